Context: an optimization exercise on an open-source flow, tuned for small area and a short achievable clock period. The choices shown serve that exercise and are no tape-out recipe.
The RTL was checked by simulation tests, not by an equivalence proof against the original design.
Order is by start time. A run may have started before the one above it ended, and the first run may already hold edits.
The series may have gaps, and a smaller design here may also do less where the tests do not look.

File: flow/design.v
module DIv (clock, rst, numerator, denom, div );
	input clock , rst ;
	input [63:0] numerator, denom;
	output reg [63:0] div;
	reg [63:0] one_by_x ;  
	reg [127:0] a_div;
	wire [127:0] t;
	wire [63:0] h , t2;
	wire [7:0] t1; 
	reg [7:0] n ; 
	reg [63:0]  numerator1, sum1,sum2;
	reg [7:0] n1 ; 
	reg [8:0] lut_index ;
	always @(*)
	begin
		case (lut_index)
		9'd0 : one_by_x = 64'h0000000000000000 ;
		9'd1 : one_by_x = 64'hffffffffffffffff ;
		9'd2 : one_by_x = 64'h7fffffffffffffff ;
		9'd3 : one_by_x = 64'h55554f7fffffffff ;
		9'd4 : one_by_x = 64'h3fffffffffffffff ;
		9'd5 : one_by_x = 64'h3333333fffffffff ;
		9'd6 : one_by_x = 64'h2aaab03fffffffff ;
		9'd7 : one_by_x = 64'h249246bfffffffff ;
		9'd8 : one_by_x = 64'h1fffffffffffffff ;
		9'd9 : one_by_x = 64'h1c71c53fffffffff ;
		9'd10 : one_by_x = 64'h1999999fffffffff ;
		9'd11 : one_by_x = 64'h1745cfdfffffffff ;
		9'd12 : one_by_x = 64'h15554fbfffffffff ;
		9'd13 : one_by_x = 64'h13b139bfffffffff ;
		9'd14 : one_by_x = 64'h12492bbfffffffff ;
		9'd15 : one_by_x = 64'h1111169fffffffff ;
		9'd16 : one_by_x = 64'h0fffffffffffffff ;
		9'd17 : one_by_x = 64'h0f0f16efffffffff ;
		9'd18 : one_by_x = 64'h0e38eaffffffffff ;
		9'd19 : one_by_x = 64'h0d794a6fffffffff ;
		9'd20 : one_by_x = 64'h0ccccccfffffffff ;
		9'd21 : one_by_x = 64'h0c30c23fffffffff ;
		9'd22 : one_by_x = 64'h0ba2f05fffffffff ;
		9'd23 : one_by_x = 64'h0b215fcfffffffff ;
		9'd24 : one_by_x = 64'h0aaab03fffffffff ;
		9'd25 : one_by_x = 64'h0a3d709fffffffff ;
		9'd26 : one_by_x = 64'h09d8a54fffffffff ;
		9'd27 : one_by_x = 64'h097b41bfffffffff ;
		9'd28 : one_by_x = 64'h09248d7fffffffff ;
		9'd29 : one_by_x = 64'h08d3e0bfffffffff ;
		9'd30 : one_by_x = 64'h088882efffffffff ;
		9'd31 : one_by_x = 64'h08420f6fffffffff ;
		9'd32 : one_by_x = 64'h07ffffffffffffff ;
		9'd33 : one_by_x = 64'h07c1eff7ffffffff ;
		9'd34 : one_by_x = 64'h07878b77ffffffff ;
		9'd35 : one_by_x = 64'h07506dd7ffffffff ;
		9'd36 : one_by_x = 64'h071c757fffffffff ;
		9'd37 : one_by_x = 64'h06eb3dcfffffffff ;
		9'd38 : one_by_x = 64'h06bca537ffffffff ;
		9'd39 : one_by_x = 64'h06906897ffffffff ;
		9'd40 : one_by_x = 64'h06666667ffffffff ;
		9'd41 : one_by_x = 64'h063e6c4fffffffff ;
		9'd42 : one_by_x = 64'h0618697fffffffff ;
		9'd43 : one_by_x = 64'h05f41aefffffffff ;
		9'd44 : one_by_x = 64'h05d16fc7ffffffff ;
		9'd45 : one_by_x = 64'h05b05747ffffffff ;
		9'd46 : one_by_x = 64'h0590afe7ffffffff ;
		9'd47 : one_by_x = 64'h057268cfffffffff ;
		9'd48 : one_by_x = 64'h05554fbfffffffff ;
		9'd49 : one_by_x = 64'h0539756fffffffff ;
		9'd50 : one_by_x = 64'h051eb84fffffffff ;
		9'd51 : one_by_x = 64'h050507a7ffffffff ;
		9'd52 : one_by_x = 64'h04ec52a7ffffffff ;
		9'd53 : one_by_x = 64'h04d4887fffffffff ;
		9'd54 : one_by_x = 64'h04bda93fffffffff ;
		9'd55 : one_by_x = 64'h04a79357ffffffff ;
		9'd56 : one_by_x = 64'h049246bfffffffff ;
		9'd57 : one_by_x = 64'h047dc377ffffffff ;
		9'd58 : one_by_x = 64'h0469e7f7ffffffff ;
		9'd59 : one_by_x = 64'h0456c507ffffffff ;
		9'd60 : one_by_x = 64'h044449d7ffffffff ;
		9'd61 : one_by_x = 64'h043254e7ffffffff ;
		9'd62 : one_by_x = 64'h042107b7ffffffff ;
		9'd63 : one_by_x = 64'h041040bfffffffff ;
		9'd64 : one_by_x = 64'h03ffffffffffffff ;
		9'd65 : one_by_x = 64'h03f04577ffffffff ;
		9'd66 : one_by_x = 64'h03e1005fffffffff ;
		9'd67 : one_by_x = 64'h03d21ff3ffffffff ;
		9'd68 : one_by_x = 64'h03c3c5bbffffffff ;
		9'd69 : one_by_x = 64'h03b5d02fffffffff ;
		9'd70 : one_by_x = 64'h03a83f4fffffffff ;
		9'd71 : one_by_x = 64'h039b1317ffffffff ;
		9'd72 : one_by_x = 64'h038e3abfffffffff ;
		9'd73 : one_by_x = 64'h0381c713ffffffff ;
		9'd74 : one_by_x = 64'h0375a74bffffffff ;
		9'd75 : one_by_x = 64'h0369ca9fffffffff ;
		9'd76 : one_by_x = 64'h035e529bffffffff ;
		9'd77 : one_by_x = 64'h03531db3ffffffff ;
		9'd78 : one_by_x = 64'h03483cafffffffff ;
		9'd79 : one_by_x = 64'h033d8dffffffffff ;
		9'd80 : one_by_x = 64'h03333333ffffffff ;
		9'd81 : one_by_x = 64'h03291b83ffffffff ;
		9'd82 : one_by_x = 64'h031f3627ffffffff ;
		9'd83 : one_by_x = 64'h031593e3ffffffff ;
		9'd84 : one_by_x = 64'h030c34bfffffffff ;
		9'd85 : one_by_x = 64'h030307f3ffffffff ;
		9'd86 : one_by_x = 64'h02fa0d77ffffffff ;
		9'd87 : one_by_x = 64'h02f14553ffffffff ;
		9'd88 : one_by_x = 64'h02e8c047ffffffff ;
		9'd89 : one_by_x = 64'h02e05ccbffffffff ;
		9'd90 : one_by_x = 64'h02d82ba3ffffffff ;
		9'd91 : one_by_x = 64'h02d02cd3ffffffff ;
		9'd92 : one_by_x = 64'h02c86057ffffffff ;
		9'd93 : one_by_x = 64'h02c0b567ffffffff ;
		9'd94 : one_by_x = 64'h02b92c07ffffffff ;
		9'd95 : one_by_x = 64'h02b1d4f7ffffffff ;
		9'd96 : one_by_x = 64'h02aab043ffffffff ;
		9'd97 : one_by_x = 64'h02a39c4fffffffff ;
		9'd98 : one_by_x = 64'h029cbab7ffffffff ;
		9'd99 : one_by_x = 64'h0295faa7ffffffff ;
		9'd100 : one_by_x = 64'h028f5c27ffffffff ;
		9'd101 : one_by_x = 64'h0288df37ffffffff ;
		9'd102 : one_by_x = 64'h028283d3ffffffff ;
		9'd103 : one_by_x = 64'h027c49fbffffffff ;
		9'd104 : one_by_x = 64'h027620efffffffff ;
		9'd105 : one_by_x = 64'h02702a33ffffffff ;
		9'd106 : one_by_x = 64'h026a443fffffffff ;
		9'd107 : one_by_x = 64'h02647fdbffffffff ;
		9'd108 : one_by_x = 64'h025ecc3fffffffff ;
		9'd109 : one_by_x = 64'h02593a2bffffffff ;
		9'd110 : one_by_x = 64'h0253c9abffffffff ;
		9'd111 : one_by_x = 64'h024e69efffffffff ;
		9'd112 : one_by_x = 64'h02492bc3ffffffff ;
		9'd113 : one_by_x = 64'h0243fe5bffffffff ;
		9'd114 : one_by_x = 64'h023ee1bbffffffff ;
		9'd115 : one_by_x = 64'h0239e6abffffffff ;
		9'd116 : one_by_x = 64'h0234fc5fffffffff ;
		9'd117 : one_by_x = 64'h023022dbffffffff ;
		9'd118 : one_by_x = 64'h022b6ae7ffffffff ;
		9'd119 : one_by_x = 64'h0226b2f3ffffffff ;
		9'd120 : one_by_x = 64'h02221c8bffffffff ;
		9'd121 : one_by_x = 64'h021d96e7ffffffff ;
		9'd122 : one_by_x = 64'h021932d7ffffffff ;
		9'd123 : one_by_x = 64'h0214cec3ffffffff ;
		9'd124 : one_by_x = 64'h02108c3fffffffff ;
		9'd125 : one_by_x = 64'h020c49bbffffffff ;
		9'd126 : one_by_x = 64'h020828c3ffffffff ;
		9'd127 : one_by_x = 64'h020407cbffffffff ;
		9'd128 : one_by_x = 64'h01fff79bffffffff ;
		9'd129 : one_by_x = 64'h01fc08f9ffffffff ;
		9'd130 : one_by_x = 64'h01f81a57ffffffff ;
		9'd131 : one_by_x = 64'h01f44d43ffffffff ;
		9'd132 : one_by_x = 64'h01f0802fffffffff ;
		9'd133 : one_by_x = 64'h01ecc3e3ffffffff ;
		9'd134 : one_by_x = 64'h01e9185bffffffff ;
		9'd135 : one_by_x = 64'h01e56cd5ffffffff ;
		9'd136 : one_by_x = 64'h01e1e2ddffffffff ;
		9'd137 : one_by_x = 64'h01de58e5ffffffff ;
		9'd138 : one_by_x = 64'h01dadfb5ffffffff ;
		9'd139 : one_by_x = 64'h01d77749ffffffff ;
		9'd140 : one_by_x = 64'h01d41fa7ffffffff ;
		9'd141 : one_by_x = 64'h01d0c803ffffffff ;
		9'd142 : one_by_x = 64'h01cd8127ffffffff ;
		9'd143 : one_by_x = 64'h01ca4b11ffffffff ;
		9'd144 : one_by_x = 64'h01c714fbffffffff ;
		9'd145 : one_by_x = 64'h01c40075ffffffff ;
		9'd146 : one_by_x = 64'h01c0db27ffffffff ;
		9'd147 : one_by_x = 64'h01bdd765ffffffff ;
		9'd148 : one_by_x = 64'h01bad3a5ffffffff ;
		9'd149 : one_by_x = 64'h01b7cfe5ffffffff ;
		9'd150 : one_by_x = 64'h01b4edb1ffffffff ;
		9'd151 : one_by_x = 64'h01b20b7fffffffff ;
		9'd152 : one_by_x = 64'h01af294dffffffff ;
		9'd153 : one_by_x = 64'h01ac57e1ffffffff ;
		9'd154 : one_by_x = 64'h01a9973dffffffff ;
		9'd155 : one_by_x = 64'h01a6d697ffffffff ;
		9'd156 : one_by_x = 64'h01a415f3ffffffff ;
		9'd157 : one_by_x = 64'h01a16615ffffffff ;
		9'd158 : one_by_x = 64'h019ec6ffffffffff ;
		9'd159 : one_by_x = 64'h019c27e9ffffffff ;
		9'd160 : one_by_x = 64'h01999999ffffffff ;
		9'd161 : one_by_x = 64'h01970b49ffffffff ;
		9'd162 : one_by_x = 64'h01948dc1ffffffff ;
		9'd163 : one_by_x = 64'h01921037ffffffff ;
		9'd164 : one_by_x = 64'h018fa375ffffffff ;
		9'd165 : one_by_x = 64'h018d36b3ffffffff ;
		9'd166 : one_by_x = 64'h018ac9f1ffffffff ;
		9'd167 : one_by_x = 64'h01886df7ffffffff ;
		9'd168 : one_by_x = 64'h018611fdffffffff ;
		9'd169 : one_by_x = 64'h0183c6c9ffffffff ;
		9'd170 : one_by_x = 64'h01817b95ffffffff ;
		9'd171 : one_by_x = 64'h017f4127ffffffff ;
		9'd172 : one_by_x = 64'h017d06bbffffffff ;
		9'd173 : one_by_x = 64'h017acc4dffffffff ;
		9'd174 : one_by_x = 64'h0178a2a9ffffffff ;
		9'd175 : one_by_x = 64'h01767903ffffffff ;
		9'd176 : one_by_x = 64'h01746023ffffffff ;
		9'd177 : one_by_x = 64'h01724745ffffffff ;
		9'd178 : one_by_x = 64'h01702e65ffffffff ;
		9'd179 : one_by_x = 64'h016e264dffffffff ;
		9'd180 : one_by_x = 64'h016c1e35ffffffff ;
		9'd181 : one_by_x = 64'h016a161dffffffff ;
		9'd182 : one_by_x = 64'h01681ecdffffffff ;
		9'd183 : one_by_x = 64'h016616b5ffffffff ;
		9'd184 : one_by_x = 64'h0164302bffffffff ;
		9'd185 : one_by_x = 64'h016238d9ffffffff ;
		9'd186 : one_by_x = 64'h0160524fffffffff ;
		9'd187 : one_by_x = 64'h015e7c8dffffffff ;
		9'd188 : one_by_x = 64'h015c9603ffffffff ;
		9'd189 : one_by_x = 64'h015ac03fffffffff ;
		9'd190 : one_by_x = 64'h0158ea7bffffffff ;
		9'd191 : one_by_x = 64'h0157257fffffffff ;
		9'd192 : one_by_x = 64'h01554fbdffffffff ;
		9'd193 : one_by_x = 64'h01538ac1ffffffff ;
		9'd194 : one_by_x = 64'h0151d68bffffffff ;
		9'd195 : one_by_x = 64'h0150118fffffffff ;
		9'd196 : one_by_x = 64'h014e5d5bffffffff ;
		9'd197 : one_by_x = 64'h014ca925ffffffff ;
		9'd198 : one_by_x = 64'h014b05b7ffffffff ;
		9'd199 : one_by_x = 64'h01495181ffffffff ;
		9'd200 : one_by_x = 64'h0147ae13ffffffff ;
		9'd201 : one_by_x = 64'h01460aa5ffffffff ;
		9'd202 : one_by_x = 64'h01446737ffffffff ;
		9'd203 : one_by_x = 64'h0142d48fffffffff ;
		9'd204 : one_by_x = 64'h014141e9ffffffff ;
		9'd205 : one_by_x = 64'h013faf41ffffffff ;
		9'd206 : one_by_x = 64'h013e1c9bffffffff ;
		9'd207 : one_by_x = 64'h013c9abbffffffff ;
		9'd208 : one_by_x = 64'h013b18d9ffffffff ;
		9'd209 : one_by_x = 64'h013996f9ffffffff ;
		9'd210 : one_by_x = 64'h01381519ffffffff ;
		9'd211 : one_by_x = 64'h01369339ffffffff ;
		9'd212 : one_by_x = 64'h0135221fffffffff ;
		9'd213 : one_by_x = 64'h0133b107ffffffff ;
		9'd214 : one_by_x = 64'h01323fedffffffff ;
		9'd215 : one_by_x = 64'h0130ced3ffffffff ;
		9'd216 : one_by_x = 64'h012f6e81ffffffff ;
		9'd217 : one_by_x = 64'h012dfd69ffffffff ;
		9'd218 : one_by_x = 64'h012c9d15ffffffff ;
		9'd219 : one_by_x = 64'h012b3cc3ffffffff ;
		9'd220 : one_by_x = 64'h0129dc71ffffffff ;
		9'd221 : one_by_x = 64'h01288ce7ffffffff ;
		9'd222 : one_by_x = 64'h01273d5bffffffff ;
		9'd223 : one_by_x = 64'h0125dd09ffffffff ;
		9'd224 : one_by_x = 64'h01248d7dffffffff ;
		9'd225 : one_by_x = 64'h01233df1ffffffff ;
		9'd226 : one_by_x = 64'h0121ff2dffffffff ;
		9'd227 : one_by_x = 64'h0120afa1ffffffff ;
		9'd228 : one_by_x = 64'h011f70ddffffffff ;
		9'd229 : one_by_x = 64'h011e3219ffffffff ;
		9'd230 : one_by_x = 64'h011cf355ffffffff ;
		9'd231 : one_by_x = 64'h011bb491ffffffff ;
		9'd232 : one_by_x = 64'h011a75cdffffffff ;
		9'd233 : one_by_x = 64'h011947cfffffffff ;
		9'd234 : one_by_x = 64'h011819d1ffffffff ;
		9'd235 : one_by_x = 64'h0116db0dffffffff ;
		9'd236 : one_by_x = 64'h0115ad0fffffffff ;
		9'd237 : one_by_x = 64'h01147f13ffffffff ;
		9'd238 : one_by_x = 64'h011361dbffffffff ;
		9'd239 : one_by_x = 64'h011233dfffffffff ;
		9'd240 : one_by_x = 64'h011116a7ffffffff ;
		9'd241 : one_by_x = 64'h010fe8abffffffff ;
		9'd242 : one_by_x = 64'h010ecb73ffffffff ;
		9'd243 : one_by_x = 64'h010dae3dffffffff ;
		9'd244 : one_by_x = 64'h010c9107ffffffff ;
		9'd245 : one_by_x = 64'h010b8497ffffffff ;
		9'd246 : one_by_x = 64'h010a6761ffffffff ;
		9'd247 : one_by_x = 64'h01095af1ffffffff ;
		9'd248 : one_by_x = 64'h01083dbbffffffff ;
		9'd249 : one_by_x = 64'h0107314bffffffff ;
		9'd250 : one_by_x = 64'h010624ddffffffff ;
		9'd251 : one_by_x = 64'h0105186dffffffff ;
		9'd252 : one_by_x = 64'h01040bfdffffffff ;
		9'd253 : one_by_x = 64'h01031055ffffffff ;
		9'd254 : one_by_x = 64'h010203e5ffffffff ;
		9'd255 : one_by_x = 64'h0101083dffffffff ;
		9'd256 : one_by_x = 64'h00ff00feffffffff ;
		default : one_by_x = 64'h0000000000000000 ;
		endcase
	end
	always @(posedge clock)
	begin
		if (rst==1'b0)
		begin
			a_div <= 128'b0;
			numerator1 <= 64'b0;			
			lut_index <= 8'b0;
			div <= 64'b0;
		    n <= 8'd0 ; 
			n1 <= 8'b0 ; 
	end
		else 
		begin
			numerator1 <= numerator ; 
			if (denom[63] ^ 1'b1   == 1'b0)
			begin
			lut_index <= denom[63:56] ;  
			n <= 8'd0 ;
			end                                  
			else if (denom[62] ^ 1'b1   == 1'b0) 
			begin                                
			lut_index <= denom[62:55] + 8'd1 ;       
			n <= 8'd1 ;
			end                                 
			else if (denom[61] ^ 1'b1   == 1'b0) 
			begin                                
			lut_index <= denom[61:54] + 8'd1 ;       
			n <= 8'd2 ;
			end                                
			else if (denom[60] ^ 1'b1   == 1'b0) 
			begin                                
			lut_index <= denom[60:53] + 8'd1 ;       
			n <= 8'd3 ;
			end                                
			else if (denom[59] ^ 1'b1   == 1'b0) 
			begin                                
			lut_index <= denom[59:52] + 8'd1 ;       
			n <= 8'd4 ;
			end                               
			else if (denom[58] ^ 1'b1   == 1'b0) 
			begin                                
			lut_index <= denom[58:51] + 8'd1 ;       
			n <= 8'd5 ;
			end                               
			else if (denom[57] ^ 1'b1   == 1'b0) 
			begin                                
			lut_index <= denom[57:50] + 8'd1 ;       
			n <= 8'd6 ;
			end                               
			else if (denom[56] ^ 1'b1   == 1'b0) 
			begin                                
			lut_index <= denom[56:49] + 8'd1 ;       
			n <= 8'd7 ;
			end                               
			else if (denom[55] ^ 1'b1   == 1'b0) 
			begin                                
			lut_index <= denom[55:48] + 8'd1 ;       
			n <= 8'd8 ;
			end                              
			else if (denom[54] ^ 1'b1   == 1'b0) 
			begin                                
			lut_index <= denom[54:47] + 8'd1 ;       
			n <= 8'd9 ;
			end 
			else if (denom[53] ^ 1'b1   == 1'b0) 
			begin                                
			lut_index <= denom[53:46] + 8'd1 ;       
			n <= 8'd10 ;
			end                             
			else if (denom[52] ^ 1'b1   == 1'b0) 
			begin                                
			lut_index <= denom[52:45] + 8'd1 ;       
			n <= 8'd11 ;
			end                            
			else if (denom[51] ^ 1'b1   == 1'b0) 
			begin                                
			lut_index <= denom[51:44] + 8'd1 ;       
			n <= 8'd12 ;
			end                           
			else if (denom[50] ^ 1'b1   == 1'b0) 
			begin                                
			lut_index <= denom[50:43] + 8'd1 ;       
			n <= 8'd13 ;
			end                          
			else if (denom[49] ^ 1'b1   == 1'b0) 
			begin                                
			lut_index <= denom[49:42] + 8'd1 ;       
			n <= 8'd14 ;
			end                         
			else if (denom[48] ^ 1'b1   == 1'b0) 
			begin                                
			lut_index <= denom[48:41] + 8'd1 ;       
			n <= 8'd15 ;
			end                        
			else if (denom[47] ^ 1'b1   == 1'b0) 
			begin                                
			lut_index <= denom[47:40] + 8'd1 ;       
			n <= 8'd16 ;
			end                        
			else if (denom[46] ^ 1'b1   == 1'b0) 
			begin                                
			lut_index <= denom[46:39] + 8'd1 ;       
			n <= 8'd17 ;
			end                       
			else if (denom[45] ^ 1'b1   == 1'b0) 
			begin                                
			lut_index <= denom[45:38] + 8'd1 ;       
			n <= 8'd18 ;
			end                       
			else if (denom[44] ^ 1'b1   == 1'b0) 
			begin                                
			lut_index <= denom[44:37] + 8'd1 ;       
			n <= 8'd19 ;
			end                      
			else if (denom[43] ^ 1'b1   == 1'b0) 
			begin                                
			lut_index <= denom[43:36] + 8'd1 ;       
			n <= 8'd20 ;
			end         
			else if (denom[42] ^ 1'b1   == 1'b0) 
			begin                                
			lut_index <= denom[42:35] + 8'd1 ;       
			n <= 8'd21 ;
			end 
			else if (denom[41] ^ 1'b1   == 1'b0) 
			begin                                
			lut_index <= denom[41:34] + 8'd1 ;       
			n <= 8'd22 ;
			end 
			else if (denom[40] ^ 1'b1   == 1'b0) 
			begin                                
			lut_index <= denom[40:33] + 8'd1 ;       
			n <= 8'd23 ;
			end 
			else if (denom[39] ^ 1'b1   == 1'b0) 
			begin                                
			lut_index <= denom[39:32] + 8'd1 ;       
			n <= 8'd24 ;
			end 
			else if (denom[38] ^ 1'b1   == 1'b0) 
			begin                                
			lut_index <= denom[38:31] + 8'd1 ;       
			n <= 8'd25 ;
			end 
			else if (denom[37] ^ 1'b1   == 1'b0) 
			begin                                
			lut_index <= denom[37:30] + 8'd1 ;       
			n <= 8'd26 ;
			end 
			else if (denom[36] ^ 1'b1   == 1'b0) 
			begin                                
			lut_index <= denom[36:29] + 8'd1 ;       
			n <= 8'd27 ;
			end 
			else if (denom[35] ^ 1'b1   == 1'b0) 
			begin                                
			lut_index <= denom[35:28] + 8'd1 ;       
			n <= 8'd28 ;
			end 
			else if (denom[34] ^ 1'b1   == 1'b0) 
			begin                                
			lut_index <= denom[34:27] + 8'd1 ;       
			n <= 8'd29 ;
			end 
			else if (denom[33] ^ 1'b1   == 1'b0) 
			begin                                
			lut_index <= denom[33:26] + 8'd1 ;       
			n <= 8'd30 ;
			end 
			else if (denom[32] ^ 1'b1   == 1'b0) 
			begin                                
			lut_index <= denom[32:25] + 8'd1 ;       
			n <= 8'd31 ;
			end 
			else if (denom[31] ^ 1'b1   == 1'b0)
			begin
			lut_index <= denom[31:24] + 8'd1 ;
			n <= 8'd32 ;			
			end                                  
			else if (denom[30] ^ 1'b1   == 1'b0) 
			begin                                
			lut_index <= denom[30:23] + 8'd1 ;       
			n <= 8'd33 ;
			end                                  
			else if (denom[29] ^ 1'b1   == 1'b0) 
			begin                                
			lut_index <= denom[29:22] + 8'd1 ;       
			n <= 8'd34 ;
			end			                         
			else if (denom[28] ^ 1'b1  == 1'b0)  
			begin                                
			lut_index <= denom[28:21] + 8'd1 ;       
			n <= 8'd35 ;
			end			                        
			else if (denom[27] ^ 1'b1  == 1'b0) 
			begin                               
			lut_index <= denom[27:20] + 8'd1 ;      
			n <= 8'd36 ;
			end			                         
			else if (denom[26] ^ 1'b1  == 1'b0)  
			begin                                
			lut_index <= denom[26:19] + 8'd1 ;       
			n <= 8'd37 ;
			end			                         
			else if (denom[25] ^ 1'b1  == 1'b0)  
			begin                                
			lut_index <= denom[25:18] + 8'd1 ;       
			n <= 8'd38 ;
			end				                     
			else if (denom[24] ^ 1'b1  == 1'b0)  
			begin                                
			lut_index <= denom[24:17] + 8'd1 ;       
			n <= 8'd39 ;
			end				                    
			else if (denom[23] ^ 1'b1  == 1'b0) 
			begin                               
			lut_index <= denom[23:16] + 8'd1 ;      
			n <= 8'd40 ;
			end				                     
			else if (denom[22] ^ 1'b1  == 1'b0)  
			begin                                
			lut_index <= denom[22:15] + 8'd1 ;       
			n <= 8'd41 ;
			end				                     
			else if (denom[21] ^ 1'b1 == 1'b0)   
			begin                                
			lut_index <= denom[21:14] + 8'd1 ;       
			n <= 8'd42 ;
			end				                     
			else if (denom[20] ^ 1'b1 == 1'b0)   
			begin                                
			lut_index <= denom[20:13] + 8'd1 ;       
			n <= 8'd43 ;
			end				                    
			else if (denom[19] ^ 1'b1 == 1'b0)  
			begin                               
			lut_index <= denom[19:12] + 8'd1 ;      
			n <= 8'd44 ;
			end				                     
			else if (denom[18] ^ 1'b1 == 1'b0)   
			begin                                
			lut_index <= denom[18:11] + 8'd1 ;       							
			n <= 8'd45 ;
			end				                     
			else if (denom[17] ^ 1'b1 == 1'b0)   
			begin                                
			lut_index <= denom[17:10] + 8'd1 ;       
			n <= 8'd46 ;
			end				                     
			else if (denom[16] ^ 1'b1 == 1'b0)   
			begin                                
			lut_index <= denom[16:9] + 8'd1  ;      
			n <= 8'd47 ;
			end				                    
			else if (denom[15] ^ 1'b1 == 1'b0)  
			begin                               
			lut_index <= denom[15:8] + 8'd1 ;       
			n <= 8'd48 ;
			end			                        
			else if (denom[14] ^ 1'b1 == 1'b0)  
			begin                               
			lut_index <= denom[14:7] + 8'd1 ;       
			n <= 8'd49 ;
			end			                        
			else if (denom[13] ^ 1'b1 == 1'b0)  
			begin                               
			lut_index <= denom[13:6] + 8'd1 ;       
			n <= 8'd50 ;
			end			                        
			else if (denom[12] ^ 1'b1 == 1'b0)  
			begin                               
			lut_index <= denom[12:5] + 8'd1 ;       
			n <= 8'd51 ;
			end			                        
			else if (denom[11] ^ 1'b1 == 1'b0)  
			begin                               
			lut_index <= denom[11:4] + 8'd1 ;       
			n <= 8'd52 ;
			end			                        
			else if (denom[10] ^ 1'b1 == 1'b0)  
			begin                               
			lut_index <= denom[10:3] + 8'd1 ;       
			n <= 8'd53 ;
			end			                        
			else if (denom[9 ] ^ 1'b1 == 1'b0)  
			begin                              
			lut_index <= denom[9:2] + 8'd1 ;        
			n <= 8'd54 ;
			end			                        
			else if (denom[8 ] ^ 1'b1 == 1'b0)  
			begin                               
			lut_index <= denom[8:1] + 8'd1 ;        
			n <= 8'd55 ;
			end			                        
			else if (denom[7 ] ^ 1'b1 == 1'b0)  
			begin                               
			lut_index <= denom[7:0] + 8'd1 ;        
			n <= 8'd56 ;
			end	
			else if (denom[6 ] ^ 1'b1 == 1'b0)
			begin
			lut_index <= {1'b0,denom[6:0]} + 8'd1 ;
			n <= 8'd57 ;
			end			  
			else if (denom[5 ] ^ 1'b1 == 1'b0)
			begin
			lut_index <= {2'b0,denom[5:0]} + 8'd1 ;
			n <= 8'd58 ;
			end			  
			else if (denom[4 ] ^ 1'b1 == 1'b0)
			begin
			lut_index <= {3'b0,denom[4:0]} + 8'd1 ;
			n <= 8'd59 ;
			end			  
			else if (denom[3 ] ^ 1'b1 == 1'b0)
			begin
			lut_index <= {4'b0,denom[3:0]} + 8'd1;
			n <= 8'd60 ;
			end			  
			else if (denom[2 ] ^ 1'b1 == 1'b0)
			begin
			lut_index <= {5'b0,denom[2:0]} + 8'd1;
			n <= 8'd61 ;
			end			                                 
			else if (denom[1 ] ^ 1'b1 == 1'b0)           
			begin                                        
			lut_index <= {6'b0,denom[1:0]} + 8'd1;           
			n <= 8'd62 ;
			end			                                 
			else if (denom[0 ] ^ 1'b1 == 1'b0)           
			begin                                        
			lut_index <= {7'b0,denom[0]} + 8'd1 ;            
			n <= 8'd63 ;
			end	
		    n1 <= n ; 
			a_div <= one_by_x * numerator1 ; 
			div <= a_div[127:64] <<< (n1+4'd8)	    ;
			end
	end
assign h = one_by_x ;
assign t = a_div;
assign t1 = lut_index; 
assign t2 = numerator1;
endmodule
File: flow/run.sh
#!/bin/bash
# synth_recipe.tcl (not shown) runs the flow's synth.tcl, then flattens the netlist and writes it again
# the make line also repeats each setting of config.mk as NAME=value (left out here)
make -C /OpenROAD-flow-scripts/flow DESIGN_CONFIG=/design/flow/config.mk WORK_HOME=/design/flow/orfs CLKGATE_MAP_FILE= SYNTH_SCRIPT=/design/flow/synth_recipe.tcl finish
File: flow/config.mk
export PLATFORM = sky130hd
export DESIGN_NAME = DIv
export DESIGN_NICKNAME = DIv
export VERILOG_FILES = /design/flow/design.v
export SDC_FILE = /design/flow/constraint.sdc
export NUM_CORES = 4
export LEC_CHECK = 0
export CAP_MARGIN = 20
export CORE_MARGIN = 2
export CORE_UTILIZATION = 40
export SETUP_SLACK_MARGIN = 0.5
export SLEW_MARGIN = 20
export SYNTH_MEMORY_MAX_BITS = 32768
File: flow/constraint.sdc
create_clock -name core_clock -period 12.5 [get_ports {clock}]
set_input_delay 2.5000 -clock core_clock [delete_from_list [all_inputs] [get_ports {clock}]]
set_output_delay 2.5000 -clock core_clock [all_outputs]
set_load 0.01 [all_outputs]
==> summary.txt, run 1 <==
Flow run
  – Max_cap viols: 0

Timing
  – Slew Limit Fails: 0
  – Period minus WS final: 11.81 ns
  – Relative slew margins: 0.237
  – Crit share post-route: 0.945
  – Tightest Pin Transition: 1.14 ns
  – Worst Skew: 0.0499 ns
  – Setup violations, final: 0
  – Setup TNS: 0 ns
  – RSZ-0062 raised after global routing: true
  – Max Clk Rate: 84.7 MHz
  – Hold Fails Final Rpt: 0

Setup path
  – CP Data Arrival Time: 12.39 ns
  – Setup crit start kind: register
  – R2R Path Start: lut_index[1]
  – Cell family with most CP delay: adder cells
  – R2R Setup Slk: 0.69 ns
  – Reg2reg end: a_div[112]
  – Critical path startpoint: lut_index[1]
  – Nature of the critical path endpoint: register
  – CP Buf/Inv Count: 14
  – Critical path class: reg2reg
  – Top cell by count, worst path: fa_1
  – R2r worst-path depth: 46
  – Crit path max fanout: 16
  – WP data required: 13.08 ns
  – Slowest CP cell: fa_1
  – Worst path max stage delay: 0.56 ns

Hold path
  – HP Class: reg2reg
  – Worst hold stages: 1
  – HP Start: n[4]
  – Hold Path End: n1[4]

Layout
  – Final instance area: 125000 sq um
  – Leading cell type in the layout, fill and taps excluded: fa_1
  – Multi-input logic area: 96100 sq um
  – FF+latch area: 4320 sq um
  – Share of layout cells above drive strength 1: 0.0930
  – Layout filler cell count: 27.6k
  – Most frequent cells in the layout: 2591 x fa_1, 2548 x inv_1, 2175 x nand2_1
  – Layout area overhead: 11.7%
  – Nets: 16.7k

Synthesis
  – Distinct cells, synth: 96
  – Avg Synthesized Cell Area: 8.63 sq um
  – Number of synthesized register bits: 213
  – Synth Instances: 13.0k
  – Synth top area share: 0.466
  – Async SR Flop Fraction: 0
  – Top_reg_cell synth: dfxtp_1
  – Number of flops mapped to enable cells by yosys: 0
  – Area contributors post-synth: fa_1 47%, inv_1 8.6%, ha_1 8.5%
  – Synthesis Warnings: 1
  – Cell Area, Synth: 112000 sq um
  – Sequential fraction of the synthesis area: 0.0380
  – Largest area contributor in the netlist: fa_1

Clock tree
  – Clk latency of the worst-skew pair: 0.69 ns
  – Clock Sink Count: 213
  – CTS root buffer: clkbuf_16
  – TritonCTS clock tree: yes
  – Longest Clk Path Bufs: 3
  – Worst-path clk slew: 0.10 ns
  – Number of H-tree levels: 2
  – Num CTS Buffers: 34

Global route
  – GRT Util Overall: 0.299
  – First-pass GRT wire length: 640000 um
  – Initial antenna violation count: 35
  – Largest net degree at the start of global routing: 100
  – GRT overflow: 0
  – Number of global-route vias before repair: 97.9k

Drt
  – Initial DRC count: 9400
  – Vias/cell: 5.59
  – Vias: 94.8k
  – Wirelength per Cell: 25.2 um
  – Drc violations: 0
  – Antenna-violating nets left: 0
  – Pre-antenna DRT Iters: 8
  – Final WL: 427000 um

Outcome
  – Outcome: timing/DRC/antenna clean

Die
  – Die area: 285000 sq um
  – Core Region: 279000 sq um
  – Die height: 534 um
  – Top Ports: 194
  – Die Width: 534 um
  – Row count: 194
  – Initial Util: 0.402

Placement
  – PortBufs: 193
  – Placed instance area: 122000 sq um
  – Hpwl dp: 348000 um
  – GP Congestion: 1.03
==> cell families after synthesis <==
kind of cell	share of synthesized area
XOR/XNOR	0.0253
AO/OA/AOI/OAI	0.0982
flip-flops	0.0380
AND/OR/NAND/NOR	0.152
buffers and inverters	0.116
adder cells (fa/ha/maj)	0.551
multiplexers	0.0190
==> registers in the layout, summed over array words and instances, names as in the netlist <==
signal and count:
a_div 64, div 64, numerator1 64, lut_index 9
n1 6, n 6
==> cells in the mapped netlist (all sizes together) (31+ instances only) <==
| cell type | count |
|---|---|
| fa | 2612 |
| xor2 | 60 |
| nor3 | 99 |
| a311oi | 44 |
| a211oi | 109 |
| o21ai | 379 |
| inv | 2572 |
| o31ai | 39 |
| mux4 | 48 |
| xnor2 | 264 |
| nor2 | 445 |
| mux2 | 44 |
| dfxtp | 213 |
| o211ai | 71 |
| nand3 | 182 |
| buf | 187 |
| a21o | 64 |
| o221ai | 31 |
| o22ai | 58 |
| ha | 765 |
| a221oi | 55 |
| nand2 | 2191 |
| clkbuf | 658 |
| mux2i | 56 |
| and3 | 52 |
| and2 | 636 |
| a21oi | 447 |
| a31oi | 89 |
| nand4 | 65 |
| o311ai | 32 |
==> worst max-delay path by stage <==
stage                       endpoint  slack (ns)  cells past startpoint
final                     a_div[112]        0.69                     46
after floorplan           a_div[127]        0.99                     39
after global placement    a_div[109]       -0.14                     39
after detailed placement  a_div[109]       -0.14                     39
after global routing      a_div[109]        0.45                     47
after CTS                 a_div[109]        0.47                     42
==> what timing repair did <==
action | in CTS | in global routing
endpoints found under the setup margin | 50 | 54
pin swaps | 5 | 64
hold buffers | 0 | 0
cloned | 1 | 11
buffers inserted | 5 | 50
gates resized for setup | 55 | 204
==> cell type report <==
cell class	count	area share
Timing Repair Buffer	1005	0.0744
Clock buffer	37	0.00712
Tap cell	3724	0.0372
Antenna cell	18	0.000359
Inverter	2594	0.0780
Sequential cell	213	0.0344
Multi-Input combinational cell	9360	0.766
Clock inverter	21	0.00219
==> metrics by stage <==
step / hold slack, ns / instances / setup WS (ns) / util
after floorplan: 0.424 / 13012 / 0.991 / -
after global placement: 0.439 / 16829 / -0.141 / 0.438
after detailed placement: 0.448 / 16829 / -0.138 / 0.438
after CTS: 0.468 / 16893 / 0.474 / 0.443
after global routing: 0.487 / 16958 / 0.453 / 0.449
final: 0.466 / 16972 / 0.688 / 0.449
==> metal layers <==
metal / GRT usage / vias to the layer above / routed length, um
met4: 0.137 / 26 / 23800
met2: 0.472 / 4785 / 195000
met5: 0 / - / 171
met3: 0.0681 / 987 / 44100
li1: - / 40508 / -
met1: 0.389 / 48484 / 165000
Power of run 1 is not shown: default switching activity piles up to over one toggle a cycle in this logic, so the estimate is an artifact.
## Run 2: large edit since run 1, in outline
flow/design.v: 620 -> 2015 lines; modules unchanged: 0
  DIv: edited, 620 -> 2015 lines, shown in part
==> module DIv as of run 2, first 41 of 2015 lines <==
module DIv (clock, rst, numerator, denom, div);
  input clock, rst;
  input [63:0] numerator, denom;
  output [63:0] div;
  reg  [63:0] x;       
  reg  [5:0]  n;       
  reg         f;       
  reg  [6:0]  m;       
  reg  [5:0]  lz;
  integer k;
  always @(*) begin
    lz = 6'd63;
    for (k = 0; k < 64; k = k + 1) if (denom[k]) lz = 6'd63 - k[5:0];
  end
  wire [63:0] dn = denom << lz;
  always @(posedge clock) begin
    x <= numerator;
    if (!rst) n <= 6'd63;
    else if (|denom) n <= lz;
    if (|denom) begin f <= denom[63]; m <= dn[62:56]; end
  end
  reg [12:0] one, two, neg;
  always @(*) begin
    case ({f, m})
      8'd0: begin one = 13'h252; two = 13'h1021; neg = 13'h223; end
      8'd1: begin one = 13'h28; two = 13'h1256; neg = 13'h232; end
      8'd2: begin one = 13'h6fa; two = 13'h1000; neg = 13'h420; end
      8'd3: begin one = 13'h50c; two = 13'h1080; neg = 13'h484; end
      8'd4: begin one = 13'h7a2; two = 13'h1004; neg = 13'h684; end
      8'd5: begin one = 13'h50a; two = 13'h1264; neg = 13'h622; end
      8'd6: begin one = 13'h37c; two = 13'h1483; neg = 13'h469; end
      8'd7: begin one = 13'h38; two = 13'h1545; neg = 13'h459; end
      8'd8: begin one = 13'h890; two = 13'h1567; neg = 13'h925; end
      8'd9: begin one = 13'hb8c; two = 13'h1443; neg = 13'hb8d; end
      8'd10: begin one = 13'hd5e; two = 13'h12a1; neg = 13'h953; end
      8'd11: begin one = 13'he0c; two = 13'h1042; neg = 13'h80e; end
      8'd12: begin one = 13'hdc2; two = 13'h1020; neg = 13'h8a0; end
      8'd13: begin one = 13'he1c; two = 13'h1182; neg = 13'ha86; end
      8'd14: begin one = 13'hef6; two = 13'h1101; neg = 13'hb31; end
      8'd15: begin one = 13'h972; two = 13'h1200; neg = 13'h902; end
      8'd16: begin one = 13'ha04; two = 13'h100b; neg = 13'h805; end
==> run 2 against run 1 <==
Effect of this change: still clean on timing, DRC and antenna; utilization decreased by 0.89 points; die area fell by 48%; clock-buffer cell count is 5 higher; global-route usage rose by 13 points; worst hold slack worse by 0.023 ns; first-iteration DRC count up 2.1%; critical path type unchanged.
==> summary.txt, run 2 <==
Timing
  – Max Clk Rate: 96.4 MHz (+14%)
  – Hold Fails Final Rpt: 0 (unchanged)
  – Period minus WS final: 10.37 ns (-1.44 ns)
  – Relative slew margins: 0.126 (-0.111)
  – Slew Limit Fails: 0 (unchanged)
  – Setup violations, final: 0 (unchanged)
  – Crit share post-route: 0.830 (-0.115)
  – Worst Skew: 0.0692 ns (+0.0192 ns)
  – Tightest Pin Transition: 1.28 ns (+0.135 ns)
  – RSZ-0062 raised after global routing: false
  – Setup TNS: 0 ns (unchanged)

Layout
  – Most frequent cells in the layout: 830 x a22oi_1, 749 x inv_1, 720 x fa_1
  – Layout area overhead: 8.98%
  – Multi-input logic area: 47500 sq um (-51%)
  – Max reg flops: 64
  – Largest reg by FF count: x
  – Top flop regs: x x64, dv x56, w x56
  – Layout filler cell count: 14.4k (-48%)
  – Share of layout cells above drive strength 1: 0.0938 (+0.000736)
  – Leading cell type in the layout, fill and taps excluded: a22oi_1
  – FF+latch area: 4880 sq um (+13%)
  – Nets: 7883 (-53%)

Synthesis
  – Async SR Flop Fraction: 0 (unchanged)
  – Number of flops mapped to enable cells by yosys: 8 (+8)
  – Top_reg_cell synth: dfxtp_1
  – Synth top area share: 0.248 (-0.217)
  – Synthesis Warnings: 1 (unchanged)
  – Synth top cells by count: 830 x a22oi_1, 750 x inv_1, 720 x fa_1, 460 x xor2_1, 409 x nand2_1
  – Synth Instances: 7019 (-46%)
  – Most frequent cell after synthesis: a22oi_1
  – Avg Synthesized Cell Area: 8.27 sq um (-4.2%)
  – Sequential fraction of the synthesis area: 0.0821 (+0.0441)
  – Area contributors post-synth: fa_1 25%, a22oi_1 11%, dfxtp_1 7.8%
  – Number of synthesized register bits: 234 (+9.9%)
  – Largest area contributor in the netlist: fa_1
  – Distinct cells, synth: 110 (+15%)
  – Cell Area, Synth: 58000 sq um (-48%)

Placement
  – Hpwl dp: 222000 um (-36%)
  – PortBufs: 185 (-4.1%)
  – GP Congestion: 1.10 (+6.5%)

Drt
  – Wirelength per Cell: 36.7 um (+46%)
  – Vias/cell: 6.95 (+24%)
  – Antenna-violating nets left: 0 (unchanged)
  – Vias: 60.8k (-36%)
  – Final WL: 321000 um (-25%)
  – Initial DRC count: 9602 (+2.1%)
  – Drc violations: 0 (unchanged)
  – Pre-antenna DRT Iters: 7 (-1)

Global route
  – GRT overflow: 0 (unchanged)
  – GRT Util Overall: 0.424 (+0.126)
  – Number of global-route vias before repair: 59.9k (-39%)
  – First-pass GRT wire length: 454000 um (-29%)
  – Largest net degree at the start of global routing: 81 (-19%)
  – Initial antenna violation count: 23 (-34%)

Setup path
  – Critical path class: reg2reg
  – Worst path max stage delay: 0.80 ns (+0.24 ns)
  – WP data required: 13.05 ns (-0.03 ns)
  – Crit path max fanout: 35 (+19)
  – Top cell by count, worst path: fa_1
  – Setup crit start kind: register
  – Nature of the critical path endpoint: register
  – Slowest CP cell: nor3_1
  – CP Data Arrival Time: 10.92 ns (-1.47 ns)

Die
  – Row count: 139 (-28%)
  – Core Region: 144000 sq um (-49%)
  – Initial Util: 0.404 (+0.00167)
  – Die area: 148000 sq um (-48%)
  – Die Width: 385 um (-28%)
  – Top Ports: 194 (unchanged)
  – Die height: 385 um (-28%)

Clock tree
  – Clock Sink Count: 234 (+9.9%)
  – TritonCTS clock tree: yes
  – Hold buffers post-CTS: 0 (unchanged)
  – Number of H-tree levels: 2 (unchanged)
  – Longest Clk Path Bufs: 3 (unchanged)
  – Cells resized by post-CTS repair: 0 (-100%)
  – Worst-path clk slew: 0.06 ns (-0.04 ns)
  – Post-CTS Setup Bufs: 0 (-5)
  – Clk latency of the worst-skew pair: 0.66 ns (-0.03 ns)
  – CTS root buffer: clkbuf_16
  – Num CTS Buffers: 34 (unchanged)

Hold path
  – HP Class: reg2reg

Outcome
  – Outcome: timing/DRC/antenna clean

Flow run
  – Max_cap viols: 0 (unchanged)
-- run 2: cell count changes after synthesis, moves of 50 or more --
cell	previous run	this run
nand2_1	2189	409
ha_1	765	223
a21oi_1	444	292
xor2_1	60	460
and2_1	634	25
fa_1	2612	720
a22oi_1	24	830
xnor2_1	264	370
a211oi_1	107	57
clkbuf_1	658	400
buf_1	76	218
o21ai_0	365	268
inv_1	2559	750
nor2_1	444	275
-- run 2: final timing paths --
kind | startpoint | endpoint | slack, ns | cells past startpoint
min | n[5] | n1[5] | 0.44 | 1
max | two[2] | w[55] | 2.13 | 28
max reg2reg | two[2] | w[55] | 2.13 | 28
min reg2reg | n[5] | n1[5] | 0.44 | 1
-- run 2: cell type report --
| class | instances | share of cell area |
|---|---|---|
| multi-input cells | 5259 | 0.750 |
| flip-flops and latches | 234 | 0.0771 |
| repair buffers | 521 | 0.0701 |
| inverters | 760 | 0.0451 |
| well taps | 1903 | 0.0376 |
| clock buffers | 42 | 0.0153 |
| clock inverters | 19 | 0.00374 |
| diodes | 16 | 0.000633 |
-- run 2: worst max-delay path: cells and delay by family, from the launching register on --
family | cells | cell delay [ns]
buffers and inverters | 4 | 0.73
DFF | 1 | 0.60
xor gates and xnor gates | 2 | 0.40
AOI/OAI and AO/OA | 12 | 3.85
and+or+nand+nor | 3 | 1.09
adders and majority gates | 7 | 3.59
-- run 2: logic make-up (layout without fill, tap and decap cells) --
family	Yosys count	after routing	share of synthesized area
muxes	145	145	0.0342
adders and majority gates	943	943	0.296
and+or+nand+nor	1177	1177	0.0954
buffers and inverters	1533	1342	0.104
DFF	234	234	0.0821
other	1	24	0.0000646
AOI/OAI and AO/OA	2156	2156	0.262
xor gates and xnor gates	830	830	0.125
-- run 2: per-stage QoR --
step	hold WS [ns]	utilization	setup slack (ns)	cells	cell area, sq um
after floorplan	0.405	-	4.73	7026	58100
after global placement	0.423	0.431	1.97	8677	62000
after detailed placement	0.425	0.431	1.95	8677	62000
after CTS	0.449	0.439	2.57	8738	63200
after global routing	0.480	0.440	1.95	8739	63200
final	0.444	0.440	2.13	8754	63300
-- run 2: routing by layer --
metal	wire (um)	track usage
met1	120000	0.542
met2	132000	0.608
met3	41900	0.133
met4	27300	0.292
met5	58	0
Power of run 2 is left out for the same reason.
==> inputs of run 3 (changes only) <==
--- a/flow/design.v
+++ b/flow/design.v
@@ -2,311 +2,101 @@
   input clock, rst;
   input [63:0] numerator, denom;
   output [63:0] div;
-  reg  [63:0] x;       
-  reg  [5:0]  n;       
+  reg  [63:0] x;
+  reg  [5:0]  n;
   reg         f;       
   reg  [6:0]  m;       
-  reg  [5:0]  lz;
+  wire [7:0]  bnz;     
+  genvar gi;
+  generate for (gi = 0; gi < 8; gi = gi + 1) begin : g_bnz
+    assign bnz[gi] = |denom[8*gi+7:8*gi];
+  end endgenerate
+  reg [2:0] hb;        
   integer k;
   always @(*) begin
-    lz = 6'd63;
-    for (k = 0; k < 64; k = k + 1) if (denom[k]) lz = 6'd63 - k[5:0];
+    hb = 3'd7;
+    for (k = 0; k < 8; k = k + 1) if (bnz[k]) hb = 3'd7 - k[2:0];
   end
-  wire [63:0] dn = denom << lz;
+  wire [63:0] d1 = denom << {hb, 3'b000};    
+  reg [2:0] lb;
+  always @(*) begin
+    lb = 3'd7;
+    for (k = 0; k < 8; k = k + 1) if (d1[56+k]) lb = 3'd7 - k[2:0];
+  end
+  wire [14:0] d2 = d1[62:48] << lb;
   always @(posedge clock) begin
     x <= numerator;
     if (!rst) n <= 6'd63;
-    else if (|denom) n <= lz;
-    if (|denom) begin f <= denom[63]; m <= dn[62:56]; end
-  end
-  reg [12:0] one, two, neg;
-  always @(*) begin
-    case ({f, m})
-      8'd0: begin one = 13'h252; two = 13'h1021; neg = 13'h223; end
-      8'd1: begin one = 13'h28; two = 13'h1256; neg = 13'h232; end
-      8'd2: begin one = 13'h6fa; two = 13'h1000; neg = 13'h420; end
-      8'd3: begin one = 13'h50c; two = 13'h1080; neg = 13'h484; end
-      8'd4: begin one = 13'h7a2; two = 13'h1004; neg = 13'h684; end
-      8'd5: begin one = 13'h50a; two = 13'h1264; neg = 13'h622; end
-      8'd6: begin one = 13'h37c; two = 13'h1483; neg = 13'h469; end
-      8'd7: begin one = 13'h38; two = 13'h1545; neg = 13'h459; end
-      8'd8: begin one = 13'h890; two = 13'h1567; neg = 13'h925; end
-      8'd9: begin one = 13'hb8c; two = 13'h1443; neg = 13'hb8d; end
-      8'd10: begin one = 13'hd5e; two = 13'h12a1; neg = 13'h953; end
-      8'd11: begin one = 13'he0c; two = 13'h1042; neg = 13'h80e; end
-      8'd12: begin one = 13'hdc2; two = 13'h1020; neg = 13'h8a0; end
-      8'd13: begin one = 13'he1c; two = 13'h1182; neg = 13'ha86; end
-      8'd14: begin one = 13'hef6; two = 13'h1101; neg = 13'hb31; end
-      8'd15: begin one = 13'h972; two = 13'h1200; neg = 13'h902; end
-      8'd16: begin one = 13'ha04; two = 13'h100b; neg = 13'h805; end
-      8'd17: begin one = 13'h9bc; two = 13'h1042; neg = 13'h8b6; end
-      8'd18: begin one = 13'had0; two = 13'h112f; neg = 13'ha95; end
-      8'd19: begin one = 13'hbe8; two = 13'h1007; neg = 13'hb8d; end
-      8'd20: begin one = 13'hcc0; two = 13'h1207; neg = 13'hc85; end
-      8'd21: begin one = 13'hf6e; two = 13'h1011; neg = 13'hc6d; end
-      8'd22: begin one = 13'he60; two = 13'h1108; neg = 13'hd28; end
-      8'd23: begin one = 13'hddc; two = 13'h1021; neg = 13'hd61; end
-      8'd24: begin one = 13'hec2; two = 13'h1025; neg = 13'he05; end
-      8'd25: begin one = 13'hc58; two = 13'h13a1; neg = 13'he91; end
-      8'd26: begin one = 13'h9d0; two = 13'h162e; neg = 13'hd9a; end
-      8'd27: begin one = 13'ha66; two = 13'h1410; neg = 13'hc04; end
-      8'd28: begin one = 13'h904; two = 13'h14f3; neg = 13'hc51; end
-      8'd29: begin one = 13'h190; two = 13'h1c20; neg = 13'h990; end
-      8'd30: begin one = 13'h286; two = 13'h1c61; neg = 13'ha47; end
-      8'd31: begin one = 13'h2; two = 13'h1ffd; neg = 13'haab; end
-      8'd32: begin one = 13'h57e; two = 13'h1a01; neg = 13'h933; end
-      8'd33: begin one = 13'h76a; two = 13'h1891; neg = 13'h8a9; end
-      8'd34: begin one = 13'h648; two = 13'h1902; neg = 13'h902; end
-      8'd35: begin one = 13'h4b4; two = 13'h184b; neg = 13'h8d5; end
-      8'd36: begin one = 13'h7de; two = 13'h1820; neg = 13'ha5c; end
-      8'd37: begin one = 13'h7c6; two = 13'h1831; neg = 13'hba5; end
-      8'd38: begin one = 13'h460; two = 13'h1a92; neg = 13'ha62; end
-      8'd39: begin one = 13'h40; two = 13'h1b11; neg = 13'h901; end
-      8'd40: begin one = 13'h29e; two = 13'h1821; neg = 13'h89b; end
-      8'd41: begin one = 13'h124; two = 13'h188b; neg = 13'h829; end
-      8'd42: begin one = 13'h119c; two = 13'h802; neg = 13'h106; end
-      8'd43: begin one = 13'h131a; two = 13'h820; neg = 13'h21a; end
-      8'd44: begin one = 13'h13ec; two = 13'h801; neg = 13'h3a1; end
-      8'd45: begin one = 13'h11be; two = 13'ha41; neg = 13'h2df; end
-      8'd46: begin one = 13'h1412; two = 13'hba0; neg = 13'h520; end
-      8'd47: begin one = 13'h160a; two = 13'h8c4; neg = 13'h444; end
-      8'd48: begin one = 13'h1698; two = 13'h923; neg = 13'h511; end
-      8'd49: begin one = 13'h14c0; two = 13'h81f; neg = 13'h455; end
-      8'd50: begin one = 13'h148c; two = 13'h971; neg = 13'h551; end
-      8'd51: begin one = 13'h160c; two = 13'h853; neg = 13'h615; end
-      8'd52: begin one = 13'h1640; two = 13'h935; neg = 13'h711; end
-      8'd53: begin one = 13'h141c; two = 13'ha41; neg = 13'h619; end
-      8'd54: begin one = 13'h105c; two = 13'hf23; neg = 13'h51d; end
-      8'd55: begin one = 13'h12ce; two = 13'hc00; neg = 13'h446; end
-      8'd56: begin one = 13'h129a; two = 13'hd25; neg = 13'h52b; end
-      8'd57: begin one = 13'h10ec; two = 13'hc10; neg = 13'h410; end
-      8'd58: begin one = 13'h1834; two = 13'h589; neg = 13'h129; end
-      8'd59: begin one = 13'h1b42; two = 13'h4b0; neg = 13'h290; end
-      8'd60: begin one = 13'h1b88; two = 13'h400; neg = 13'h380; end
-      8'd61: begin one = 13'h1962; two = 13'h618; neg = 13'h272; end
-      8'd62: begin one = 13'h1da0; two = 13'h258; neg = 13'h148; end
-      8'd63: begin one = 13'h1fc8; two = 13'h1; neg = 13'h9; end
-      8'd64: begin one = 13'h1e7a; two = 13'h81; neg = 13'hb9; end
-      8'd65: begin one = 13'h1cd6; two = 13'h128; neg = 13'h9a; end
-      8'd66: begin one = 13'h1c44; two = 13'h18; neg = 13'h8; end
-      8'd67: begin one = 13'h1cba; two = 13'h144; neg = 13'h122; end
-      8'd68: begin one = 13'h1fd8; two = 13'h27; neg = 13'h2e5; end
-      8'd69: begin one = 13'h1f28; two = 13'h12; neg = 13'h30a; end
-      8'd70: begin one = 13'h1dc2; two = 13'h219; neg = 13'h209; end
-      8'd71: begin one = 13'h18c6; two = 13'h210; neg = 13'hd0; end
-      8'd72: begin one = 13'h1878; two = 13'h307; neg = 13'h13d; end
-      8'd73: begin one = 13'h1a18; two = 13'he2; neg = 13'h52; end
-      8'd74: begin one = 13'h1bf4; two = 13'h8; neg = 13'h188; end
-      8'd75: begin one = 13'h1986; two = 13'h11; neg = 13'h7; end
-      8'd76: begin one = 13'h18da; two = 13'h1; neg = 13'hd1; end
-      8'd77: begin one = 13'h1832; two = 13'h14c; neg = 13'h12a; end
-      8'd78: begin one = 13'h1b3a; two = 13'hc0; neg = 13'h2ba; end
-      8'd79: begin one = 13'h1b1a; two = 13'h65; neg = 13'h32b; end
-      8'd80: begin one = 13'h1852; two = 13'h3a1; neg = 13'h293; end
-      8'd81: begin one = 13'h1872; two = 13'h205; neg = 13'h203; end
-      8'd82: begin one = 13'h1d7a; two = 13'h281; neg = 13'h593; end
-      8'd83: begin one = 13'h1fa8; two = 13'h54; neg = 13'h454; end
-      8'd84: begin one = 13'h1ed4; two = 13'h2; neg = 13'h4c2; end
-      8'd85: begin one = 13'h1e84; two = 13'h101; neg = 13'h505; end
-      8'd86: begin one = 13'h1dde; two = 13'h0; neg = 13'h498; end
-      8'd87: begin one = 13'h1d52; two = 13'h89; neg = 13'h559; end
-      8'd88: begin one = 13'h1e36; two = 13'h109; neg = 13'h627; end
-      8'd89: begin one = 13'h1f34; two = 13'hc3; neg = 13'h6a1; end
-      8'd90: begin one = 13'h1fba; two = 13'h0; neg = 13'h728; end
-      8'd91: begin one = 13'h1ca6; two = 13'h349; neg = 13'h6a5; end
-      8'd92: begin one = 13'h1d74; two = 13'h282; neg = 13'h6a6; end
-      8'd93: begin one = 13'h19ba; two = 13'h604; neg = 13'h522; end
-      8'd94: begin one = 13'h1ab6; two = 13'h541; neg = 13'h4a3; end
-      8'd95: begin one = 13'h1b70; two = 13'h489; neg = 13'h4a1; end
-      8'd96: begin one = 13'h1ba6; two = 13'h411; neg = 13'h525; end
-      8'd97: begin one = 13'h181c; two = 13'h501; neg = 13'h415; end
-      8'd98: begin one = 13'h19ca; two = 13'h405; neg = 13'h4cd; end
-      8'd99: begin one = 13'h1158; two = 13'h485; neg = 13'h149; end
-      8'd100: begin one = 13'h10e2; two = 13'h515; neg = 13'h153; end
-      8'd101: begin one = 13'h137c; two = 13'h403; neg = 13'h251; end
-      8'd102: begin one = 13'h12f6; two = 13'h409; neg = 13'h2c9; end
-      8'd103: begin one = 13'h126c; two = 13'h591; neg = 13'h349; end
-      8'd104: begin one = 13'h118c; two = 13'h620; neg = 13'h208; end
-      8'd105: begin one = 13'h100e; two = 13'h671; neg = 13'h229; end
-      8'd106: begin one = 13'h15b4; two = 13'h241; neg = 13'h1b1; end
-      8'd107: begin one = 13'h16f4; two = 13'h100; neg = 13'he0; end
-      8'd108: begin one = 13'h1616; two = 13'h80; neg = 13'h10; end
-      8'd109: begin one = 13'h170a; two = 13'hd4; neg = 13'h14a; end
-      8'd110: begin one = 13'h16e0; two = 13'h104; neg = 13'h144; end
-      8'd111: begin one = 13'h155c; two = 13'h22; neg = 13'h1e; end
-      8'd112: begin one = 13'h145e; two = 13'h20; neg = 13'h6e; end
-      8'd113: begin one = 13'h15f6; two = 13'h8; neg = 13'h1b4; end
-      8'd114: begin one = 13'h16c8; two = 13'h111; neg = 13'h2d1; end
-      8'd115: begin one = 13'h1754; two = 13'h82; neg = 13'h282; end
-      8'd116: begin one = 13'h1630; two = 13'h8e; neg = 13'h28a; end
-      8'd117: begin one = 13'h1612; two = 13'h1ed; neg = 13'h355; end
-      8'd118: begin one = 13'h15b6; two = 13'h241; neg = 13'h235; end
-      8'd119: begin one = 13'h14aa; two = 13'h210; neg = 13'h22a; end
-      8'd120: begin one = 13'h11de; two = 13'h200; neg = 13'h142; end
-      8'd121: begin one = 13'h10b8; two = 13'h345; neg = 13'h149; end
-      8'd122: begin one = 13'h1304; two = 13'h69; neg = 13'h25; end
-      8'd123: begin one = 13'h1260; two = 13'h1; neg = 13'h21; end
-      8'd124: begin one = 13'h134c; two = 13'h3; neg = 13'h101; end
-      8'd125: begin one = 13'h1220; two = 13'h107; neg = 13'h105; end
-      8'd126: begin one = 13'h1148; two = 13'h21; neg = 13'h21; end
-      8'd127: begin one = 13'h1111; two = 13'h0; neg = 13'h101; end
-      8'd128: begin one = 13'h42; two = 13'h102c; neg = 13'h4a; end
-      8'd129: begin one = 13'h252; two = 13'h1021; neg = 13'h223; end
-      8'd130: begin one = 13'h28; two = 13'h1256; neg = 13'h232; end
-      8'd131: begin one = 13'h6fa; two = 13'h1000; neg = 13'h420; end
-      8'd132: begin one = 13'h50c; two = 13'h1080; neg = 13'h484; end
-      8'd133: begin one = 13'h7a2; two = 13'h1004; neg = 13'h684; end
-      8'd134: begin one = 13'h50a; two = 13'h1264; neg = 13'h622; end
-      8'd135: begin one = 13'h37c; two = 13'h1483; neg = 13'h469; end
-      8'd136: begin one = 13'h38; two = 13'h1545; neg = 13'h459; end
-      8'd137: begin one = 13'h890; two = 13'h1567; neg = 13'h925; end
-      8'd138: begin one = 13'hb8c; two = 13'h1443; neg = 13'hb8d; end
-      8'd139: begin one = 13'hd5e; two = 13'h12a1; neg = 13'h953; end
-      8'd140: begin one = 13'he0c; two = 13'h1042; neg = 13'h80e; end
-      8'd141: begin one = 13'hdc2; two = 13'h1020; neg = 13'h8a0; end
-      8'd142: begin one = 13'he1c; two = 13'h1182; neg = 13'ha86; end
-      8'd143: begin one = 13'hef6; two = 13'h1101; neg = 13'hb31; end
-      8'd144: begin one = 13'h972; two = 13'h1200; neg = 13'h902; end
-      8'd145: begin one = 13'ha04; two = 13'h100b; neg = 13'h805; end
-      8'd146: begin one = 13'h9bc; two = 13'h1042; neg = 13'h8b6; end
-      8'd147: begin one = 13'had0; two = 13'h112f; neg = 13'ha95; end
-      8'd148: begin one = 13'hbe8; two = 13'h1007; neg = 13'hb8d; end
-      8'd149: begin one = 13'hcc0; two = 13'h1207; neg = 13'hc85; end
-      8'd150: begin one = 13'hf6e; two = 13'h1011; neg = 13'hc6d; end
-      8'd151: begin one = 13'he60; two = 13'h1108; neg = 13'hd28; end
-      8'd152: begin one = 13'hddc; two = 13'h1021; neg = 13'hd61; end
-      8'd153: begin one = 13'hec2; two = 13'h1025; neg = 13'he05; end
-      8'd154: begin one = 13'hc58; two = 13'h13a1; neg = 13'he91; end
-      8'd155: begin one = 13'h9d0; two = 13'h162e; neg = 13'hd9a; end
-      8'd156: begin one = 13'ha66; two = 13'h1410; neg = 13'hc04; end
-      8'd157: begin one = 13'h904; two = 13'h14f3; neg = 13'hc51; end
-      8'd158: begin one = 13'h190; two = 13'h1c20; neg = 13'h990; end
-      8'd159: begin one = 13'h286; two = 13'h1c61; neg = 13'ha47; end
-      8'd160: begin one = 13'h2; two = 13'h1ffd; neg = 13'haab; end
-      8'd161: begin one = 13'h57e; two = 13'h1a01; neg = 13'h933; end
-      8'd162: begin one = 13'h76a; two = 13'h1891; neg = 13'h8a9; end
-      8'd163: begin one = 13'h648; two = 13'h1902; neg = 13'h902; end
-      8'd164: begin one = 13'h4b4; two = 13'h184b; neg = 13'h8d5; end
-      8'd165: begin one = 13'h7de; two = 13'h1820; neg = 13'ha5c; end
-      8'd166: begin one = 13'h7c6; two = 13'h1831; neg = 13'hba5; end
-      8'd167: begin one = 13'h460; two = 13'h1a92; neg = 13'ha62; end
-      8'd168: begin one = 13'h40; two = 13'h1b11; neg = 13'h901; end
-      8'd169: begin one = 13'h29e; two = 13'h1821; neg = 13'h89b; end
-      8'd170: begin one = 13'h124; two = 13'h188b; neg = 13'h829; end
-      8'd171: begin one = 13'h119c; two = 13'h802; neg = 13'h106; end
-      8'd172: begin one = 13'h131a; two = 13'h820; neg = 13'h21a; end
-      8'd173: begin one = 13'h13ec; two = 13'h801; neg = 13'h3a1; end
-      8'd174: begin one = 13'h11be; two = 13'ha41; neg = 13'h2df; end
-      8'd175: begin one = 13'h1412; two = 13'hba0; neg = 13'h520; end
-      8'd176: begin one = 13'h160a; two = 13'h8c4; neg = 13'h444; end
-      8'd177: begin one = 13'h1698; two = 13'h923; neg = 13'h511; end
-      8'd178: begin one = 13'h14c0; two = 13'h81f; neg = 13'h455; end
-      8'd179: begin one = 13'h148c; two = 13'h971; neg = 13'h551; end
-      8'd180: begin one = 13'h160c; two = 13'h853; neg = 13'h615; end
-      8'd181: begin one = 13'h1640; two = 13'h935; neg = 13'h711; end
-      8'd182: begin one = 13'h141c; two = 13'ha41; neg = 13'h619; end
-      8'd183: begin one = 13'h105c; two = 13'hf23; neg = 13'h51d; end
-      8'd184: begin one = 13'h12ce; two = 13'hc00; neg = 13'h446; end
-      8'd185: begin one = 13'h129a; two = 13'hd25; neg = 13'h52b; end
-      8'd186: begin one = 13'h10ec; two = 13'hc10; neg = 13'h410; end
-      8'd187: begin one = 13'h1834; two = 13'h589; neg = 13'h129; end
-      8'd188: begin one = 13'h1b42; two = 13'h4b0; neg = 13'h290; end
-      8'd189: begin one = 13'h1b88; two = 13'h400; neg = 13'h380; end
-      8'd190: begin one = 13'h1962; two = 13'h618; neg = 13'h272; end
-      8'd191: begin one = 13'h1da0; two = 13'h258; neg = 13'h148; end
-      8'd192: begin one = 13'h1fc8; two = 13'h1; neg = 13'h9; end
-      8'd193: begin one = 13'h1e7a; two = 13'h81; neg = 13'hb9; end
-      8'd194: begin one = 13'h1cd6; two = 13'h128; neg = 13'h9a; end
-      8'd195: begin one = 13'h1c44; two = 13'h18; neg = 13'h8; end
-      8'd196: begin one = 13'h1cba; two = 13'h144; neg = 13'h122; end
-      8'd197: begin one = 13'h1fd8; two = 13'h27; neg = 13'h2e5; end
-      8'd198: begin one = 13'h1f28; two = 13'h12; neg = 13'h30a; end
-      8'd199: begin one = 13'h1dc2; two = 13'h219; neg = 13'h209; end
-      8'd200: begin one = 13'h18c6; two = 13'h210; neg = 13'hd0; end
-      8'd201: begin one = 13'h1878; two = 13'h307; neg = 13'h13d; end
-      8'd202: begin one = 13'h1a18; two = 13'he2; neg = 13'h52; end
-      8'd203: begin one = 13'h1bf4; two = 13'h8; neg = 13'h188; end
-      8'd204: begin one = 13'h1986; two = 13'h11; neg = 13'h7; end
-      8'd205: begin one = 13'h18da; two = 13'h1; neg = 13'hd1; end
-      8'd206: begin one = 13'h1832; two = 13'h14c; neg = 13'h12a; end
-      8'd207: begin one = 13'h1b3a; two = 13'hc0; neg = 13'h2ba; end
-      8'd208: begin one = 13'h1b1a; two = 13'h65; neg = 13'h32b; end
-      8'd209: begin one = 13'h1852; two = 13'h3a1; neg = 13'h293; end
-      8'd210: begin one = 13'h1872; two = 13'h205; neg = 13'h203; end
-      8'd211: begin one = 13'h1d7a; two = 13'h281; neg = 13'h593; end
-      8'd212: begin one = 13'h1fa8; two = 13'h54; neg = 13'h454; end
-      8'd213: begin one = 13'h1ed4; two = 13'h2; neg = 13'h4c2; end
-      8'd214: begin one = 13'h1e84; two = 13'h101; neg = 13'h505; end
-      8'd215: begin one = 13'h1dde; two = 13'h0; neg = 13'h498; end
-      8'd216: begin one = 13'h1d52; two = 13'h89; neg = 13'h559; end
-      8'd217: begin one = 13'h1e36; two = 13'h109; neg = 13'h627; end
-      8'd218: begin one = 13'h1f34; two = 13'hc3; neg = 13'h6a1; end
-      8'd219: begin one = 13'h1fba; two = 13'h0; neg = 13'h728; end
-      8'd220: begin one = 13'h1ca6; two = 13'h349; neg = 13'h6a5; end
-      8'd221: begin one = 13'h1d74; two = 13'h282; neg = 13'h6a6; end
-      8'd222: begin one = 13'h19ba; two = 13'h604; neg = 13'h522; end
-      8'd223: begin one = 13'h1ab6; two = 13'h541; neg = 13'h4a3; end
-      8'd224: begin one = 13'h1b70; two = 13'h489; neg = 13'h4a1; end
-      8'd225: begin one = 13'h1ba6; two = 13'h411; neg = 13'h525; end
-      8'd226: begin one = 13'h181c; two = 13'h501; neg = 13'h415; end
-      8'd227: begin one = 13'h19ca; two = 13'h405; neg = 13'h4cd; end
-      8'd228: begin one = 13'h1158; two = 13'h485; neg = 13'h149; end
-      8'd229: begin one = 13'h10e2; two = 13'h515; neg = 13'h153; end
-      8'd230: begin one = 13'h137c; two = 13'h403; neg = 13'h251; end
-      8'd231: begin one = 13'h12f6; two = 13'h409; neg = 13'h2c9; end
-      8'd232: begin one = 13'h126c; two = 13'h591; neg = 13'h349; end
-      8'd233: begin one = 13'h118c; two = 13'h620; neg = 13'h208; end
-      8'd234: begin one = 13'h100e; two = 13'h671; neg = 13'h229; end
-      8'd235: begin one = 13'h15b4; two = 13'h241; neg = 13'h1b1; end
-      8'd236: begin one = 13'h16f4; two = 13'h100; neg = 13'he0; end
-      8'd237: begin one = 13'h1616; two = 13'h80; neg = 13'h10; end
-      8'd238: begin one = 13'h170a; two = 13'hd4; neg = 13'h14a; end
-      8'd239: begin one = 13'h16e0; two = 13'h104; neg = 13'h144; end
-      8'd240: begin one = 13'h155c; two = 13'h22; neg = 13'h1e; end
-      8'd241: begin one = 13'h145e; two = 13'h20; neg = 13'h6e; end
-      8'd242: begin one = 13'h15f6; two = 13'h8; neg = 13'h1b4; end
-      8'd243: begin one = 13'h16c8; two = 13'h111; neg = 13'h2d1; end
-      8'd244: begin one = 13'h1754; two = 13'h82; neg = 13'h282; end
-      8'd245: begin one = 13'h1630; two = 13'h8e; neg = 13'h28a; end
-      8'd246: begin one = 13'h1612; two = 13'h1ed; neg = 13'h355; end
-      8'd247: begin one = 13'h15b6; two = 13'h241; neg = 13'h235; end
-      8'd248: begin one = 13'h14aa; two = 13'h210; neg = 13'h22a; end
-      8'd249: begin one = 13'h11de; two = 13'h200; neg = 13'h142; end
-      8'd250: begin one = 13'h10b8; two = 13'h345; neg = 13'h149; end
-      8'd251: begin one = 13'h1304; two = 13'h69; neg = 13'h25; end
-      8'd252: begin one = 13'h1260; two = 13'h1; neg = 13'h21; end
-      8'd253: begin one = 13'h134c; two = 13'h3; neg = 13'h101; end
-      8'd254: begin one = 13'h1220; two = 13'h107; neg = 13'h105; end
-      8'd255: begin one = 13'h1148; two = 13'h21; neg = 13'h21; end
-      default: begin one = 13'h0; two = 13'h0; neg = 13'h0; end
-    endcase
+    else if (|denom) n <= {hb, lb};
+    if (|denom) begin f <= denom[63]; m <= d2[14:8]; end
   end
-  wire [64:0] pp0;
-  assign pp0 = ({x, 1'b0} & {65{two[0]}} | {1'b0, x} & {65{one[0]}}) ^ {65{neg[0]}};
-  wire [64:0] pp1;
-  assign pp1 = ({x, 1'b0} & {65{two[1]}} | {1'b0, x} & {65{one[1]}}) ^ {65{neg[1]}};
-  wire [64:0] pp2;
-  assign pp2 = ({x, 1'b0} & {65{two[2]}} | {1'b0, x} & {65{one[2]}}) ^ {65{neg[2]}};
-  wire [64:0] pp3;
-  assign pp3 = ({x, 1'b0} & {65{two[3]}} | {1'b0, x} & {65{one[3]}}) ^ {65{neg[3]}};
-  wire [64:0] pp4;
-  assign pp4 = ({x, 1'b0} & {65{two[4]}} | {1'b0, x} & {65{one[4]}}) ^ {65{neg[4]}};
-  wire [64:0] pp5;
-  assign pp5 = ({x, 1'b0} & {65{two[5]}} | {1'b0, x} & {65{one[5]}}) ^ {65{neg[5]}};
-  wire [64:0] pp6;
-  assign pp6 = ({x, 1'b0} & {65{two[6]}} | {1'b0, x} & {65{one[6]}}) ^ {65{neg[6]}};
-  wire [64:0] pp7;
-  assign pp7 = ({x, 1'b0} & {65{two[7]}} | {1'b0, x} & {65{one[7]}}) ^ {65{neg[7]}};
-  wire [64:0] pp8;
-  assign pp8 = ({x, 1'b0} & {65{two[8]}} | {1'b0, x} & {65{one[8]}}) ^ {65{neg[8]}};
-  wire [64:0] pp9;
-  assign pp9 = ({x, 1'b0} & {65{two[9]}} | {1'b0, x} & {65{one[9]}}) ^ {65{neg[9]}};
-  wire [64:0] pp10;
-  assign pp10 = ({x, 1'b0} & {65{two[10]}} | {1'b0, x} & {65{one[10]}}) ^ {65{neg[10]}};
-  wire [64:0] pp11;
-  assign pp11 = ({x, 1'b0} & {65{two[11]}} | {1'b0, x} & {65{one[11]}}) ^ {65{neg[11]}};
-  wire [64:0] pp12;
-  assign pp12 = ({x, 1'b0} & {65{two[12]}} | {1'b0, x} & {65{one[12]}}) ^ {65{neg[12]}};
+  wire [7:0] ta = {f, m};
+  wire [12:0] one, two, neg;
+  localparam [255:0] ONE0 = 256'h0000000000000000000000000000000080000000000000000000000000000000;
+  localparam [255:0] TWO0 = 256'hfcc80dff974f32a30afe6757a77a8f827e6406ffcba79951857f33abd3bd47c1;
+  localparam [255:0] NEG0 = 256'hfcc80dff974f32a30afe6757a77a8f82fe6406ffcba79951857f33abd3bd47c1;
+  assign one[0] = ONE0[ta]; assign two[0] = TWO0[ta]; assign neg[0] = NEG0[ta];
+  localparam [255:0] ONE1 = 256'h03c664aadb8ff1965301d2679241a86b01e332556dc7f8cb2980e933c920d435;
+  localparam [255:0] TWO1 = 256'h603100402420066000960c98283e56843018802012100330004b064c141f2b42;
+  localparam [255:0] NEG1 = 256'h03334020e22fd45443005a8b880558470199a0107117ea2a21802d45c402ac23;
+  assign one[1] = ONE1[ta]; assign two[1] = TWO1[ta]; assign neg[1] = NEG1[ta];
+  localparam [255:0] ONE2 = 256'h2a973fc6b6e0190c0dd86e72b146dc90154b9fe35b700c8606ec373958a36e48;
+  localparam [255:0] TWO2 = 256'h4460c03840154230022500010a3803652230601c200aa11801128000851c01b2;
+  localparam [255:0] NEG2 = 256'h48c7800e3250122001954870927e56302463c0071928091000caa438493f2b18;
+  assign one[2] = ONE2[ta]; assign two[2] = TWO2[ta]; assign neg[2] = NEG2[ta];
+  localparam [255:0] ONE3 = 256'ha70b475c4899a67327db7a2e05545ddc5385a3ae244cd33993edbd1702aa2eee;
+  localparam [255:0] TWO3 = 256'h086400811300488cc8040411088a000104320040898024466402020884450000;
+  localparam [255:0] NEG3 = 256'h052347980981cacf8ac0562508d015810291a3cc04c0e567c5602b1284680ac0;
+  assign one[3] = ONE3[ta]; assign two[3] = TWO3[ta]; assign neg[3] = NEG3[ta];
+  localparam [255:0] ONE4 = 256'h06f738d5efafee360ac2da324d0dcb8a837b9c6af7d7f71b05616d192686e5c5;
+  localparam [255:0] TWO4 = 256'h01084522001011c8d43c01c53040000400842291000808e46a1e00e298200002;
+  localparam [255:0] NEG4 = 256'h00cd2864019aa70654fe52326c0c89040066943200cd53832a7f291936064482;
+  assign one[4] = ONE4[ta]; assign two[4] = TWO4[ta]; assign neg[4] = NEG4[ta];
+  localparam [255:0] ONE5 = 256'h55a499e3fe1cca52cc00649610d581ac2ad24cf1ff0e65296600324b086ac0d6;
+  localparam [255:0] TWO5 = 256'h884306000003042412aa9261ef082a43442183000001821209554930f7841521;
+  localparam [255:0] NEG5 = 256'h99861c03fe01c2324a00a4c701c4a2ce4cc30e01ff00e1192500526380e25167;
+  assign one[5] = ONE5[ta]; assign two[5] = TWO5[ta]; assign neg[5] = NEG5[ta];
+  localparam [255:0] ONE6 = 256'hb21f91f921ae2baf55a421ee1ff9a88b590fc8fc90d715d7aad210f70ffcd445;
+  localparam [255:0] TWO6 = 256'h0cc04c009411c41080594011a0041744066026004a08e208402ca008d0020ba2;
+  localparam [255:0] NEG6 = 256'h064ad1f801302520c10d40b0a1400981032568fc009812906086a05850a004c0;
+  assign one[6] = ONE6[ta]; assign two[6] = TWO6[ta]; assign neg[6] = NEG6[ta];
+  localparam [255:0] ONE7 = 256'h078c9aaad8f039b5a70e6a70cb3ca62803c64d556c781cdad3873538659e5314;
+  localparam [255:0] TWO7 = 256'h00706111250a8402180184852400489000383088928542010c00c24292002448;
+  localparam [255:0] NEG7 = 256'h003c1889b4aaa926300062554c3c6430001e0c44da5554931800312aa61e3218;
+  assign one[7] = ONE7[ta]; assign two[7] = TWO7[ta]; assign neg[7] = NEG7[ta];
+  localparam [255:0] ONE8 = 256'haa954a5b6d9998e1f0007c6669552cf0d54aa52db6cccc70f8003e3334aa9678;
+  localparam [255:0] TWO8 = 256'h44489124924242140aaa81090488c300222448924921210a0555408482446180;
+  localparam [255:0] NEG8 = 256'h6644c93249494a50aaaaa94a49918e00b322649924a4a528555554a524c8c700;
+  assign one[8] = ONE8[ta]; assign two[8] = TWO8[ta]; assign neg[8] = NEG8[ta];
+  localparam [255:0] ONE9 = 256'h7878f1c38e718c633333326c92dad4aa3c3c78e1c738c63199999936496d6a55;
+  localparam [255:0] TWO9 = 256'h07800e00700e0380c0c0c1830c21084403c00700380701c0606060c186108422;
+  localparam [255:0] NEG9 = 256'h01f807c03e0780e0707070e18618c46600fc03e01f03c07038383870c30c6233;
+  assign one[9] = ONE9[ta]; assign two[9] = TWO9[ta]; assign neg[9] = NEG9[ta];
+  localparam [255:0] ONE10 = 256'h01fff8003ff800ff807f80fe07e0f87800fffc001ffc007fc03fc07f03f07c3c;
+  localparam [255:0] TWO10 = 256'h000007ffc00000007f800001f8000780000003ffe00000003fc00000fc0003c0;
+  localparam [255:0] NEG10 = 256'h0000000ffff8000007ff80003fe001f800000007fffc000003ffc0001ff000fc;
+  assign one[10] = ONE10[ta]; assign two[10] = TWO10[ta]; assign neg[10] = NEG10[ta];
+  localparam [255:0] ONE11 = 256'h0000000ffffffffff80000003ffffe0000000007fffffffffc0000001fffff00;
+  localparam [255:0] TWO11 = 256'h000000000000000007ffffffc0000000000000000000000003ffffffe0000000;
+  localparam [255:0] NEG11 = 256'h0000000000000000000007fffffffe000000000000000000000003ffffffff00;
+  assign one[11] = ONE11[ta]; assign two[11] = TWO11[ta]; assign neg[11] = NEG11[ta];
+  localparam [255:0] ONE12 = 256'hfffffffffffffffffffff80000000000fffffffffffffffffffffc0000000000;
+  localparam [255:0] TWO12 = 256'h0000000000000000000007ffffffffff0000000000000000000003ffffffffff;
+  localparam [255:0] NEG12 = 256'h0000000000000000000000000000000000000000000000000000000000000000;
+  assign one[12] = ONE12[ta]; assign two[12] = TWO12[ta]; assign neg[12] = NEG12[ta];
+  wire [64:0] pp0 = ({x, 1'b0} & {65{two[0]}} | {1'b0, x} & {65{one[0]}}) ^ {65{neg[0]}};
+  wire [64:0] pp1 = ({x, 1'b0} & {65{two[1]}} | {1'b0, x} & {65{one[1]}}) ^ {65{neg[1]}};
+  wire [64:0] pp2 = ({x, 1'b0} & {65{two[2]}} | {1'b0, x} & {65{one[2]}}) ^ {65{neg[2]}};
+  wire [64:0] pp3 = ({x, 1'b0} & {65{two[3]}} | {1'b0, x} & {65{one[3]}}) ^ {65{neg[3]}};
+  wire [64:0] pp4 = ({x, 1'b0} & {65{two[4]}} | {1'b0, x} & {65{one[4]}}) ^ {65{neg[4]}};
+  wire [64:0] pp5 = ({x, 1'b0} & {65{two[5]}} | {1'b0, x} & {65{one[5]}}) ^ {65{neg[5]}};
+  wire [64:0] pp6 = ({x, 1'b0} & {65{two[6]}} | {1'b0, x} & {65{one[6]}}) ^ {65{neg[6]}};
+  wire [64:0] pp7 = ({x, 1'b0} & {65{two[7]}} | {1'b0, x} & {65{one[7]}}) ^ {65{neg[7]}};
+  wire [64:0] pp8 = ({x, 1'b0} & {65{two[8]}} | {1'b0, x} & {65{one[8]}}) ^ {65{neg[8]}};
+  wire [64:0] pp9 = ({x, 1'b0} & {65{two[9]}} | {1'b0, x} & {65{one[9]}}) ^ {65{neg[9]}};
+  wire [64:0] pp10 = ({x, 1'b0} & {65{two[10]}} | {1'b0, x} & {65{one[10]}}) ^ {65{neg[10]}};
+  wire [64:0] pp11 = ({x, 1'b0} & {65{two[11]}} | {1'b0, x} & {65{one[11]}}) ^ {65{neg[11]}};
+  wire [64:0] pp12 = ({x, 1'b0} & {65{two[12]}} | {1'b0, x} & {65{one[12]}}) ^ {65{neg[12]}};
   wire z = ~|x[31:0];
   wire t1 = pp0[22] ^ pp1[20];
   wire t2 = pp0[22] & pp1[20];
@@ -1998,15 +1788,27 @@
   wire t1688 = t1513 & 1'b1 | t1513 & t1512 | 1'b1 & t1512;
   wire t1689 = ~neg[11] ^ pp12[63] ^ t1514;
   wire t1690 = ~neg[11] & pp12[63] | ~neg[11] & t1514 | pp12[63] & t1514;
-  wire [87:0] ra = {t1689 , t1687 , t1685 , t1683 , t1681 , t1679 , t1677 , t1675 , t1673 , t1671 , t1669 , t1667 , t1665 , t1663 , t1661 , t1659 , t1657 , t1655 , t1653 , t1651 , t1649 , t1647 , t1645 , t1643 , t1641 , t1639 , t1637 , t1635 , t1633 , t1631 , t1629 , t1627 , t1625 , t1623 , t1621 , t1619 , t1617 , t1615 , t1613 , t1611 , t1609 , t1607 , t1605 , t1603 , t1601 , t1599 , t1597 , t1595 , t1593 , t1591 , t1589 , t1587 , t1585 , t1583 , t1581 , t1579 , t1577 , t1575 , t1573 , t1571 , t1569 , t1567 , t1565 , t1563 , t1561 , t1559 , t1557 , t1555 , t1553 , t1551 , t1549 , t1547 , t1545 , t1543 , t1541 , t1539 , t1537 , t1535 , t1533 , t1531 , t1529 , t1527 , t1525 , t1523 , t1521 , t1519 , t1517 , t1515};
-  wire [87:0] rb = {t1688 , t1686 , t1684 , t1682 , t1680 , t1678 , t1676 , t1674 , t1672 , t1670 , t1668 , t1666 , t1664 , t1662 , t1660 , t1658 , t1656 , t1654 , t1652 , t1650 , t1648 , t1646 , t1644 , t1642 , t1640 , t1638 , t1636 , t1634 , t1632 , t1630 , t1628 , t1626 , t1624 , t1622 , t1620 , t1618 , t1616 , t1614 , t1612 , t1610 , t1608 , t1606 , t1604 , t1602 , t1600 , t1598 , t1596 , t1594 , t1592 , t1590 , t1588 , t1586 , t1584 , t1582 , t1580 , t1578 , t1576 , t1574 , t1572 , t1570 , t1568 , t1566 , t1564 , t1562 , t1560 , t1558 , t1556 , t1554 , t1552 , t1550 , t1548 , t1546 , t1544 , t1542 , t1540 , t1538 , t1536 , t1534 , t1532 , t1530 , t1528 , t1526 , t1524 , t1522 , t1520 , t1518 , t1516 , z};
-  wire [87:0] r = ra + rb;
-  reg [55:0] w;
+  wire [87:0] ra = {t1689, t1687, t1685, t1683, t1681, t1679, t1677, t1675, t1673, t1671, t1669, t1667, t1665, t1663, t1661, t1659, t1657, t1655, t1653, t1651, t1649, t1647, t1645, t1643, t1641, t1639, t1637, t1635, t1633, t1631, t1629, t1627, t1625, t1623, t1621, t1619, t1617, t1615, t1613, t1611, t1609, t1607, t1605, t1603, t1601, t1599, t1597, t1595, t1593, t1591, t1589, t1587, t1585, t1583, t1581, t1579, t1577, t1575, t1573, t1571, t1569, t1567, t1565, t1563, t1561, t1559, t1557, t1555, t1553, t1551, t1549, t1547, t1545, t1543, t1541, t1539, t1537, t1535, t1533, t1531, t1529, t1527, t1525, t1523, t1521, t1519, t1517, t1515};
+  wire [87:0] rb = {t1688, t1686, t1684, t1682, t1680, t1678, t1676, t1674, t1672, t1670, t1668, t1666, t1664, t1662, t1660, t1658, t1656, t1654, t1652, t1650, t1648, t1646, t1644, t1642, t1640, t1638, t1636, t1634, t1632, t1630, t1628, t1626, t1624, t1622, t1620, t1618, t1616, t1614, t1612, t1610, t1608, t1606, t1604, t1602, t1600, t1598, t1596, t1594, t1592, t1590, t1588, t1586, t1584, t1582, t1580, t1578, t1576, t1574, t1572, t1570, t1568, t1566, t1564, t1562, t1560, t1558, t1556, t1554, t1552, t1550, t1548, t1546, t1544, t1542, t1540, t1538, t1536, t1534, t1532, t1530, t1528, t1526, t1524, t1522, t1520, t1518, t1516, z};
+  wire [7:0] lg, lp;
+  generate for (gi = 0; gi < 8; gi = gi + 1) begin : g_low
+    wire [4:0] s = {1'b0, ra[4*gi+3:4*gi]} + {1'b0, rb[4*gi+3:4*gi]};
+    assign lg[gi] = s[4];
+    assign lp[gi] = &(ra[4*gi+3:4*gi] ^ rb[4*gi+3:4*gi]);
+  end endgenerate
+  reg [55:0] sa, sb;
+  reg [7:0] sg, sp;
   reg [5:0] n1;
   always @(posedge clock) begin
-    w <= r[87:32];
+    sa <= ra[87:32]; sb <= rb[87:32]; sg <= lg; sp <= lp;
     if (!rst) n1 <= 6'd63; else n1 <= n;
   end
+  reg c32;
+  always @(*) begin
+    c32 = 1'b0;
+    for (k = 0; k < 8; k = k + 1) c32 = sg[k] | sp[k] & c32;
+  end
+  wire [55:0] w = sa + sb + c32;
   reg [55:0] dv;
   always @(posedge clock) begin
     if (!rst) dv <= 56'd0; else dv <= w << n1;
==> flow/config.mk (replaced) <==
export PLATFORM = sky130hd
export DESIGN_NAME = DIv
export DESIGN_NICKNAME = DIv
export VERILOG_FILES = /design/flow/design.v
export SDC_FILE = /design/flow/constraint.sdc
export NUM_CORES = 4
export LEC_CHECK = 0
export ABC_CLOCK_PERIOD_IN_PS = 6000
export CAP_MARGIN = 20
export CORE_MARGIN = 2
export CORE_UTILIZATION = 60
export SETUP_SLACK_MARGIN = 5
export SLEW_MARGIN = 20
export SYNTH_MEMORY_MAX_BITS = 32768
==> run 3 against run 2 <==
Effect of this change: synthesized cell count increased by 0.17%; synthesized area decreased by 1.0%; the run now fails in global routing.
==> summary.txt, run 3 <==
Synthesis
  – Synth top cells by count: 843 x inv_1, 764 x a22oi_1, 722 x fa_1, 564 x clkbuf_1, 428 x xnor2_1
  – Avg Synthesized Cell Area: 8.17 sq um (-1.2%)
  – Sequential fraction of the synthesis area: 0.0945 (+0.0124)
  – Largest area contributor in the netlist: fa_1
  – Number of synthesized register bits: 267 (+14%)
  – Synth Instances: 7031 (+0.17%)
  – Cell Area, Synth: 57400 sq um (-1.0%)
  – Async SR Flop Fraction: 0 (unchanged)
  – Distinct cells, synth: 93 (-15%)
  – Synthesis Warnings: 1 (unchanged)
  – Most frequent cell after synthesis: inv_1
  – Area contributors post-synth: fa_1 25%, a22oi_1 10%, dfxtp_1 9.0%
  – Synth top area share: 0.252 (+0.00332)
  – Top_reg_cell synth: dfxtp_1
  – Number of flops mapped to enable cells by yosys: 8 (unchanged)

Clock tree
  – Number of H-tree levels: 2 (unchanged)
  – Clock Sink Count: 267 (+14%)
  – Longest Clk Path Bufs: 3 (unchanged)
  – Num CTS Buffers: 35 (+2.9%)
  – CTS root buffer: clkbuf_16
  – Hold buffers post-CTS: 0 (unchanged)

Placement
  – Hpwl dp: 204000 um (-8.4%)
  – PortBufs: 185 (unchanged)
  – GP Congestion: 1.13 (+3.2%)

Outcome
  – Err: [ERROR GRT-0232] Routing congestion too high. Check the congestion heatmap in the GUI.
  – Halt Stage: global routing
  – Outcome: stopped before the end

Die
  – Row count: 113 (-19%)
  – Die height: 313 um (-19%)
  – Die Width: 313 um (-19%)
  – Initial Util: 0.605 (+0.202)
  – Top Ports: 194 (unchanged)

Global route
  – GRT overflow: 6
  – GRT Util Overall: 0.692
  – Largest net degree at the start of global routing: 137
[run 3: cell types whose count changed after synthesis, moves of 71 or more]
cell	delta
buf_2	-79
nand3_1	-71
inv_1	+93
clkbuf_1	+164
xor2_1	-130
o21ai_0	+79
buf_1	-91
[run 3: cells by family after synthesis]
kind of cell | synth area share
xor gates and xnor gates | 0.116
adders and majority gates | 0.299
AOI/OAI and AO/OA | 0.263
DFF | 0.0945
other | 0.0000653
buffers and inverters | 0.106
and+or+nand+nor | 0.0919
muxes | 0.0299
[run 3: repair_timing]
action | 4_1_cts
cloned | 11
gates resized for setup | 201
pin swaps | 11
endpoints found under the setup margin | 115
buffers inserted | 31
[run 3: per-layer routing]
metal	GRT overflow	track usage
met1	1	0.725
met2	5	0.853
met3	0	0.512
met4	0	0.637
met5	0	0.321
[run 3: how the worst max path moves through the flow]
stage | startpoint | endpoint | slack [ns] | cells past startpoint
floorplan | m[2] | sg[7] | 5.04 | 30
global placement | m[0] | sp[7] | 3.16 | 27
detailed placement | m[0] | sg[7] | 2.91 | 25
CTS | m[1] | sg[7] | 4.99 | 28
[run 3: metrics by stage]
step	instances	hold slack (ns)	cell area, sq um	utilization	worst slack (ns)
after floorplan	7038	0.405	57500	-	5.04
after global placement	7950	0.420	60000	0.632	3.16
after detailed placement	7950	0.425	60000	0.632	2.91
after CTS	8056	0.437	62400	0.658	4.99
--- run 4: outline of the changes from run 3 ---
flow/design.v: 1817 -> 2954 lines; modules unchanged: 0
  DIv: edited, 1817 -> 2931 lines, shown in part
  fa: new, 6 lines
  shl56: new, 6 lines
  aoi222: new, 5 lines
  ha: new, 6 lines
==> module DIv, changes in run 4, first 55 of 4719 lines <==
@@ -4,1814 +4,2928 @@
   output [63:0] div;
   reg  [63:0] x;
   reg  [5:0]  n;
-  reg         f;       
-  reg  [6:0]  m;       
-  wire [7:0]  bnz;     
   genvar gi;
-  generate for (gi = 0; gi < 8; gi = gi + 1) begin : g_bnz
-    assign bnz[gi] = |denom[8*gi+7:8*gi];
-  end endgenerate
-  reg [2:0] hb;        
   integer k;
+  wire [15:0] nz, hi, ln;
+  generate for (gi = 0; gi < 16; gi = gi + 1) begin : g_nz
+    assign nz[gi] = |denom[4*gi+3:4*gi];
+    if (gi == 15) begin : g_top
+      assign hi[gi] = 1'b0;
+    end else begin : g_low
+      assign hi[gi] = |nz[15:gi+1];
+    end
+    assign ln[gi] = nz[gi] & ~hi[gi];
+  end endgenerate
+  wire [71:0] dp = {denom, 8'd0};
+  reg [11:0] win;
+  reg [3:0] hn;       
   always @(*) begin
-    hb = 3'd7;
-    for (k = 0; k < 8; k = k + 1) if (bnz[k]) hb = 3'd7 - k[2:0];
-  end
-  wire [63:0] d1 = denom << {hb, 3'b000};    
-  reg [2:0] lb;
-  always @(*) begin
-    lb = 3'd7;
-    for (k = 0; k < 8; k = k + 1) if (d1[56+k]) lb = 3'd7 - k[2:0];
+    win = 12'd0; hn = 4'd0;
+    for (k = 0; k < 16; k = k + 1) begin
+      win = win | (dp[4*k +: 12] & {12{ln[k]}});
+      hn = hn | ((4'd15 - k[3:0]) & {4{ln[k]}});
+    end
   end
-  wire [14:0] d2 = d1[62:48] << lb;
+  wire c = ~denom[63];
+  wire [1:0] lq = win[11] ? 2'd0 : win[10] ? 2'd1 : win[9] ? 2'd2 : 2'd3;
+  wire [6:0] w7 = win[11] ? win[10:4] : win[10] ? win[9:3] : win[9] ? win[8:2] : win[7:1];
+  wire [15:0] e16;
+  wire [7:0] e8;
+  generate for (gi = 0; gi < 16; gi = gi + 1) begin : g_e16
+    assign e16[gi] = w7[3:0] == gi;
+  end endgenerate
+  generate for (gi = 0; gi < 8; gi = gi + 1) begin : g_e8
+    assign e8[gi] = w7[6:4] == gi;
+  end endgenerate
+  wire cy = c & (&w7[3:0]);
+  wire [15:0] al = c ? {e16[14:0], e16[15]} : e16;
==> module fa as of run 4 <==
module fa (a, b, c, s, co);
  input a, b, c;
  output s, co;
  assign s = a ^ b ^ c;
  assign co = a & b | a & c | b & c;
endmodule
==> module shl56 as of run 4 <==
module shl56 (a, n, y);
  input [55:0] a;
  input [5:0] n;
  output [55:0] y;
  assign y = a << n;
endmodule
==> module aoi222 as of run 4 <==
module aoi222 (a1, a2, b1, b2, c1, c2, y);
  input a1, a2, b1, b2, c1, c2;
  output y;
  assign y = ~(a1 & a2 | b1 & b2 | c1 & c2);
endmodule
==> module ha as of run 4 <==
module ha (a, b, s, co);
  input a, b;
  output s, co;
  assign s = a ^ b;
  assign co = a & b;
endmodule
removed: flow/run.sh
==> flow/flow/run.sh (new file) <==
#!/bin/bash
set -euo pipefail
MARGIN=$(cat flow/margin.txt)
sed -E "s/SETUP_SLACK_MARGIN=[^ ]*/SETUP_SLACK_MARGIN=${MARGIN}/" standard.sh > standard_margin.sh
grep -q "SETUP_SLACK_MARGIN=${MARGIN}" standard_margin.sh
bash standard_margin.sh > standard_margin.log 2>&1
==> flow/flow/margin.txt (new file) <==
7
==> flow/standard.sh (new file) <==
#!/bin/bash
# synth_recipe.tcl (not shown) runs the flow's synth.tcl, then flattens the netlist and writes it again
# the make line also repeats each setting of config.mk as NAME=value (left out here)
make -C /OpenROAD-flow-scripts/flow DESIGN_CONFIG=/design/flow/config.mk WORK_HOME=/design/flow/orfs CLKGATE_MAP_FILE= SYNTH_SCRIPT=/design/flow/synth_recipe.tcl "${@:-finish}"
==> flow/config.mk (replaced) <==
export PLATFORM = sky130hd
export DESIGN_NAME = DIv
export DESIGN_NICKNAME = DIv
export VERILOG_FILES = /design/flow/design.v
export SDC_FILE = /design/flow/constraint.sdc
export NUM_CORES = 4
export LEC_CHECK = 0
export CAP_MARGIN = 20
export CELL_PAD_IN_SITES_DETAIL_PLACEMENT = 1
export CELL_PAD_IN_SITES_GLOBAL_PLACEMENT = 1
export CORE_MARGIN = 2
export CORE_UTILIZATION = 40
export PLACE_DENSITY = 0.45
export SETUP_SLACK_MARGIN = 5
export SLEW_MARGIN = 20
export SYNTH_HIERARCHICAL = 1
export SYNTH_MEMORY_MAX_BITS = 32768
==> run 4 against run 3 <==
Effect of this change: now clean on timing, DRC and antenna; synthesized cell count down 41%; synthesized area shrank 20%.
==> summary.txt, run 4 <==
Die
  – Core Region: 114000 sq um
  – Die height: 342 um (+9.3%)
  – Top Ports: 194 (unchanged)
  – Die area: 117000 sq um
  – Die Width: 342 um (+9.3%)
  – Initial Util: 0.402 (-0.204)
  – Row count: 124 (+9.7%)

Drt
  – Pre-antenna DRT Iters: 17
  – Final WL: 252000 um
  – Vias/cell: 7.71
  – Initial DRC count: 11.6k
  – Wirelength per Cell: 40.4 um
  – Drc violations: 0
  – Antenna-violating nets left: 0
  – Vias: 48.0k

Timing
  – Max Clk Rate: 170 MHz
  – Tightest Pin Transition: 1.35 ns
  – Relative slew margins: 0.0987
  – Hold Fails Final Rpt: 0
  – Worst Skew: 0.0575 ns
  – Setup TNS: 0 ns
  – RSZ-0062 raised after global routing: true
  – Slew Limit Fails: 0
  – Crit share post-route: 0.469
  – Period minus WS final: 5.87 ns
  – Setup violations, final: 0

Setup path
  – Top cell by count, worst path: fa_1
  – Critical path class: reg2reg
  – R2r worst-path depth: 18
  – R2R Setup Slk: 6.63 ns
  – Cell-by-cell listing of the critical path: buf_12 > or2_4 > or2_4 > buf_4 > o31ai_2 > nand3_4 > buf_12 > a222oi_1 > fa_1 > fa_2 > fa_1 > fa_1 > inv_2 > ha_4 > a21oi_2 > nor2b_1 > o21ai_1 > nand2b_1
  – Nature of the critical path endpoint: register
  – Reg2reg end: sg[4]
  – Slowest CP cell: o31ai_2
  – CP Data Arrival Time: 6.42 ns
  – WP data required: 13.05 ns
  – Crit path max fanout: 47
  – Critical path startpoint: dl[0]
  – Worst path max stage delay: 0.79 ns
  – R2R Path Start: dl[0]
  – Setup crit start kind: register

Clock tree
  – TritonCTS clock tree: yes
  – Clk latency of the worst-skew pair: 0.69 ns
  – Clock Sink Count: 368 (+38%)
  – Longest Clk Path Bufs: 3 (unchanged)
  – Num CTS Buffers: 50 (+43%)
  – CTS root buffer: clkbuf_16
  – Number of H-tree levels: 2 (unchanged)
  – Worst-path clk slew: 0.06 ns

Global route
  – Initial antenna violation count: 9
  – Largest net degree at the start of global routing: 68
  – GRT overflow: 0
  – First-pass GRT wire length: 357000 um
  – GRT Util Overall: 0.414
  – Number of global-route vias before repair: 49.8k

Layout
  – Largest reg by FF count: cs
  – Max reg flops: 137
  – Nets: 5726
  – Final instance area: 56400 sq um
  – Layout area overhead: 23.1%
  – Share of layout cells above drive strength 1: 0.221
  – Top flop regs: cs x137, x3h x65, x x64
  – Most frequent cells in the layout: 769 x a222oi_1, 460 x fa_1, 314 x dfxtp_1
  – Leading cell type in the layout, fill and taps excluded: a222oi_1

Synthesis
  – Synth top cells by count: 769 x a222oi_1, 745 x fa_1, 343 x dfxtp_1, 254 x inv_1, 224 x nand2_1
  – Cell Area, Synth: 45800 sq um (-20%)
  – Distinct cells, synth: 105 (+13%)
  – Sequential fraction of the synthesis area: 0.166 (+0.0718)
  – Synth Instances: 4183 (-41%)
  – Most frequent cell after synthesis: a222oi_1
  – Area contributors post-synth: fa_1 33%, a222oi_1 17%, dfxtp_1 15%
  – Synth top area share: 0.325 (+0.0738)
  – Async SR Flop Fraction: 0 (unchanged)
  – Largest area contributor in the netlist: fa_1
  – Synthesis Warnings: 7 (+6)
  – Number of synthesized register bits: 368 (+38%)
  – Number of flops mapped to enable cells by yosys: 25 (+17)
  – Top_reg_cell synth: dfxtp_1
  – Avg Synthesized Cell Area: 11.0 sq um (+34%)

Placement
  – Placed instance area: 50600 sq um (-16%)
  – PortBufs: 185 (unchanged)
  – Hpwl dp: 145000 um (-29%)
  – GP Congestion: 0.921 (-19%)

Outcome
  – Outcome: timing/DRC/antenna clean

Hold path
  – Worst hold stages: 1
  – HP Start: n[1]
  – HP Class: reg2reg
  – Hold Path End: n1[1]

Flow run
  – Max_cap viols: 0
run 4: cell types whose count changed after synthesis, sizes merged, moves of 174 or more:
cell and delta:
nand2 -174, xor2 -295, o21ai -187, inv -591, a222oi +766, clkbuf -450, xnor2 -366, a22oi -730
a21oi -239
run 4: per-module statistics from Yosys, one instance, submodules excluded:
| module | cell area (sq um) | flip-flops and latches | copies in the design | cells |
|---|---|---|---|---|
| ha | 12.5 | 0 | 28 | 1 |
| aoi222 | 10.0 | 0 | 756 | 1 |
| fa | 20.0 | 0 | 739 | 1 |
| shl56 | 3650 | 0 | 1 | 406 |
| DIv | 19500 | 368 | 1 | 2254 |
run 4: cell families (layout without fill, tap and decap cells):
logic type               count (synthesis)  after routing  synth area share
other                                    1             76         0.0000818
flip-flops                             368            368             0.166
XOR/XNOR                                97             97            0.0185
buffers and inverters                  420            873            0.0393
AO/OA/AOI/OAI                         1386           1387             0.257
AND/OR/NAND/NOR                        857            861            0.0986
multiplexers                           132            132            0.0466
adder cells (fa/ha/maj)                922            922             0.374
run 4: final cells by class:
type                            instances  area [sq um]
Fill cell                           12169         57600
Multi-Input combinational cell       3470         38400
Sequential cell                       368          7660
Timing Repair Buffer                  528          5820
Tap cell                             1512          1890
Clock buffer                           64          1420
Inverter                              256           961
Clock inverter                         25           211
Antenna cell                            5          12.5
run 4: metrics by stage:
step	utilization	instances	setup WS [ns]	hold slack, ns
3_3_place_gp	0.443	5925	5.40	0.433
3_5_place_dp	0.444	5926	5.30	0.454
6_report	0.495	6228	6.63	0.452
5_1_grt	0.495	6224	6.58	0.476
4_1_cts	0.483	6168	6.79	0.462
2_1_floorplan	-	4253	5.94	0.406
run 4: how the worst max path moves through the flow:
stage / to / slack, ns / cells after the start
after floorplan: sg[4] / 5.94 / 21
after global placement: dh[5] / 5.40 / 14
after detailed placement: dh[5] / 5.30 / 14
after CTS: sg[3] / 6.79 / 22
after global routing: cs[88] / 6.58 / 16
final: sg[4] / 6.63 / 18
run 4: what timing repair did:
item,in CTS,in global routing
endpoints found under the setup margin,192,164
buffers inserted,124,45
cloned,29,9
pin swaps,324,227
gates resized for setup,322,212
hold buffers,0,0
run 4: critical path, delay by kind of cell (launching register included):
family,cells,cell delay [ns]
AOI/OAI and AO/OA,4,1.51
buffers and inverters,4,0.68
and+or+nand+nor,5,0.93
DFF,1,0.43
adders and majority gates,5,2.18
run 4: metal layers:
layer,up-vias,wire (um),global-route usage
met1,24022,91200,0.531
met3,1158,39300,0.168
met5,-,106,0.000408
met4,7,18200,0.222
li1,18135,-,-
met2,4699,103000,0.596
Power of run 4 is left out for the same reason.
--- run 5: outline of the changes from run 4 ---
flow/design.v: 2954 -> 2954 lines; modules unchanged: 4
  DIv: edited, 2931 -> 2931 lines, shown in part
==> module DIv, changes in run 5, first 21 of 1274 lines <==
@@ -1666,573 +1666,568 @@
   wire t357, t358; fa u_t357 (.a(t349), .b(t330), .c(t351), .s(t357), .co(t358));
   wire t359, t360; fa u_t359 (.a(t353), .b(t332), .c(t334), .s(t359), .co(t360));
   wire t361, t362; fa u_t361 (.a(t355), .b(t357), .c(t336), .s(t361), .co(t362));
-  wire t363, t364; fa u_t363 (.a(t359), .b(t338), .c(t361), .s(t363), .co(t364));
-  wire t365, t366; fa u_t365 (.a(x[60]), .b(pn0[28]), .c(pn10[8]), .s(t365), .co(t366));
-  wire t367, t368; fa u_t367 (.a(pn11[6]), .b(pn12[4]), .c(pn1[26]), .s(t367), .co(t368));
-  wire t369, t370; fa u_t369 (.a(pn2[24]), .b(pn3[22]), .c(pn4[20]), .s(t369), .co(t370));
-  wire t371, t372; fa u_t371 (.a(pn5[18]), .b(pn6[16]), .c(pn7[14]), .s(t371), .co(t372));
-  wire t373, t374; fa u_t373 (.a(pn8[12]), .b(pn9[10]), .c(t342), .s(t373), .co(t374));
-  wire t375, t376; fa u_t375 (.a(t344), .b(t346), .c(t348), .s(t375), .co(t376));
-  wire t377, t378; fa u_t377 (.a(t365), .b(t367), .c(t369), .s(t377), .co(t378));
-  wire t379, t380; fa u_t379 (.a(t371), .b(t350), .c(t352), .s(t379), .co(t380));
-  wire t381, t382; fa u_t381 (.a(t373), .b(t354), .c(t375), .s(t381), .co(t382));
-  wire t383, t384; fa u_t383 (.a(t377), .b(t356), .c(t358), .s(t383), .co(t384));
-  wire t385, t386; fa u_t385 (.a(t379), .b(t381), .c(t360), .s(t385), .co(t386));
-  wire t387, t388; fa u_t387 (.a(t383), .b(t362), .c(t385), .s(t387), .co(t388));
-  wire t389, t390; fa u_t389 (.a(x[61]), .b(pn0[29]), .c(pn10[9]), .s(t389), .co(t390));
-  wire t391, t392; fa u_t391 (.a(pn11[7]), .b(pn12[5]), .c(pn1[27]), .s(t391), .co(t392));
-  wire t393, t394; fa u_t393 (.a(pn2[25]), .b(pn3[23]), .c(pn4[21]), .s(t393), .co(t394));
-  wire t395, t396; fa u_t395 (.a(pn5[19]), .b(pn6[17]), .c(pn7[15]), .s(t395), .co(t396));
--- a/flow/config.mk
+++ b/flow/config.mk
@@ -15,3 +15,4 @@
 export SLEW_MARGIN = 20
 export SYNTH_HIERARCHICAL = 1
 export SYNTH_MEMORY_MAX_BITS = 32768
+export TNS_END_PERCENT = 5
==> run 5 against run 4 <==
Effect of this change: utilization is 1.8 points lower; worst hold slack improved by 0.0020 ns; still clean on timing, DRC and antenna; highest routed layer unchanged; synthesized cell count grew 1.9%; clock skew fell by 0.0091 ns; critical path type unchanged; global-route usage shrank 1.6 points; largest cell class unchanged; sequential cell count grew 5.
==> summary.txt, run 5 <==
Outcome
  – Outcome: timing/DRC/antenna clean

Drt
  – Wirelength per Cell: 39.3 um (-2.7%)
  – Drc violations: 0 (unchanged)
  – Final WL: 243000 um (-3.3%)
  – Initial DRC count: 10.9k (-6.6%)
  – Vias/cell: 7.65 (-0.74%)
  – Pre-antenna DRT Iters: 13 (-4)
  – Antenna-violating nets left: 0 (unchanged)
  – Vias: 47.4k (-1.3%)

Layout
  – Nets: 5690 (-0.63%)
  – Largest reg by FF count: cs
  – Layout area overhead: 17.7%
  – Share of layout cells above drive strength 1: 0.134 (-0.0870)
  – Most frequent cells in the layout: 759 x a222oi_1, 729 x fa_1, 317 x dfxtp_1
  – Max reg flops: 142 (+3.6%)
  – Top flop regs: cs x142, x3h x65, x x64
  – Leading cell type in the layout, fill and taps excluded: a222oi_1
  – Post-Layout Cell Count: 6190 (-0.61%)
  – Layout filler cell count: 12.3k (+1.3%)

Clock tree
  – TritonCTS clock tree: yes
  – Clock Sink Count: 373 (+1.4%)
  – CTS root buffer: clkbuf_16
  – Num CTS Buffers: 49 (-2.0%)
  – Worst-path clk slew: 0.06 ns (about the same)
  – Hold buffers post-CTS: 0 (unchanged)
  – Clk latency of the worst-skew pair: 0.68 ns (about the same)
  – Longest Clk Path Bufs: 3 (unchanged)
  – Number of H-tree levels: 2 (unchanged)

Flow run
  – Max_cap viols: 0 (unchanged)

Placement
  – Setup WS pre-CTS: 4.87 ns (-0.429 ns)
  – GP Congestion: 0.914 (-0.80%)
  – Hpwl dp: 147000 um (+1.1%)
  – PortBufs: 185 (unchanged)
  – DP Cell Count: 5992 (+1.1%)

Setup path
  – Worst path max stage delay: 0.62 ns (-0.17 ns)
  – Slowest CP cell: fa_1
  – Crit path max fanout: 11 (-77%)
  – Cell family with most CP delay: adder cells
  – Cell-by-cell listing of the critical path: buf_12 > buf_12 > or2_4 > or3_4 > or4_1 > a222oi_1 > buf_4 > nand3_4 > buf_12 > buf_12 > buf_16 > a222oi_1 > fa_1 > fa_1 > fa_1 > fa_1 > fa_1
  – Top cell by count, worst path: fa_1
  – WP data required: 13.03 ns (-0.02 ns)
  – Setup crit start kind: register
  – CP Buf/Inv Count: 6 (+2)
  – CP Data Arrival Time: 6.43 ns (about the same)
  – Critical path class: reg2reg
  – Nature of the critical path endpoint: register

Synthesis
  – Cell Area, Synth: 46400 sq um (+1.2%)
  – Top_reg_cell synth: dfxtp_1
  – Distinct cells, synth: 99 (-5.7%)
  – Most frequent cell after synthesis: a222oi_1
  – Synthesis Warnings: 7 (unchanged)
  – Avg Synthesized Cell Area: 10.9 sq um (-0.61%)
  – Synth Instances: 4261 (+1.9%)
  – Synth top area share: 0.323 (-0.00269)
  – Number of synthesized register bits: 373 (+1.4%)
  – Largest area contributor in the netlist: fa_1
  – Area contributors post-synth: fa_1 32%, a222oi_1 16%, dfxtp_1 15%
  – Synth top cells by count: 759 x a222oi_1, 748 x fa_1, 348 x dfxtp_1, 264 x inv_1, 247 x nand2_1
  – Sequential fraction of the synthesis area: 0.166 (about the same)
  – Number of flops mapped to enable cells by yosys: 25 (unchanged)
  – Async SR Flop Fraction: 0 (unchanged)

Die
  – Die Width: 345 um (+0.61%)
  – Top Ports: 194 (unchanged)
  – Initial Util: 0.405 (+0.00278)
  – Row count: 124 (unchanged)
  – Die height: 345 um (+0.61%)
  – Die area: 119000 sq um (+1.2%)
  – Core Region: 115000 sq um (+0.54%)

Global route
  – GRT Util Overall: 0.399 (-0.0157)
  – First-pass GRT wire length: 348000 um (-2.4%)
  – Largest net degree at the start of global routing: 68 (unchanged)
  – Initial antenna violation count: 4 (-5)
  – GRT overflow: 0 (unchanged)
  – Number of global-route vias before repair: 49.6k (-0.38%)

Timing
  – Worst Skew: 0.0484 ns (-0.00913 ns)
  – Relative slew margins: 0.117 (+0.0180)
  – RSZ-0062 raised after global routing: true
  – Setup ws final: 6.60 ns (-0.0352 ns)
  – Hold Fails Final Rpt: 0 (unchanged)
  – Setup violations, final: 0 (unchanged)
  – Setup TNS: 0 ns (unchanged)
  – Tightest Pin Transition: 1.32 ns (-0.0270 ns)
  – Crit share post-route: 0.472 (+0.00282)
  – WHS: 0.454 ns (+0.00205 ns)
  – Max Clk Rate: 169 MHz (-0.60%)
  – Period minus WS final: 5.90 ns (+0.0352 ns)
  – Slew Limit Fails: 0 (unchanged)

Hold path
  – HP Class: reg2reg
[run 5: cell types whose count changed after synthesis, moves of 10 or more]
cell      previous run  this run
nand3_1             46        71
nand2_1            224       247
clkbuf_1           112       130
a22oi_1             33        22
a21oi_1            118       128
a222oi_1           769       759
a22o_1              11         1
inv_1              254       264
nor2_1             157       147
[run 5: per-module statistics from Yosys (local to each module, per instance)]
module  cells inside  flip-flops and latches  cell area [sq um]  copies in the design
DIv             2332                     373              20000                     1
shl56            406                       0               3650                     1
fa                 1                       0               20.0                   739
ha                 1                       0               12.5                    28
aoi222             1                       0               10.0                   756
[run 5: layer usage]
metal  wire length, um  GRT usage
met1             89800      0.512
met2            101000      0.587
met3             37600      0.154
met4             14500      0.193
met5               201    0.00441
[run 5: worst reg2reg max path: cells and delay by family (launching register included)]
kind                       cells  cell delay [ns]
adders and majority gates      5             2.53
and+or+nand+nor                4             1.12
buffers and inverters          6             1.03
AOI/OAI and AO/OA              2             0.67
DFF                            1             0.44
[run 5: cells by family (layout without fill, tap and decap cells)]
logic type | Yosys count | after routing | share of synthesized area
simple gates | 863 | 864 | 0.0984
flops | 373 | 373 | 0.166
compound gates | 1422 | 1422 | 0.260
buf+inv | 449 | 790 | 0.0405
fa+ha+maj | 923 | 923 | 0.370
xor+xnor | 95 | 95 | 0.0179
other cells | 1 | 76 | 0.0000808
mux | 135 | 135 | 0.0465
[run 5: layout make-up]
type / instances / area [sq um] / share of cell area
clock buffer: 59 / 1360 / 0.0248
inverter: 265 / 995 / 0.0182
multi-input combinational: 3510 / 37800 / 0.692
sequential: 373 / 7760 / 0.142
tap: 1512 / 1890 / 0.0346
antenna: 5 / 12.5 / 0.000229
timing repair buffer: 438 / 4350 / 0.0796
clock inverter: 28 / 433 / 0.00793
[run 5: metrics by stage]
stage | cell area (sq um) | util
2_1_floorplan | 46700 | -
3_3_place_gp | 50800 | 0.443
3_5_place_dp | 50800 | 0.443
4_1_cts | 54000 | 0.471
5_1_grt | 54600 | 0.476
6_report | 54600 | 0.476
[run 5: what timing repair did]
action | 4_1_cts | 5_1_grt
gates cloned | 9 | 3
setup endpoints to repair | 244 | 197
pin swaps | 64 | 62
buffers inserted | 73 | 19
resized for setup | 167 | 62
[run 5: final timing paths]
kind | start | to | slack [ns] | depth (start not counted)
setup / recovery | dl[4] | cs[89] | 6.60 | 17
hold / removal | n[2] | n1[2] | 0.45 | 1
setup reg to reg | dl[4] | cs[89] | 6.60 | 17
hold reg to reg | n[2] | n1[2] | 0.45 | 1
Power of run 5 is left out for the same reason.
==> inputs of run 6 (changes only) <==
==> flow/flow/margin.txt (replaced) <==
8
==> run 6 against run 5 <==
Effect of this change: still clean on timing, DRC and antenna; synthesized cell count stayed put; first-iteration DRC count is 6.4% higher; fmax grew 1.7%; sequential cell count unchanged.
==> summary.txt, run 6 <==
Outcome
  – Outcome: timing/DRC/antenna clean

Die
  – Die area: 119000 sq um (unchanged)
  – Top Ports: 194 (unchanged)
  – Initial Util: 0.405 (unchanged)
  – Row count: 124 (unchanged)
  – Core Region: 115000 sq um (unchanged)
  – Die height: 345 um (unchanged)
  – Die Width: 345 um (unchanged)

Flow run
  – Max_cap viols: 0 (unchanged)

Placement
  – GP Congestion: 0.914 (about the same)
  – Placed instance area: 50700 sq um (about the same)
  – Hpwl dp: 147000 um (-0.18%)
  – PortBufs: 185 (unchanged)

Clock tree
  – TritonCTS clock tree: yes
  – Longest Clk Path Bufs: 3 (unchanged)
  – Number of H-tree levels: 2 (unchanged)
  – Worst-path clk slew: 0.06 ns (about the same)
  – Hold buffers post-CTS: 0 (unchanged)
  – Clock Sink Count: 373 (unchanged)
  – CTS root buffer: clkbuf_16
  – Clk latency of the worst-skew pair: 0.67 ns (about the same)
  – Num CTS Buffers: 48 (-2.0%)

Synthesis
  – Most frequent cell after synthesis: a222oi_1
  – Synth top area share: 0.323 (unchanged)
  – Synthesis Warnings: 7 (unchanged)
  – Number of flops mapped to enable cells by yosys: 25 (unchanged)
  – Area contributors post-synth: fa_1 32%, a222oi_1 16%, dfxtp_1 15%
  – Top_reg_cell synth: dfxtp_1
  – Synth Instances: 4261 (unchanged)
  – Number of synthesized register bits: 373 (unchanged)
  – Async SR Flop Fraction: 0 (unchanged)
  – Sequential fraction of the synthesis area: 0.166 (unchanged)
  – Largest area contributor in the netlist: fa_1
  – Distinct cells, synth: 99 (unchanged)
  – Synth top cells by count: 759 x a222oi_1, 748 x fa_1, 348 x dfxtp_1, 264 x inv_1, 247 x nand2_1
  – Cell Area, Synth: 46400 sq um (unchanged)
  – Avg Synthesized Cell Area: 10.9 sq um (unchanged)

Global route
  – GR Util met2: 0.578 (-0.00873)
  – Initial antenna violation count: 5 (+1)
  – Met1 global-route usage: 0.511 (-0.00131)
  – GR Util met3: 0.139 (-0.0144)
  – Largest net degree at the start of global routing: 68 (unchanged)
  – Grt peak-use layer: met2
  – GRT overflow: 0 (unchanged)
  – Number of global-route vias before repair: 49.7k (+0.21%)
  – GRT Util Overall: 0.393 (-0.00580)
  – First-pass GRT wire length: 345000 um (-1.0%)

Setup path
  – CP Buf/Inv Count: 4 (-2)
  – Top cell by count, worst path: fa_1
  – WP data required: 13.00 ns (-0.03 ns)
  – Worst path max stage delay: 0.56 ns (-0.06 ns)
  – Setup crit start kind: register
  – Cell family with most CP delay: adder cells
  – Slowest CP cell: fa_1
  – Nature of the critical path endpoint: register
  – Cell-by-cell listing of the critical path: buf_12 > or2_4 > or3_4 > or4_4 > a222oi_1 > nand3_4 > buf_12 > buf_4 > clkbuf_16 > a222oi_1 > fa_1 > fa_1 > fa_1 > fa_1 > fa_1
  – Critical path class: reg2reg
  – Crit path max fanout: 9 (-2)
  – CP Data Arrival Time: 6.31 ns (-0.12 ns)

Drt
  – Drc violations: 0 (unchanged)
  – Wirelength per Cell: 39.3 um (about the same)
  – Antenna-violating nets left: 0 (unchanged)
  – Initial DRC count: 11.6k (+6.4%)
  – Pre-antenna DRT Iters: 12 (-1)
  – Final WL: 247000 um (+1.3%)
  – Vias/cell: 7.66 (about the same)
  – Vias: 48.0k (+1.3%)

Layout
  – Leading cell type in the layout, fill and taps excluded: a222oi_1
  – Layout filler cell count: 12.2k (-0.68%)
  – Final instance area: 55700 sq um (+1.9%)
  – Most frequent cells in the layout: 759 x a222oi_1, 730 x fa_1, 322 x dfxtp_1
  – Top flop regs: cs x142, x3h x65, x x64
  – Max reg flops: 142 (unchanged)
  – Nets: 5767 (+1.4%)
  – Share of layout cells above drive strength 1: 0.172 (+0.0378)
  – Largest reg by FF count: cs
  – Layout area overhead: 20.0%

Timing
  – Hold Fails Final Rpt: 0 (unchanged)
  – Slew Limit Fails: 0 (unchanged)
  – Setup violations, final: 0 (unchanged)
  – Period minus WS final: 5.80 ns (-0.101 ns)
  – Worst Skew: 0.0525 ns (+0.00413 ns)
  – Tightest Pin Transition: 1.31 ns (-0.0179 ns)
  – Crit share post-route: 0.464 (-0.00808)
  – RSZ-0062 raised after global routing: true
  – Setup TNS: 0 ns (unchanged)
  – Relative slew margins: 0.129 (+0.0120)
  – Max Clk Rate: 172 MHz (+1.7%)

Hold path
  – HP Class: reg2reg
run 6: what timing repair did:
item,CTS,global route
endpoints found under the setup margin,310,275
gates resized for setup,449,147
pin swaps,101,97
buffers inserted,100,63
cloned,5,16
run 6: logic make-up (layout without fill, tap and decap cells):
logic type / Yosys count / in the layout / synth area share
xor+xnor: 95 / 95 / 0.0179
fa+ha+maj: 923 / 923 / 0.370
flops: 373 / 373 / 0.166
simple gates: 863 / 864 / 0.0984
compound gates: 1422 / 1423 / 0.260
buf+inv: 449 / 867 / 0.0405
other cells: 1 / 73 / 0.0000808
mux: 135 / 135 / 0.0465
run 6: layout make-up:
cell class                      instances  area, sq um  share of cell area
Sequential cell                       373         7750               0.139
Timing Repair Buffer                  515         4990              0.0896
Antenna cell                            2         5.00           0.0000899
Clock inverter                         28          322             0.00578
Tap cell                             1512         1890              0.0340
Multi-Input combinational cell       3511        38400               0.689
Clock buffer                           59         1350              0.0242
Inverter                              265          995              0.0179
run 6: final timing paths:
| path | from | to | slack, ns | cells past startpoint |
|---|---|---|---|---|
| worst max-delay path | dl[10] | cs[33] | 6.70 | 15 |
| worst min-delay path | n[2] | n1[2] | 0.45 | 1 |
| worst max register to register | dl[10] | cs[33] | 6.70 | 15 |
| worst min register to register | n[2] | n1[2] | 0.45 | 1 |
run 6: metal layers:
| metal | share of wire | vias up |
|---|---|---|
| li1 | - | 18354 |
| met5 | 0.00091 | - |
| met4 | 0.062 | 12 |
| met2 | 0.41 | 4481 |
| met3 | 0.15 | 1038 |
| met1 | 0.37 | 24088 |
run 6: worst reg2reg max path, stage by stage, from the launching register on:
cell       delay (ns)
edfxtp_1         0.43
buf_12           0.17
or2_4            0.27
or3_4            0.40
or4_4            0.42
a222oi_1         0.43
nand3_4          0.15
buf_12           0.21
buf_4            0.17
clkbuf_16        0.17
a222oi_1         0.41
fa_1             0.53
fa_1             0.54
fa_1             0.41
fa_1             0.56
fa_1             0.42
run 6: Yosys stat by module (local to each module, per instance):
module / flip-flops and latches / cells inside
DIv: 373 / 2332
aoi222: 0 / 1
fa: 0 / 1
ha: 0 / 1
shl56: 0 / 406
run 6: stage by stage:
stage                     hold slack (ns)  setup WS, ns   util  instances
after CTS                           0.460          6.87  0.472       6183
after detailed placement            0.441          4.62  0.442       5991
final                               0.450          6.70  0.486       6265
after floorplan                     0.401          6.02      -       4331
after global routing                0.491          6.55  0.485       6263
after global placement              0.443          4.76  0.442       5991
Power of run 6 is left out for the same reason.
==> inputs of run 7 (changes only) <==
--- a/flow/design.v
+++ b/flow/design.v
@@ -667,70 +667,70 @@
   wire u24 = (dh[0]) | (dh[1]) | (dh[2]) | (dh[3]) | (dh[4]) | (dh[5]) | (dh[6]) | (dh[7]);
   wire [65:0] x3 = {x3h, x[0]};
   wire [65:0] pn0;
-  assign pn0[0] = ~(s1_0 & x[0] | s3_0 & x3[0]);
-  aoi222 u_pp0_1 (.a1(s1_0), .a2(x[1]), .b1(s2_0), .b2(x[0]), .c1(s3_0), .c2(x3[1]), .y(pn0[1]));
-  aoi222 u_pp0_2 (.a1(s1_0), .a2(x[2]), .b1(s2_0), .b2(x[1]), .c1(s3_0), .c2(x3[2]), .y(pn0[2]));
-  aoi222 u_pp0_3 (.a1(s1_0), .a2(x[3]), .b1(s2_0), .b2(x[2]), .c1(s3_0), .c2(x3[3]), .y(pn0[3]));
-  aoi222 u_pp0_4 (.a1(s1_0), .a2(x[4]), .b1(s2_0), .b2(x[3]), .c1(s3_0), .c2(x3[4]), .y(pn0[4]));
-  aoi222 u_pp0_5 (.a1(s1_0), .a2(x[5]), .b1(s2_0), .b2(x[4]), .c1(s3_0), .c2(x3[5]), .y(pn0[5]));
-  aoi222 u_pp0_6 (.a1(s1_0), .a2(x[6]), .b1(s2_0), .b2(x[5]), .c1(s3_0), .c2(x3[6]), .y(pn0[6]));
-  aoi222 u_pp0_7 (.a1(s1_0), .a2(x[7]), .b1(s2_0), .b2(x[6]), .c1(s3_0), .c2(x3[7]), .y(pn0[7]));
-  aoi222 u_pp0_8 (.a1(s1_0), .a2(x[8]), .b1(s2_0), .b2(x[7]), .c1(s3_0), .c2(x3[8]), .y(pn0[8]));
-  aoi222 u_pp0_9 (.a1(s1_0), .a2(x[9]), .b1(s2_0), .b2(x[8]), .c1(s3_0), .c2(x3[9]), .y(pn0[9]));
-  aoi222 u_pp0_10 (.a1(s1_0), .a2(x[10]), .b1(s2_0), .b2(x[9]), .c1(s3_0), .c2(x3[10]), .y(pn0[10]));
-  aoi222 u_pp0_11 (.a1(s1_0), .a2(x[11]), .b1(s2_0), .b2(x[10]), .c1(s3_0), .c2(x3[11]), .y(pn0[11]));
-  aoi222 u_pp0_12 (.a1(s1_0), .a2(x[12]), .b1(s2_0), .b2(x[11]), .c1(s3_0), .c2(x3[12]), .y(pn0[12]));
-  aoi222 u_pp0_13 (.a1(s1_0), .a2(x[13]), .b1(s2_0), .b2(x[12]), .c1(s3_0), .c2(x3[13]), .y(pn0[13]));
-  aoi222 u_pp0_14 (.a1(s1_0), .a2(x[14]), .b1(s2_0), .b2(x[13]), .c1(s3_0), .c2(x3[14]), .y(pn0[14]));
-  aoi222 u_pp0_15 (.a1(s1_0), .a2(x[15]), .b1(s2_0), .b2(x[14]), .c1(s3_0), .c2(x3[15]), .y(pn0[15]));
-  aoi222 u_pp0_16 (.a1(s1_0), .a2(x[16]), .b1(s2_0), .b2(x[15]), .c1(s3_0), .c2(x3[16]), .y(pn0[16]));
-  aoi222 u_pp0_17 (.a1(s1_0), .a2(x[17]), .b1(s2_0), .b2(x[16]), .c1(s3_0), .c2(x3[17]), .y(pn0[17]));
-  aoi222 u_pp0_18 (.a1(s1_0), .a2(x[18]), .b1(s2_0), .b2(x[17]), .c1(s3_0), .c2(x3[18]), .y(pn0[18]));
-  aoi222 u_pp0_19 (.a1(s1_0), .a2(x[19]), .b1(s2_0), .b2(x[18]), .c1(s3_0), .c2(x3[19]), .y(pn0[19]));
-  aoi222 u_pp0_20 (.a1(s1_0), .a2(x[20]), .b1(s2_0), .b2(x[19]), .c1(s3_0), .c2(x3[20]), .y(pn0[20]));
-  aoi222 u_pp0_21 (.a1(s1_0), .a2(x[21]), .b1(s2_0), .b2(x[20]), .c1(s3_0), .c2(x3[21]), .y(pn0[21]));
-  aoi222 u_pp0_22 (.a1(s1_0), .a2(x[22]), .b1(s2_0), .b2(x[21]), .c1(s3_0), .c2(x3[22]), .y(pn0[22]));
-  aoi222 u_pp0_23 (.a1(s1_0), .a2(x[23]), .b1(s2_0), .b2(x[22]), .c1(s3_0), .c2(x3[23]), .y(pn0[23]));
-  aoi222 u_pp0_24 (.a1(s1_0), .a2(x[24]), .b1(s2_0), .b2(x[23]), .c1(s3_0), .c2(x3[24]), .y(pn0[24]));
-  aoi222 u_pp0_25 (.a1(s1_0), .a2(x[25]), .b1(s2_0), .b2(x[24]), .c1(s3_0), .c2(x3[25]), .y(pn0[25]));
-  aoi222 u_pp0_26 (.a1(s1_0), .a2(x[26]), .b1(s2_0), .b2(x[25]), .c1(s3_0), .c2(x3[26]), .y(pn0[26]));
-  aoi222 u_pp0_27 (.a1(s1_0), .a2(x[27]), .b1(s2_0), .b2(x[26]), .c1(s3_0), .c2(x3[27]), .y(pn0[27]));
-  aoi222 u_pp0_28 (.a1(s1_0), .a2(x[28]), .b1(s2_0), .b2(x[27]), .c1(s3_0), .c2(x3[28]), .y(pn0[28]));
-  aoi222 u_pp0_29 (.a1(s1_0), .a2(x[29]), .b1(s2_0), .b2(x[28]), .c1(s3_0), .c2(x3[29]), .y(pn0[29]));
-  aoi222 u_pp0_30 (.a1(s1_0), .a2(x[30]), .b1(s2_0), .b2(x[29]), .c1(s3_0), .c2(x3[30]), .y(pn0[30]));
-  aoi222 u_pp0_31 (.a1(s1_0), .a2(x[31]), .b1(s2_0), .b2(x[30]), .c1(s3_0), .c2(x3[31]), .y(pn0[31]));
-  aoi222 u_pp0_32 (.a1(s1_0), .a2(x[32]), .b1(s2_0), .b2(x[31]), .c1(s3_0), .c2(x3[32]), .y(pn0[32]));
-  aoi222 u_pp0_33 (.a1(s1_0), .a2(x[33]), .b1(s2_0), .b2(x[32]), .c1(s3_0), .c2(x3[33]), .y(pn0[33]));
-  aoi222 u_pp0_34 (.a1(s1_0), .a2(x[34]), .b1(s2_0), .b2(x[33]), .c1(s3_0), .c2(x3[34]), .y(pn0[34]));
-  aoi222 u_pp0_35 (.a1(s1_0), .a2(x[35]), .b1(s2_0), .b2(x[34]), .c1(s3_0), .c2(x3[35]), .y(pn0[35]));
-  aoi222 u_pp0_36 (.a1(s1_0), .a2(x[36]), .b1(s2_0), .b2(x[35]), .c1(s3_0), .c2(x3[36]), .y(pn0[36]));
-  aoi222 u_pp0_37 (.a1(s1_0), .a2(x[37]), .b1(s2_0), .b2(x[36]), .c1(s3_0), .c2(x3[37]), .y(pn0[37]));
-  aoi222 u_pp0_38 (.a1(s1_0), .a2(x[38]), .b1(s2_0), .b2(x[37]), .c1(s3_0), .c2(x3[38]), .y(pn0[38]));
-  aoi222 u_pp0_39 (.a1(s1_0), .a2(x[39]), .b1(s2_0), .b2(x[38]), .c1(s3_0), .c2(x3[39]), .y(pn0[39]));
-  aoi222 u_pp0_40 (.a1(s1_0), .a2(x[40]), .b1(s2_0), .b2(x[39]), .c1(s3_0), .c2(x3[40]), .y(pn0[40]));
-  aoi222 u_pp0_41 (.a1(s1_0), .a2(x[41]), .b1(s2_0), .b2(x[40]), .c1(s3_0), .c2(x3[41]), .y(pn0[41]));
-  aoi222 u_pp0_42 (.a1(s1_0), .a2(x[42]), .b1(s2_0), .b2(x[41]), .c1(s3_0), .c2(x3[42]), .y(pn0[42]));
-  aoi222 u_pp0_43 (.a1(s1_0), .a2(x[43]), .b1(s2_0), .b2(x[42]), .c1(s3_0), .c2(x3[43]), .y(pn0[43]));
-  aoi222 u_pp0_44 (.a1(s1_0), .a2(x[44]), .b1(s2_0), .b2(x[43]), .c1(s3_0), .c2(x3[44]), .y(pn0[44]));
-  aoi222 u_pp0_45 (.a1(s1_0), .a2(x[45]), .b1(s2_0), .b2(x[44]), .c1(s3_0), .c2(x3[45]), .y(pn0[45]));
-  aoi222 u_pp0_46 (.a1(s1_0), .a2(x[46]), .b1(s2_0), .b2(x[45]), .c1(s3_0), .c2(x3[46]), .y(pn0[46]));
-  aoi222 u_pp0_47 (.a1(s1_0), .a2(x[47]), .b1(s2_0), .b2(x[46]), .c1(s3_0), .c2(x3[47]), .y(pn0[47]));
-  aoi222 u_pp0_48 (.a1(s1_0), .a2(x[48]), .b1(s2_0), .b2(x[47]), .c1(s3_0), .c2(x3[48]), .y(pn0[48]));
-  aoi222 u_pp0_49 (.a1(s1_0), .a2(x[49]), .b1(s2_0), .b2(x[48]), .c1(s3_0), .c2(x3[49]), .y(pn0[49]));
-  aoi222 u_pp0_50 (.a1(s1_0), .a2(x[50]), .b1(s2_0), .b2(x[49]), .c1(s3_0), .c2(x3[50]), .y(pn0[50]));
-  aoi222 u_pp0_51 (.a1(s1_0), .a2(x[51]), .b1(s2_0), .b2(x[50]), .c1(s3_0), .c2(x3[51]), .y(pn0[51]));
-  aoi222 u_pp0_52 (.a1(s1_0), .a2(x[52]), .b1(s2_0), .b2(x[51]), .c1(s3_0), .c2(x3[52]), .y(pn0[52]));
-  aoi222 u_pp0_53 (.a1(s1_0), .a2(x[53]), .b1(s2_0), .b2(x[52]), .c1(s3_0), .c2(x3[53]), .y(pn0[53]));
-  aoi222 u_pp0_54 (.a1(s1_0), .a2(x[54]), .b1(s2_0), .b2(x[53]), .c1(s3_0), .c2(x3[54]), .y(pn0[54]));
-  aoi222 u_pp0_55 (.a1(s1_0), .a2(x[55]), .b1(s2_0), .b2(x[54]), .c1(s3_0), .c2(x3[55]), .y(pn0[55]));
-  aoi222 u_pp0_56 (.a1(s1_0), .a2(x[56]), .b1(s2_0), .b2(x[55]), .c1(s3_0), .c2(x3[56]), .y(pn0[56]));
-  aoi222 u_pp0_57 (.a1(s1_0), .a2(x[57]), .b1(s2_0), .b2(x[56]), .c1(s3_0), .c2(x3[57]), .y(pn0[57]));
-  aoi222 u_pp0_58 (.a1(s1_0), .a2(x[58]), .b1(s2_0), .b2(x[57]), .c1(s3_0), .c2(x3[58]), .y(pn0[58]));
-  aoi222 u_pp0_59 (.a1(s1_0), .a2(x[59]), .b1(s2_0), .b2(x[58]), .c1(s3_0), .c2(x3[59]), .y(pn0[59]));
-  aoi222 u_pp0_60 (.a1(s1_0), .a2(x[60]), .b1(s2_0), .b2(x[59]), .c1(s3_0), .c2(x3[60]), .y(pn0[60]));
-  aoi222 u_pp0_61 (.a1(s1_0), .a2(x[61]), .b1(s2_0), .b2(x[60]), .c1(s3_0), .c2(x3[61]), .y(pn0[61]));
-  aoi222 u_pp0_62 (.a1(s1_0), .a2(x[62]), .b1(s2_0), .b2(x[61]), .c1(s3_0), .c2(x3[62]), .y(pn0[62]));
-  aoi222 u_pp0_63 (.a1(s1_0), .a2(x[63]), .b1(s2_0), .b2(x[62]), .c1(s3_0), .c2(x3[63]), .y(pn0[63]));
+  assign pn0[0] = ~(s3_0 & x3[0]);
+  assign pn0[1] = ~(s2_0 & x[0] | s3_0 & x3[1]);
+  assign pn0[2] = ~(s2_0 & x[1] | s3_0 & x3[2]);
+  assign pn0[3] = ~(s2_0 & x[2] | s3_0 & x3[3]);
+  assign pn0[4] = ~(s2_0 & x[3] | s3_0 & x3[4]);
+  assign pn0[5] = ~(s2_0 & x[4] | s3_0 & x3[5]);
+  assign pn0[6] = ~(s2_0 & x[5] | s3_0 & x3[6]);
+  assign pn0[7] = ~(s2_0 & x[6] | s3_0 & x3[7]);
+  assign pn0[8] = ~(s2_0 & x[7] | s3_0 & x3[8]);
+  assign pn0[9] = ~(s2_0 & x[8] | s3_0 & x3[9]);
+  assign pn0[10] = ~(s2_0 & x[9] | s3_0 & x3[10]);
+  assign pn0[11] = ~(s2_0 & x[10] | s3_0 & x3[11]);
+  assign pn0[12] = ~(s2_0 & x[11] | s3_0 & x3[12]);
+  assign pn0[13] = ~(s2_0 & x[12] | s3_0 & x3[13]);
+  assign pn0[14] = ~(s2_0 & x[13] | s3_0 & x3[14]);
+  assign pn0[15] = ~(s2_0 & x[14] | s3_0 & x3[15]);
+  assign pn0[16] = ~(s2_0 & x[15] | s3_0 & x3[16]);
+  assign pn0[17] = ~(s2_0 & x[16] | s3_0 & x3[17]);
+  assign pn0[18] = ~(s2_0 & x[17] | s3_0 & x3[18]);
+  assign pn0[19] = ~(s2_0 & x[18] | s3_0 & x3[19]);
+  assign pn0[20] = ~(s2_0 & x[19] | s3_0 & x3[20]);
+  assign pn0[21] = ~(s2_0 & x[20] | s3_0 & x3[21]);
+  assign pn0[22] = ~(s2_0 & x[21] | s3_0 & x3[22]);
+  assign pn0[23] = ~(s2_0 & x[22] | s3_0 & x3[23]);
+  assign pn0[24] = ~(s2_0 & x[23] | s3_0 & x3[24]);
+  assign pn0[25] = ~(s2_0 & x[24] | s3_0 & x3[25]);
+  assign pn0[26] = ~(s2_0 & x[25] | s3_0 & x3[26]);
+  assign pn0[27] = ~(s2_0 & x[26] | s3_0 & x3[27]);
+  assign pn0[28] = ~(s2_0 & x[27] | s3_0 & x3[28]);
+  assign pn0[29] = ~(s2_0 & x[28] | s3_0 & x3[29]);
+  assign pn0[30] = ~(s2_0 & x[29] | s3_0 & x3[30]);
+  assign pn0[31] = ~(s2_0 & x[30] | s3_0 & x3[31]);
+  assign pn0[32] = ~(s2_0 & x[31] | s3_0 & x3[32]);
+  assign pn0[33] = ~(s2_0 & x[32] | s3_0 & x3[33]);
+  assign pn0[34] = ~(s2_0 & x[33] | s3_0 & x3[34]);
+  assign pn0[35] = ~(s2_0 & x[34] | s3_0 & x3[35]);
+  assign pn0[36] = ~(s2_0 & x[35] | s3_0 & x3[36]);
+  assign pn0[37] = ~(s2_0 & x[36] | s3_0 & x3[37]);
+  assign pn0[38] = ~(s2_0 & x[37] | s3_0 & x3[38]);
+  assign pn0[39] = ~(s2_0 & x[38] | s3_0 & x3[39]);
+  assign pn0[40] = ~(s2_0 & x[39] | s3_0 & x3[40]);
+  assign pn0[41] = ~(s2_0 & x[40] | s3_0 & x3[41]);
+  assign pn0[42] = ~(s2_0 & x[41] | s3_0 & x3[42]);
+  assign pn0[43] = ~(s2_0 & x[42] | s3_0 & x3[43]);
+  assign pn0[44] = ~(s2_0 & x[43] | s3_0 & x3[44]);
+  assign pn0[45] = ~(s2_0 & x[44] | s3_0 & x3[45]);
+  assign pn0[46] = ~(s2_0 & x[45] | s3_0 & x3[46]);
+  assign pn0[47] = ~(s2_0 & x[46] | s3_0 & x3[47]);
+  assign pn0[48] = ~(s2_0 & x[47] | s3_0 & x3[48]);
+  assign pn0[49] = ~(s2_0 & x[48] | s3_0 & x3[49]);
+  assign pn0[50] = ~(s2_0 & x[49] | s3_0 & x3[50]);
+  assign pn0[51] = ~(s2_0 & x[50] | s3_0 & x3[51]);
+  assign pn0[52] = ~(s2_0 & x[51] | s3_0 & x3[52]);
+  assign pn0[53] = ~(s2_0 & x[52] | s3_0 & x3[53]);
+  assign pn0[54] = ~(s2_0 & x[53] | s3_0 & x3[54]);
+  assign pn0[55] = ~(s2_0 & x[54] | s3_0 & x3[55]);
+  assign pn0[56] = ~(s2_0 & x[55] | s3_0 & x3[56]);
+  assign pn0[57] = ~(s2_0 & x[56] | s3_0 & x3[57]);
+  assign pn0[58] = ~(s2_0 & x[57] | s3_0 & x3[58]);
+  assign pn0[59] = ~(s2_0 & x[58] | s3_0 & x3[59]);
+  assign pn0[60] = ~(s2_0 & x[59] | s3_0 & x3[60]);
+  assign pn0[61] = ~(s2_0 & x[60] | s3_0 & x3[61]);
+  assign pn0[62] = ~(s2_0 & x[61] | s3_0 & x3[62]);
+  assign pn0[63] = ~(s2_0 & x[62] | s3_0 & x3[63]);
   assign pn0[64] = ~(s2_0 & x[63] | s3_0 & x3[64]);
   assign pn0[65] = ~(s3_0 & x3[65]);
   wire [65:0] pn1;
@@ -2922,10 +2922,11 @@
   wire [87:0] r = {fc_s, 20'd0};
   wire [55:0] w = r[87:32];
   wire [55:0] ws;
-  shl56 u_shl (.a(w), .n(n1), .y(ws));
+  wire [5:0] sh = rst ? n1 : 6'd63;    
+  shl56 u_shl (.a(w), .n(sh), .y(ws));
   reg [55:0] dv;
   always @(posedge clock) begin
-    if (!rst) dv <= 56'd0; else dv <= ws;
+    dv <= ws;
   end
   assign div = {dv, 8'd0};
 endmodule
==> flow/flow/margin.txt (replaced) <==
7
==> run 7 against run 6 <==
Effect of this change: still clean on timing, DRC and antenna; via count is 1.7% lower; clock-buffer cell count is 1 higher; fmax is 0.97% higher; synthesized area is 1.6% lower; critical path depth is 1 higher; register-to-register slack better by 0.06 ns; largest cell class unchanged.
==> summary.txt, run 7 <==
Timing
  – Hold Fails Final Rpt: 0 (unchanged)
  – Crit share post-route: 0.460 (-0.00448)
  – Slew Limit Fails: 0 (unchanged)
  – Max Clk Rate: 174 MHz (+0.97%)
  – Relative slew margins: 0.116 (-0.0127)
  – Period minus WS final: 5.75 ns (-0.0560 ns)
  – Tightest Pin Transition: 1.32 ns (+0.0191 ns)
  – RSZ-0062 raised after global routing: true
  – Setup violations, final: 0 (unchanged)
  – Setup TNS: 0 ns (unchanged)
  – Worst Skew: 0.0522 ns (-0.000281 ns)
  – Setup ws final: 6.75 ns (+0.0560 ns)

Synthesis
  – Synthesis Warnings: 7 (unchanged)
  – Avg Synthesized Cell Area: 10.9 sq um (about the same)
  – Number of flops mapped to enable cells by yosys: 25 (unchanged)
  – Async SR Flop Fraction: 0 (unchanged)
  – Synth Area in Compound Gates: 0.257 (-0.00297)
  – Post-Synth Adder-Cell Area: 0.376 (+0.00594)
  – Largest family of logic cells by synthesized area: adder cells
  – Area contributors post-synth: fa_1 33%, a222oi_1 15%, dfxtp_1 15%
  – Distinct cells, synth: 95 (-4.0%)
  – Mux contribution to synthesized area: 0.0460 (-0.000568)
  – Top_reg_cell synth: dfxtp_1
  – Number of synthesized register bits: 373 (unchanged)
  – Synth Instances: 4197 (-1.5%)
  – Most frequent cell after synthesis: fa_1
  – Largest area contributor in the netlist: fa_1
  – Cell Area, Synth: 45700 sq um (-1.6%)
  – Sequential fraction of the synthesis area: 0.169 (+0.00267)
  – Synth top area share: 0.328 (+0.00518)
  – Post-synthesis simple-gate area fraction: 0.0922 (-0.00615)
  – XOR/XNOR Fraction of Synth Area: 0.0200 (+0.00201)
  – Synth top cells by count: 748 x fa_1, 701 x a222oi_1, 348 x dfxtp_1, 253 x inv_1, 237 x nand2_1

Drt
  – Final WL: 243000 um (-1.3%)
  – Antenna-violating nets left: 0 (unchanged)
  – Initial DRC count: 10.9k (-5.4%)
  – Vias/cell: 7.73 (+0.99%)
  – Pre-antenna DRT Iters: 17 (+5)
  – Drc violations: 0 (unchanged)
  – Vias: 47.1k (-1.7%)
  – Wirelength per Cell: 39.9 um (+1.4%)

Clock tree
  – Hold buffers post-CTS: 0 (unchanged)
  – Num CTS Buffers: 49 (+2.1%)
  – CTS root buffer: clkbuf_16
  – Longest Clk Path Bufs: 3 (unchanged)
  – Clock Sink Count: 373 (unchanged)
  – Number of H-tree levels: 2 (unchanged)
  – TritonCTS clock tree: yes
  – Worst-path clk slew: 0.06 ns (about the same)
  – Clk latency of the worst-skew pair: 0.67 ns (about the same)

Placement
  – PortBufs: 185 (unchanged)
  – GP Congestion: 0.895 (-2.0%)
  – Hpwl dp: 145000 um (-1.5%)
  – Setup WS pre-CTS: 4.92 ns (+0.302 ns)

Setup path
  – Reg2reg end: cs[73]
  – Nature of the critical path endpoint: register
  – Cell family with most CP delay: adder cells
  – Cell-by-cell listing of the critical path: buf_12 > or2_4 > buf_12 > buf_6 > or4_4 > a221oi_4 > nand3_4 > buf_12 > buf_12 > buf_4 > a222oi_1 > fa_1 > fa_1 > fa_1 > fa_1 > fa_1
  – Critical path class: reg2reg
  – Crit path max fanout: 8 (-1)
  – R2r worst-path depth: 16 (+1)
  – Top cell by count, worst path: fa_1
  – Setup crit start kind: register
  – Critical path startpoint: dl[3]
  – WP data required: 13.00 ns (about the same)
  – Slowest CP cell: fa_1
  – Worst path max stage delay: 0.58 ns (+0.02 ns)
  – R2R Path Start: dl[3]
  – CP Buf/Inv Count: 6 (+2)
  – R2R Setup Slk: 6.75 ns (+0.06 ns)
  – CP Data Arrival Time: 6.25 ns (-0.06 ns)

Die
  – Initial Util: 0.405 (about the same)
  – Die Width: 342 um (-0.79%)
  – Core Region: 113000 sq um (-1.6%)
  – Die area: 117000 sq um (-1.6%)
  – Die height: 342 um (-0.79%)
  – Top Ports: 194 (unchanged)
  – Row count: 123 (-0.81%)

Layout
  – Leading cell type in the layout, fill and taps excluded: fa_1
  – Layout area overhead: 19.4%
  – Largest reg by FF count: cs
  – Most frequent cells in the layout: 714 x fa_1, 701 x a222oi_1, 325 x dfxtp_1
  – Share of layout cells above drive strength 1: 0.156 (-0.0165)
  – Nets: 5605 (-2.8%)
  – Top flop regs: cs x142, x3h x65, x x64
  – Max reg flops: 142 (unchanged)

Global route
  – Number of global-route vias before repair: 49.0k (-1.4%)
  – Initial antenna violation count: 10 (+5)
  – First-pass GRT wire length: 349000 um (+1.2%)
  – GRT Util Overall: 0.405 (+0.0120)
  – GRT overflow: 0 (unchanged)
  – Largest net degree at the start of global routing: 68 (unchanged)

Outcome
  – Outcome: timing/DRC/antenna clean

Flow run
  – Max_cap viols: 0 (unchanged)

Hold path
  – Worst hold stages: 1 (unchanged)
  – HP Start: n[0]
  – Hold Path End: n1[0]
  – HP Class: reg2reg
[run 7: cell types whose count changed after synthesis, sizes merged, moves of 10 or more]
cell	before	now
and2	73	9
a222oi	759	701
a22oi	23	72
nor2	148	165
a22o	1	14
nand4	63	50
a21o	26	38
inv	265	254
nand2b	35	46
nand2	247	237
[run 7: modules after synthesis (local to each module, per instance)]
module / flops+latches / cells / area (sq um)
fa: 0 / 1 / 20.0
shl56: 0 / 406 / 3650
ha: 0 / 1 / 12.5
aoi222: 0 / 1 / 10.0
DIv: 373 / 2331 / 19900
[run 7: metal layers]
layer / global-route usage / routed length, um
met2: 0.584 / 101000
met1: 0.524 / 89900
met3: 0.168 / 37700
met5: 0.00286 / 172
met4: 0.194 / 14800
[run 7: repair_timing]
action / in CTS / in global routing
buffers inserted: 100 / 22
pin swaps: 81 / 83
setup endpoints to repair: 248 / 200
gates resized for setup: 260 / 100
gates cloned: 13 / 5
endpoints found under the hold margin: 0 / 0
[run 7: how the worst max path moves through the flow]
stage / slack (ns) / depth (start not counted) / end
2_1_floorplan: 6.00 / 15 / sp[4]
3_3_place_gp: 5.01 / 12 / dh[1]
3_5_place_dp: 4.92 / 12 / dh[3]
4_1_cts: 6.80 / 19 / dv[53]
5_1_grt: 6.65 / 17 / sg[4]
6_report: 6.75 / 16 / cs[73]
[run 7: layout make-up]
| cell class | instances | area [sq um] |
|---|---|---|
| timing repair buffer | 470 | 4770 |
| clock buffer | 60 | 1340 |
| clock inverter | 31 | 433 |
| antenna | 4 | 10.0 |
| tap | 1500 | 1880 |
| inverter | 254 | 953 |
| sequential | 373 | 7750 |
| multi-input combinational | 3404 | 37400 |
| fill | 12057 | 58300 |
[run 7: kinds of logic (layout without fill, tap and decap cells)]
family	Yosys count	count (layout)
xor gates and xnor gates	104	104
buffers and inverters	432	815
muxes	129	129
adders and majority gates	923	923
and+or+nand+nor	831	834
AOI/OAI and AO/OA	1404	1406
other	1	12
DFF	373	373
[run 7: stage by stage]
step                      hold slack [ns]  area [sq um]  instances   util
final                               0.573         54500       6096  0.483
after CTS                           0.556         53800       6064  0.477
after global placement              0.598         49900       5860  0.443
after floorplan                     0.405         45800       4204      -
after global routing                0.560         54500       6092  0.483
after detailed placement            0.590         49900       5860  0.443
Power of run 7 is left out for the same reason.
==> inputs of run 8 (changes only) <==
==> flow/run.sh (new file) <==
#!/bin/bash
# synth_recipe.tcl (not shown) runs the flow's synth.tcl, then flattens the netlist and writes it again
# the make line also repeats each setting of config.mk as NAME=value (left out here)
make -C /OpenROAD-flow-scripts/flow DESIGN_CONFIG=/design/flow/config.mk WORK_HOME=/design/flow/orfs CLKGATE_MAP_FILE= SYNTH_SCRIPT=/design/flow/synth_recipe.tcl finish
removed: flow/flow/run.sh
removed: flow/flow/margin.txt
removed: flow/standard.sh
==> run 8 against run 7 <==
Effect of this change: still clean on timing, DRC and antenna; die area stayed put; utilization is 2.7 points lower; clock-buffer cell count is 6 higher; worst hold slack worse by 0.0086 ns; critical path depth is 4 lower; sequential cell count stayed put; non-clock buffer count is 139 lower; cell count is 2.4% lower; first-iteration DRC count is 2.5% lower; largest cell class unchanged; highest routed layer unchanged.
==> summary.txt, run 8 <==
Outcome
  – Outcome: timing/DRC/antenna clean

Layout
  – Nets: 5461 (-2.6%)
  – Largest reg by FF count: cs
  – Leading cell type in the layout, fill and taps excluded: fa_1
  – Most frequent cells in the layout: 748 x fa_1, 701 x a222oi_1, 330 x dfxtp_1
  – Max reg flops: 142 (unchanged)
  – Share of layout cells above drive strength 1: 0.0926 (-0.0631)
  – Core Util, Final: 0.457 (-0.0269)
  – Top flop regs: cs x142, x3h x65, x x64
  – Layout area overhead: 12.8%

Synthesis
  – Largest area contributor in the netlist: fa_1
  – Number of synthesized register bits: 373 (unchanged)
  – Distinct cells, synth: 95 (unchanged)
  – Avg Synthesized Cell Area: 10.9 sq um (unchanged)
  – Synth top area share: 0.328 (unchanged)
  – Async SR Flop Fraction: 0 (unchanged)
  – Top_reg_cell synth: dfxtp_1
  – Area contributors post-synth: fa_1 33%, a222oi_1 15%, dfxtp_1 15%
  – Number of flops mapped to enable cells by yosys: 25 (unchanged)
  – Most frequent cell after synthesis: fa_1
  – Synth top cells by count: 748 x fa_1, 701 x a222oi_1, 348 x dfxtp_1, 253 x inv_1, 237 x nand2_1
  – Cell Area, Synth: 45700 sq um (unchanged)
  – Synthesis Warnings: 7 (unchanged)
  – Synth Instances: 4197 (unchanged)
  – Sequential fraction of the synthesis area: 0.169 (unchanged)

Setup path
  – CP Data Arrival Time: 7.66 ns (+1.41 ns)
  – Setup crit start kind: register
  – Cell-by-cell listing of the critical path: or2_2 > or3_1 > or2_2 > o41ai_1 > nand3b_1 > buf_4 > a222oi_1 > fa_1 > fa_1 > fa_1 > fa_1 > fa_1
  – R2R Path Start: dl[3]
  – Worst path max stage delay: 0.81 ns (+0.23 ns)
  – Slowest CP cell: nand3b_1
  – Reg2reg end: cs[45]
  – R2R Setup Slk: 5.34 ns (-1.42 ns)
  – Crit path max fanout: 48 (+40)
  – Top cell by count, worst path: fa_1
  – CP Buf/Inv Count: 1 (-5)
  – Critical path class: reg2reg
  – WP data required: 13.00 ns (about the same)
  – Cell family with most CP delay: adder cells
  – R2r worst-path depth: 12 (-4)
  – Nature of the critical path endpoint: register

Timing
  – Max Clk Rate: 140 MHz (-20%)
  – Slew Limit Fails: 0 (unchanged)
  – Crit share post-route: 0.573 (+0.113)
  – Period minus WS final: 7.16 ns (+1.42 ns)
  – Relative slew margins: 0.145 (+0.0290)
  – Hold Fails Final Rpt: 0 (unchanged)
  – Setup violations, final: 0 (unchanged)
  – RSZ-0062 raised after global routing: false
  – Setup TNS: 0 ns (unchanged)
  – Tightest Pin Transition: 1.28 ns (-0.0417 ns)
  – WHS: 0.565 ns (-0.00860 ns)
  – Worst Skew: 0.0626 ns (+0.0104 ns)

Global route
  – GRT Util Overall: 0.389 (-0.0159)
  – GRT overflow: 0 (unchanged)
  – Largest net degree at the start of global routing: 68 (unchanged)
  – Number of global-route vias before repair: 47.9k (-2.2%)
  – Initial antenna violation count: 1 (-9)
  – First-pass GRT wire length: 338000 um (-3.2%)

Drt
  – Drc violations: 0 (unchanged)
  – Wirelength per Cell: 39.1 um (-2.0%)
  – Pre-antenna DRT Iters: 12 (-5)
  – Antenna-violating nets left: 0 (unchanged)
  – Final WL: 233000 um (-4.4%)
  – Initial DRC count: 10.7k (-2.5%)
  – Vias/cell: 7.72 (-0.10%)
  – Vias: 46.0k (-2.5%)

Clock tree
  – Post-CTS Setup Bufs: 0 (-100%)
  – Longest Clk Path Bufs: 3 (unchanged)
  – Clk latency of the worst-skew pair: 0.68 ns (about the same)
  – Clock Sink Count: 373 (unchanged)
  – Cells resized by post-CTS repair: 0 (-100%)
  – CTS root buffer: clkbuf_16
  – Worst-path clk slew: 0.06 ns (about the same)
  – Hold buffers post-CTS: 0 (unchanged)
  – Number of H-tree levels: 2 (unchanged)
  – Num CTS Buffers: 49 (unchanged)
  – TritonCTS clock tree: yes

Die
  – Die area: 117000 sq um (unchanged)
  – Initial Util: 0.405 (unchanged)
  – Die height: 342 um (unchanged)
  – Core Region: 113000 sq um (unchanged)
  – Row count: 123 (unchanged)
  – Top Ports: 194 (unchanged)
  – Die Width: 342 um (unchanged)

Placement
  – GP Congestion: 0.902 (+0.73%)
  – Hpwl dp: 144000 um (-0.51%)
  – PortBufs: 185 (unchanged)

Hold path
  – Hold Path End: n1[0]
  – HP Class: reg2reg
  – HP Start: n[0]
  – Worst hold stages: 1 (unchanged)

Flow run
  – Max_cap viols: 0 (unchanged)
## run 8: Yosys stat by module (local to each module, per instance)
module / copies in the design / area [sq um]
DIv: 1 / 19900
shl56: 1 / 3650
aoi222: 693 / 10.0
fa: 739 / 20.0
ha: 28 / 12.5
## run 8: worst max-delay path by stage
| stage | start | end | cells after the start |
|---|---|---|---|
| finish | dl[3] | cs[45] | 12 |
| global route | denom[63] | dh[3] | 12 |
| CTS | dl[3] | cs[47] | 12 |
| detailed placement | denom[63] | dh[1] | 12 |
| global placement | denom[63] | dh[3] | 12 |
| floorplan | dl[1] | sg[4] | 16 |
## run 8: logic make-up (layout without fill, tap and decap cells)
logic type                 count (synthesis)  after routing  share of synthesized area
AOI/OAI and AO/OA                       1404           1404                      0.257
adders and majority gates                923            923                      0.376
and+or+nand+nor                          831            831                     0.0922
buffers and inverters                    432            676                     0.0396
DFF                                      373            373                      0.169
muxes                                    129            129                     0.0460
xor gates and xnor gates                 104            104                     0.0200
other                                      1              9                  0.0000821
## run 8: metal layers
| metal | vias to the layer above | wire (um) | part of all wire | GRT usage |
|---|---|---|---|---|
| met4 | 2 | 12700 | 0.055 | 0.175 |
| met1 | 23242 | 88200 | 0.38 | 0.511 |
| li1 | 17562 | - | - | - |
| met3 | 886 | 35100 | 0.15 | 0.152 |
| met5 | - | 11 | 0.000047 | 0.00163 |
| met2 | 4264 | 96400 | 0.41 | 0.565 |
## run 8: area by class of cell
type / instances / area (sq um)
fill: 12276 / 61300
multi-input combinational: 3399 / 36300
sequential: 373 / 7740
timing repair buffer: 331 / 2950
tap: 1500 / 1880
clock buffer: 66 / 1420
inverter: 254 / 953
clock inverter: 25 / 229
antenna: 1 / 2.50
## run 8: stage by stage
step | instances | setup WS, ns | cell area [sq um]
global route | 5948 | 5.05 | 51500
finish | 5949 | 5.34 | 51500
global placement | 5857 | 5.05 | 49800
detailed placement | 5857 | 4.86 | 49800
floorplan | 4204 | 5.71 | 45700
CTS | 5948 | 5.53 | 51500
Power of run 8 is left out for the same reason.

[static timing again, ports no longer ideal]
The flow's constraints put no driver on any port. The routed layouts listed below were extracted and timed again, unchanged, in two steps.
Step 1: set_driving_cell puts a clkbuf_16 on clock and a buf_2 on each other input, an assumption about the parent block.
Step 2 also shifts input and output timing later by t, the mid clock arrival at the registers, as if the neighbouring blocks saw the same clock.
Three values: ideal, step 1, step 2; two values: the first two.
run	t (ns)	setup WS [ns]	clock arrival spread, ns	cell pins on the clock port's net
run 1	0.753	0.688 / 0.688 / 0.688	0.050 / 0.050	1
run 2	0.710	2.126 / 2.126 / 1.534	0.069 / 0.069	1
run 4	0.735	6.632 / 6.632 / 6.370	0.063 / 0.064	1
run 5	0.731	6.597 / 6.597 / 6.203	0.050 / 0.050	1
run 6	0.718	6.698 / 6.698 / 6.208	0.057 / 0.057	1
run 7	0.722	6.754 / 6.754 / 6.181	0.053 / 0.053	1
run 8	0.720	5.339 / 5.339 / 4.846	0.066 / 0.066	1
After both steps every run listed still meets setup and hold. For run 2, which loses most, drivers alone change the setup slack by 0.000 ns; drivers and shift together by -0.592 ns.
